This is an optimization exercise on Yosys and OpenROAD, whose aim is small area, a short achievable clock period and few clock cycles, not a production implementation. Where RTL was checked, it was by simulation tests only, not by an equivalence proof against the original. Order is by start time. A run may have started before the one above it ended, and the first run may already hold edits. The series may have gaps, and a smaller design here may also do less where the tests do not look. The RTL of runs 2 and 3 was laid out without a check of its function.

**flow/config.mk**
```make
export PLATFORM = sky130hd
export DESIGN_NAME = top
export DESIGN_NICKNAME = top
export VERILOG_FILES = /design/flow/design.v
export SDC_FILE = /design/flow/constraint.sdc
export NUM_CORES = 8
export LEC_CHECK = 0
export CAP_MARGIN = 20
export CORE_MARGIN = 2
export CORE_UTILIZATION = 40
export SLEW_MARGIN = 20
```
**flow/constraint.sdc**
```tcl
create_clock -name core_clock -period 10.0 [get_ports {clk}]
set_input_delay 2.0000 -clock core_clock [delete_from_list [all_inputs] [get_ports {clk}]]
set_output_delay 2.0000 -clock core_clock [all_outputs]
set_load 0.01 [all_outputs]
```
**flow/design.v**
```verilog
module if_stage
(
    input wire clk,
    input wire rst_n,
    output wire ice,               
    output reg [31:0] pc,          
    output wire [31:0] iaddr,      
    input wire [31:0] jump_addr_1,  
    input wire [31:0] jump_addr_2,  
    input wire [31:0] jump_addr_3,  
    input wire [1:0] jtsel,         
    output wire [31:0] pc_plus_4,
    input wire [3:0] stall
);
wire [31:0] pc_next;  
assign pc_plus_4 = (rst_n) ? pc + 4 : 32'h00000000;
assign pc_next = (jtsel == 2'b00) ? pc_plus_4 :
                    (jtsel == 2'b01) ? jump_addr_1 :
                    (jtsel == 2'b10) ? jump_addr_3 :
                    (jtsel == 2'b11) ? jump_addr_2 : 32'h00000000;
wire ce = (!rst_n) ? 1'b0 : 1'b1;
assign ice = (stall [1] == 1'b1) ? 0 : ce;
always @(posedge clk or negedge rst_n) begin
    if (!rst_n) begin
        pc <= 32'h00000000;  
    end
    else begin
        if (stall[0] == 1'b0) begin
            pc <= pc_next;
        end
    end
end
assign iaddr = (ice) ? pc : 32'h00000000;
endmodule
module ifid_reg(
    input wire clk,
    input wire rst_n,
    input wire [31:0] if_pc,         
    output reg [31:0] id_pc,         
    input wire [31:0] if_pc_plus_4,  
    output reg [31:0] id_pc_plus_4,  
    input wire [3:0] stall
);
    always @(posedge clk or negedge rst_n) begin
        if(!rst_n) begin
            id_pc <= 32'h0000_3000;
            id_pc_plus_4 <= 32'h0000_3000;
        end else if (stall[1] == 1'b1 && stall[2] == 1'b0) begin
            id_pc <= 32'h0000_0000;
            id_pc_plus_4 <= 32'h0000_0000;
        end
        else if (stall[1] == 1'b0) begin
            id_pc <= if_pc;
            id_pc_plus_4 <= if_pc_plus_4;
        end
    end
endmodule
module id_stage(
    input wire rst_n,
    input wire [31:0] id_inst_i,
    input wire [31:0] id_pc_i,  
    input wire [31:0] rd1,
    input wire [31:0] rd2,
    output wire [2:0] id_alutype_o,   
    output wire [7:0] id_aluop_o,     
    output wire       id_whilo_o,     
    output wire       id_mreg_o,      
    output wire       id_wreg_o,      
    output wire [4:0] id_wa_o,        
    output wire [31:0] id_din_o,      
    output wire [31:0] id_src1_o,
    output wire [31:0] id_src2_o,
    output wire rreg1,
    output wire rreg2,
    output wire [4:0] ra1,
    output wire [4:0] ra2,
    input wire exe2id_wreg,
    input wire [4:0] exe2id_wa,
    input wire [31:0] exe2id_wd,
    input wire mem2id_wreg,
    input wire [4:0] mem2id_wa,
    input wire [31:0] mem2id_wd,
    input wire [31:0] pc_plus_4,  
    output wire [31:0] jump_addr_1,  
    output wire [31:0] jump_addr_2,  
    output wire [31:0] jump_addr_3,  
    output wire [1:0] jtsel ,    
    output wire [31:0] ret_addr,
    input wire exe2id_mreg,
    input wire mem2id_mreg,
    output wire stallreq_id
);
wire [31:0] id_inst = {id_inst_i[7:0], id_inst_i[15:8], id_inst_i[23:16], id_inst_i[31:24]};
wire [5:0] op = id_inst[31:26];
wire [4:0] rs = id_inst[25:21];
wire [4:0] rt = id_inst[20:16];
wire [4:0] rd = id_inst[15:11];
wire [4:0] sa = id_inst[10:6];
wire [5:0] funct = id_inst[5:0];
wire [15:0] imm = id_inst[15:0];
wire [1:0] fwrd1 = (rst_n == 1'b0) ? 2'b00 : 
                    (exe2id_wreg && exe2id_wa == ra1 && rreg1 && ra1 != 5'b0) ? 2'b01 : 
                    (mem2id_wreg && mem2id_wa == ra1 && rreg1 && ra1 != 5'b0) ? 2'b10 :
                    (rreg1) ? 2'b11 : 2'b00;
wire [1:0] fwrd2 = (rst_n == 1'b0) ? 2'b00 :
                    (exe2id_wreg && exe2id_wa == ra2 && rreg2 && ra2 != 5'b0) ? 2'b01 : 
                    (mem2id_wreg && mem2id_wa == ra2 && rreg2 && ra2 != 5'b0) ? 2'b10 :
                    (rreg2) ? 2'b11 : 2'b00;
assign id_din_o = (rst_n == 1'b0) ? 32'b0 :
                    (fwrd2 == 2'b01) ? exe2id_wd :
                    (fwrd2 == 2'b10) ? mem2id_wd :
                    (fwrd2 == 2'b11) ? rd2 : 32'b0;
wire inst_reg  = ~|op;
wire inst_div = inst_reg & ~funct[5] &  funct[4] &  funct[3] & ~funct[2] & funct[1] & ~funct[0];
wire inst_add  = inst_reg & funct[5] & ~funct[4] & ~funct[3] & ~funct[2] & ~funct[1] & ~funct[0];
wire inst_subu = inst_reg & funct[5] & ~funct[4] & ~funct[3] & ~funct[2] &  funct[1] &  funct[0];
wire inst_slt  = inst_reg & funct[5] & ~funct[4] &  funct[3] & ~funct[2] &  funct[1] & ~funct[0];
wire inst_and  = inst_reg & funct[5] & ~funct[4] & ~funct[3] &  funct[2] & ~funct[1] & ~funct[0];
wire inst_mult = inst_reg & ~funct[5] &  funct[4] &  funct[3] & ~funct[2] & ~funct[1] & ~funct[0];
wire inst_mfhi = inst_reg & ~funct[5] &  funct[4] & ~funct[3] & ~funct[2] & ~funct[1] & ~funct[0];
wire inst_mflo = inst_reg & ~funct[5] &  funct[4] & ~funct[3] & ~funct[2] &  funct[1] & ~funct[0];
wire inst_sll  = inst_reg & ~funct[5] & ~funct[4] & ~funct[3] & ~funct[2] & ~funct[1] & ~funct[0];
wire inst_ori  = ~op[5] & ~op[4] &  op[3] &  op[2] & ~op[1] &  op[0];
wire inst_lui  = ~op[5] & ~op[4] &  op[3] &  op[2] &  op[1] &  op[0];
wire inst_addiu= ~op[5] & ~op[4] &  op[3] & ~op[2] & ~op[1] &  op[0];
wire inst_sltiu= ~op[5] & ~op[4] &  op[3] & ~op[2] &  op[1] &  op[0];
wire inst_lb   =  op[5] & ~op[4] & ~op[3] & ~op[2] & ~op[1] & ~op[0];
wire inst_lw   =  op[5] & ~op[4] & ~op[3] & ~op[2] &  op[1] &  op[0];
wire inst_sb   =  op[5] & ~op[4] &  op[3] & ~op[2] & ~op[1] & ~op[0];
wire inst_sw   =  op[5] & ~op[4] &  op[3] & ~op[2] &  op[1] &  op[0];
wire inst_i = ~op[5] & ~op[4] & ~op[3] & ~op[2] & op[1] & ~op[0];
wire inst_jal = ~op[5] & ~op[4] & ~op[3] & ~op[2] & op[1] & op[0];
wire inst_jr = inst_reg & ~funct[5] & ~funct[4] & funct[3] & ~funct[2] & ~funct[1] & ~funct[0];
wire inst_beq = ~op[5] & ~op[4] & ~op[3] & op[2] & ~op[1] & ~op[0];
wire inst_ben = ~op[5] & ~op[4] & ~op[3] & op[2] & ~op[1] & op[0];
wire equ = (rst_n == 1'b0) ?1'b0 :
            (inst_beq) ? (id_src1_o == id_src2_o) :
            (inst_ben) ? (id_src1_o != id_src2_o) :
            1'b0;
assign id_alutype_o[2] = (rst_n == 1'b0) ? 1'b0 : (inst_sll | inst_i | inst_jal | inst_jr | inst_beq | inst_ben);
assign id_alutype_o[1] = (rst_n == 1'b0) ? 1'b0 : (inst_and | inst_mfhi | inst_mflo | inst_ori | inst_lui);
assign id_alutype_o[0] = (rst_n == 1'b0) ? 1'b0 : (inst_add | inst_subu | inst_slt | inst_mfhi | inst_mflo | inst_addiu | inst_sltiu | inst_lb | inst_lw | inst_sb | inst_sw | inst_i | inst_jal | inst_jr | inst_beq | inst_ben);
assign id_aluop_o[7] = (rst_n == 1'b0) ? 1'b0 : (inst_lb | inst_lw | inst_sb | inst_sw);
assign id_aluop_o[6] = 1'b0;
assign id_aluop_o[5] = (rst_n == 1'b0) ? 1'b0 : (inst_slt | inst_sltiu | inst_i | inst_jal | inst_jr | inst_beq | inst_ben);
assign id_aluop_o[4] = (rst_n == 1'b0) ? 1'b0 : (inst_add | inst_subu | inst_and | inst_mult | inst_sll | inst_ori | inst_addiu | inst_lb | inst_lw | inst_sb | inst_sw | inst_beq | inst_ben | inst_div);
assign id_aluop_o[3] = (rst_n == 1'b0) ? 1'b0 : (inst_add | inst_subu | inst_and | inst_mfhi | inst_mflo | inst_ori | inst_addiu | inst_sb | inst_sw | inst_i | inst_jal | inst_jr);
assign id_aluop_o[2] = (rst_n == 1'b0) ? 1'b0 : (inst_slt | inst_and | inst_mult | inst_mfhi | inst_mflo | inst_ori | inst_lui | inst_sltiu |inst_i | inst_jal | inst_jr | inst_div);
assign id_aluop_o[1] = (rst_n == 1'b0) ? 1'b0 : (inst_subu | inst_slt | inst_sltiu | inst_lw | inst_sw | inst_jal | inst_div);
assign id_aluop_o[0] = (rst_n == 1'b0) ? 1'b0 : (inst_subu | inst_mflo | inst_sll | inst_ori | inst_lui | inst_addiu | inst_sltiu | inst_jr | inst_ben);
assign id_wreg_o = (rst_n == 1'b0) ? 1'b0 : (inst_add | inst_subu | inst_slt | inst_and | inst_mfhi | inst_mflo | inst_sll | inst_ori | inst_lui | inst_addiu | inst_sltiu | inst_lb | inst_lw | inst_jal);
assign id_whilo_o = (rst_n == 1'b0) ? 1'b0 : (inst_mult | inst_div);
assign id_mreg_o = (rst_n == 1'b0) ? 1'b0 : (inst_lb | inst_lw);
wire shift = inst_sll;
wire immsel = inst_ori | inst_lui | inst_addiu | inst_sltiu | inst_lb | inst_lw | inst_sb | inst_sw;
wire rtsel  = inst_ori | inst_lui | inst_addiu | inst_sltiu | inst_lb | inst_lw;
wire sext   = inst_addiu | inst_sltiu | inst_lb | inst_lw | inst_sb | inst_sw;
wire upper  = inst_lui;
assign rreg1 = (rst_n == 1'b0) ? 1'b0 : (inst_add | inst_subu | inst_slt | inst_and | inst_mult | inst_ori | inst_addiu | inst_sltiu | inst_lb | inst_lw | inst_sb | inst_sw | inst_jr | inst_beq | inst_ben | inst_div);
assign rreg2 = (rst_n == 1'b0) ? 1'b0 : (inst_add | inst_subu | inst_slt | inst_and | inst_mult | inst_sll | inst_sb | inst_sw | inst_beq | inst_ben | inst_div);
assign ra1 = (rst_n == 1'b0) ? 5'b0 : rs;
assign ra2 = (rst_n == 1'b0) ? 5'b0 : rt;
wire jal = inst_jal;
assign jtsel[1] = inst_jr | inst_beq & equ | inst_ben & equ;
assign jtsel[0] = inst_i | inst_jal | inst_beq & equ | inst_ben & equ;
wire [31:0] imm_ext = (rst_n == 1'b0) ? 32'b0 :
                      (upper ? (imm << 16) : (sext ? {{16{imm[15]}}, imm} : {16'b0, imm}));
assign id_wa_o = (rst_n == 1'b0) ? 5'b0 :
                    (rtsel) ? rt :
                    (jal) ? 5'b11111 :
                    rd;
assign id_src1_o = (rst_n == 1'b0) ? 32'b0 : 
                    (shift) ? {27'b0, sa} :
                    (fwrd1 == 2'b01) ? exe2id_wd :
                    (fwrd1 == 2'b10) ? mem2id_wd :
                    (fwrd1 == 2'b11) ? rd1 : 32'b0;
assign id_src2_o = (rst_n == 1'b0) ? 32'b0 :
                    (immsel) ? imm_ext :
                    (fwrd2 == 2'b01) ? exe2id_wd :
                    (fwrd2 == 2'b10) ? mem2id_wd :
                    (fwrd2 == 2'b11) ? rd2 : 32'b0;
wire [31:0] pc_plus_8 = pc_plus_4 + 4;
wire [25:0] instr_index = id_inst[25:0];
wire [31:0] imm_jump = {{14{imm[15]}}, imm, 2'b00};
assign jump_addr_1 = {pc_plus_4[31:28], instr_index, 2'b00};
assign jump_addr_2 = pc_plus_8 + imm_jump;
assign jump_addr_3 = id_src1_o;
assign ret_addr = pc_plus_8;
assign stallreq_id = (rst_n == 1'b0) ? 1'b0 :
                        (((exe2id_wreg && exe2id_wa == ra1 && rreg1) || (exe2id_wreg && exe2id_wa == ra2 &&rreg2)) && (exe2id_mreg)) ? 1'b1 :
                        (((mem2id_wreg && mem2id_wa == ra1 && rreg1) || (mem2id_wreg && mem2id_wa == ra2 && rreg2)) && (mem2id_mreg)) ? 1'b1 : 1'b0;
endmodule
module regfile(
    input wire clk,
    input wire rst_n,
    input wire [4:0] wa,        
    input wire [31:0] wd,       
    input wire we,              
    input wire re1,             
    input wire [4:0] ra1,       
    output reg [31:0] rd1,      
    input wire re2,             
    input wire [4:0] ra2,       
    output reg [31:0] rd2       
);
reg [31:0] rf [0:31];  
integer i;
always @(posedge clk or negedge rst_n) begin
    if (!rst_n) begin
        for (i = 0; i < 32; i = i + 1) begin
            rf[i] <= 32'b0;
        end
    end else if (we ) begin
        rf[wa] <= wd;
    end
end
always @(*) begin
    if (!re1) begin
        rd1 = 32'b0;
    end else if (ra1 == 5'b0) begin
        rd1 = 32'b0;
    end else if (re1 && we && wa == ra1) begin
        rd1 = wd;
    end else begin
        rd1 = rf[ra1];
    end
end
always @(*) begin
    if (!re2) begin
        rd2 = 32'b0;
    end else if (ra2 == 5'b0) begin
        rd2 = 32'b0;
    end else if (re2 && we && wa == ra2) begin
        rd2 = wd;
    end else begin
        rd2 = rf[ra2];
    end
end
endmodule
module idexe_reg(
    input wire clk,
    input wire rst_n,
    input wire [2:0] id_alutype,   
    input wire [7:0] id_aluop,     
    input wire [31:0] id_src1,     
    input wire [31:0] id_src2,     
    input wire [4:0] id_wa,        
    input wire id_wreg,            
    input wire id_mreg,            
    input wire [31:0] id_din,      
    input wire id_whilo,           
    output reg [2:0] exe_alutype,
    output reg [7:0] exe_aluop,
    output reg [31:0] exe_src1,
    output reg [31:0] exe_src2,
    output reg [4:0] exe_wa,
    output reg exe_wreg,
    output reg exe_mreg,
    output reg [31:0] exe_din,
    output reg exe_whilo,
    input wire [31:0] id_ret_addr,
    output reg [31:0] exe_ret_addr,
    input wire [3:0] stall
);
always @(posedge clk or negedge rst_n) begin
    if (!rst_n) begin
        exe_alutype <= 3'b0;
        exe_aluop   <= 8'b0;
        exe_src1    <= 32'b0;
        exe_src2    <= 32'b0;
        exe_wa      <= 5'b0;
        exe_wreg    <= 1'b0;
        exe_mreg    <= 1'b0;
        exe_din     <= 32'b0;
        exe_whilo   <= 1'b0;
        exe_ret_addr <= 32'b0;
    end else if (stall[2] == 1'b1 && stall[3] == 1'b0) begin
        exe_alutype <= 3'b000;
        exe_aluop   <= 8'h16;
        exe_src1    <= 32'b0;
        exe_src2    <= 32'b0;
        exe_wa      <= 5'b0;
        exe_wreg    <= 1'b0;
        exe_mreg    <= 1'b0;
        exe_din     <= 32'b0;
        exe_whilo   <= 1'b0;
        exe_ret_addr <= 32'b0;
    end
    else if (stall[2] == 1'b0) begin
        exe_alutype <= id_alutype;
        exe_aluop   <= id_aluop;
        exe_src1    <= id_src1;
        exe_src2    <= id_src2;
        exe_wa      <= id_wa;
        exe_wreg    <= id_wreg;
        exe_mreg    <= id_mreg;
        exe_din     <= id_din;
        exe_whilo   <= id_whilo;
        exe_ret_addr <= id_ret_addr;
    end
end
endmodule
module exe_stage(
    input wire rst_n,
    input wire [2:0] exe_alutype_i,
    input wire [7:0] exe_aluop_i,
    input wire [31:0] exe_src1_i,
    input wire [31:0] exe_src2_i,
    input wire [4:0] exe_wa_i,
    input wire exe_wreg_i,
    input wire exe_mreg_i,
    input wire [31:0] exe_din_i,
    input wire exe_whilo_i,
    input wire [31:0] hi_i,
    input wire [31:0] lo_i,
    output wire [7:0] exe_aluop_o,
    output wire [4:0] exe_wa_o,
    output wire [31:0] exe_wd_o,
    output wire exe_wreg_o,
    output wire exe_mreg_o,
    output wire exe_whilo_o,
    output wire [31:0] exe_din_o,
    output wire [63:0] exe_hilo_o,
    input wire mem_2exe_whilo,
    input wire [63:0] mem_2exe_hilo,
    input wire wb2exe_whilo,
    input wire [63:0] wb2exe_hilo,
    input wire [31:0] ret_addr,
    input wire clk,
    output wire stallreq_exe
);
    wire [31:0] logicres = (rst_n == 1'b0) ? 32'b0 :
        (exe_aluop_i == 8'h1C) ? (exe_src1_i & exe_src2_i) :  
        (exe_aluop_i == 8'h1D) ? (exe_src1_i | exe_src2_i) :  
        (exe_aluop_i == 8'h05) ? exe_src2_i : 32'b0;          
    wire [31:0] shiftres = (rst_n == 1'b0) ? 32'b0 :
        (exe_aluop_i == 8'h11) ? (exe_src2_i << exe_src1_i) : 32'b0;  
    wire [31:0] hi_t = (rst_n == 1'b0) ? 32'b0 : 
                        (mem_2exe_whilo) ? mem_2exe_hilo[63:32] :
                        (wb2exe_whilo) ? wb2exe_hilo[63:32] : hi_i;
    wire [31:0] lo_t = (rst_n == 1'b0) ? 32'b0 : 
                        (mem_2exe_whilo) ? mem_2exe_hilo[31:0] :
                        (wb2exe_whilo) ? wb2exe_hilo[31:0] : lo_i;
    wire [31:0] moveres = (rst_n == 1'b0) ? 32'b0 :
        (exe_aluop_i == 8'h0C) ? hi_t :  
        (exe_aluop_i == 8'h0D) ? lo_t : 32'b0;  
    wire [31:0] arithres = (rst_n == 1'b0) ? 32'b0 :
        (exe_aluop_i == 8'h18) ? (exe_src1_i + exe_src2_i) :  
        (exe_aluop_i == 8'h90) ? (exe_src1_i + exe_src2_i) :  
        (exe_aluop_i == 8'h92) ? (exe_src1_i + exe_src2_i) :  
        (exe_aluop_i == 8'h98) ? (exe_src1_i + exe_src2_i) :  
        (exe_aluop_i == 8'h9A) ? (exe_src1_i + exe_src2_i) :  
        (exe_aluop_i == 8'h19) ? (exe_src1_i + exe_src2_i) :  
        (exe_aluop_i == 8'h1B) ? (exe_src1_i + (~exe_src2_i) + 1) :  
        (exe_aluop_i == 8'h26) ? (($signed(exe_src1_i) < $signed(exe_src2_i)) ? 32'b1 : 32'b0) :  
        (exe_aluop_i == 8'h27) ? ((exe_src1_i < exe_src2_i) ? 32'b1 : 32'b0) : 32'b0;  
    wire [63:0] mulres = $signed(exe_src1_i) * $signed(exe_src2_i);
    reg  [63:0] divres;
    reg  [5:0]  div_cnt;
    reg  [1:0]  state;
    reg         div_ready;
    reg  [31:0] dividend_reg, divisor_reg;
    reg  [31:0] quotient, remainder;
    reg         div_sign;
    reg         busy;
    wire        div_start = (rst_n == 1'b0) ? 1'b0 : ((exe_aluop_i == 8'h16) && (div_ready == 1'b0)) ? 1'b1 : 1'b0;
    assign stallreq_exe = (rst_n == 1'b0) ? 1'b0 : ((exe_aluop_i == 8'h16) && (div_ready == 1'b0)) ? 1'b1 : 1'b0;
    always @(posedge clk) begin
        if (!rst_n) begin
            state     <= 2'b00;
            div_ready <= 1'b0;
            divres    <= 64'b0;
            busy      <= 1'b0;
            div_cnt   <= 6'd0;
            quotient  <= 32'b0;
            remainder <= 32'b0;
            dividend_reg <= 32'b0;
            divisor_reg  <= 32'b0;
            div_sign     <= 1'b0;
        end else begin
            case (state)
            2'b00: begin  
                if (div_start) begin
                    state <= 2'b10;
                    busy  <= 1'b1;
                    div_ready <= 1'b0;
                    div_cnt   <= 6'd0;
                    div_sign <= exe_src1_i[31] ^ exe_src2_i[31];
                    dividend_reg <= exe_src1_i[31] ? (~exe_src1_i + 1) : exe_src1_i;
                    divisor_reg  <= exe_src2_i[31] ? (~exe_src2_i + 1) : exe_src2_i;
                    quotient     <= 32'b0;
                    remainder    <= 32'b0;
                end else begin
                    div_ready <= 1'b0;
                    divres    <= 64'b0;
                    busy      <= 1'b0;
                end
            end
            2'b10: begin  
                if (div_cnt < 6'd32) begin
                    {remainder, dividend_reg} = {remainder, dividend_reg} << 1;
                    if (remainder[31:0] >= divisor_reg) begin
                        remainder = remainder - divisor_reg;
                        quotient[31-div_cnt] = 1'b1;
                    end
                    div_cnt = div_cnt + 1;
                end else begin
                    if (div_sign) quotient = ~quotient + 1;
                    if (exe_src1_i[31]) remainder = ~remainder + 1;
                    divres <= {remainder, quotient};
                    div_ready <= 1'b1;
                    state <= 2'b11;
                    busy  <= 1'b0;
                end
            end
            2'b11: begin  
                if (!div_start) begin
                    state     <= 2'b00;
                    div_ready <= 1'b0;
                end
            end
            endcase
        end
    end
    assign exe_hilo_o = (rst_n == 1'b0) ? 64'b0 :
        (exe_aluop_i == 8'h14) ? mulres :
        (exe_aluop_i == 8'h16) ? divres : 64'b0;
    assign exe_aluop_o = (rst_n == 1'b0) ? 8'b0 : exe_aluop_i;
    assign exe_wa_o    = (rst_n == 1'b0) ? 5'b0 : exe_wa_i;
    assign exe_wreg_o  = (rst_n == 1'b0) ? 1'b0 : exe_wreg_i;
    assign exe_mreg_o  = (rst_n == 1'b0) ? 1'b0 : exe_mreg_i;
    assign exe_whilo_o = (rst_n == 1'b0) ? 1'b0 : exe_whilo_i;
    assign exe_din_o   = (rst_n == 1'b0) ? 32'b0 : exe_din_i;
    assign exe_wd_o = (rst_n == 1'b0) ? 32'b0 :
        (exe_alutype_i == 3'b010) ? logicres :  
        (exe_alutype_i == 3'b100) ? shiftres :  
        (exe_alutype_i == 3'b011) ? moveres  :  
        (exe_alutype_i == 3'b001) ? arithres :  
        (exe_alutype_i == 3'b101) ? ret_addr :
        32'b0;
endmodule
module exemem_reg(
    input wire clk,
    input wire rst_n,
    input wire [7:0] exe_aluop,     
    input wire [4:0] exe_wa,        
    input wire [31:0] exe_wd,       
    input wire exe_wreg,            
    input wire exe_mreg,            
    input wire exe_whilo,           
    input wire[31:0] exe_din,       
    input wire[63:0] exe_hilo,      
    output reg [7:0] mem_aluop,
    output reg [4:0] mem_wa,
    output reg [31:0] mem_wd,
    output reg mem_wreg,
    output reg mem_mreg,
    output reg mem_whilo,
    output reg [31:0] mem_din,
    output reg [63:0] mem_hilo,
    input wire [3:0] stall
);
always @(posedge clk or negedge rst_n) begin
    if (!rst_n) begin
        mem_aluop  <= 8'b0;
        mem_wa     <= 5'b0;
        mem_wd     <= 32'b0;
        mem_wreg   <= 1'b0;
        mem_mreg   <= 1'b0;
        mem_whilo  <= 1'b0;
        mem_din    <= 32'b0;
        mem_hilo   <= 64'b0;
    end else if (stall[3] == 1'b1) begin
        mem_aluop  <= 8'h11;
        mem_wa     <= 5'b00000;
        mem_wd     <= 32'b0;
        mem_wreg   <= 1'b0;
        mem_mreg   <= 1'b0;
        mem_whilo  <= 1'b0;
        mem_din    <= 32'b0;
        mem_hilo   <= 64'b0;
    end
    else if (stall[3] == 1'b0) begin
        mem_aluop  <= exe_aluop;
        mem_wa     <= exe_wa;
        mem_wd     <= exe_wd;
        mem_wreg   <= exe_wreg;
        mem_mreg   <= exe_mreg;
        mem_whilo  <= exe_whilo;
        mem_din    <= exe_din;
        mem_hilo   <= exe_hilo;
    end
end
endmodule
module mem_stage(
    input wire rst_n,
    input wire [7:0] mem_aluop_i,     
    input wire [4:0] mem_wa_i,        
    input wire mem_wreg_i,            
    input wire mem_mreg_i,            
    input wire [31:0] mem_wd_i,       
    input wire [31:0] mem_din_i,      
    input wire [63:0] mem_hilo_i,     
    input wire mem_whilo_i,           
    output wire [31:0] mem_dreg_o,
    output wire [4:0] mem_wa_o,
    output wire mem_wreg_o,
    output wire mem_mreg_o,
    output wire [3:0] dre,
    output wire mem_whilo_o,
    output wire [63:0] mem_hilo_o,
    output wire dce,
    output wire [31:0] daddr,         
    output wire [31:0] din,           
    output wire [3:0] we              
);
    wire inst_lb = (mem_aluop_i == 8'h90);
    wire inst_lw = (mem_aluop_i == 8'h92);
    wire inst_sb = (mem_aluop_i == 8'h98);
    wire inst_sw = (mem_aluop_i == 8'h9A);
    assign dre[3] = (rst_n == 1'b0) ? 1'b0 : (((inst_lb | inst_sb) & (mem_wd_i[1:0] == 2'b00)) | inst_lw | inst_sw);
    assign dre[2] = (rst_n == 1'b0) ? 1'b0 : (((inst_lb | inst_sb) & (mem_wd_i[1:0] == 2'b01)) | inst_lw | inst_sw);
    assign dre[1] = (rst_n == 1'b0) ? 1'b0 : (((inst_lb | inst_sb) & (mem_wd_i[1:0] == 2'b10)) | inst_lw | inst_sw);
    assign dre[0] = (rst_n == 1'b0) ? 1'b0 : (((inst_lb | inst_sb) & (mem_wd_i[1:0] == 2'b11)) | inst_lw | inst_sw);
    assign dce = (rst_n == 1'b0) ? 1'b0 : (inst_lb | inst_lw | inst_sb | inst_sw);
    assign daddr = (rst_n == 1'b0) ? 32'b0 : mem_wd_i;
    wire [3:0] we_internal;
    assign we_internal[3] = (rst_n == 1'b0) ? 1'b0 : ((inst_sb | inst_sw) ? dre[3] : 1'b0);
    assign we_internal[2] = (rst_n == 1'b0) ? 1'b0 : ((inst_sb | inst_sw) ? dre[2] : 1'b0);
    assign we_internal[1] = (rst_n == 1'b0) ? 1'b0 : ((inst_sb | inst_sw) ? dre[1] : 1'b0);
    assign we_internal[0] = (rst_n == 1'b0) ? 1'b0 : ((inst_sb | inst_sw) ? dre[0] : 1'b0);
    assign we = we_internal;
    wire [31:0] din_reverse = {mem_din_i[7:0], mem_din_i[15:8], mem_din_i[23:16], mem_din_i[31:24]};
    wire [31:0] din_byte    = {mem_din_i[7:0], mem_din_i[7:0], mem_din_i[7:0], mem_din_i[7:0]};
    assign din = (rst_n == 1'b0) ? 32'b0 :
                 (we == 4'b1111) ? din_reverse :
                 (we == 4'b1000) ? din_byte :
                 (we == 4'b0100) ? din_byte :
                 (we == 4'b0010) ? din_byte :
                 (we == 4'b0001) ? din_byte : 32'b0;
    assign mem_wa_o    = (rst_n == 1'b0) ? 5'b0  : mem_wa_i;
    assign mem_wreg_o  = (rst_n == 1'b0) ? 1'b0  : mem_wreg_i;
    assign mem_dreg_o  = (rst_n == 1'b0) ? 32'b0 : mem_wd_i;
    assign mem_whilo_o = (rst_n == 1'b0) ? 1'b0  : mem_whilo_i;
    assign mem_hilo_o  = (rst_n == 1'b0) ? 64'b0 : mem_hilo_i;
    assign mem_mreg_o  = (rst_n == 1'b0) ? 1'b0  : mem_mreg_i;
endmodule
module memwb_reg(
    input wire clk,
    input wire rst_n,
    input wire [31:0] mem_dreg,     
    input wire [4:0] mem_wa,        
    input wire mem_wreg,            
    input wire mem_mreg,            
    input wire [3:0] dre,
    input wire mem_whilo,           
    input wire [63:0] mem_hilo,     
    output reg [31:0] wb_dreg,
    output reg [4:0] wb_wa,
    output reg wb_wreg,
    output reg wb_mreg,
    output reg [3:0] wb_dre,
    output reg wb_whilo,
    output reg [63:0] wb_hilo
);
always @(posedge clk or negedge rst_n) begin
    if (!rst_n) begin
        wb_dreg   <= 32'b0;
        wb_wa     <= 5'b0;
        wb_wreg   <= 1'b0;
        wb_mreg   <= 1'b0;
        wb_dre    <= 4'b0;
        wb_whilo  <= 1'b0;
        wb_hilo   <= 64'b0;
    end else begin
        wb_dreg   <= mem_dreg;
        wb_wa     <= mem_wa;
        wb_wreg   <= mem_wreg;
        wb_mreg   <= mem_mreg;
        wb_dre    <= dre;
        wb_whilo  <= mem_whilo;
        wb_hilo   <= mem_hilo;
    end
end
endmodule
module wb_stage(
    input wire rst_n,
    input wire [4:0] wb_wa_i,        
    input wire wb_wreg_i,            
    input wire [31:0] wb_dreg_i,     
    input wire wb_mreg_i,            
    input wire [3:0] wb_dre_i,       
    input wire wb_whilo_i,           
    input wire [63:0] wb_hilo_i,     
    input wire [31:0] dm,            
    output wire [4:0] wb_wa_o,
    output wire wb_wreg_o,
    output wire [31:0] wb_wd_o,
    output wire wb_whilo_o,
    output wire [63:0] wb_hilo_o
);
    assign wb_wa_o    = (rst_n == 1'b0) ? 5'b0 : wb_wa_i;
    assign wb_wreg_o  = (rst_n == 1'b0) ? 1'b0 : wb_wreg_i;
    assign wb_whilo_o = (rst_n == 1'b0) ? 1'b0 : wb_whilo_i;
    assign wb_hilo_o  = (rst_n == 1'b0) ? 64'b0 : wb_hilo_i;
    wire [31:0] data = (rst_n == 1'b0) ? 32'b0 :
        (wb_dre_i == 4'b1111) ? {dm[7:0], dm[15:8], dm[23:16], dm[31:24]} :
        (wb_dre_i == 4'b1000) ? {{24{dm[31]}}, dm[31:24]} :
        (wb_dre_i == 4'b0100) ? {{24{dm[23]}}, dm[23:16]} :
        (wb_dre_i == 4'b0010) ? {{24{dm[15]}}, dm[15:8 ]} :
        (wb_dre_i == 4'b0001) ? {{24{dm[7 ]}}, dm[7 :0 ]} : 32'b0;
    assign wb_wd_o = (rst_n == 1'b0) ? 32'b0 :
        (wb_mreg_i ? data : wb_dreg_i);
endmodule
module hilo(
    input wire clk,
    input wire rst_n,
    input wire we,
    input wire [31:0] hi_i,
    input wire [31:0] lo_i,
    output reg [31:0] hi_o,
    output reg [31:0] lo_o
);
always @(posedge clk or negedge rst_n) begin
    if (!rst_n) begin
        hi_o <= 32'h0;
        lo_o <= 32'h0;
    end
    else if (we) begin
        hi_o <= hi_i;
        lo_o <= lo_i;
    end
end
endmodule
module scu(
    input wire rst_n,
    input wire stallreq_id,
    input wire stallreq_exe,
    output wire [3:0] stall
);
reg [3:0] stall_r;
assign stall = (rst_n) ? stall_r : 4'b0000;
always @(*) begin
    if (rst_n == 1'b0)
        stall_r = 4'b0000;
    else if (stallreq_exe === 1'b1)
        stall_r = 4'b1111;
    else if (stallreq_id === 1'b1)
        stall_r = 4'b0111;
    else
        stall_r = 4'b0000;
end
endmodule
module top(
    input wire clk,
    input wire rst_n,
    output wire [31:0] iaddr,
    output wire ice,
    input wire [31:0] inst,
    output wire dce,
    output wire [31:0] daddr,
    output wire [3:0] we,
    output wire [31:0] din,
    input wire [31:0] dm
);
wire [31:0] pc;
wire [31:0] id_pc_i;
wire re1;
wire [4:0] ra1;
wire [31:0] rd1;
wire re2;
wire [4:0] ra2;
wire [31:0] rd2;
wire [7:0] id_aluop_o;
wire [2:0] id_alutype_o;
wire [31:0] id_src1_o;
wire [31:0] id_src2_o;
wire id_wreg_o;
wire [4:0] id_wa_o;
wire whilo_o;
wire mreg_o;
wire [31:0] id_din_o;
wire [7:0] exe_aluop_i;
wire [2:0] exe_alutype_i;
wire [31:0] exe_src1_i;
wire [31:0] exe_src2_i;
wire exe_wreg_i;
wire [4:0] exe_wa_i;
wire whilo_i;
wire mreg_i;
wire [31:0] exe_din_i;
wire [31:0] hi_i;
wire [31:0] lo_i;
wire [7:0] exe_aluop_o;
wire exe_wreg_o;
wire [4:0] exe_wa_o;
wire [31:0] exe_wd_o;
wire exe_mreg_o;
wire [31:0] exe_din_o;
wire exe_whilo_o;
wire [63:0] exe_hilo_o;
wire [7:0] mem_aluop_i;
wire mem_wreg_i;
wire [4:0] mem_wa_i;
wire [31:0] mem_wd_i;
wire mem_mreg_i;
wire [31:0] mem_din_i;
wire mem_whilo_i;
wire [63:0] mem_hilo_i;
wire mem_wreg_o;
wire [4:0] mem_wa_o;
wire [31:0] mem_dreg_o;
wire mem_mreg_o;
wire [3:0] mem_dre_o;
wire mem_whilo_o;
wire [63:0] mem_hilo_o;
wire wb_wreg_i;
wire [4:0] wb_wa_i;
wire [31:0] wb_dreg_i;
wire wb_mreg_i;
wire [3:0] wb_dre_i;
wire wb_whilo_i;
wire [63:0] wb_hilo_i;
wire [4:0] wb_wa_o;
wire [31:0] wb_wd_o;
wire wb_wreg_o;
wire wb_whilo_o;
wire [63:0] wb_hilo_o;
wire [31:0] jump_addr_1;
wire [31:0] jump_addr_2;
wire [31:0] jump_addr_3;
wire [1:0] jtsel;
wire [31:0] ret_addr;
wire [31:0] pc_plus_4;
wire [31:0] id_pc_plus_4;
wire [31:0] id_ret_addr;
wire [3:0] stall;
wire stallreq_id;
wire stallreq_exe;
if_stage if_stage(
    .clk(clk),
    .rst_n(rst_n),
    .ice(ice),
    .iaddr(iaddr),
    .pc(pc),
    .pc_plus_4(pc_plus_4),
    .jump_addr_1(jump_addr_1),
    .jump_addr_2(jump_addr_2),
    .jump_addr_3(jump_addr_3),
    .jtsel(jtsel),
    .stall(stall)
);
ifid_reg ifid_reg(
    .clk(clk),
    .rst_n(rst_n),
    .if_pc(pc),
    .id_pc(id_pc_i),
    .if_pc_plus_4(pc_plus_4),
    .id_pc_plus_4(id_pc_plus_4),
    .stall(stall)
);
id_stage id_stage(
    .rst_n(rst_n),
    .id_inst_i(inst),
    .id_pc_i(id_pc_i),
    .rd1(rd1),
    .rd2(rd2),
    .ra1(ra1),
    .ra2(ra2),
    .rreg1(re1),
    .rreg2(re2),
    .id_aluop_o(id_aluop_o),
    .id_alutype_o(id_alutype_o),
    .id_src1_o(id_src1_o),
    .id_src2_o(id_src2_o),
    .id_wreg_o(id_wreg_o),
    .id_wa_o(id_wa_o),
    .id_whilo_o(whilo_o),
    .id_mreg_o(mreg_o),
    .id_din_o(id_din_o),
    .exe2id_wa(exe_wa_o),
    .exe2id_wreg(exe_wreg_o),
    .exe2id_wd(exe_wd_o),
    .mem2id_wa(mem_wa_o),
    .mem2id_wreg(mem_wreg_o),
    .mem2id_wd(mem_dreg_o),
    .jump_addr_1(jump_addr_1),
    .jump_addr_2(jump_addr_2),
    .jump_addr_3(jump_addr_3),
    .jtsel(jtsel),
    .ret_addr(ret_addr),
    .pc_plus_4(id_pc_plus_4),
    .exe2id_mreg(exe_mreg_o),
    .mem2id_mreg(mem_mreg_o),
    .stallreq_id(stallreq_id)
);
regfile regfile(
    .clk(clk),
    .rst_n(rst_n),
    .re1(re1),
    .ra1(ra1),
    .rd1(rd1),
    .re2(re2),
    .ra2(ra2),
    .rd2(rd2),
    .we(wb_wreg_o),
    .wa(wb_wa_o),
    .wd(wb_wd_o)
);
idexe_reg id_exe_reg(
    .clk(clk),
    .rst_n(rst_n),
    .id_alutype(id_alutype_o),
    .id_aluop(id_aluop_o),
    .id_src1(id_src1_o),
    .id_src2(id_src2_o),
    .id_wreg(id_wreg_o),
    .id_wa(id_wa_o),
    .id_whilo(whilo_o),
    .id_mreg(mreg_o),
    .id_din(id_din_o),
    .exe_alutype(exe_alutype_i),
    .exe_aluop(exe_aluop_i),
    .exe_src1(exe_src1_i),
    .exe_src2(exe_src2_i),
    .exe_wreg(exe_wreg_i),
    .exe_wa(exe_wa_i),
    .exe_whilo(whilo_i),
    .exe_mreg(mreg_i),
    .exe_din(exe_din_i),
    .id_ret_addr(ret_addr),
    .exe_ret_addr(id_ret_addr),
    .stall(stall)
);
exe_stage exe_stage(
    .rst_n(rst_n),
    .exe_alutype_i(exe_alutype_i),
    .exe_aluop_i(exe_aluop_i),
    .exe_src1_i(exe_src1_i),
    .exe_src2_i(exe_src2_i),
    .exe_wreg_i(exe_wreg_i),
    .exe_wa_i(exe_wa_i),
    .exe_whilo_i(whilo_i),
    .exe_mreg_i(mreg_i),
    .exe_din_i(exe_din_i),
    .hi_i(hi_i),
    .lo_i(lo_i),
    .exe_aluop_o(exe_aluop_o),
    .exe_wreg_o(exe_wreg_o),
    .exe_wa_o(exe_wa_o),
    .exe_wd_o(exe_wd_o),
    .exe_mreg_o(exe_mreg_o),
    .exe_din_o(exe_din_o),
    .exe_whilo_o(exe_whilo_o),
    .exe_hilo_o(exe_hilo_o),
    .mem_2exe_whilo(mem_whilo_o),
    .mem_2exe_hilo(mem_hilo_o),
    .wb2exe_whilo(wb_whilo_o),
    .wb2exe_hilo(wb_hilo_o),
    .ret_addr(id_ret_addr),
    .clk(clk),
    .stallreq_exe(stallreq_exe)
    );
exemem_reg exe_mem_reg(
    .clk(clk),
    .rst_n(rst_n),
    .exe_aluop(exe_aluop_o),
    .exe_wa(exe_wa_o),
    .exe_wd(exe_wd_o),
    .exe_wreg(exe_wreg_o),
    .exe_mreg(exe_mreg_o),
    .exe_din(exe_din_o),
    .exe_whilo(exe_whilo_o),
    .exe_hilo(exe_hilo_o),
    .mem_aluop(mem_aluop_i),
    .mem_wa(mem_wa_i),
    .mem_wd(mem_wd_i),
    .mem_wreg(mem_wreg_i),
    .mem_mreg(mem_mreg_i),
    .mem_din(mem_din_i),
    .mem_whilo(mem_whilo_i),
    .mem_hilo(mem_hilo_i),
    .stall(stall)
);
mem_stage mem_stage(
    .rst_n(rst_n),
    .mem_aluop_i(mem_aluop_i),
    .mem_wa_i(mem_wa_i),
    .mem_wreg_i(mem_wreg_i),
    .mem_mreg_i(mem_mreg_i),
    .mem_wd_i(mem_wd_i),
    .mem_din_i(mem_din_i),
    .mem_hilo_i(mem_hilo_i),
    .mem_whilo_i(mem_whilo_i),
    .mem_dreg_o(mem_dreg_o),
    .mem_wa_o(mem_wa_o),
    .mem_wreg_o(mem_wreg_o),
    .mem_mreg_o(mem_mreg_o),
    .dre(mem_dre_o),
    .mem_whilo_o(mem_whilo_o),
    .mem_hilo_o(mem_hilo_o),
    .dce(dce),
    .daddr(daddr),
    .din(din),
    .we(we)
);
memwb_reg mem_wb_reg(
    .clk(clk),
    .rst_n(rst_n),
    .mem_dreg(mem_dreg_o),
    .mem_wa(mem_wa_o),
    .mem_wreg(mem_wreg_o),
    .mem_mreg(mem_mreg_o),
    .dre(mem_dre_o),
    .mem_whilo(mem_whilo_o),
    .mem_hilo(mem_hilo_o),
    .wb_dreg(wb_dreg_i),
    .wb_wa(wb_wa_i),
    .wb_wreg(wb_wreg_i),
    .wb_mreg(wb_mreg_i),
    .wb_dre(wb_dre_i),
    .wb_whilo(wb_whilo_i),
    .wb_hilo(wb_hilo_i)
);
wb_stage wb_stage(
    .rst_n(rst_n),
    .wb_dreg_i(wb_dreg_i),
    .wb_wa_i(wb_wa_i),
    .wb_wreg_i(wb_wreg_i),
    .wb_mreg_i(wb_mreg_i),
    .wb_dre_i(wb_dre_i),
    .wb_whilo_i(wb_whilo_i),
    .wb_hilo_i(wb_hilo_i),
    .dm(dm),
    .wb_wa_o(wb_wa_o),
    .wb_wd_o(wb_wd_o),
    .wb_wreg_o(wb_wreg_o),
    .wb_whilo_o(wb_whilo_o),
    .wb_hilo_o(wb_hilo_o)
);
hilo hilo_reg(
    .clk(clk),
    .rst_n(rst_n),
    .hi_i(wb_hilo_o[63:32]),
    .lo_i(wb_hilo_o[31:0]),
    .hi_o(hi_i),
    .lo_o(lo_i),
    .we(wb_whilo_o)
);
scu scu(
    .rst_n(rst_n),
    .stall(stall),
    .stallreq_id(stallreq_id),
    .stallreq_exe(stallreq_exe)
);
endmodule
```
**flow/run.sh**
```bash
#!/bin/bash
# synth_recipe.tcl (not shown) runs the flow's synth.tcl, then flattens the netlist and writes it again
# the make line also repeats each setting of config.mk as NAME=value (left out here)
make -C /OpenROAD-flow-scripts/flow DESIGN_CONFIG=/design/flow/config.mk WORK_HOME=/design/flow/orfs CLKGATE_MAP_FILE= SYNTH_SCRIPT=/design/flow/synth_recipe.tcl finish
```
==> results.json, run 1 <==
{
  "status": "finished clean",
  "track_usage_pct": 40.55,
  "layout_common_cells": "nand2_1, dfrtp_1, o21ai_0",
  "crit_top_cell": "fa_1",
  "via_per_inst": 6.567,
  "numClockSinks": 1719,
  "holdPathStages": 2,
  "drc": 0,
  "grt_max_degree": 141,
  "tightest_slew_ns": 1.407,
  "fin_skew_ns": 0.09254,
  "synth_ff_type": "dfrtp_1",
  "cts_max_level": 4,
  "max-clock-path-buffers": 4,
  "vias": 129200,
  "grt_pass1_wl_um": 956900,
  "drive_above_1_share_pct": 9.445,
  "worstSetupPathType": "reg -> reg",
  "dieArea_um2": 333000,
  "post-dp-hpwl_um": 501000,
  "detail-route-antenna-nets": 0,
  "synth_area_leader_cell": "dfrtp_1",
  "clock_latency_ns": 0.93,
  "post-place-ws_ns": 0.4170,
  "wirelength_um": 688300,
  "rows": 210,
  "worstPathArrival_ns": 10.28,
  "io_buffers": 167,
  "gp_congestion": 1.075,
  "fin_tns_setup_ns": 0,
  "area_growth_pct": 12.51,
  "min_period_ns": 9.529,
  "top_register": "regfile.rf",
  "reg2reg_slack_ns": 0.47,
  "synth_top_area_share_pct": 28.86,
  "synth-edff-count": 0,
  "grt_pass1_vias": 120000,
  "ys_seq_area_share_pct": 31.98,
  "die_w_um": 577.1,
  "cts_buffers": 195,
  "worstPathMaxFanout": 16,
  "whs_ns": 0.4432,
  "wl_per_cell_um": 34.99,
  "final_hold_viol_count": 0,
  "core_um2": 327100,
  "crit_slowest_cell": "dfrtp_1",
  "cap_violations": 0,
  "antenna_found_initial": 86,
  "ios": 168,
  "syn_inst": 15220,
  "floorplan.die.height_um": 577.1,
  "grt_overflow": 0,
  "synth_nets": 16730,
  "slew_headroom_pct": 5.944,
  "critical_path_required_ns": 10.75,
  "synthTopCellsByArea": "dfrtp_1, fa_1, nand2_1",
  "clk_pin_slew_worst_paths_ns": 0.06,
  "cts_hold_buffers": 0,
  "maxSlewViolCount": 0,
  "drt_iter0_drc": 22590,
  "synth_mux_area_share_pct": 1.456,
  "first_pass_iters": 10,
  "synthArstFlopShare_pct": 88.25,
  "synthAdderAreaFrac_pct": 19.95,
  "ys_types": 111,
  "yosysWarnings": 10,
  "cts_tree": "built",
  "largest_reg_flops": 992,
  "fin_nets": 16640,
  "start_util_pct": 40.15,
  "ys_ff_latch": 1719,
  "rsz0062_at_grt": "false",
  "avgSynthCellArea_um2": 8.631,
  "synth-compound-area-share_pct": 19.72,
  "layout_commonest_cell": "nand2_1",
  "start_kind": "flop",
  "fin_crit_sh_pct": 95.29,
  "synth_xor_area_share_pct": 2.314,
  "rr_worst_depth": 33,
  "synth-simple-area-share_pct": 17.19,
  "max_stage_delay_ns": 1.10,
  "min-delay-path-class": "reg -> reg",
  "synth_top_family_by_area": "adder cells",
  "hold_end": "exe_mem_reg.mem_hilo[58]",
  "clock.fmax_ghz": 0.1049,
  "min-delay-start": "exe_stage.divres[58]",
  "synth_area_um2": 131400,
  "reg2reg_from": "id_exe_reg.exe_src1[27]",
  "setup_slack_ns": 0.4707,
  "r2r-end": "exe_mem_reg.mem_hilo[61]",
  "setup_viol": 0,
  "cts_root_buffer": "clkbuf_16",
  "end_kind": "flop"
}
## worst max-delay path, delay by kind of cell, from the launching register on
kind	cells	cell delay [ns]
AO/OA/AOI/OAI	13	2.75
XOR/XNOR	1	0.16
adder cells (fa/ha/maj)	9	4.07
buffers and inverters	7	0.88
flip-flops	1	1.10
AND/OR/NAND/NOR	3	0.45
## timing repair
| action | CTS | global route |
|---|---|---|
| endpoints found under the setup margin | 0 | 8 |
| setup buffers | 0 | 0 |
| resized for setup | 0 | 11 |
## synth_stat cells (all sizes together) (24+ instances only)
master / n
nand2: 2452
dfrtp: 1515
o21ai: 1451
inv: 1337
fa: 1086
clkbuf: 985
nor2: 961
a22oi: 719
a21oi: 556
ha: 357
nand3: 333
and3: 266
xnor2: 219
buf: 204
dfxtp: 202
nand4: 189
and2: 184
nor3: 138
xor2: 128
o22ai: 127
a211oi: 115
a221oi: 113
a22o: 93
a21o: 90
a31oi: 89
o31ai: 82
nand2b: 76
o211ai: 73
or3: 72
mux2: 71
nor2b: 66
a2111oi: 65
nor4: 61
mux2i: 46
a222oi: 35
or4: 35
clkinv: 33
mux4: 29
o21a: 29
o21bai: 28
o41ai: 27
nand3b: 26
a32o: 24
and4: 24
## final cells by class
type	count	area, µm²
diodes	50	125.1
well taps	4346	5438
clock inverters	79	1059
multi-input cells	10940	80610
inverters	1370	5161
fillers	32380	179300
repair buffers	903	7755
flip-flops and latches	1719	42020
clock buffers	266	5614
## worst max-delay path by stage
stage,from,slack [ns],depth (start not counted),endpoint
6_report,id_exe_reg.exe_src1[27],0.47,33,exe_mem_reg.mem_hilo[61]
2_1_floorplan,id_exe_reg.exe_src1[3],0.82,35,exe_mem_reg.mem_hilo[58]
5_1_grt,id_exe_reg.exe_src1[7],0.02,34,exe_mem_reg.mem_hilo[58]
4_1_cts,id_exe_reg.exe_src2[14],0.39,26,exe_mem_reg.mem_hilo[61]
3_3_place_gp,id_exe_reg.exe_src2[14],0.42,26,exe_mem_reg.mem_hilo[61]
3_5_place_dp,id_exe_reg.exe_src2[14],0.42,26,exe_mem_reg.mem_hilo[61]
## stage by stage
step	instances	instance area, µm²	util, %
after floorplan	15220	131400	-
after global placement	19280	140800	43.05
after detailed placement	19280	140900	43.06
after CTS	19620	147500	45.10
after global routing	19630	147700	45.14
final	19670	147800	45.18
## cells by family after synthesis
family / after synthesis
buffers and inverters: 2559
multiplexers: 146
XOR/XNOR: 347
AND/OR/NAND/NOR: 4995
AO/OA/AOI/OAI: 4010
adder cells (fa/ha/maj): 1443
flip-flops: 1719
## routing by layer
metal | track usage [%] | part of all wire, % | vias up
li1 | - | - | 51990
met1 | 54.65 | 39 | 64040
met2 | 53.04 | 38 | 10500
met3 | 17.91 | 16 | 2598
met4 | 23.62 | 7.5 | 74
met5 | 0.2009 | 0.097 | -
Testbench counts, summed over its fixed seeds: cycles 76,299.
Power of run 1 is not shown: the default activity estimate is doubtful for this run.
==> inputs of run 2 (changes only) <==
==> flow/design.v (replaced) <==
module regfile(
    input wire clk,
    input wire rst_n,
    input wire we,               
    input wire [4:0] wa,
    input wire [31:0] wd,
    input wire [4:0] ra1,
    output wire [31:0] rd1,
    input wire [4:0] ra2,
    output wire [31:0] rd2,
    output wire [31:0] r31       
);
reg [31:0] rf [0:31];
reg [31:0] vld;
integer i;
always @(posedge clk) begin
    for (i = 1; i < 32; i = i + 1)
        if (we && wa == i) rf[i] <= wd;
end
always @(posedge clk or negedge rst_n) begin
    if (!rst_n) vld <= 32'b0;
    else if (we) vld[wa] <= (wa != 5'd0);
end
assign rd1 = vld[ra1] ? rf[ra1] : 32'b0;
assign rd2 = vld[ra2] ? rf[ra2] : 32'b0;
assign r31 = vld[31] ? rf[31] : 32'b0;
endmodule
module hilo(
    input wire clk,
    input wire rst_n,
    input wire start_mul,
    input wire start_div,
    input wire [31:0] a,         
    input wire [31:0] b,         
    input wire [31:0] abs_a,
    input wire [31:0] abs_b,
    output reg [31:0] hi,
    output reg [31:0] lo,
    output reg neg_hi,
    output reg neg_lo,
    output wire busy
);
localparam IDLE = 2'd0, MUL = 2'd1, DSET = 2'd2, DIV = 2'd3;
reg [1:0] st;
reg [4:0] cnt;
reg [31:0] dv;               
reg [5:0] za, zb;            
assign busy = (st != IDLE);
function [5:0] clz;
    input [31:0] x;
    integer k;
    reg found;
    begin
        clz = 6'd32;
        found = 1'b0;
        for (k = 31; k >= 0; k = k - 1)
            if (!found && x[k]) begin
                clz = 31 - k;
                found = 1'b1;
            end
    end
endfunction
function [5:0] clz_abs;
    input [31:0] x;
    reg [31:0] y;
    begin
        y = x[31] ? ~x : x;
        clz_abs = clz(y) - {5'b0, x[31] & ~|({1'b0, y[31:1]} & ~y)};
    end
endfunction
reg [3:0] b_one, b_two, b_neg;
function [11:0] booth_dec;       
    input [7:0] x;
    input xl;
    reg [8:0] y;
    integer j;
    begin
        y = {x, xl};
        for (j = 0; j < 4; j = j + 1) begin
            booth_dec[j] = y[2*j] ^ y[2*j+1];
            booth_dec[4+j] = (~y[2*j+2] & y[2*j+1] & y[2*j]) | (y[2*j+2] & ~y[2*j+1] & ~y[2*j]);
            booth_dec[8+j] = y[2*j+2];
        end
    end
endfunction
wire [40:0] r0 = {{9{hi[31]}}, hi};
wire [40:0] r1, r2, r3, r4;
wire [40:0] r5 = {34'b0, b_neg[3], 1'b0, b_neg[2], 1'b0, b_neg[1], 1'b0, b_neg[0]};
genvar k;
generate
    for (k = 0; k < 4; k = k + 1) begin : booth
        wire [32:0] mag = ({33{b_one[k]}} & {dv[31], dv}) | ({33{b_two[k]}} & {dv, 1'b0});
        wire [32:0] row = mag ^ {33{b_neg[k]}};
        wire [40:0] ext = {{8{row[32]}}, row} << (2 * k);
        if (k == 0) assign r1 = ext;
        if (k == 1) assign r2 = ext;
        if (k == 2) assign r3 = ext;
        if (k == 3) assign r4 = ext;
    end
endgenerate
wire [40:0] s1 = r0 ^ r1 ^ r2;
wire [40:0] c1 = {(r0[39:0] & r1[39:0]) | (r0[39:0] & r2[39:0]) | (r1[39:0] & r2[39:0]), 1'b0};
wire [40:0] s2 = r3 ^ r4 ^ r5;
wire [40:0] c2 = {(r3[39:0] & r4[39:0]) | (r3[39:0] & r5[39:0]) | (r4[39:0] & r5[39:0]), 1'b0};
wire [40:0] s3 = s1 ^ c1 ^ s2;
wire [40:0] c3 = {(s1[39:0] & c1[39:0]) | (s1[39:0] & s2[39:0]) | (c1[39:0] & s2[39:0]), 1'b0};
wire [40:0] s4 = s3 ^ c3 ^ c2;
wire [40:0] c4 = {(s3[39:0] & c3[39:0]) | (s3[39:0] & c2[39:0]) | (c3[39:0] & c2[39:0]), 1'b0};
wire [40:0] prod = s4 + c4;
wire [5:0] sh = zb - za;
wire [31:0] dv_al = dv << sh[4:0];
wire [32:0] diff = {1'b0, hi} - {1'b0, dv};
wire ge = ~diff[32];
always @(posedge clk or negedge rst_n) begin
    if (!rst_n) begin
        st <= IDLE;
        hi <= 32'b0;
        lo <= 32'b0;
        neg_hi <= 1'b0;
        neg_lo <= 1'b0;
        cnt <= 5'd0;
        b_one <= 4'b0;
        b_two <= 4'b0;
        b_neg <= 4'b0;
    end else begin
        case (st)
        IDLE: begin
            if (start_mul) begin
                hi <= 32'b0;
                lo <= b;
                neg_hi <= 1'b0;
                neg_lo <= 1'b0;
                cnt <= 5'd0;
                {b_neg, b_two, b_one} <= booth_dec(b[7:0], 1'b0);
                st <= MUL;
            end else if (start_div) begin
                hi <= abs_a;
                neg_hi <= a[31];
                neg_lo <= a[31] ^ b[31];
                st <= DSET;
            end
        end
        MUL: begin
            hi <= prod[39:8];
            lo <= {prod[7:0], lo[31:8]};
            {b_neg, b_two, b_one} <= booth_dec(lo[15:8], lo[7]);
            cnt <= cnt + 5'd1;
            if (cnt[1:0] == 2'd3) st <= IDLE;
        end
        DSET: begin
            if (zb == 6'd32) begin           
                lo <= 32'hffffffff;
                st <= IDLE;
            end else if (zb < za) begin      
                lo <= 32'b0;
                st <= IDLE;
            end else begin
                lo <= 32'b0;
                cnt <= sh[4:0];
                st <= DIV;
            end
        end
        DIV: begin
            if (ge) hi <= diff[31:0];
            lo <= {lo[30:0], ge};
            cnt <= cnt - 5'd1;
            if (cnt == 5'd0) st <= IDLE;
        end
        endcase
    end
end
always @(posedge clk) begin
    if (st == IDLE) begin
        if (start_mul) dv <= a;
        else if (start_div) dv <= abs_b;
        za <= clz_abs(a);
        zb <= clz_abs(b);
    end else if (st == DSET) begin
        dv <= dv_al;
    end else if (st == DIV) begin
        dv <= {1'b0, dv[31:1]};
    end
end
endmodule
module top(
    input wire clk,
    input wire rst_n,
    output wire [31:0] iaddr,
    output wire ice,
    input wire [31:0] inst,
    output wire dce,
    output wire [31:0] daddr,
    output wire [3:0] we,
    output wire [31:0] din,
    input wire [31:0] dm
);
reg [31:0] pc_f;             
reg        kill_d;           
reg [31:0] e_a;              
reg [31:0] e_b;              
reg [31:0] e_alt;            
reg [15:0] e_imm16;
reg [4:0]  e_dest;
reg        e_wreg;
reg        e_add, e_sub, e_slt, e_sltu, e_and, e_or, e_sll, e_lui, e_jal;
reg        e_mfhi, e_mflo, e_mult, e_div;
reg        e_beq, e_bne, e_jr, e_pred;
reg        e_load, e_lb, e_store, e_sb;
reg        e_imm;            
reg        e_zext;           
reg        fa_m, fa_w, fa_x, fb_m, fb_w, fb_x;
reg        hz;
reg [31:0] m_res;
reg [4:0]  m_dest;
reg        m_wreg, m_load, m_lb, m_dce;
reg [3:0]  m_we;
reg [31:0] m_din;
reg [31:0] w_res;
reg [4:0]  w_dest;
reg        w_wreg, w_load, w_lb;
reg [31:0] x_val;
reg [4:0]  x_dest;
reg        x_wreg;
wire stall;
wire redirect;
wire [31:0] w_val;             
wire [31:0] redirect_pc;
wire [31:0] pc_f4 = pc_f + 32'd4;
assign iaddr = pc_f;
assign ice = ~stall;
wire [31:0] ir = {inst[7:0], inst[15:8], inst[23:16], inst[31:24]};
wire [5:0]  op = ir[31:26];
wire [4:0]  rs = ir[25:21];
wire [4:0]  rt = ir[20:16];
wire [4:0]  rd = ir[15:11];
wire [5:0]  fn = ir[5:0];
wire [15:0] imm = ir[15:0];
wire rtype   = (op == 6'h00);
wire i_sll   = rtype & (fn == 6'h00);
wire i_jr    = rtype & (fn == 6'h08);
wire i_mfhi  = rtype & (fn == 6'h10);
wire i_mflo  = rtype & (fn == 6'h12);
wire i_mult  = rtype & (fn == 6'h18);
wire i_div   = rtype & (fn == 6'h1a);
wire i_add   = rtype & (fn == 6'h20);
wire i_subu  = rtype & (fn == 6'h23);
wire i_and   = rtype & (fn == 6'h24);
wire i_slt   = rtype & (fn == 6'h2a);
wire i_j     = (op == 6'h02);
wire i_jal   = (op == 6'h03);
wire i_beq   = (op == 6'h04);
wire i_bne   = (op == 6'h05);
wire i_addiu = (op == 6'h09);
wire i_sltiu = (op == 6'h0b);
wire i_ori   = (op == 6'h0d);
wire i_lui   = (op == 6'h0f);
wire i_lb    = (op == 6'h20);
wire i_lw    = (op == 6'h23);
wire i_sb    = (op == 6'h28);
wire i_sw    = (op == 6'h2b);
wire d_valid = ~kill_d;
wire use_rs = i_add | i_subu | i_slt | i_and | i_mult | i_div | i_jr |
              i_ori | i_addiu | i_sltiu | i_lb | i_lw | i_sb | i_sw | i_beq | i_bne;
wire use_rt = i_add | i_subu | i_slt | i_and | i_sll | i_mult | i_div |
              i_sb | i_sw | i_beq | i_bne;
wire wr_rd  = i_add | i_subu | i_slt | i_and | i_sll | i_mfhi | i_mflo;
wire wr_rt  = i_ori | i_lui | i_addiu | i_sltiu | i_lb | i_lw;
wire [4:0] d_dest = i_jal ? 5'd31 : wr_rt ? rt : rd;
wire d_wreg = (wr_rd | wr_rt | i_jal) & (d_dest != 5'd0);
wire [4:0] d_rsn = (d_valid & use_rs) ? rs : 5'd0;
wire [4:0] d_rtn = (d_valid & use_rt) ? rt : 5'd0;
wire [31:0] rd1, rd2, r31;
wire pred_jr = i_jr & (rs == 5'd31);
wire take_d  = d_valid & (i_j | i_jal | pred_jr);
wire [31:0] d_target = pred_jr ? r31 : {pc_f[31:28], ir[25:0], 2'b00};
regfile regfile(
    .clk(clk),
    .rst_n(rst_n),
    .we(w_wreg),
    .wa(w_dest),
    .wd(w_val),
    .ra1(rs),
    .rd1(rd1),
    .ra2(rt),
    .rd2(rd2),
    .r31(r31)
);
wire e_go = e_wreg & ~stall;             
wire nfa_m = e_go & (e_dest == d_rsn);
wire nfa_w = m_wreg & (m_dest == d_rsn);
wire nfa_x = w_wreg & (w_dest == d_rsn);
wire nfb_m = e_go & (e_dest == d_rtn);
wire nfb_w = m_wreg & (m_dest == d_rtn);
wire nfb_x = w_wreg & (w_dest == d_rtn);
wire nhz = (nfa_m & e_load) | (~nfa_m & nfa_w & m_load) |
           (nfb_m & e_load) | (~nfb_m & nfb_w & m_load);
wire [31:0] fa = fa_m ? m_res : fa_w ? w_res : fa_x ? x_val : e_a;
wire [31:0] fb = fb_m ? m_res : fb_w ? w_res : fb_x ? x_val : e_b;
wire md_busy;
wire md_op = e_mfhi | e_mflo | e_mult | e_div;
assign stall = hz | (md_op & md_busy);
wire [31:0] immx = {e_zext ? 16'b0 : {16{e_imm16[15]}}, e_imm16};
wire [31:0] opb = e_imm ? immx : fb;
wire sub = e_sub | e_slt | e_sltu;
wire [33:0] sum2 = {1'b0, fa, 1'b1} + {1'b0, sub ? ~opb : opb, sub};
wire [32:0] sum = sum2[33:1];
wire lt_s = (fa[31] ^ opb[31]) ? fa[31] : sum[31];
wire lt_u = ~sum[32];
wire [31:0] shl = fb << e_imm16[10:6];
wire [31:0] hi, lo;
wire neg_hi, neg_lo;
wire mf = e_mfhi | e_mflo;
wire [31:0] hl = e_mfhi ? hi : lo;
wire hl_neg = e_mfhi ? neg_hi : neg_lo;
wire [31:0] neg_in = mf ? hl : fa;
wire [31:0] neg_out = 32'd0 - neg_in;
wire [31:0] abs_a = fa[31] ? neg_out : fa;
wire [31:0] abs_b = fb[31] ? (32'd0 - fb) : fb;
wire [31:0] mfres = hl_neg ? neg_out : hl;
wire [31:0] e_res = ({32{e_add | e_sub}} & sum[31:0]) |
                    {31'b0, (e_slt & lt_s) | (e_sltu & lt_u)} |
                    ({32{e_and}} & (fa & opb)) |
                    ({32{e_or}} & (fa | opb)) |
                    ({32{e_sll}} & shl) |
                    ({32{e_lui}} & {e_imm16, 16'b0}) |
                    ({32{e_jal}} & e_alt) |
                    ({32{mf}} & mfres);
wire [31:0] btarget = e_alt + {{14{e_imm16[15]}}, e_imm16, 2'b00};
wire eq = (fa == fb);
wire taken = (e_beq & eq) | (e_bne & ~eq);
wire jr_mis = e_jr & (~e_pred | (e_alt != fa));
assign redirect = ~stall & (taken | jr_mis);
assign redirect_pc = e_jr ? fa : btarget;
hilo hilo_reg(
    .clk(clk),
    .rst_n(rst_n),
    .start_mul(e_mult & ~stall),
    .start_div(e_div & ~stall),
    .a(fa),
    .b(fb),
    .abs_a(abs_a),
    .abs_b(abs_b),
    .hi(hi),
    .lo(lo),
    .neg_hi(neg_hi),
    .neg_lo(neg_lo),
    .busy(md_busy)
);
wire [7:0] lbyte = (w_res[1:0] == 2'd0) ? dm[31:24] :
                   (w_res[1:0] == 2'd1) ? dm[23:16] :
                   (w_res[1:0] == 2'd2) ? dm[15:8] : dm[7:0];
wire [31:0] ldval = w_lb ? {{24{lbyte[7]}}, lbyte} :
                    {dm[7:0], dm[15:8], dm[23:16], dm[31:24]};
assign w_val = w_load ? ldval : w_res;
assign dce = m_dce;
assign daddr = m_res;
assign we = m_we;
assign din = m_din;
always @(posedge clk or negedge rst_n) begin
    if (!rst_n) begin
        pc_f <= 32'b0;
        kill_d <= 1'b0;
    end else if (!stall) begin
        pc_f <= redirect ? redirect_pc : take_d ? d_target : pc_f4;
        kill_d <= redirect;
    end
end
always @(posedge clk or negedge rst_n) begin
    if (!rst_n) begin
        fa_m <= 1'b0; fa_w <= 1'b0; fa_x <= 1'b0;
        fb_m <= 1'b0; fb_w <= 1'b0; fb_x <= 1'b0;
        hz <= 1'b0;
    end else if (stall) begin
        fa_m <= 1'b0; fa_w <= fa_m; fa_x <= fa_w;
        fb_m <= 1'b0; fb_w <= fb_m; fb_x <= fb_w;
        hz <= (fa_m | fb_m) & m_load;
    end else begin
        fa_m <= nfa_m; fa_w <= nfa_w; fa_x <= nfa_x;
        fb_m <= nfb_m; fb_w <= nfb_w; fb_x <= nfb_x;
        hz <= nhz;
    end
end
always @(posedge clk or negedge rst_n) begin
    if (!rst_n) begin
        e_dest <= 5'd0; e_wreg <= 1'b0;
        e_add <= 1'b0; e_sub <= 1'b0; e_slt <= 1'b0; e_sltu <= 1'b0;
        e_and <= 1'b0; e_or <= 1'b0; e_sll <= 1'b0; e_lui <= 1'b0; e_jal <= 1'b0;
        e_mfhi <= 1'b0; e_mflo <= 1'b0; e_mult <= 1'b0; e_div <= 1'b0;
        e_beq <= 1'b0; e_bne <= 1'b0; e_jr <= 1'b0; e_pred <= 1'b0;
        e_load <= 1'b0; e_lb <= 1'b0; e_store <= 1'b0; e_sb <= 1'b0;
        e_imm <= 1'b0; e_zext <= 1'b0;
    end else if (!stall) begin
        e_dest <= d_dest;
        e_wreg <= d_valid & d_wreg;
        e_add <= d_valid & (i_add | i_addiu | i_lb | i_lw | i_sb | i_sw);
        e_sub <= d_valid & i_subu;
        e_slt <= d_valid & i_slt;
        e_sltu <= d_valid & i_sltiu;
        e_and <= d_valid & i_and;
        e_or <= d_valid & i_ori;
        e_sll <= d_valid & i_sll;
        e_lui <= d_valid & i_lui;
        e_jal <= d_valid & i_jal;
        e_mfhi <= d_valid & i_mfhi;
        e_mflo <= d_valid & i_mflo;
        e_mult <= d_valid & i_mult;
        e_div <= d_valid & i_div;
        e_beq <= d_valid & i_beq;
        e_bne <= d_valid & i_bne;
        e_jr <= d_valid & i_jr;
        e_pred <= pred_jr;
        e_load <= d_valid & (i_lb | i_lw);
        e_lb <= i_lb;
        e_store <= d_valid & (i_sb | i_sw);
        e_sb <= i_sb;
        e_imm <= i_addiu | i_sltiu | i_ori | i_lb | i_lw | i_sb | i_sw;
        e_zext <= i_ori;
    end
end
always @(posedge clk) begin
    if (stall) begin
        e_a <= fa;
        e_b <= fb;
    end else begin
        e_a <= rd1;
        e_b <= rd2;
        e_alt <= i_jr ? r31 : pc_f4;
        e_imm16 <= imm;
    end
end
always @(posedge clk or negedge rst_n) begin
    if (!rst_n) begin
        m_dest <= 5'd0; m_wreg <= 1'b0; m_load <= 1'b0; m_lb <= 1'b0;
        m_dce <= 1'b0; m_we <= 4'b0;
    end else begin
        m_dest <= e_dest;
        m_wreg <= e_wreg & ~stall;
        m_load <= e_load & ~stall;
        m_lb <= e_lb;
        m_dce <= (e_load | e_store) & ~stall;
        m_we <= (e_store & ~stall) ? (e_sb ? (4'b1000 >> sum[1:0]) : 4'b1111) : 4'b0000;
    end
end
always @(posedge clk) begin
    m_res <= e_res;
    m_din <= e_sb ? {4{fb[7:0]}} : {fb[7:0], fb[15:8], fb[23:16], fb[31:24]};
end
always @(posedge clk or negedge rst_n) begin
    if (!rst_n) begin
        w_dest <= 5'd0; w_wreg <= 1'b0; w_load <= 1'b0; w_lb <= 1'b0;
        x_dest <= 5'd0; x_wreg <= 1'b0;
    end else begin
        w_dest <= m_dest;
        w_wreg <= m_wreg;
        w_load <= m_load;
        w_lb <= m_lb;
        x_dest <= w_dest;
        x_wreg <= w_wreg;
    end
end
always @(posedge clk) begin
    w_res <= m_res;
    x_val <= w_val;
end
endmodule
--- a/flow/config.mk
+++ b/flow/config.mk
@@ -6,6 +6,8 @@
 export NUM_CORES = 8
 export LEC_CHECK = 0
+export ABC_CLOCK_PERIOD_IN_PS = 4000
 export CAP_MARGIN = 20
 export CORE_MARGIN = 2
 export CORE_UTILIZATION = 40
+export SETUP_SLACK_MARGIN = 5
 export SLEW_MARGIN = 20
==> run 2 against run 1 <==
Effect of this change: first-iteration DRC count fell by 11%; sequential share of layout area rose by 12 points; final area fell by 30%; die area fell by 32%; still clean on timing, DRC and antenna; non-clock buffer count fell by 283; core utilization rose by 1.6 points.
==> results.json, run 2 <==
{
  "floorplan.die.height_um": 475.4,
  "max-clock-path-buffers": 3,
  "clock_latency_ns": 0.89,
  "synth_mux_area_share_pct": 4.302,
  "grt_overflow": 0,
  "cap_violations": 0,
  "hold_end": "w_lb",
  "min_period_ns": 5.272,
  "cts_buffers": 163,
  "start_kind": "flop",
  "synthTopCellsByCount": "edfxtp_1, nand2_1, clkbuf_1, nor2_1, o21ai_0",
  "vias": 87000,
  "dieArea_um2": 226000,
  "synthTopCellsByArea": "edfxtp_1, dfrtp_1, dfxtp_1",
  "drive_above_1_share_pct": 15.48,
  "track_usage_pct": 40.72,
  "synthAdderAreaFrac_pct": 5.240,
  "synth_area_leader_cell": "edfxtp_1",
  "worstSetupPathType": "reg -> reg",
  "final_cells": 11680,
  "setup_slack_ns": 4.728,
  "die_w_um": 475.4,
  "synth_top_family_by_area": "compound AO/OA/AOI/OAI gates",
  "avgSynthCellArea_um2": 10.55,
  "max_stage_delay_ns": 0.52,
  "gp_congestion": 1.050,
  "ys_types": 109,
  "nFillCells": 20050,
  "cts_root_buffer": "clkbuf_16",
  "final_hold_viol_count": 0,
  "holdPathStages": 0,
  "wirelength_um": 479200,
  "r2r-end": "hilo_reg.hi[29]",
  "via_per_inst": 7.447,
  "synth_ff_type": "edfxtp_1",
  "rr_worst_depth": 21,
  "syn_inst": 8428,
  "synth-simple-area-share_pct": 10.33,
  "critical_path_required_ns": 10.65,
  "post-dp-hpwl_um": 302200,
  "worstPathArrival_ns": 5.92,
  "drc": 0,
  "numClockSinks": 1483,
  "min-delay-path-class": "reg -> reg",
  "area_growth_pct": 16.76,
  "synth-edff-count": 1084,
  "worstPathMaxFanout": 6,
  "synth_area_um2": 88880,
  "grt_max_degree": 120,
  "synthArstFlopShare_pct": 13.96,
  "setup_viol": 0,
  "synth-compound-area-share_pct": 24.09,
  "clk_pin_slew_worst_paths_ns": 0.06,
  "yosysMostFrequentCell": "edfxtp_1",
  "wl_per_cell_um": 41.02,
  "placed_cells": 11200,
  "end_kind": "flop",
  "fin_tns_setup_ns": 0,
  "cts_tree": "built",
  "postPlaceCellArea_um2": 95100,
  "antenna_found_initial": 38,
  "fin_nets": 8913,
  "finalInstanceArea_um2": 103800,
  "rows": 173,
  "layout_common_cells": "edfxtp_1, nand2_1, nor2_1",
  "reg2reg_from": "hilo_reg.b_one[0]",
  "first_pass_iters": 22,
  "largest_reg_flops": 992,
  "synth_top_area_share_pct": 36.63,
  "drt_iter0_drc": 20010,
  "status": "finished clean",
  "clock.fmax_ghz": 0.1897,
  "cts_hold_buffers": 0,
  "reg2reg_slack_ns": 4.73,
  "top_register": "regfile.rf",
  "maxSlewViolCount": 0,
  "synth_nets": 8802,
  "rsz0062_at_grt": "true",
  "fin_skew_ns": 0.1146,
  "cts_max_level": 4,
  "crit_slowest_cell": "or4b_4",
  "grt_pass1_wl_um": 643900,
  "ys_seq_area_share_pct": 46.78,
  "layout_commonest_cell": "edfxtp_1",
  "detail-route-antenna-nets": 0,
  "synth_xor_area_share_pct": 4.839,
  "yosysWarnings": 36,
  "ys_ff_latch": 1483,
  "grt_pass1_vias": 79530,
  "min-delay-start": "m_lb",
  "tightest_slew_ns": 1.157,
  "ios": 168,
  "path_cells": "buf_6 > buf_4 > a22oi_2 > xor2_1 > fa_2 > inv_2 > fa_1 > inv_1 > fa_1 > inv_2 > ha_4 > o21ai_2 > o21ai_1 > or4b_4 > a221oi_4 > a41oi_4 > o21ai_4 > a311oi_2 > xnor2_2 > a221oi_2 > a31oi_1",
  "io_buffers": 167,
  "core_um2": 221700,
  "post-place-ws_ns": 3.609,
  "start_util_pct": 40.10,
  "fin_crit_sh_pct": 52.72,
  "slew_headroom_pct": 22.88
}
[run 2: cell types whose count changed after synthesis, sizes merged, moves of 194 or more]
cell,previous run,this run
a221oi,113,358
a22o,93,287
a22oi,719,394
and3,266,30
clkbuf,985,559
dfrtp,1515,207
edfxtp,0,1084
fa,1086,107
inv,1337,320
nand2,2452,601
nor2,961,528
o21ai,1451,459
[run 2: cell type report]
| cell class | instances | area [µm²] | share of cell area [%] |
|---|---|---|---|
| diodes | 28 | 70.07 | 0.06752 |
| clock buffers | 201 | 4353 | 4.195 |
| clock inverters | 105 | 1339 | 1.290 |
| inverters | 330 | 1297 | 1.250 |
| multi-input cells | 5938 | 45780 | 44.12 |
| flip-flops and latches | 1483 | 41620 | 40.11 |
| well taps | 2975 | 3722 | 3.587 |
| repair buffers | 620 | 5557 | 5.355 |
| repair inverters | 3 | 26.28 | 0.02532 |
[run 2: cells by family after synthesis]
group           count (synthesis)
compound gates               2888
simple gates                 1940
flops                        1483
buf+inv                      1007
xor+xnor                      491
mux                           311
fa+ha+maj                     308
[run 2: worst max path at each step]
stage	startpoint	endpoint	slack (ns)
after global routing	hilo_reg.b_one[0]	hilo_reg.hi[29]	4.55
after CTS	hilo_reg.b_one[0]	hilo_reg.hi[29]	4.79
after global placement	inst[13]	e_a[20]	3.62
after floorplan	hilo_reg.b_one[1]	hilo_reg.hi[29]	4.94
final	hilo_reg.b_one[0]	hilo_reg.hi[29]	4.73
after detailed placement	inst[5]	pc_f[12]	3.61
[run 2: layer usage]
| metal | global-route usage [%] | up-vias | part of all wire, % |
|---|---|---|---|
| met5 | 2.537 | - | 0.27 |
| met4 | 29.20 | 44 | 9.5 |
| met3 | 19.59 | 2791 | 17 |
| met2 | 56.14 | 9120 | 39 |
| met1 | 49.06 | 41840 | 34 |
| li1 | - | 33210 | - |
[run 2: what timing repair did]
item,CTS,global route
cloned,5,0
endpoints found under the hold margin,0,0
pin swaps,66,66
setup buffers,113,33
endpoints found under the setup margin,157,126
gates resized for setup,204,141
[run 2: per-stage QoR]
step / utilization [%] / hold slack [ns]
after detailed placement: 42.91 / 0.3388
after floorplan: - / 0.3312
after CTS: 46.36 / 0.3574
final: 46.82 / 0.3528
after global routing: 46.79 / 0.3668
after global placement: 42.89 / 0.3357
[run 2: worst max-delay path, delay by kind of cell, from the launching register on]
family          cells  cell delay [ns]
compound gates      9             1.78
xor+xnor            2             0.41
fa+ha+maj           4             1.49
buf+inv             5             0.42
flops               1             0.49
simple gates        1             0.52
Power of run 2 is not shown: the default activity estimate is doubtful for this run.
==> inputs of run 3 (changes only) <==
--- a/flow/design.v
+++ b/flow/design.v
@@ -22,6 +22,16 @@
     else if (we) vld[wa] <= (wa != 5'd0);
 end
-assign rd1 = vld[ra1] ? rf[ra1] : 32'b0;
-assign rd2 = vld[ra2] ? rf[ra2] : 32'b0;
+reg [31:0] rd1_r, rd2_r;
+integer j;
+always @(*) begin
+    rd1_r = 32'b0;
+    rd2_r = 32'b0;
+    for (j = 1; j < 32; j = j + 1) begin
+        rd1_r = rd1_r | ({32{vld[j] && ra1 == j}} & rf[j]);
+        rd2_r = rd2_r | ({32{vld[j] && ra2 == j}} & rf[j]);
+    end
+end
+assign rd1 = rd1_r;
+assign rd2 = rd2_r;
 assign r31 = vld[31] ? rf[31] : 32'b0;
 endmodule
@@ -33,13 +43,16 @@
     input wire [31:0] a,         
     input wire [31:0] b,         
-    input wire [31:0] abs_a,
-    input wire [31:0] abs_b,
-    output reg [31:0] hi,
-    output reg [31:0] lo,
-    output reg neg_hi,
-    output reg neg_lo,
-    output wire busy
+    output wire [31:0] mf_hi,    
+    output wire [31:0] mf_lo,    
+    output wire dset,            
+    output wire [31:0] sh_in,
+    output wire [4:0] sh_amt,
+    input wire [31:0] sh_out,
+    output wire busy,
+    output wire busy_next
 );
 localparam IDLE = 2'd0, MUL = 2'd1, DSET = 2'd2, DIV = 2'd3;
+reg [31:0] hi, lo;
+reg neg_hi, neg_lo;
 reg [1:0] st;
 reg [4:0] cnt;
@@ -47,4 +60,8 @@
 reg [5:0] za, zb;            
 assign busy = (st != IDLE);
+assign busy_next = (st == IDLE) ? (start_mul | start_div) :
+                   (st == MUL) ? (cnt[1:0] != 2'd3) :
+                   (st == DSET) ? (zb != 6'd32 && zb >= za) :
+                   (cnt != 5'd0);
 function [5:0] clz;
     input [31:0] x;
@@ -108,6 +125,14 @@
 wire [40:0] c4 = {(s3[39:0] & c3[39:0]) | (s3[39:0] & c2[39:0]) | (c3[39:0] & c2[39:0]), 1'b0};
 wire [40:0] prod = s4 + c4;
+wire [31:0] n1 = 32'd0 - hi;
+wire [31:0] n2 = 32'd0 - ((st == DSET) ? dv : lo);
+assign mf_hi = neg_hi ? n1 : hi;
+assign mf_lo = neg_lo ? n2 : lo;
 wire [5:0] sh = zb - za;
-wire [31:0] dv_al = dv << sh[4:0];
+wire [31:0] abs_b = (neg_hi ^ neg_lo) ? n2 : dv;
+assign dset = (st == DSET);
+assign sh_in = abs_b;
+assign sh_amt = sh[4:0];
+wire [31:0] dv_al = sh_out;
 wire [32:0] diff = {1'b0, hi} - {1'b0, dv};
 wire ge = ~diff[32];
@@ -135,5 +160,5 @@
                 st <= MUL;
             end else if (start_div) begin
-                hi <= abs_a;
+                hi <= a;
                 neg_hi <= a[31];
                 neg_lo <= a[31] ^ b[31];
@@ -149,4 +174,5 @@
         end
         DSET: begin
+            hi <= mf_hi;
             if (zb == 6'd32) begin           
                 lo <= 32'hffffffff;
@@ -173,5 +199,5 @@
     if (st == IDLE) begin
         if (start_mul) dv <= a;
-        else if (start_div) dv <= abs_b;
+        else if (start_div) dv <= b;
         za <= clz_abs(a);
         zb <= clz_abs(b);
@@ -210,5 +236,4 @@
 reg        e_zext;           
 reg        fa_m, fa_w, fa_x, fb_m, fb_w, fb_x;
-reg        hz;
 reg [31:0] m_res;
 reg [4:0]  m_dest;
@@ -271,7 +296,11 @@
 wire [4:0] d_rtn = (d_valid & use_rt) ? rt : 5'd0;
 wire [31:0] rd1, rd2, r31;
+wire [10:0] bsum = {1'b0, pc_f4[11:2]} + {1'b0, imm[9:0]};
+wire pred_b  = (i_beq | i_bne) & (&imm[15:10]) & bsum[10];
 wire pred_jr = i_jr & (rs == 5'd31);
-wire take_d  = d_valid & (i_j | i_jal | pred_jr);
-wire [31:0] d_target = pred_jr ? r31 : {pc_f[31:28], ir[25:0], 2'b00};
+wire take_d  = d_valid & (i_j | i_jal | pred_jr | pred_b);
+wire [31:0] d_target = pred_jr ? r31 :
+                       pred_b ? {pc_f4[31:12], bsum[9:0], pc_f4[1:0]} :
+                       {pc_f[31:28], ir[25:0], 2'b00};
 regfile regfile(
     .clk(clk),
@@ -297,7 +326,13 @@
 wire [31:0] fa = fa_m ? m_res : fa_w ? w_res : fa_x ? x_val : e_a;
 wire [31:0] fb = fb_m ? m_res : fb_w ? w_res : fb_x ? x_val : e_b;
-wire md_busy;
+wire md_busy, md_busy_next;
 wire md_op = e_mfhi | e_mflo | e_mult | e_div;
-assign stall = hz | (md_op & md_busy);
+reg stall_r;
+assign stall = stall_r;
+wire d_mdop = d_valid & (i_mfhi | i_mflo | i_mult | i_div);
+wire md_start_div = e_div & ~stall & ~md_busy;
+wire nstall = (stall ? ((fa_m | fb_m) & m_load) : nhz) |
+              (md_start_div & (stall ? e_sll : d_valid & i_sll)) |
+              ((stall ? md_op : d_mdop) & md_busy_next);
 wire [31:0] immx = {e_zext ? 16'b0 : {16{e_imm16[15]}}, e_imm16};
 wire [31:0] opb = e_imm ? immx : fb;
@@ -307,15 +342,11 @@
 wire lt_s = (fa[31] ^ opb[31]) ? fa[31] : sum[31];
 wire lt_u = ~sum[32];
-wire [31:0] shl = fb << e_imm16[10:6];
-wire [31:0] hi, lo;
-wire neg_hi, neg_lo;
+wire md_dset;
+wire [31:0] md_sh_in;
+wire [4:0] md_sh_amt;
+wire [31:0] shl = (md_dset ? md_sh_in : fb) << (md_dset ? md_sh_amt : e_imm16[10:6]);
+wire [31:0] mf_hi, mf_lo;
 wire mf = e_mfhi | e_mflo;
-wire [31:0] hl = e_mfhi ? hi : lo;
-wire hl_neg = e_mfhi ? neg_hi : neg_lo;
-wire [31:0] neg_in = mf ? hl : fa;
-wire [31:0] neg_out = 32'd0 - neg_in;
-wire [31:0] abs_a = fa[31] ? neg_out : fa;
-wire [31:0] abs_b = fb[31] ? (32'd0 - fb) : fb;
-wire [31:0] mfres = hl_neg ? neg_out : hl;
+wire [31:0] mfres = e_mfhi ? mf_hi : mf_lo;
 wire [31:0] e_res = ({32{e_add | e_sub}} & sum[31:0]) |
                     {31'b0, (e_slt & lt_s) | (e_sltu & lt_u)} |
@@ -329,7 +360,8 @@
 wire eq = (fa == fb);
 wire taken = (e_beq & eq) | (e_bne & ~eq);
+wire br_mis = (e_beq | e_bne) & (taken ^ e_pred);
 wire jr_mis = e_jr & (~e_pred | (e_alt != fa));
-assign redirect = ~stall & (taken | jr_mis);
-assign redirect_pc = e_jr ? fa : btarget;
+assign redirect = ~stall & (br_mis | jr_mis);
+assign redirect_pc = e_jr ? fa : taken ? btarget : e_alt;
 hilo hilo_reg(
     .clk(clk),
@@ -339,11 +371,12 @@
     .a(fa),
     .b(fb),
-    .abs_a(abs_a),
-    .abs_b(abs_b),
-    .hi(hi),
-    .lo(lo),
-    .neg_hi(neg_hi),
-    .neg_lo(neg_lo),
-    .busy(md_busy)
+    .mf_hi(mf_hi),
+    .mf_lo(mf_lo),
+    .dset(md_dset),
+    .sh_in(md_sh_in),
+    .sh_amt(md_sh_amt),
+    .sh_out(shl),
+    .busy(md_busy),
+    .busy_next(md_busy_next)
 );
 wire [7:0] lbyte = (w_res[1:0] == 2'd0) ? dm[31:24] :
@@ -358,4 +391,8 @@
 assign din = m_din;
 always @(posedge clk or negedge rst_n) begin
+    if (!rst_n) stall_r <= 1'b0;
+    else stall_r <= nstall;
+end
+always @(posedge clk or negedge rst_n) begin
     if (!rst_n) begin
         pc_f <= 32'b0;
@@ -370,13 +407,10 @@
         fa_m <= 1'b0; fa_w <= 1'b0; fa_x <= 1'b0;
         fb_m <= 1'b0; fb_w <= 1'b0; fb_x <= 1'b0;
-        hz <= 1'b0;
     end else if (stall) begin
         fa_m <= 1'b0; fa_w <= fa_m; fa_x <= fa_w;
         fb_m <= 1'b0; fb_w <= fb_m; fb_x <= fb_w;
-        hz <= (fa_m | fb_m) & m_load;
     end else begin
         fa_m <= nfa_m; fa_w <= nfa_w; fa_x <= nfa_x;
         fb_m <= nfb_m; fb_w <= nfb_w; fb_x <= nfb_x;
-        hz <= nhz;
     end
 end
@@ -409,5 +443,5 @@
         e_bne <= d_valid & i_bne;
         e_jr <= d_valid & i_jr;
-        e_pred <= pred_jr;
+        e_pred <= pred_jr | pred_b;
         e_load <= d_valid & (i_lb | i_lw);
         e_lb <= i_lb;
==> flow/flow/run.sh (new file) <==
#!/bin/bash
# Standard ORFS layout, with timing repair aiming for extra setup slack.
# Each ORFS step writes its own log under orfs/logs/; make's output goes
# to flow_make.log.
set -o pipefail
MARGIN=$(cat flow/margin.txt)
bash standard.sh SETUP_SLACK_MARGIN=$MARGIN finish > flow_make.log 2>&1
==> flow/flow/margin.txt (new file) <==
6
==> flow/standard.sh (new file) <==
#!/bin/bash
# synth_recipe.tcl (not shown) runs the flow's synth.tcl, then flattens the netlist and writes it again
# the make line also repeats each setting of config.mk as NAME=value (left out here)
make -C /OpenROAD-flow-scripts/flow DESIGN_CONFIG=/design/flow/config.mk WORK_HOME=/design/flow/orfs CLKGATE_MAP_FILE= SYNTH_SCRIPT=/design/flow/synth_recipe.tcl "${@:-finish}"
--- a/flow/config.mk
+++ b/flow/config.mk
@@ -10,4 +10,3 @@
 export CORE_MARGIN = 2
 export CORE_UTILIZATION = 40
-export SETUP_SLACK_MARGIN = 5
 export SLEW_MARGIN = 20
removed: flow/run.sh
==> run 3 against run 2 <==
Effect of this change: critical path type unchanged; critical path depth stayed put; global-route usage is 3.2 points higher; via count is 6.2% higher; critical endpoint is now hilo_reg.hi[31]; still clean on timing, DRC and antenna; synthesized area is 0.71% higher; non-clock buffer count is 362 higher; fmax is 1.8% lower; sequential cell count is 1 lower.
==> results.json, run 3 <==
{
  "worstPathArrival_ns": 6.08,
  "yosysMostFrequentCell": "edfxtp_1",
  "layout_common_cells": "edfxtp_1, buf_4, nand2_1",
  "finalInstanceArea_um2": 112100,
  "avgSynthCellArea_um2": 10.13,
  "first_pass_iters": 13,
  "clk_pin_slew_worst_paths_ns": 0.06,
  "dieArea_um2": 227600,
  "largest_reg_flops": 992,
  "maxSlewViolCount": 0,
  "setup_viol": 0,
  "synthTopCellsByCount": "edfxtp_1, clkbuf_1, a21oi_1, nand2_1, a22oi_1",
  "max-clock-path-buffers": 3,
  "ys_seq_area_share_pct": 46.42,
  "area_growth_pct": 25.21,
  "synthArstFlopShare_pct": 13.90,
  "fin_tns_setup_ns": 0,
  "fin_nets": 9626,
  "core_um2": 222300,
  "min-delay-path-class": "reg -> reg",
  "cts_buffers": 165,
  "synth_area_leader_cell": "edfxtp_1",
  "critical_path_required_ns": 10.71,
  "final_hold_viol_count": 0,
  "path_cells": "buf_6 > a22oi_2 > xnor2_1 > fa_1 > fa_1 > inv_2 > fa_1 > inv_2 > ha_4 > o21ai_2 > o21a_1 > o21ai_2 > a21oi_2 > o31a_1 > o21ai_4 > a31oi_4 > o21ai_2 > o211ai_1 > mux2i_1 > a41oi_1 > mux2_4",
  "crit_slowest_cell": "edfxtp_1",
  "synth-edff-count": 1084,
  "layout_commonest_cell": "edfxtp_1",
  "vias": 92380,
  "drt_iter0_drc": 19670,
  "cts_hold_buffers": 0,
  "clock_latency_ns": 0.91,
  "synth_top_area_share_pct": 36.37,
  "grt_pass1_vias": 84820,
  "synth_nets": 9216,
  "slew_headroom_pct": 8.695,
  "min_period_ns": 5.367,
  "clock.fmax_ghz": 0.1863,
  "tightest_slew_ns": 1.370,
  "fin_crit_sh_pct": 53.67,
  "worstPathMaxFanout": 5,
  "antenna_found_initial": 39,
  "ios": 168,
  "top_register": "regfile.rf",
  "floorplan.die.height_um": 477.0,
  "max_stage_delay_ns": 0.61,
  "post-route-util_pct": 50.41,
  "grt_pass1_wl_um": 700600,
  "synthTopCellsByArea": "edfxtp_1, dfrtp_1, a22oi_1",
  "wl_per_cell_um": 42.38,
  "post-dp-hpwl_um": 327000,
  "status": "finished clean",
  "worstSetupPathType": "reg -> reg",
  "whs_ns": 0.3636,
  "start_kind": "flop",
  "cts_root_buffer": "clkbuf_16",
  "cap_violations": 0,
  "fin_skew_ns": 0.08661,
  "numClockSinks": 1482,
  "postPlaceCellArea_um2": 95760,
  "track_usage_pct": 43.95,
  "io_buffers": 167,
  "synth_area_um2": 89500,
  "via_per_inst": 7.451,
  "crit_family": "compound AO/OA/AOI/OAI gates",
  "cts_max_level": 4,
  "grt_overflow": 0,
  "crit_buf_inv": 3,
  "grt_max_degree": 115,
  "synth_ff_type": "edfxtp_1",
  "start_util_pct": 40.26,
  "ys_ff_latch": 1482,
  "ys_types": 111,
  "detail-route-antenna-nets": 0,
  "gp_congestion": 1.087,
  "die_w_um": 477.0,
  "rows": 173,
  "syn_inst": 8835,
  "drc": 0,
  "cts_tree": "built",
  "wirelength_um": 525500,
  "drive_above_1_share_pct": 22.51,
  "rsz0062_at_grt": "true",
  "yosysWarnings": 4,
  "end_kind": "flop",
  "nFillCells": 19690
}
[run 3: logic make-up (layout without fill, tap and decap cells)]
logic type | after synthesis | in the layout | share of synthesized area, %
other | 0 | 38 | 0
AND/OR/NAND/NOR | 2118 | 2122 | 11.45
XOR/XNOR | 475 | 475 | 4.648
adder cells (fa/ha/maj) | 315 | 315 | 5.309
flip-flops | 1482 | 1482 | 46.42
multiplexers | 194 | 195 | 2.371
AO/OA/AOI/OAI | 3162 | 3162 | 25.03
buffers and inverters | 1089 | 1634 | 4.773
[run 3: per-layer routing]
metal | vias up | GRT usage (%) | share of wire [%]
met5 | - | 1.008 | 0.11
met4 | 37 | 39.31 | 12
met3 | 3358 | 19.40 | 15
met2 | 9575 | 62.84 | 41
met1 | 44280 | 49.25 | 32
li1 | 35140 | - | -
[run 3: final cells by class]
cell class	instances	area [µm²]	area share, %
diodes	38	95.09	0.08485
clock buffers	203	4312	3.847
clock inverters	104	1365	1.218
inverters	344	1469	1.311
multi-input cells	6269	49610	44.27
flip-flops and latches	1482	41640	37.16
well taps	2975	3722	3.321
repair buffers	982	9842	8.782
repair inverters	1	8.758	0.007815
[run 3: worst register-to-register path, stage by stage (launching register included)]
cell and delay [ns]:
edfxtp_1 0.61, buf_6 0.23, a22oi_2 0.13, xnor2_1 0.16
fa_1 0.50, fa_1 0.57, inv_2 0.04, fa_1 0.50
inv_2 0.05, ha_4 0.27, o21ai_2 0.06, o21a_1 0.20
o21ai_2 0.20, a21oi_2 0.11, o31a_1 0.32, o21ai_4 0.28
a31oi_4 0.16, o21ai_2 0.16, o211ai_1 0.12, mux2i_1 0.18
a41oi_1 0.12, mux2_4 0.29
[run 3: repair_timing]
action | CTS | global route
gates resized for setup | 935 | 434
cloned | 36 | 6
pin swaps | 249 | 253
setup buffers | 334 | 144
endpoints found under the setup margin | 258 | 219
[run 3: worst paths after layout]
check | cells after the start | slack, ns | startpoint | end
worst min register to register | 0 | 0.36 | m_lb | w_lb
worst min-delay path | 0 | 0.36 | m_lb | w_lb
worst max-delay path | 21 | 4.63 | hilo_reg.dv[2] | hilo_reg.hi[31]
worst max register to register | 21 | 4.63 | hilo_reg.dv[2] | hilo_reg.hi[31]
min in group asynchronous | 1 | 1.10 | rst_n | regfile.vld[5]
max in group asynchronous | 2 | 7.24 | rst_n | hilo_reg.b_one[1]
[run 3: metrics by stage]
| stage | setup WS (ns) | cells |
|---|---|---|
| 3_5_place_dp | 3.850 | 11530 |
| 3_3_place_gp | 3.865 | 11530 |
| 5_1_grt | 4.476 | 12360 |
| 2_1_floorplan | 5.075 | 8835 |
| 4_1_cts | 4.742 | 12210 |
| 6_report | 4.633 | 12400 |
Power of run 3 is not shown: the default activity estimate is doubtful for this run.
==> inputs of run 4 (changes only) <==
--- a/flow/design.v
+++ b/flow/design.v
@@ -226,5 +226,4 @@
 reg [31:0] e_b;              
 reg [31:0] e_alt;            
-reg [15:0] e_imm16;
 reg [4:0]  e_dest;
 reg        e_wreg;
@@ -234,5 +233,4 @@
 reg        e_load, e_lb, e_store, e_sb;
 reg        e_imm;            
-reg        e_zext;           
 reg        fa_m, fa_w, fa_x, fb_m, fb_w, fb_x;
 reg [31:0] m_res;
@@ -296,10 +294,10 @@
 wire [4:0] d_rtn = (d_valid & use_rt) ? rt : 5'd0;
 wire [31:0] rd1, rd2, r31;
-wire [10:0] bsum = {1'b0, pc_f4[11:2]} + {1'b0, imm[9:0]};
-wire pred_b  = (i_beq | i_bne) & (&imm[15:10]) & bsum[10];
+wire [31:0] btarget = pc_f4 + {{14{imm[15]}}, imm, 2'b00};     
+wire pred_b  = (i_beq | i_bne) & imm[15];
 wire pred_jr = i_jr & (rs == 5'd31);
 wire take_d  = d_valid & (i_j | i_jal | pred_jr | pred_b);
 wire [31:0] d_target = pred_jr ? r31 :
-                       pred_b ? {pc_f4[31:12], bsum[9:0], pc_f4[1:0]} :
+                       pred_b ? btarget :
                        {pc_f[31:28], ir[25:0], 2'b00};
 regfile regfile(
@@ -335,6 +333,5 @@
               (md_start_div & (stall ? e_sll : d_valid & i_sll)) |
               ((stall ? md_op : d_mdop) & md_busy_next);
-wire [31:0] immx = {e_zext ? 16'b0 : {16{e_imm16[15]}}, e_imm16};
-wire [31:0] opb = e_imm ? immx : fb;
+wire [31:0] opb = e_imm ? e_alt : fb;
 wire sub = e_sub | e_slt | e_sltu;
 wire [33:0] sum2 = {1'b0, fa, 1'b1} + {1'b0, sub ? ~opb : opb, sub};
@@ -345,5 +342,5 @@
 wire [31:0] md_sh_in;
 wire [4:0] md_sh_amt;
-wire [31:0] shl = (md_dset ? md_sh_in : fb) << (md_dset ? md_sh_amt : e_imm16[10:6]);
+wire [31:0] shl = (md_dset ? md_sh_in : fb) << (md_dset ? md_sh_amt : e_alt[10:6]);
 wire [31:0] mf_hi, mf_lo;
 wire mf = e_mfhi | e_mflo;
@@ -354,8 +351,6 @@
                     ({32{e_or}} & (fa | opb)) |
                     ({32{e_sll}} & shl) |
-                    ({32{e_lui}} & {e_imm16, 16'b0}) |
-                    ({32{e_jal}} & e_alt) |
+                    ({32{e_lui | e_jal}} & e_alt) |
                     ({32{mf}} & mfres);
-wire [31:0] btarget = e_alt + {{14{e_imm16[15]}}, e_imm16, 2'b00};
 wire eq = (fa == fb);
 wire taken = (e_beq & eq) | (e_bne & ~eq);
@@ -363,5 +358,5 @@
 wire jr_mis = e_jr & (~e_pred | (e_alt != fa));
 assign redirect = ~stall & (br_mis | jr_mis);
-assign redirect_pc = e_jr ? fa : taken ? btarget : e_alt;
+assign redirect_pc = e_jr ? fa : e_alt;
 hilo hilo_reg(
     .clk(clk),
@@ -423,5 +418,5 @@
         e_beq <= 1'b0; e_bne <= 1'b0; e_jr <= 1'b0; e_pred <= 1'b0;
         e_load <= 1'b0; e_lb <= 1'b0; e_store <= 1'b0; e_sb <= 1'b0;
-        e_imm <= 1'b0; e_zext <= 1'b0;
+        e_imm <= 1'b0;
     end else if (!stall) begin
         e_dest <= d_dest;
@@ -449,5 +444,4 @@
         e_sb <= i_sb;
         e_imm <= i_addiu | i_sltiu | i_ori | i_lb | i_lw | i_sb | i_sw;
-        e_zext <= i_ori;
     end
 end
@@ -459,6 +453,9 @@
         e_a <= rd1;
         e_b <= rd2;
-        e_alt <= i_jr ? r31 : pc_f4;
-        e_imm16 <= imm;
+        e_alt <= i_jal ? pc_f4 :
+                 (i_beq | i_bne) ? (pred_b ? pc_f4 : btarget) :
+                 i_jr ? r31 :
+                 i_lui ? {imm, 16'b0} :
+                 i_ori ? {16'b0, imm} : {{16{imm[15]}}, imm};
     end
 end
==> flow/run.sh (new file) <==
#!/bin/bash
# synth_recipe.tcl (not shown) runs the flow's synth.tcl, then flattens the netlist and writes it again
# the make line also repeats each setting of config.mk as NAME=value (left out here)
make -C /OpenROAD-flow-scripts/flow DESIGN_CONFIG=/design/flow/config.mk WORK_HOME=/design/flow/orfs CLKGATE_MAP_FILE= SYNTH_SCRIPT=/design/flow/synth_recipe.tcl finish
--- a/flow/config.mk
+++ b/flow/config.mk
@@ -10,3 +10,4 @@
 export CORE_MARGIN = 2
 export CORE_UTILIZATION = 40
+export SETUP_SLACK_MARGIN = 5
 export SLEW_MARGIN = 20
removed: flow/flow/run.sh
removed: flow/flow/margin.txt
removed: flow/standard.sh
==> run 4 against run 3 <==
Effect of this change: critical endpoint is now hilo_reg.hi[12]; routed wire length shrank 2.6%; critical path depth is 1 lower; clock skew fell by 0.012 ns.
==> results.json, run 4 <==
{
  "core_um2": 220200,
  "r2r-end": "hilo_reg.hi[12]",
  "start_kind": "flop",
  "critical_path_required_ns": 10.75,
  "min-delay-path-class": "reg -> reg",
  "yosysWarnings": 4,
  "holdPathStages": 0,
  "min-delay-start": "m_lb",
  "clock.fmax_ghz": 0.1867,
  "layout_commonest_cell": "edfxtp_1",
  "drc": 0,
  "ios": 168,
  "avgSynthCellArea_um2": 10.10,
  "area_growth_pct": 18.32,
  "rr_worst_depth": 20,
  "drive_above_1_share_pct": 16.17,
  "status": "finished clean",
  "synth_area_leader_cell": "edfxtp_1",
  "clock_latency_ns": 0.91,
  "ys_ff_latch": 1465,
  "synthTopCellsByArea": "edfxtp_1, dfrtp_1, dfxtp_1",
  "grt_pass1_vias": 81610,
  "rsz0062_at_grt": "true",
  "worstPathArrival_ns": 6.10,
  "end_kind": "flop",
  "yosysMostFrequentCell": "edfxtp_1",
  "fin_crit_sh_pct": 53.56,
  "syn_inst": 8790,
  "track_usage_pct": 43.63,
  "numClockSinks": 1465,
  "final_hold_viol_count": 0,
  "grt_max_degree": 98,
  "clk_pin_slew_worst_paths_ns": 0.06,
  "grt_overflow": 0,
  "fin_tns_setup_ns": 0,
  "cts_buffers": 165,
  "dieArea_um2": 225800,
  "maxSlewViolCount": 0,
  "synth_top_area_share_pct": 36.11,
  "path_cells": "buf_12 > a22oi_2 > xnor2_2 > fa_1 > fa_1 > inv_2 > fa_1 > ha_4 > o21a_1 > o21a_1 > o21ai_2 > a211oi_4 > nor2_4 > o21ai_2 > a21o_1 > a21oi_2 > xor2_2 > o22ai_4 > a211oi_4 > a21oi_1",
  "synthArstFlopShare_pct": 13.99,
  "synthTopCellsByCount": "edfxtp_1, a21oi_1, clkbuf_1, nand2_1, nor2_1",
  "reg2reg_from": "hilo_reg.b_two[1]",
  "fin_skew_ns": 0.07489,
  "top_register": "regfile.rf",
  "ys_types": 102,
  "cts_max_level": 4,
  "antenna_found_initial": 45,
  "cap_violations": 0,
  "min_period_ns": 5.356,
  "tightest_slew_ns": 1.242,
  "io_buffers": 167,
  "grt_pass1_wl_um": 682500,
  "crit_top_cell": "fa_1",
  "synth_nets": 9160,
  "synth_area_um2": 88820,
  "floorplan.die.height_um": 475.2,
  "die_w_um": 475.2,
  "wl_per_cell_um": 42.50,
  "post-dp-hpwl_um": 327800,
  "first_pass_iters": 13,
  "rows": 172,
  "largest_reg_flops": 992,
  "layout_common_cells": "edfxtp_1, nand2_1, a21oi_1",
  "reg2reg_slack_ns": 4.64,
  "setup_viol": 0,
  "detail-route-antenna-nets": 0,
  "via_per_inst": 7.384,
  "synth-edff-count": 1068,
  "fin_nets": 9286,
  "slew_headroom_pct": 16.32,
  "cts_root_buffer": "clkbuf_16",
  "worstPathMaxFanout": 8,
  "multiInputGateArea_um2": 46580,
  "hold_end": "w_lb",
  "worstSetupPathType": "reg -> reg",
  "crit_family": "compound AO/OA/AOI/OAI gates",
  "ys_seq_area_share_pct": 46.21,
  "vias": 88960,
  "crit_buf_inv": 2,
  "gp_congestion": 1.087,
  "crit_slowest_cell": "a211oi_4",
  "start_util_pct": 40.34,
  "nFillCells": 20090,
  "synth_ff_type": "edfxtp_1",
  "wirelength_um": 512100,
  "regArea_um2": 41090,
  "max-clock-path-buffers": 3,
  "drt_iter0_drc": 17750,
  "cts_tree": "built",
  "max_stage_delay_ns": 0.58
}
[run 4: cell families after synthesis]
group	Yosys count	share of synthesized area, %
AOI/OAI and AO/OA	3161	25.17
xor gates and xnor gates	497	4.901
DFF	1465	46.21
muxes	252	3.116
buffers and inverters	1091	4.735
and+or+nand+nor	2020	10.68
adders and majority gates	304	5.187
[run 4: how the worst max path moves through the flow]
stage / from / cells after the start / slack (ns) / end
3_3_place_gp: hilo_reg.b_neg[0] / 21 / 3.06 / hilo_reg.hi[12]
4_1_cts: hilo_reg.b_two[1] / 21 / 4.81 / hilo_reg.hi[12]
3_5_place_dp: inst[3] / 15 / 3.37 / pc_f[21]
6_report: hilo_reg.b_two[1] / 20 / 4.64 / hilo_reg.hi[12]
2_1_floorplan: hilo_reg.b_neg[1] / 21 / 5.01 / hilo_reg.hi[31]
5_1_grt: hilo_reg.b_one[0] / 22 / 4.56 / hilo_reg.hi[31]
[run 4: what timing repair did]
| item | CTS | global route |
|---|---|---|
| cloned | 11 | 4 |
| pin swaps | 111 | 90 |
| hold buffers | 0 | 0 |
| resized for setup | 347 | 222 |
| setup buffers | 152 | 61 |
| setup endpoints to repair | 148 | 145 |
[run 4: routing by layer]
layer | global-route usage [%] | up-vias | share of wire (%)
met4 | 36.25 | 40 | 11
met1 | 50.98 | 43230 | 33
met5 | 0.4478 | - | 0.089
li1 | - | 34260 | -
met3 | 17.10 | 2760 | 15
met2 | 62.92 | 8674 | 41
[run 4: area by class of cell]
class / instances / share of cell area [%]
Antenna cell: 36 / 0.08573
Clock buffer: 213 / 4.228
Clock inverter: 92 / 1.197
Inverter: 350 / 1.353
Multi-Input combinational cell: 6238 / 44.33
Sequential cell: 1465 / 39.10
Tap cell: 2958 / 3.522
Timing Repair Buffer: 696 / 6.187
[run 4: through the flow]
stage                     instances  hold slack (ns)  instance area [µm²]  utilization (%)  setup WS (ns)
after global routing          12010           0.3691               105000            47.69          4.557
final                         12050           0.3566               105100            47.73          4.644
after CTS                     11950           0.3610               103400            46.96          4.810
after detailed placement      11480           0.3386                94480            42.91          3.373
after global placement        11480           0.3442                94390            42.87          3.062
after floorplan                8790           0.3312                88880                -          5.013
Testbench counts for the RTL of run 4, summed over its fixed seeds: cycles 42,920.
Power of run 4 is not shown: the default activity estimate is doubtful for this run.
==> inputs of run 5 (changes only) <==
--- a/flow/design.v
+++ b/flow/design.v
@@ -53,9 +53,14 @@
 );
 localparam IDLE = 2'd0, MUL = 2'd1, DSET = 2'd2, DIV = 2'd3;
-reg [31:0] hi, lo;
+reg [32:0] hi;                
+reg [32:0] hc;                
+reg cin;                      
+reg hi_cs;                    
+reg [31:0] lo;
 reg neg_hi, neg_lo;
 reg [1:0] st;
 reg [4:0] cnt;
-reg [31:0] dv;               
+reg [32:0] dv;               
+reg dset_q;                  
 reg [5:0] za, zb;            
 assign busy = (st != IDLE);
@@ -101,15 +106,17 @@
     end
 endfunction
-wire [40:0] r0 = {{9{hi[31]}}, hi};
+wire [40:0] r0 = {8'b0, hi};
+wire [40:0] r5 = {8'b0, hc};
+wire [40:0] r6 = {2'b0, 1'b1, 1'b0, 1'b1, 1'b0, 1'b1, 1'b0, 1'b1, 25'b0,
+                  b_neg[3], 1'b0, b_neg[2], 1'b0, b_neg[1], 1'b0, b_neg[0]};
 wire [40:0] r1, r2, r3, r4;
-wire [40:0] r5 = {34'b0, b_neg[3], 1'b0, b_neg[2], 1'b0, b_neg[1], 1'b0, b_neg[0]};
 genvar k;
 generate
     for (k = 0; k < 4; k = k + 1) begin : booth
-        wire [32:0] mag = ({33{b_one[k]}} & {dv[31], dv}) | ({33{b_two[k]}} & {dv, 1'b0});
-        wire [32:0] row = mag ^ {33{b_neg[k]}};
-        wire [40:0] ext = {{8{row[32]}}, row} << (2 * k);
+        wire [33:0] mag = ({34{b_one[k]}} & {dv[31], dv[31], dv[31:0]}) | ({34{b_two[k]}} & {dv[31], dv[31:0], 1'b0});
+        wire [33:0] row = mag ^ {34{b_neg[k]}};
+        wire [40:0] ext = {7'b0, ~row[33], row[32:0]} << (2 * k);
         if (k == 0) assign r1 = ext;
-        if (k == 1) assign r2 = ext;
+        if (k == 1) assign r2 = {ext[40:1], cin};
         if (k == 2) assign r3 = ext;
         if (k == 3) assign r4 = ext;
@@ -124,21 +131,27 @@
 wire [40:0] s4 = s3 ^ c3 ^ c2;
 wire [40:0] c4 = {(s3[39:0] & c3[39:0]) | (s3[39:0] & c2[39:0]) | (c3[39:0] & c2[39:0]), 1'b0};
-wire [40:0] prod = s4 + c4;
-wire [31:0] n1 = 32'd0 - hi;
-wire [31:0] n2 = 32'd0 - ((st == DSET) ? dv : lo);
-assign mf_hi = neg_hi ? n1 : hi;
+wire [40:0] s5 = s4 ^ c4 ^ r6;
+wire [40:0] c5 = {(s4[39:0] & c4[39:0]) | (s4[39:0] & r6[39:0]) | (c4[39:0] & r6[39:0]), 1'b0};
+wire [8:0] lowb = {1'b0, s5[7:0]} + {1'b0, c5[7:0]};
+wire [31:0] n1 = (hi_cs ? hi[31:0] : ~hi[31:0]) + (hi_cs ? hc[31:0] : 32'd0) + {31'b0, hi_cs ? cin : 1'b1};
+wire [31:0] n2 = 32'd0 - lo;
+assign mf_hi = (hi_cs | neg_hi) ? n1 : hi[31:0];
 assign mf_lo = neg_lo ? n2 : lo;
 wire [5:0] sh = zb - za;
-wire [31:0] abs_b = (neg_hi ^ neg_lo) ? n2 : dv;
-assign dset = (st == DSET);
-assign sh_in = abs_b;
+wire bneg = neg_hi ^ neg_lo;             
+assign dset = dset_q;
+assign sh_in = dv[31:0];
 assign sh_amt = sh[4:0];
 wire [31:0] dv_al = sh_out;
-wire [32:0] diff = {1'b0, hi} - {1'b0, dv};
-wire ge = ~diff[32];
+wire [33:0] diff = {2'b0, hi[31:0]} + ({dv[32], dv} ^ {34{~bneg}}) + {33'b0, ~bneg};
+wire ge = ~diff[33];
 always @(posedge clk or negedge rst_n) begin
     if (!rst_n) begin
         st <= IDLE;
-        hi <= 32'b0;
+        hi <= 33'b0;
+        hc <= 33'b0;
+        cin <= 1'b0;
+        hi_cs <= 1'b0;
+        dset_q <= 1'b0;
         lo <= 32'b0;
         neg_hi <= 1'b0;
@@ -149,8 +162,12 @@
         b_neg <= 4'b0;
     end else begin
+        dset_q <= (st == IDLE) & ~start_mul & start_div;
         case (st)
         IDLE: begin
             if (start_mul) begin
-                hi <= 32'b0;
+                hi <= {1'b1, 32'b0};
+                hc <= 33'b0;
+                cin <= 1'b0;
+                hi_cs <= 1'b1;
                 lo <= b;
                 neg_hi <= 1'b0;
@@ -160,5 +177,6 @@
                 st <= MUL;
             end else if (start_div) begin
-                hi <= a;
+                hi <= {1'b0, a};
+                hi_cs <= 1'b0;
                 neg_hi <= a[31];
                 neg_lo <= a[31] ^ b[31];
@@ -167,6 +185,8 @@
         end
         MUL: begin
-            hi <= prod[39:8];
-            lo <= {prod[7:0], lo[31:8]};
+            hi <= s5[40:8];
+            hc <= c5[40:8];
+            cin <= lowb[8];
+            lo <= {lowb[7:0], lo[31:8]};
             {b_neg, b_two, b_one} <= booth_dec(lo[15:8], lo[7]);
             cnt <= cnt + 5'd1;
@@ -174,5 +194,5 @@
         end
         DSET: begin
-            hi <= mf_hi;
+            hi <= {1'b0, mf_hi};
             if (zb == 6'd32) begin           
                 lo <= 32'hffffffff;
@@ -188,5 +208,5 @@
         end
         DIV: begin
-            if (ge) hi <= diff[31:0];
+            if (ge) hi <= {1'b0, diff[31:0]};
             lo <= {lo[30:0], ge};
             cnt <= cnt - 5'd1;
@@ -198,12 +218,12 @@
 always @(posedge clk) begin
     if (st == IDLE) begin
-        if (start_mul) dv <= a;
-        else if (start_div) dv <= b;
+        if (start_mul) dv <= {a[31], a};
+        else if (start_div) dv <= {b[31], b};
         za <= clz_abs(a);
         zb <= clz_abs(b);
     end else if (st == DSET) begin
-        dv <= dv_al;
+        dv <= {bneg, dv_al};
     end else if (st == DIV) begin
-        dv <= {1'b0, dv[31:1]};
+        dv <= {dv[32], dv[32:1]};
     end
 end
==> flow/flow/run.sh (new file) <==
#!/bin/bash
# Standard ORFS layout, with timing repair aiming for extra setup slack.
# Each ORFS step writes its own log under orfs/logs/; make's output goes
# to flow_make.log.
set -o pipefail
MARGIN=$(cat flow/margin.txt)
bash standard.sh SETUP_SLACK_MARGIN=$MARGIN finish > flow_make.log 2>&1
==> flow/flow/margin.txt (new file) <==
6
==> flow/standard.sh (new file) <==
#!/bin/bash
# synth_recipe.tcl (not shown) runs the flow's synth.tcl, then flattens the netlist and writes it again
# the make line also repeats each setting of config.mk as NAME=value (left out here)
make -C /OpenROAD-flow-scripts/flow DESIGN_CONFIG=/design/flow/config.mk WORK_HOME=/design/flow/orfs CLKGATE_MAP_FILE= SYNTH_SCRIPT=/design/flow/synth_recipe.tcl "${@:-finish}"
--- a/flow/config.mk
+++ b/flow/config.mk
@@ -10,4 +10,3 @@
 export CORE_MARGIN = 2
 export CORE_UTILIZATION = 40
-export SETUP_SLACK_MARGIN = 5
 export SLEW_MARGIN = 20
removed: flow/run.sh
==> run 5 against run 4 <==
Effect of this change: via count grew 2.9%; clock skew fell by 0.012 ns; die area is 2.5% higher; final area increased by 7.5%; sequential share of layout area shrank 1.8 points; synthesized area rose by 2.5%; setup slack better by 0.85 ns; hold slack better by 0.0066 ns; sequential cell count is 38 higher; register-to-register slack improved by 0.85 ns; core utilization is 2.1 points higher; critical endpoint is now hilo_reg.za[4].
==> results.json, run 5 <==
{
  "numClockSinks": 1503,
  "regArea_um2": 42140,
  "area_growth_pct": 24.14,
  "synth_nets": 9203,
  "worstPathArrival_ns": 5.08,
  "post-dp-hpwl_um": 315100,
  "layout_commonest_cell": "edfxtp_1",
  "cts_tree": "built",
  "min_period_ns": 4.507,
  "die_w_um": 481.0,
  "start_util_pct": 40.13,
  "largest_reg_flops": 992,
  "grt_pass1_wl_um": 689200,
  "clock.fmax_ghz": 0.2219,
  "clk_pin_slew_worst_paths_ns": 0.06,
  "end_kind": "flop",
  "wirelength_um": 518400,
  "min-delay-path-class": "reg -> reg",
  "start_kind": "flop",
  "maxSlewViolCount": 0,
  "wl_per_cell_um": 41.88,
  "layout_common_cells": "edfxtp_1, buf_4, nand2_1",
  "drc": 0,
  "reg2reg_slack_ns": 5.49,
  "cts_max_level": 4,
  "finalInstanceArea_um2": 113000,
  "ys_ff_latch": 1503,
  "synthTopCellsByCount": "edfxtp_1, clkbuf_1, a21oi_1, nand2_1, a22oi_1",
  "track_usage_pct": 42.69,
  "yosysMostFrequentCell": "edfxtp_1",
  "top_register": "regfile.rf",
  "tightest_slew_ns": 1.392,
  "floorplan.die.height_um": 481.0,
  "post-place-ws_ns": 3.894,
  "path_cells": "buf_12 > clkbuf_16 > mux2_2 > mux2i_4 > o21a_1 > buf_12 > inv_8 > or4_4 > a21o_1 > and4bb_2 > and2_4 > a221oi_4 > ha_4 > ha_4 > nand2_4 > nor2_4 > xnor2_2",
  "nFillCells": 20220,
  "cts_hold_buffers": 0,
  "gp_congestion": 1.033,
  "ios": 168,
  "clock_latency_ns": 0.88,
  "via_per_inst": 7.397,
  "ys_types": 98,
  "fin_crit_sh_pct": 45.07,
  "first_pass_iters": 15,
  "whs_ns": 0.3632,
  "vias": 91570,
  "synth_area_um2": 91020,
  "crit_family": "simple AND/OR/NAND/NOR gates",
  "antenna_found_initial": 42,
  "fin_nets": 9609,
  "postPlaceCellArea_um2": 96610,
  "cts_root_buffer": "clkbuf_16",
  "synthArstFlopShare_pct": 16.10,
  "status": "finished clean",
  "fin_skew_ns": 0.06257,
  "synth-edff-count": 1069,
  "drt_iter0_drc": 19130,
  "critical_path_required_ns": 10.57,
  "yosysWarnings": 4,
  "cap_violations": 0,
  "synth_ff_type": "edfxtp_1",
  "ys_seq_area_share_pct": 46.14,
  "setup_viol": 0,
  "syn_inst": 8794,
  "rsz0062_at_grt": "true",
  "max_stage_delay_ns": 0.57,
  "dieArea_um2": 231400,
  "rows": 175,
  "worstSetupStartpoint": "fa_x",
  "multiInputGateArea_um2": 49540,
  "max-clock-path-buffers": 3,
  "crit_buf_inv": 4,
  "worstPathMaxFanout": 8,
  "final_hold_viol_count": 0,
  "cts_buffers": 169,
  "grt_overflow": 0,
  "detail-route-antenna-nets": 0,
  "grt_max_degree": 83,
  "synthTopCellsByArea": "edfxtp_1, dfrtp_1, dfxtp_1",
  "avgSynthCellArea_um2": 10.35,
  "synth_area_leader_cell": "edfxtp_1",
  "worstSetupPathType": "reg -> reg",
  "reg2reg_from": "fa_x",
  "drive_above_1_share_pct": 22.99,
  "core_um2": 226800,
  "setup_slack_ns": 5.493,
  "fin_tns_setup_ns": 0,
  "slew_headroom_pct": 6.878,
  "io_buffers": 167,
  "crit_slowest_cell": "dfrtp_4",
  "synth_top_area_share_pct": 35.27,
  "grt_pass1_vias": 84120,
  "min-delay-start": "m_lb"
}
==> run 5: routing by layer <==
layer / GRT usage [%] / wire [µm] / vias up
met3: 18.64 / 79990 / 3219
met2: 60.74 / 208800 / 9405
met5: 1.988 / 353 / -
met4: 37.77 / 61670 / 38
li1: - / - / 34810
met1: 48.30 / 167600 / 44100
==> run 5: area by class of cell <==
cell class / count / share of cell area, %
flip-flops and latches: 1503 / 37.29
clock inverters: 100 / 1.283
clock buffers: 215 / 4.013
repair inverters: 2 / 0.01550
repair buffers: 984 / 8.564
inverters: 426 / 1.600
diodes: 26 / 0.05758
multi-input cells: 6114 / 43.84
well taps: 3009 / 3.332
==> run 5: per-stage QoR <==
step           instances  util, %
5_1_grt            12360    49.78
3_3_place_gp       11500    42.57
4_1_cts            12110    47.72
6_report           12380    49.81
2_1_floorplan       8794        -
3_5_place_dp       11500    42.59
==> run 5: repair_timing <==
| action | in CTS | in global routing |
|---|---|---|
| gates resized for setup | 826 | 571 |
| endpoints found under the setup margin | 725 | 529 |
| pin swaps | 143 | 256 |
| gates cloned | 20 | 13 |
| setup buffers | 270 | 231 |
==> run 5: kinds of logic after synthesis <==
logic type | count (synthesis) | share of synthesized area [%]
fa+ha+maj | 343 | 5.820
xor+xnor | 509 | 4.906
mux | 285 | 3.782
simple gates | 1944 | 10.45
compound gates | 3030 | 23.92
flops | 1503 | 46.14
buf+inv | 1180 | 4.979
==> run 5: worst paths after layout <==
check | to | depth (start not counted)
max | hilo_reg.za[4] | 17
min | w_lb | 0
max reg2reg | hilo_reg.za[4] | 17
min reg2reg | w_lb | 0
max in group asynchronous | stall_r | 2
min in group asynchronous | pc_f[15] | 1
Testbench counts for the RTL of run 5, summed over its fixed seeds: cycles 42,920.
Power of run 5 is not shown: the default activity estimate is doubtful for this run.
==> inputs of run 6 (changes only) <==
==> flow/run.sh (new file) <==
#!/bin/bash
# synth_recipe.tcl (not shown) runs the flow's synth.tcl, then flattens the netlist and writes it again
# the make line also repeats each setting of config.mk as NAME=value (left out here)
make -C /OpenROAD-flow-scripts/flow DESIGN_CONFIG=/design/flow/config.mk WORK_HOME=/design/flow/orfs CLKGATE_MAP_FILE= SYNTH_SCRIPT=/design/flow/synth_recipe.tcl finish
--- a/flow/config.mk
+++ b/flow/config.mk
@@ -10,3 +10,4 @@
 export CORE_MARGIN = 2
 export CORE_UTILIZATION = 40
+export SETUP_SLACK_MARGIN = 5
 export SLEW_MARGIN = 20
removed: flow/flow/run.sh
removed: flow/flow/margin.txt
removed: flow/standard.sh
==> run 6 against run 5 <==
Effect of this change: sequential cell count did not move; fmax is 11% lower; hold slack better by 0.020 ns; non-clock buffer count decreased by 473; synthesized cell count did not move; still clean; core utilization shrank 4.2 points; synthesized area unchanged; routed wire length shrank 4.6%; setup slack worse by 0.55 ns; register-to-register slack got worse by 0.46 ns.
==> results.json, run 6 <==
{
  "worstPathMaxFanout": 24,
  "maxSlewViolCount": 0,
  "via_per_inst": 7.318,
  "layout_common_cells": "edfxtp_1, nand2_1, a21oi_1",
  "clk_pin_slew_worst_paths_ns": 0.06,
  "wirelength_um": 494400,
  "cap_violations": 0,
  "min_period_ns": 5.060,
  "tightest_slew_ns": 1.323,
  "cts_root_buffer": "clkbuf_16",
  "synthAdderAreaFrac_pct": 5.820,
  "grt_use_met2_pct": 60.81,
  "status": "finished clean",
  "synth-simple-area-share_pct": 10.45,
  "post-route-util_pct": 45.63,
  "core_um2": 226800,
  "syn_inst": 8794,
  "cts_tree": "built",
  "dieArea_um2": 231400,
  "slew_headroom_pct": 11.19,
  "grt_pass1_vias": 81680,
  "gr-usage-met1_pct": 47.66,
  "whs_ns": 0.3832,
  "post-place-ws_ns": 3.468,
  "synthTopCellsByCount": "edfxtp_1, clkbuf_1, a21oi_1, nand2_1, a22oi_1",
  "antenna_found_initial": 43,
  "ys_ff_latch": 1503,
  "worstPathArrival_ns": 5.76,
  "vias": 87190,
  "grt.busiest_layer": "met2",
  "start_util_pct": 40.13,
  "layout_commonest_cell": "edfxtp_1",
  "largest_reg_flops": 992,
  "ys_seq_area_share_pct": 46.14,
  "grt_pass1_wl_um": 668800,
  "top_register": "regfile.rf",
  "setup_viol": 0,
  "fin_tns_setup_ns": 0,
  "final_hold_viol_count": 0,
  "synth_xor_area_share_pct": 4.906,
  "rows": 175,
  "synthTopCellsByArea": "edfxtp_1, dfrtp_1, dfxtp_1",
  "drc": 0,
  "post-dp-hpwl_um": 322500,
  "drive_above_1_share_pct": 12.20,
  "drt_iter0_drc": 16960,
  "io_buffers": 167,
  "end_kind": "flop",
  "fin_crit_sh_pct": 50.60,
  "start_kind": "input port",
  "synth_top_area_share_pct": 35.27,
  "ys_types": 98,
  "die_w_um": 481.0,
  "avgSynthCellArea_um2": 10.35,
  "yosysWarnings": 4,
  "rsz0062_at_grt": "true",
  "grt_overflow": 0,
  "floorplan.die.height_um": 481.0,
  "ios": 168,
  "synth_area_um2": 91020,
  "numClockSinks": 1503,
  "grt_max_degree": 97,
  "synth_top_family_by_area": "compound AO/OA/AOI/OAI gates",
  "first_pass_iters": 13,
  "synthArstFlopShare_pct": 16.10,
  "wl_per_cell_um": 41.49,
  "clock_latency_ns": 0.87,
  "min-delay-path-class": "reg -> reg",
  "cts_max_level": 4,
  "detail-route-antenna-nets": 0,
  "synth_mux_area_share_pct": 3.782,
  "grt_use_met3_pct": 15.26,
  "worstSetupPathType": "in -> reg",
  "area_growth_pct": 13.71,
  "synth-compound-area-share_pct": 23.92,
  "fin_nets": 9129,
  "clock.fmax_ghz": 0.1976,
  "setup_slack_ns": 4.940,
  "gp_congestion": 1.047,
  "synth-edff-count": 1069,
  "synth_nets": 9203,
  "synth_area_leader_cell": "edfxtp_1",
  "cts_hold_buffers": 0,
  "synth_ff_type": "edfxtp_1",
  "fin_skew_ns": 0.06236,
  "critical_path_required_ns": 10.70,
  "max-clock-path-buffers": 3,
  "track_usage_pct": 41.32,
  "cts_buffers": 166,
  "yosysMostFrequentCell": "edfxtp_1"
}
-- run 6: what timing repair did --
item,in CTS,in global routing
setup buffers,11,13
endpoints found under the setup margin,114,79
pin swaps,3,6
resized for setup,74,82
gates cloned,1,1
-- run 6: critical path: stages --
cell	delay [ns]
clkdlybuf4s50_1	0.74
nor2b_1	0.35
nor2b_1	0.22
and3_2	0.45
buf_4	0.38
a22o_1	0.30
a221oi_1	0.21
nand4_1	0.14
nor3_2	0.76
a21oi_1	0.08
-- run 6: final timing paths --
path                           from              end  slack [ns]  cells past startpoint
min in group asynchronous     rst_n         pc_f[23]        0.99                      1
max in group asynchronous     rst_n  regfile.vld[31]        7.09                      3
min                            e_lb             m_lb        0.38                      0
max                        inst[15]           e_a[6]        4.94                     10
max reg2reg                   e_imm        m_res[30]        5.03                     14
min reg2reg                    e_lb             m_lb        0.38                      0
-- run 6: final cells by class --
type / instances / area [µm²]
Fill cell: 21070 / 123300
Multi-Input combinational cell: 6111 / 45650
Sequential cell: 1503 / 42050
Clock buffer: 202 / 4486
Timing Repair Buffer: 511 / 4436
Tap cell: 3009 / 3765
Inverter: 426 / 1644
Clock inverter: 107 / 1356
Antenna cell: 45 / 112.6
Timing Repair inverter: 1 / 5.005
-- run 6: layer usage --
| layer | wire, µm | vias to the layer above | part of all wire, % |
|---|---|---|---|
| met5 | 556 | - | 0.11 |
| met4 | 53560 | 26 | 11 |
| met3 | 67290 | 2614 | 14 |
| met2 | 207600 | 8291 | 42 |
| met1 | 165400 | 42430 | 33 |
| li1 | - | 33830 | - |
-- run 6: cells by family (layout without fill, tap and decap cells) --
kind of cell	count (synthesis)	count (layout)
DFF	1503	1503
adders and majority gates	343	343
muxes	285	285
other	0	45
buffers and inverters	1180	1247
xor gates and xnor gates	509	509
and+or+nand+nor	1944	1944
AOI/OAI and AO/OA	3030	3030
-- run 6: stage by stage --
stage | cell area [µm²] | std cells
2_1_floorplan | 91020 | 8794
3_3_place_gp | 96610 | 11530
3_5_place_dp | 96640 | 11530
4_1_cts | 102800 | 11850
5_1_grt | 103400 | 11880
6_report | 103500 | 11920
Power of run 6 is not shown: the default activity estimate is doubtful for this run.
==> inputs of run 7 (changes only) <==
--- a/flow/design.v
+++ b/flow/design.v
@@ -63,5 +63,9 @@
 reg [32:0] dv;               
 reg dset_q;                  
-reg [5:0] za, zb;            
+reg hl_v;                    
+reg [5:0] za_r, zb_r;        
+reg za_c, zb_c;              
+wire [5:0] za = za_r - {5'b0, za_c};      
+wire [5:0] zb = zb_r - {5'b0, zb_c};      
 assign busy = (st != IDLE);
 assign busy_next = (st == IDLE) ? (start_mul | start_div) :
@@ -83,10 +87,8 @@
     end
 endfunction
-function [5:0] clz_abs;
+function clz_cor;
     input [31:0] x;
-    reg [31:0] y;
     begin
-        y = x[31] ? ~x : x;
-        clz_abs = clz(y) - {5'b0, x[31] & ~|({1'b0, y[31:1]} & ~y)};
+        clz_cor = x[31] & ~|({1'b0, ~x[31:1]} & x);
     end
 endfunction
@@ -136,8 +138,8 @@
 wire [31:0] n1 = (hi_cs ? hi[31:0] : ~hi[31:0]) + (hi_cs ? hc[31:0] : 32'd0) + {31'b0, hi_cs ? cin : 1'b1};
 wire [31:0] n2 = 32'd0 - lo;
-assign mf_hi = (hi_cs | neg_hi) ? n1 : hi[31:0];
-assign mf_lo = neg_lo ? n2 : lo;
+assign mf_hi = {32{hl_v}} & ((hi_cs | neg_hi) ? n1 : hi[31:0]);
+assign mf_lo = {32{hl_v}} & (neg_lo ? n2 : lo);
 wire [5:0] sh = zb - za;
-wire bneg = neg_hi ^ neg_lo;             
+reg bneg;                                
 assign dset = dset_q;
 assign sh_in = dv[31:0];
@@ -149,16 +151,6 @@
     if (!rst_n) begin
         st <= IDLE;
-        hi <= 33'b0;
-        hc <= 33'b0;
-        cin <= 1'b0;
-        hi_cs <= 1'b0;
         dset_q <= 1'b0;
-        lo <= 32'b0;
-        neg_hi <= 1'b0;
-        neg_lo <= 1'b0;
-        cnt <= 5'd0;
-        b_one <= 4'b0;
-        b_two <= 4'b0;
-        b_neg <= 4'b0;
+        hl_v <= 1'b0;
     end else begin
         dset_q <= (st == IDLE) & ~start_mul & start_div;
@@ -166,65 +158,69 @@
         IDLE: begin
             if (start_mul) begin
-                hi <= {1'b1, 32'b0};
-                hc <= 33'b0;
-                cin <= 1'b0;
-                hi_cs <= 1'b1;
-                lo <= b;
-                neg_hi <= 1'b0;
-                neg_lo <= 1'b0;
-                cnt <= 5'd0;
-                {b_neg, b_two, b_one} <= booth_dec(b[7:0], 1'b0);
+                hl_v <= 1'b1;
                 st <= MUL;
             end else if (start_div) begin
-                hi <= {1'b0, a};
-                hi_cs <= 1'b0;
-                neg_hi <= a[31];
-                neg_lo <= a[31] ^ b[31];
+                hl_v <= 1'b1;
                 st <= DSET;
             end
         end
-        MUL: begin
-            hi <= s5[40:8];
-            hc <= c5[40:8];
-            cin <= lowb[8];
-            lo <= {lowb[7:0], lo[31:8]};
-            {b_neg, b_two, b_one} <= booth_dec(lo[15:8], lo[7]);
-            cnt <= cnt + 5'd1;
-            if (cnt[1:0] == 2'd3) st <= IDLE;
-        end
+        MUL: if (cnt[1:0] == 2'd3) st <= IDLE;
         DSET: begin
-            hi <= {1'b0, mf_hi};
-            if (zb == 6'd32) begin           
-                lo <= 32'hffffffff;
-                st <= IDLE;
-            end else if (zb < za) begin      
-                lo <= 32'b0;
-                st <= IDLE;
-            end else begin
-                lo <= 32'b0;
-                cnt <= sh[4:0];
-                st <= DIV;
-            end
-        end
-        DIV: begin
-            if (ge) hi <= {1'b0, diff[31:0]};
-            lo <= {lo[30:0], ge};
-            cnt <= cnt - 5'd1;
-            if (cnt == 5'd0) st <= IDLE;
+            if (zb == 6'd32 || zb < za) st <= IDLE;
+            else st <= DIV;
         end
+        DIV: if (cnt == 5'd0) st <= IDLE;
         endcase
     end
 end
 always @(posedge clk) begin
-    if (st == IDLE) begin
-        if (start_mul) dv <= {a[31], a};
-        else if (start_div) dv <= {b[31], b};
-        za <= clz_abs(a);
-        zb <= clz_abs(b);
-    end else if (st == DSET) begin
+    case (st)
+    IDLE: begin
+        if (start_mul) begin
+            hi <= {1'b1, 32'b0};
+            hc <= 33'b0;
+            cin <= 1'b0;
+            hi_cs <= 1'b1;
+            lo <= b;
+            neg_hi <= 1'b0;
+            neg_lo <= 1'b0;
+            cnt <= 5'd0;
+            {b_neg, b_two, b_one} <= booth_dec(b[7:0], 1'b0);
+            dv <= {a[31], a};
+        end else if (start_div) begin
+            hi <= {1'b0, a};
+            hi_cs <= 1'b0;
+            neg_hi <= a[31];
+            neg_lo <= a[31] ^ b[31];
+            bneg <= b[31];
+            dv <= {b[31], b};
+        end
+        za_r <= clz(a[31] ? ~a : a);
+        za_c <= clz_cor(a);
+        zb_r <= clz(b[31] ? ~b : b);
+        zb_c <= clz_cor(b);
+    end
+    MUL: begin
+        hi <= s5[40:8];
+        hc <= c5[40:8];
+        cin <= lowb[8];
+        lo <= {lowb[7:0], lo[31:8]};
+        {b_neg, b_two, b_one} <= booth_dec(lo[15:8], lo[7]);
+        cnt <= cnt + 5'd1;
+    end
+    DSET: begin
+        hi <= {1'b0, mf_hi};
+        if (zb == 6'd32) lo <= 32'hffffffff;     
+        else lo <= 32'b0;
+        cnt <= sh[4:0];
         dv <= {bneg, dv_al};
-    end else if (st == DIV) begin
+    end
+    DIV: begin
+        if (ge) hi <= {1'b0, diff[31:0]};
+        lo <= {lo[30:0], ge};
+        cnt <= cnt - 5'd1;
         dv <= {dv[32], dv[32:1]};
     end
+    endcase
 end
 endmodule
@@ -253,5 +249,6 @@
 reg        e_load, e_lb, e_store, e_sb;
 reg        e_imm;            
-reg        fa_m, fa_w, fa_x, fb_m, fb_w, fb_x;
+reg        fa_m, fa_w, fa_x, fa_r, fb_m, fb_w, fb_x, fb_r;
+reg        ob_m, ob_w, ob_x, ob_r, ob_i;      
 reg [31:0] m_res;
 reg [4:0]  m_dest;
@@ -312,4 +309,5 @@
 wire d_wreg = (wr_rd | wr_rt | i_jal) & (d_dest != 5'd0);
 wire [4:0] d_rsn = (d_valid & use_rs) ? rs : 5'd0;
+wire d_imm = i_addiu | i_sltiu | i_ori | i_lb | i_lw | i_sb | i_sw;
 wire [4:0] d_rtn = (d_valid & use_rt) ? rt : 5'd0;
 wire [31:0] rd1, rd2, r31;
@@ -342,6 +340,6 @@
 wire nhz = (nfa_m & e_load) | (~nfa_m & nfa_w & m_load) |
            (nfb_m & e_load) | (~nfb_m & nfb_w & m_load);
-wire [31:0] fa = fa_m ? m_res : fa_w ? w_res : fa_x ? x_val : e_a;
-wire [31:0] fb = fb_m ? m_res : fb_w ? w_res : fb_x ? x_val : e_b;
+wire [31:0] fa = ({32{fa_m}} & m_res) | ({32{fa_w}} & w_res) | ({32{fa_x}} & x_val) | ({32{fa_r}} & e_a);
+wire [31:0] fb = ({32{fb_m}} & m_res) | ({32{fb_w}} & w_res) | ({32{fb_x}} & x_val) | ({32{fb_r}} & e_b);
 wire md_busy, md_busy_next;
 wire md_op = e_mfhi | e_mflo | e_mult | e_div;
@@ -353,5 +351,6 @@
               (md_start_div & (stall ? e_sll : d_valid & i_sll)) |
               ((stall ? md_op : d_mdop) & md_busy_next);
-wire [31:0] opb = e_imm ? e_alt : fb;
+wire [31:0] opb = ({32{ob_m}} & m_res) | ({32{ob_w}} & w_res) | ({32{ob_x}} & x_val) |
+                  ({32{ob_r}} & e_b) | ({32{ob_i}} & e_alt);
 wire sub = e_sub | e_slt | e_sltu;
 wire [33:0] sum2 = {1'b0, fa, 1'b1} + {1'b0, sub ? ~opb : opb, sub};
@@ -420,12 +419,25 @@
 always @(posedge clk or negedge rst_n) begin
     if (!rst_n) begin
-        fa_m <= 1'b0; fa_w <= 1'b0; fa_x <= 1'b0;
-        fb_m <= 1'b0; fb_w <= 1'b0; fb_x <= 1'b0;
+        fa_m <= 1'b0; fa_w <= 1'b0; fa_x <= 1'b0; fa_r <= 1'b1;
+        fb_m <= 1'b0; fb_w <= 1'b0; fb_x <= 1'b0; fb_r <= 1'b1;
+        ob_m <= 1'b0; ob_w <= 1'b0; ob_x <= 1'b0; ob_r <= 1'b1; ob_i <= 1'b0;
     end else if (stall) begin
-        fa_m <= 1'b0; fa_w <= fa_m; fa_x <= fa_w;
-        fb_m <= 1'b0; fb_w <= fb_m; fb_x <= fb_w;
+        fa_m <= 1'b0; fa_w <= fa_m; fa_x <= fa_w; fa_r <= ~fa_m & ~fa_w;
+        fb_m <= 1'b0; fb_w <= fb_m; fb_x <= fb_w; fb_r <= ~fb_m & ~fb_w;
+        ob_m <= 1'b0; ob_w <= ob_m; ob_x <= ob_w; ob_r <= ~ob_m & ~ob_w & ~ob_i;
     end else begin
-        fa_m <= nfa_m; fa_w <= nfa_w; fa_x <= nfa_x;
-        fb_m <= nfb_m; fb_w <= nfb_w; fb_x <= nfb_x;
+        fa_m <= nfa_m;
+        fa_w <= ~nfa_m & nfa_w;
+        fa_x <= ~nfa_m & ~nfa_w & nfa_x;
+        fa_r <= ~nfa_m & ~nfa_w & ~nfa_x;
+        fb_m <= nfb_m;
+        fb_w <= ~nfb_m & nfb_w;
+        fb_x <= ~nfb_m & ~nfb_w & nfb_x;
+        fb_r <= ~nfb_m & ~nfb_w & ~nfb_x;
+        ob_m <= ~d_imm & nfb_m;
+        ob_w <= ~d_imm & ~nfb_m & nfb_w;
+        ob_x <= ~d_imm & ~nfb_m & ~nfb_w & nfb_x;
+        ob_r <= ~d_imm & ~nfb_m & ~nfb_w & ~nfb_x;
+        ob_i <= d_imm;
     end
 end
@@ -463,5 +475,5 @@
         e_store <= d_valid & (i_sb | i_sw);
         e_sb <= i_sb;
-        e_imm <= i_addiu | i_sltiu | i_ori | i_lb | i_lw | i_sb | i_sw;
+        e_imm <= d_imm;
     end
 end
==> flow/flow/run.sh (new file) <==
#!/bin/bash
# Standard ORFS layout, with timing repair aiming for extra setup slack.
# Each ORFS step writes its own log under orfs/logs/; make's output goes
# to flow_make.log.
set -o pipefail
MARGIN=$(cat flow/margin.txt)
bash standard.sh SETUP_SLACK_MARGIN=$MARGIN finish > flow_make.log 2>&1
==> flow/flow/margin.txt (new file) <==
6
==> flow/standard.sh (new file) <==
#!/bin/bash
# synth_recipe.tcl (not shown) runs the flow's synth.tcl, then flattens the netlist and writes it again
# the make line also repeats each setting of config.mk as NAME=value (left out here)
make -C /OpenROAD-flow-scripts/flow DESIGN_CONFIG=/design/flow/config.mk WORK_HOME=/design/flow/orfs CLKGATE_MAP_FILE= SYNTH_SCRIPT=/design/flow/synth_recipe.tcl "${@:-finish}"
--- a/flow/config.mk
+++ b/flow/config.mk
@@ -6,8 +6,6 @@
 export NUM_CORES = 8
 export LEC_CHECK = 0
-export ABC_CLOCK_PERIOD_IN_PS = 4000
 export CAP_MARGIN = 20
 export CORE_MARGIN = 2
 export CORE_UTILIZATION = 40
-export SETUP_SLACK_MARGIN = 5
 export SLEW_MARGIN = 20
removed: flow/run.sh
==> run 7 against run 6 <==
Effect of this change: synthesized cell count down 5.6%; setup slack better by 0.71 ns; routed wire length up 1.1%; die area down 2.5%; final cell count down 2.6%; count of clock-buffer cells in the layout unchanged; sequential share of layout area down 0.15 points; synthesized area down 2.6%; final area up 2.5%; global-route usage up 1.1 points; critical path type is now reg -> reg; highest routed layer unchanged.
==> results.json, run 7 <==
{
  "die_w_um": 474.9,
  "synth_nets": 8717,
  "max_stage_delay_ns": 0.52,
  "synthAdderAreaFrac_pct": 6.058,
  "antenna_found_initial": 40,
  "synth_xor_area_share_pct": 4.809,
  "worstPathArrival_ns": 4.93,
  "vias": 86640,
  "r2r-end": "hilo_reg.lo[31]",
  "largest_reg_flops": 992,
  "cts_root_buffer": "clkbuf_16",
  "layout_commonest_cell": "edfxtp_1",
  "drc": 0,
  "rows": 172,
  "synth_ff_type": "edfxtp_1",
  "post-dp-hpwl_um": 312300,
  "start_util_pct": 40.29,
  "via_per_inst": 7.469,
  "placed_cells": 10970,
  "track_usage_pct": 42.44,
  "clk_pin_slew_worst_paths_ns": 0.06,
  "numClockSinks": 1513,
  "cts_hold_buffers": 0,
  "first_pass_iters": 15,
  "drive_above_1_share_pct": 18.96,
  "detail-route-antenna-nets": 0,
  "rsz0062_at_grt": "true",
  "cts_tree": "built",
  "dieArea_um2": 225500,
  "fin_crit_sh_pct": 43.49,
  "synthTopCellsByArea": "edfxtp_1, a22oi_1, dfxtp_1",
  "min-delay-start": "m_lb",
  "setup_viol": 0,
  "wirelength_um": 500000,
  "synth_area_leader_cell": "edfxtp_1",
  "ys_seq_area_share_pct": 48.33,
  "nFillCells": 19780,
  "maxSlewViolCount": 0,
  "whs_ns": 0.3504,
  "drt_iter0_drc": 18710,
  "core_um2": 220200,
  "syn_inst": 8302,
  "ios": 168,
  "cap_violations": 0,
  "crit_slowest_cell": "edfxtp_1",
  "top_register": "regfile.rf",
  "ys_types": 116,
  "avgSynthCellArea_um2": 10.68,
  "critical_path_required_ns": 10.58,
  "fin_nets": 8879,
  "reg2reg_from": "hilo_reg.dv[2]",
  "crit_family": "adder cells",
  "slew_headroom_pct": 9.018,
  "synth-simple-area-share_pct": 10.43,
  "layout_common_cells": "edfxtp_1, a22oi_1, nand2_1",
  "cts_buffers": 171,
  "synthTopCellsByCount": "edfxtp_1, clkbuf_1, a22oi_1, nand2_1, a21oi_1",
  "synth_top_family_by_area": "compound AO/OA/AOI/OAI gates",
  "io_buffers": 167,
  "max-clock-path-buffers": 3,
  "end_kind": "flop",
  "final_cells": 11600,
  "gp_congestion": 1.067,
  "grt_max_degree": 71,
  "worstSetupPathType": "reg -> reg",
  "synth_top_area_share_pct": 40.32,
  "reg2reg_slack_ns": 5.65,
  "status": "finished clean",
  "synth_mux_area_share_pct": 1.686,
  "fin_tns_setup_ns": 0,
  "holdPathStages": 0,
  "worstPathMaxFanout": 4,
  "synth-edff-count": 1191,
  "hold_end": "w_lb",
  "yosysMostFrequentCell": "edfxtp_1",
  "fin_skew_ns": 0.07659,
  "cts_max_level": 4,
  "synth-compound-area-share_pct": 24.20,
  "synth_area_um2": 88690,
  "grt_pass1_vias": 79650,
  "min-delay-path-class": "reg -> reg",
  "grt_overflow": 0,
  "yosysWarnings": 4,
  "area_growth_pct": 19.60,
  "min_period_ns": 4.349,
  "final_hold_viol_count": 0,
  "tightest_slew_ns": 1.348,
  "grt_pass1_wl_um": 663700,
  "clock_latency_ns": 0.90,
  "path_cells": "a22oi_2 > xnor2_2 > fa_1 > inv_1 > fa_1 > inv_2 > ha_4 > inv_2 > fa_1 > inv_2 > ha_4 > a21o_1 > a21o_1 > a21o_1 > a21oi_2 > xnor2_2 > a221oi_2 > o21ai_1",
  "start_kind": "flop",
  "rr_worst_depth": 18,
  "clock.fmax_ghz": 0.2299,
  "synthArstFlopShare_pct": 8.592,
  "ys_ff_latch": 1513,
  "wl_per_cell_um": 43.10,
  "crit_buf_inv": 4,
  "floorplan.die.height_um": 474.9
}
[run 7: cell types whose count changed in the layout (fill, tap and decap cells not counted), sizes merged, moves of 43 or more]
cell    delta
nor2      +49
nand2     -57
a21oi     -78
a222oi    +43
a22oi    +109
o21ai     -65
mux2      -44
inv      -155
mux2i     -66
edfxtp   +122
buf      +200
dfrtp    -115
[run 7: what timing repair did]
item / 4_1_cts / 5_1_grt
gates cloned: 13 / 5
pin swaps: 100 / 152
setup endpoints to repair: 316 / 250
setup buffers: 132 / 130
resized for setup: 574 / 347
[run 7: stage by stage]
step | utilization (%) | area, µm² | setup slack [ns]
final | 48.18 | 106100 | 5.651
after detailed placement | 42.74 | 94090 | 3.897
after global placement | 42.73 | 94070 | 3.903
after global routing | 48.15 | 106000 | 5.490
after floorplan | - | 89200 | 5.677
after CTS | 47.01 | 103500 | 5.690
[run 7: worst max-delay path by stage]
stage,from,endpoint,cells after the start
2_1_floorplan,inst[25],pc_f[23],11
3_3_place_gp,inst[4],pc_f[29],13
3_5_place_dp,inst[4],pc_f[29],13
4_1_cts,hilo_reg.dv[1],hilo_reg.lo[30],17
5_1_grt,hilo_reg.b_one[0],hilo_reg.lo[31],18
6_report,hilo_reg.dv[2],hilo_reg.lo[31],18
[run 7: final cells by class]
type	instances	area, µm²	share of cell area, %
inverter	273	1072	1.011
clock inverter	120	1444	1.361
multi-input combinational	5798	45780	43.16
clock buffer	202	4498	4.241
timing repair buffer	707	6573	6.196
sequential	1513	42930	40.47
antenna	30	75.07	0.07077
tap	2958	3701	3.489
[run 7: cell families (layout without fill, tap and decap cells)]
| kind of cell | count (synthesis) | count (layout) |
|---|---|---|
| DFF | 1513 | 1513 |
| adders and majority gates | 349 | 349 |
| xor gates and xnor gates | 487 | 487 |
| and+or+nand+nor | 1901 | 1905 |
| buffers and inverters | 997 | 1302 |
| other | 0 | 30 |
| AOI/OAI and AO/OA | 2916 | 2916 |
| muxes | 139 | 141 |
[run 7: per-layer routing]
metal	share of wire (%)	wire length, µm	up-vias	track usage, %
li1	-	-	32860	-
met1	33	164200	41910	48.87
met2	40	199600	8892	59.56
met3	16	79940	2946	19.71
met4	11	55380	38	35.16
met5	0.16	801	-	1.795
Testbench counts for the RTL of run 7, summed over its fixed seeds: cycles 42,920.
Power of run 7 is not shown: the default activity estimate is doubtful for this run.
==> inputs of run 8 (changes only) <==
--- a/flow/design.v
+++ b/flow/design.v
@@ -120,19 +120,19 @@
         wire [40:0] ext = {7'b0, ~row[33], row[32:0]} << (2 * k);
         if (k == 0) assign r1 = ext;
-        if (k == 1) assign r2 = {ext[40:1], cin};
+        if (k == 1) assign r2 = ext;
         if (k == 2) assign r3 = ext;
         if (k == 3) assign r4 = ext;
     end
 endgenerate
-wire [40:0] s1 = r0 ^ r1 ^ r2;
-wire [40:0] c1 = {(r0[39:0] & r1[39:0]) | (r0[39:0] & r2[39:0]) | (r1[39:0] & r2[39:0]), 1'b0};
-wire [40:0] s2 = r3 ^ r4 ^ r5;
-wire [40:0] c2 = {(r3[39:0] & r4[39:0]) | (r3[39:0] & r5[39:0]) | (r4[39:0] & r5[39:0]), 1'b0};
+wire [40:0] se = r0 ^ r5 ^ r6;
+wire [40:0] ce = {(r0[39:0] & r5[39:0]) | (r0[39:0] & r6[39:0]) | (r5[39:0] & r6[39:0]), cin};
+wire [40:0] s1 = r1 ^ r2 ^ r3;
+wire [40:0] c1 = {(r1[39:0] & r2[39:0]) | (r1[39:0] & r3[39:0]) | (r2[39:0] & r3[39:0]), 1'b0};
+wire [40:0] s2 = r4 ^ se ^ ce;
+wire [40:0] c2 = {(r4[39:0] & se[39:0]) | (r4[39:0] & ce[39:0]) | (se[39:0] & ce[39:0]), 1'b0};
 wire [40:0] s3 = s1 ^ c1 ^ s2;
 wire [40:0] c3 = {(s1[39:0] & c1[39:0]) | (s1[39:0] & s2[39:0]) | (c1[39:0] & s2[39:0]), 1'b0};
-wire [40:0] s4 = s3 ^ c3 ^ c2;
-wire [40:0] c4 = {(s3[39:0] & c3[39:0]) | (s3[39:0] & c2[39:0]) | (c3[39:0] & c2[39:0]), 1'b0};
-wire [40:0] s5 = s4 ^ c4 ^ r6;
-wire [40:0] c5 = {(s4[39:0] & c4[39:0]) | (s4[39:0] & r6[39:0]) | (c4[39:0] & r6[39:0]), 1'b0};
+wire [40:0] s5 = s3 ^ c3 ^ c2;
+wire [40:0] c5 = {(s3[39:0] & c3[39:0]) | (s3[39:0] & c2[39:0]) | (c3[39:0] & c2[39:0]), 1'b0};
 wire [8:0] lowb = {1'b0, s5[7:0]} + {1'b0, c5[7:0]};
 wire [31:0] n1 = (hi_cs ? hi[31:0] : ~hi[31:0]) + (hi_cs ? hc[31:0] : 32'd0) + {31'b0, hi_cs ? cin : 1'b1};
@@ -146,5 +146,5 @@
 assign sh_amt = sh[4:0];
 wire [31:0] dv_al = sh_out;
-wire [33:0] diff = {2'b0, hi[31:0]} + ({dv[32], dv} ^ {34{~bneg}}) + {33'b0, ~bneg};
+wire [33:0] diff = {2'b0, hi[31:0]} + {dv[32], dv} + {33'b0, ~bneg};
 wire ge = ~diff[33];
 always @(posedge clk or negedge rst_n) begin
@@ -214,5 +214,5 @@
         else lo <= 32'b0;
         cnt <= sh[4:0];
-        dv <= {bneg, dv_al};
+        dv <= {bneg, dv_al} ^ {33{~bneg}};    
     end
     DIV: begin
==> run 8 against run 7 <==
Effect of this change: register-to-register slack better by 0.03 ns; largest cell class unchanged; still clean on timing, DRC and antenna; sequential share of layout area is 0.089 points higher; synthesized area is 0.86% lower; final cell count is 1.4% lower.
==> results.json, run 8 <==
{
  "hold_end": "w_lb",
  "max_stage_delay_ns": 0.63,
  "crit_family": "compound AO/OA/AOI/OAI gates",
  "synth_ff_type": "edfxtp_1",
  "io_buffers": 167,
  "grt_max_degree": 92,
  "synthArstFlopShare_pct": 8.598,
  "clock.fmax_ghz": 0.2313,
  "final_cells": 11440,
  "cts_root_buffer": "clkbuf_16",
  "slew_headroom_pct": 14.56,
  "post-dp-hpwl_um": 328000,
  "start_util_pct": 40.14,
  "grt_pass1_wl_um": 677900,
  "core_um2": 219100,
  "reg2reg_slack_ns": 5.68,
  "min_period_ns": 4.323,
  "drive_above_1_share_pct": 19.38,
  "min-delay-path-class": "reg -> reg",
  "crit_buf_inv": 2,
  "worstPathMaxFanout": 8,
  "final_hold_viol_count": 0,
  "fin_tns_setup_ns": 0,
  "crit_cells": 15,
  "tightest_slew_ns": 1.277,
  "rows": 172,
  "synth_nets": 8554,
  "rr_worst_depth": 15,
  "numClockSinks": 1512,
  "top_layer": "met5",
  "drt_iter0_drc": 19030,
  "multiInputGateArea_um2": 45480,
  "via_per_inst": 7.537,
  "status": "finished clean",
  "grt_overflow": 0,
  "grt_pass1_vias": 79660,
  "synthTopCellsByCount": "edfxtp_1, clkbuf_1, a21oi_1, a22oi_1, nor2_1",
  "wl_met3_um": 78050,
  "reg2reg_from": "ob_x",
  "wirelength_um": 513300,
  "synth-edff-count": 1190,
  "crit_slowest_cell": "a22oi_2",
  "cts_max_level": 4,
  "die_w_um": 472.9,
  "wl_per_cell_um": 44.89,
  "antenna_found_initial": 36,
  "layout_commonest_cell": "edfxtp_1",
  "ys_seq_area_share_pct": 48.71,
  "syn_inst": 8144,
  "avgSynthCellArea_um2": 10.80,
  "r2r-end": "m_res[19]",
  "reg_top3": "regfile.rf: 992 flops, hilo_reg.dv: 33 flops, hilo_reg.hi: 33 flops",
  "cap_violations": 0,
  "top_register": "regfile.rf",
  "layout_common_cells": "edfxtp_1, a22oi_1, buf_4",
  "track_usage_pct": 43.83,
  "cts_tree": "built",
  "min-delay-start": "m_lb",
  "clk_pin_slew_worst_paths_ns": 0.06,
  "clock_latency_ns": 0.88,
  "yosysMostFrequentCell": "edfxtp_1",
  "area_growth_pct": 20.26,
  "crit_top_cell": "a31oi_4",
  "fin_crit_sh_pct": 43.23,
  "placed_cells": 10780,
  "synth_top_area_share_pct": 40.64,
  "yosysWarnings": 4,
  "path_cells": "buf_12 > a22oi_2 > nand2_4 > xnor2_4 > ha_4 > a2111oi_4 > or3b_4 > a31oi_4 > o31ai_4 > buf_4 > a31oi_4 > xor2_2 > o21ai_4 > a21oi_2 > o211ai_1",
  "fin_skew_ns": 0.06906,
  "critical_path_required_ns": 10.71,
  "max-clock-path-buffers": 3,
  "cts_buffers": 168,
  "worstPathArrival_ns": 5.03,
  "wl_met2_um": 205700,
  "synth_area_um2": 87930,
  "rsz0062_at_grt": "true",
  "ys_types": 101,
  "cts_hold_buffers": 0,
  "synthTopCellsByArea": "edfxtp_1, a22oi_1, dfxtp_1",
  "vias": 86190,
  "first_pass_iters": 21,
  "worstSetupPathType": "reg -> reg",
  "start_kind": "flop",
  "ys_ff_latch": 1512,
  "dieArea_um2": 223600,
  "nFillCells": 19720,
  "largest_reg_flops": 992,
  "maxSlewViolCount": 0,
  "fin_nets": 8794,
  "whs_ns": 0.3613,
  "holdPathStages": 0,
  "drc": 0,
  "floorplan.die.height_um": 472.9,
  "regArea_um2": 42900,
  "wl_met1_um": 173300,
  "ios": 168,
  "synth_area_leader_cell": "edfxtp_1",
  "detail-route-antenna-nets": 0,
  "end_kind": "flop",
  "gp_congestion": 1.064,
  "setup_viol": 0
}
[run 8: cell count changes after synthesis, moves of 20 or more]
cell     previous run  this run
a21oi_1           509       529
nor3_1            177       209
o21ai_0           313       279
inv_1             253       168
nand2_1           516       450
a22o_1            360       388
[run 8: worst max-delay path by stage]
| stage | start | to | slack (ns) |
|---|---|---|---|
| global route | ob_i | m_res[19] | 5.68 |
| floorplan | inst[31] | pc_f[17] | 5.43 |
| CTS | inst[24] | pc_f[18] | 5.75 |
| finish | ob_x | m_res[19] | 5.68 |
| global placement | inst[24] | pc_f[18] | 3.71 |
| detailed placement | inst[24] | pc_f[18] | 3.74 |
[run 8: logic make-up (layout without fill, tap and decap cells)]
logic type,after synthesis,after routing,share of synthesized area (%)
simple gates,1890,1893,10.54
flops,1512,1512,48.71
compound gates,2883,2883,24.06
other cells,0,36,0
buf+inv,896,1275,4.003
fa+ha+maj,344,344,6.082
mux,137,139,1.804
xor+xnor,482,482,4.801
[run 8: through the flow]
step	setup WS, ns	area [µm²]	util, %
after floorplan	5.431	88500	-
after global placement	3.709	93610	42.73
after detailed placement	3.745	93650	42.75
after CTS	5.753	103200	47.09
after global routing	5.682	105700	48.23
final	5.677	105700	48.27
[run 8: final cells by class]
class / instances / share of cell area, %
Antenna cell: 36 / 0.08519
Inverter: 183 / 0.7075
Timing Repair Buffer: 777 / 6.956
Clock buffer: 205 / 4.135
Multi-Input combinational cell: 5741 / 43.01
Tap cell: 2871 / 3.397
Clock inverter: 109 / 1.142
Sequential cell: 1512 / 40.56
Timing Repair inverter: 1 / 0.008282
[run 8: per-layer routing]
| layer | global-route usage (%) | vias to the layer above |
|---|---|---|
| li1 | - | 32600 |
| met1 | 51.83 | 41900 |
| met2 | 62.06 | 8791 |
| met3 | 18.63 | 2870 |
| met4 | 34.91 | 30 |
| met5 | 0.6273 | - |
[run 8: what timing repair did]
| item | 4_1_cts | 5_1_grt |
|---|---|---|
| setup endpoints to repair | 297 | 289 |
| cloned | 18 | 8 |
| pin swaps | 117 | 183 |
| resized for setup | 607 | 326 |
| setup buffers | 172 | 107 |
Testbench counts for the RTL of run 8, summed over its fixed seeds: cycles 42,920.
Power of run 8 is not shown: the default activity estimate is doubtful for this run.
==> inputs of run 9 (changes only) <==
==> flow/flow/run.sh (replaced) <==
#!/bin/bash
# Standard ORFS layout, with timing repair aiming for extra setup slack and
# no dummy clock loads in the clock tree.  Each ORFS step writes its own log
# under orfs/logs/; make's output goes to flow_make.log.
set -o pipefail
MARGIN=$(cat flow/margin.txt)
bash standard.sh SETUP_SLACK_MARGIN=$MARGIN \
  "CTS_ARGS=-sink_clustering_enable -repair_clock_nets -dont_use_dummy_load" \
  finish > flow_make.log 2>&1
==> flow/flow/margin.txt (replaced) <==
5.75
==> run 9 against run 8 <==
Effect of this change: still clean on timing, DRC and antenna; clock skew up 0.016 ns; global-route usage shrank 2.5 points; setup slack improved by 0.016 ns; sequential cell count unchanged; core utilization decreased by 2.2 points; count of clock-buffer cells in the layout shrank 37; synthesized area unchanged; synthesized cell count stayed put; critical path depth decreased by 4; highest routed layer unchanged.
==> results.json, run 9 <==
{
  "status": "finished clean",
  "min-delay-path-class": "reg -> reg",
  "synth_area_um2": 87930,
  "yosysMostFrequentCell": "edfxtp_1",
  "cap_violations": 0,
  "core_um2": 219100,
  "yosysWarnings": 4,
  "vias": 84340,
  "start_util_pct": 40.14,
  "track_usage_pct": 41.37,
  "synthTopCellsByArea": "edfxtp_1, a22oi_1, dfxtp_1",
  "tightest_slew_ns": 1.258,
  "clock_latency_ns": 0.90,
  "layout_commonest_cell": "edfxtp_1",
  "critical_path_required_ns": 10.77,
  "wirelength_um": 482600,
  "fin_crit_sh_pct": 43.07,
  "fin_skew_ns": 0.08538,
  "worstSetupPathType": "in -> reg",
  "ys_ff_latch": 1512,
  "drc": 0,
  "synth-edff-count": 1190,
  "avgSynthCellArea_um2": 10.80,
  "setup_viol": 0,
  "via_per_inst": 7.608,
  "min_period_ns": 4.307,
  "cts_root_buffer": "clkbuf_16",
  "synth_top_area_share_pct": 40.64,
  "crit_slowest_cell": "and3_4",
  "worstPathMaxFanout": 17,
  "max-clock-path-buffers": 3,
  "first_pass_iters": 17,
  "top_register": "regfile.rf",
  "io_buffers": 167,
  "end_kind": "flop",
  "dieArea_um2": 223600,
  "cts_tree": "built",
  "drive_above_1_share_pct": 14.11,
  "clock.fmax_ghz": 0.2322,
  "largest_reg_flops": 992,
  "synth_ff_type": "edfxtp_1",
  "crit_top_cell": "buf_6",
  "synthArstFlopShare_pct": 8.598,
  "grt_pass1_vias": 77770,
  "reg_top3": "regfile.rf: 992 flops, hilo_reg.dv: 33 flops, hilo_reg.hi: 33 flops",
  "antenna_found_initial": 35,
  "post-dp-hpwl_um": 310700,
  "cts_max_level": 4,
  "ys_seq_area_share_pct": 48.71,
  "fin_tns_setup_ns": 0,
  "drt_iter0_drc": 18190,
  "numClockSinks": 1512,
  "maxSlewViolCount": 0,
  "synth_nets": 8554,
  "layout_common_cells": "edfxtp_1, a22oi_1, a21oi_1",
  "die_w_um": 472.9,
  "grt_overflow": 0,
  "path_cells": "clkdlybuf4s50_1 > buf_6 > nor2b_1 > and2_1 > and3_4 > buf_6 > a22o_1 > a221oi_1 > nand4_1 > nor3_2 > a21oi_1",
  "clk_pin_slew_worst_paths_ns": 0.06,
  "cts_buffers": 168,
  "grt_max_degree": 108,
  "start_kind": "input port",
  "rsz0062_at_grt": "true",
  "synth_area_leader_cell": "edfxtp_1",
  "synthTopCellsByCount": "edfxtp_1, clkbuf_1, a21oi_1, a22oi_1, nor2_1",
  "final_hold_viol_count": 0,
  "syn_inst": 8144,
  "slew_headroom_pct": 15.99,
  "worstPathArrival_ns": 5.07,
  "wl_per_cell_um": 43.54,
  "floorplan.die.height_um": 472.9,
  "grt_pass1_wl_um": 644600,
  "detail-route-antenna-nets": 0,
  "rows": 172,
  "gp_congestion": 1.049,
  "max_stage_delay_ns": 0.58,
  "fin_nets": 8602,
  "ys_types": 101,
  "ios": 168,
  "area_growth_pct": 14.89
}
## run 9: logic make-up after synthesis
| group | after synthesis | synth area share, % |
|---|---|---|
| flip-flops | 1512 | 48.71 |
| buffers and inverters | 896 | 4.003 |
| XOR/XNOR | 482 | 4.801 |
| multiplexers | 137 | 1.804 |
| AND/OR/NAND/NOR | 1890 | 10.54 |
| adder cells (fa/ha/maj) | 344 | 6.082 |
| AO/OA/AOI/OAI | 2883 | 24.06 |
## run 9: cell type report
type	count	area, µm²
Timing Repair Buffer	588	5484
Multi-Input combinational cell	5738	44090
Antenna cell	24	60.06
Clock buffer	168	4204
Timing Repair inverter	1	5.005
Sequential cell	1512	42860
Tap cell	2871	3592
Inverter	183	726.9
Fill cell	19880	118100
## run 9: routing by layer
layer	GRT usage, %	routed length (µm)
met3	18.05	75570
met1	48.44	159900
met5	1.990	684
met4	32.69	51580
met2	58.76	194900
## run 9: repair_timing
action,4_1_cts,5_1_grt
hold buffers,0,0
setup endpoints to repair,241,193
gates cloned,6,8
gates resized for setup,309,244
pin swaps,33,77
buffers inserted,47,63
## run 9: path summary, 6_finish.rpt
| kind | startpoint | to | slack, ns | cells after the start |
|---|---|---|---|---|
| max | inst[10] | e_b[26] | 5.69 | 11 |
| min | m_lb | w_lb | 0.36 | 0 |
| max reg2reg | fb_x | pc_f[12] | 5.74 | 12 |
| min reg2reg | m_lb | w_lb | 0.36 | 0 |
| max in group asynchronous | rst_n | pc_f[11] | 7.38 | 2 |
| min in group asynchronous | rst_n | regfile.vld[7] | 1.21 | 1 |
## run 9: stage by stage
| stage | instances | hold WS [ns] | utilization (%) | area (µm²) | setup WS [ns] |
|---|---|---|---|---|---|
| 6_report | 11090 | 0.3584 | 46.11 | 101000 | 5.693 |
| 4_1_cts | 10990 | 0.3617 | 45.29 | 99220 | 5.751 |
| 5_1_grt | 11060 | 0.3779 | 46.09 | 101000 | 5.648 |
| 2_1_floorplan | 8144 | 0.3312 | - | 88160 | 5.428 |
| 3_5_place_dp | 10770 | 0.3458 | 42.63 | 93390 | 3.878 |
| 3_3_place_gp | 10770 | 0.3422 | 42.62 | 93380 | 3.816 |
## run 9: worst max-delay path, delay by kind of cell
family	cells	cell delay [ns]
AO/OA/AOI/OAI	3	0.36
AND/OR/NAND/NOR	5	1.53
buffers and inverters	3	1.12
Power of run 9 is not shown: the default activity estimate is doubtful for this run.
==> inputs of run 10 (changes only) <==
--- a/flow/design.v
+++ b/flow/design.v
@@ -313,5 +313,6 @@
 wire [31:0] rd1, rd2, r31;
 wire [31:0] btarget = pc_f4 + {{14{imm[15]}}, imm, 2'b00};     
-wire pred_b  = (i_beq | i_bne) & imm[15];
+wire same_reg = (rs == rt);
+wire pred_b  = (i_beq & (same_reg | imm[15])) | (i_bne & ~same_reg & imm[15]);
 wire pred_jr = i_jr & (rs == 5'd31);
 wire take_d  = d_valid & (i_j | i_jal | pred_jr | pred_b);
@@ -486,5 +487,5 @@
         e_b <= rd2;
         e_alt <= i_jal ? pc_f4 :
-                 (i_beq | i_bne) ? (pred_b ? pc_f4 : btarget) :
+                 (i_beq | i_bne) ? (imm[15] ? pc_f4 : btarget) :    
                  i_jr ? r31 :
                  i_lui ? {imm, 16'b0} :
==> flow/flow/margin.txt (replaced) <==
6
==> run 10 against run 9 <==
Effect of this change: first-iteration DRC count rose by 5.8%; critical path depth fell by 1; die area rose by 1.1%; critical path type unchanged; register-to-register slack improved by 0.07 ns; setup slack got worse by 0.074 ns; synthesized cell count rose by 2.2%; still clean; via count rose by 3.7%; core utilization rose by 1.9 points; routed wire length rose by 6.7%; sequential share of layout area fell by 2.1 points; count of clock-buffer cells in the layout rose by 2; fmax fell by 1.7%; highest routed layer unchanged.
==> results.json, run 10 <==
{
  "status": "finished clean",
  "clk_pin_slew_worst_paths_ns": 0.06,
  "die_w_um": 475.4,
  "synth_top_area_share_pct": 40.20,
  "end_kind": "flop",
  "largest_reg_flops": 992,
  "cts_tree": "built",
  "fin_nets": 8981,
  "grt_overflow": 0,
  "track_usage_pct": 43.56,
  "postPlaceCellArea_um2": 94800,
  "synth-edff-count": 1190,
  "gp_congestion": 1.072,
  "synth_ff_type": "edfxtp_1",
  "max-clock-path-buffers": 3,
  "antenna_found_initial": 37,
  "clock_latency_ns": 0.89,
  "regArea_um2": 42910,
  "yosysWarnings": 4,
  "cts_max_level": 4,
  "vias": 87440,
  "fin_crit_sh_pct": 43.80,
  "fin_tns_setup_ns": 0,
  "synthArstFlopShare_pct": 8.598,
  "ys_types": 91,
  "ys_ff_latch": 1512,
  "worstSetupPathType": "in -> reg",
  "multiInputGateArea_um2": 46690,
  "cts_root_buffer": "clkbuf_16",
  "min_period_ns": 4.380,
  "reg2reg_slack_ns": 5.81,
  "drc": 0,
  "tightest_slew_ns": 1.196,
  "worstSetupStartpoint": "inst[13]",
  "grt_pass1_vias": 80330,
  "ios": 168,
  "grt_max_degree": 82,
  "reg2reg_from": "ob_x",
  "nFillCells": 20040,
  "via_per_inst": 7.550,
  "drive_above_1_share_pct": 19.00,
  "yosysMostFrequentCell": "edfxtp_1",
  "avgSynthCellArea_um2": 10.68,
  "fin_skew_ns": 0.09738,
  "wl_per_cell_um": 44.47,
  "finalInstanceArea_um2": 106500,
  "final_hold_viol_count": 0,
  "top_register": "regfile.rf",
  "post-dp-hpwl_um": 328200,
  "synth_area_leader_cell": "edfxtp_1",
  "cts_buffers": 170,
  "whs_ns": 0.3701,
  "synth_nets": 8735,
  "rsz0062_at_grt": "true",
  "critical_path_required_ns": 10.69,
  "first_pass_iters": 17,
  "cts_hold_buffers": 0,
  "detail-route-antenna-nets": 0,
  "grt_pass1_wl_um": 678700,
  "min-delay-path-class": "reg -> reg",
  "clock.fmax_ghz": 0.2283,
  "layout_commonest_cell": "edfxtp_1",
  "synthTopCellsByArea": "edfxtp_1, a22oi_1, dfxtp_1",
  "numClockSinks": 1512,
  "io_buffers": 167,
  "rows": 173,
  "reg_top3": "regfile.rf: 992 flops, hilo_reg.dv: 33 flops, hilo_reg.hi: 33 flops",
  "slew_headroom_pct": 20.30,
  "layout_common_cells": "edfxtp_1, a22oi_1, nand2_1",
  "start_util_pct": 40.11,
  "syn_inst": 8325,
  "setup_viol": 0,
  "start_kind": "input port",
  "worstPathMaxFanout": 32,
  "crit_end": "e_a[0]",
  "dieArea_um2": 226000,
  "wirelength_um": 515000,
  "ys_seq_area_share_pct": 48.19,
  "maxSlewViolCount": 0,
  "synthTopCellsByCount": "edfxtp_1, clkbuf_1, a22oi_1, nand2_1, a21oi_1",
  "worstPathArrival_ns": 5.07,
  "floorplan.die.height_um": 475.4,
  "core_um2": 221700,
  "rr_worst_depth": 14,
  "drt_iter0_drc": 19240,
  "area_growth_pct": 19.79,
  "synth_area_um2": 88890,
  "r2r-end": "m_res[29]",
  "cap_violations": 0
}
==> run 10: how the worst min path moves through the flow <==
stage / from / to / slack [ns] / cells past startpoint
3_5_place_dp: m_lb / w_lb / 0.35 / 0
3_3_place_gp: m_lb / w_lb / 0.36 / 0
4_1_cts: m_lb / w_lb / 0.38 / 0
2_1_floorplan: m_lb / w_lb / 0.33 / 0
5_1_grt: m_lb / w_lb / 0.39 / 0
6_report: m_lb / w_lb / 0.37 / 0
==> run 10: final cells by class <==
cell class	count	share of cell area, %
flip-flops and latches	1512	40.30
inverters	186	0.7203
clock buffers	170	3.995
multi-input cells	5905	43.84
diodes	37	0.08695
well taps	2975	3.496
repair buffers	796	7.562
==> run 10: cells by family after synthesis <==
group,share of synthesized area (%)
AOI/OAI and AO/OA,24.58
xor gates and xnor gates,4.404
adders and majority gates,6.016
buffers and inverters,3.961
DFF,48.19
muxes,1.958
and+or+nand+nor,10.89
==> run 10: worst max-delay path: stages <==
cell,delay (ns)
clkdlybuf4s50_1,0.45
buf_12,0.18
nor3b_4,0.67
and3_4,0.31
clkbuf_8,0.53
a22o_1,0.24
a221oi_1,0.05
nand4_1,0.16
nor3_1,0.08
a22oi_2,0.38
==> run 10: metrics by stage <==
step	worst slack, ns	instances	util, %
6_report	5.620	11580	48.04
5_1_grt	5.737	11550	48.00
4_1_cts	5.815	11380	46.53
3_5_place_dp	3.639	11050	42.77
3_3_place_gp	3.642	11050	42.76
2_1_floorplan	5.657	8325	-
==> run 10: timing repair <==
| item | CTS | global route |
|---|---|---|
| pin swaps | 107 | 131 |
| gates cloned | 17 | 19 |
| buffers inserted | 141 | 145 |
| resized for setup | 674 | 426 |
| endpoints found under the setup margin | 303 | 236 |
==> run 10: routing by layer <==
layer | GRT usage (%) | part of all wire (%) | vias up
met5 | 1.194 | 0.098 | -
met4 | 36.02 | 11 | 27
met3 | 18.38 | 15 | 2893
met2 | 61.95 | 40 | 8874
met1 | 50.82 | 33 | 42420
li1 | - | - | 33230
Testbench counts for the RTL of run 10, summed over its fixed seeds: cycles 42,645.
Power of run 10 is not shown: the default activity estimate is doubtful for this run.
==> inputs of run 11 (changes only) <==
==> flow/flow/margin.txt (replaced) <==
5.75
==> run 11 against run 10 <==
Effect of this change: global-route usage shrank 0.76 points; sequential cell count is the same; first-iteration DRC count shrank 5.8%; synthesized area is the same; final cell count shrank 1.6%; core utilization shrank 1.6 points; count of clock-buffer cells in the layout shrank 2; sequential share of layout area grew 1.4 points; non-clock buffer count shrank 167; critical path type unchanged; highest routed layer unchanged.
==> results.json, run 11 <==
{
  "post-dp-hpwl_um": 327500,
  "ys_ff_latch": 1512,
  "final_hold_viol_count": 0,
  "rows": 173,
  "numClockSinks": 1512,
  "detail-route-antenna-nets": 0,
  "synth_top_family_by_area": "compound AO/OA/AOI/OAI gates",
  "fin_nets": 8807,
  "ios": 168,
  "holdPathStages": 0,
  "fin_skew_ns": 0.09327,
  "rsz0062_at_grt": "true",
  "wirelength_um": 502700,
  "avgSynthCellArea_um2": 10.68,
  "yosysMostFrequentCell": "edfxtp_1",
  "grt_overflow": 0,
  "antenna_found_initial": 40,
  "max-clock-path-buffers": 3,
  "io_buffers": 167,
  "cts_buffers": 168,
  "top_register": "regfile.rf",
  "end_kind": "flop",
  "setup_viol": 0,
  "floorplan.die.height_um": 475.4,
  "min-delay-start": "m_lb",
  "synth_nets": 8735,
  "worstSetupPathType": "in -> reg",
  "largest_reg_flops": 992,
  "synth-simple-area-share_pct": 10.89,
  "synth_top_area_share_pct": 40.20,
  "status": "finished clean",
  "area_growth_pct": 15.78,
  "slew_headroom_pct": 17.22,
  "fin_crit_sh_pct": 43.37,
  "synth_xor_area_share_pct": 4.404,
  "wl_per_cell_um": 44.10,
  "drc": 0,
  "synth-compound-area-share_pct": 24.58,
  "layout_common_cells": "edfxtp_1, a22oi_1, nand2_1",
  "postPlaceCellArea_um2": 94600,
  "layout_commonest_cell": "edfxtp_1",
  "clk_pin_slew_worst_paths_ns": 0.05,
  "synthArstFlopShare_pct": 8.598,
  "die_w_um": 475.4,
  "synth_ff_type": "edfxtp_1",
  "grt_pass1_vias": 78510,
  "synthTopCellsByArea": "edfxtp_1, a22oi_1, dfxtp_1",
  "ys_types": 91,
  "synth-edff-count": 1190,
  "cap_violations": 0,
  "worstPathMaxFanout": 18,
  "fin_tns_setup_ns": 0,
  "nFillCells": 20400,
  "first_pass_iters": 12,
  "synthTopCellsByCount": "edfxtp_1, clkbuf_1, a22oi_1, nand2_1, a21oi_1",
  "grt_max_degree": 93,
  "min-delay-path-class": "reg -> reg",
  "critical_path_required_ns": 10.62,
  "cts_hold_buffers": 0,
  "reg2reg_from": "ob_w",
  "dieArea_um2": 226000,
  "hold_end": "w_lb",
  "start_util_pct": 40.11,
  "whs_ns": 0.3468,
  "maxSlewViolCount": 0,
  "via_per_inst": 7.508,
  "synth_mux_area_share_pct": 1.958,
  "core_um2": 221700,
  "synthAdderAreaFrac_pct": 6.016,
  "drt_iter0_drc": 18120,
  "track_usage_pct": 42.80,
  "cts_tree": "built",
  "reg2reg_slack_ns": 5.68,
  "vias": 85600,
  "finalInstanceArea_um2": 102900,
  "synth_area_leader_cell": "edfxtp_1",
  "r2r-end": "m_res[31]",
  "synth_area_um2": 88890,
  "worstPathArrival_ns": 4.96,
  "rr_worst_depth": 15,
  "ys_seq_area_share_pct": 48.19,
  "gp_congestion": 1.093,
  "grt_pass1_wl_um": 667800,
  "clock.fmax_ghz": 0.2306,
  "cts_root_buffer": "clkbuf_16",
  "tightest_slew_ns": 1.234,
  "start_kind": "input port",
  "drive_above_1_share_pct": 14.81,
  "cts_max_level": 4,
  "reg_top3": "regfile.rf: 992 flops, hilo_reg.dv: 33 flops, hilo_reg.hi: 33 flops",
  "syn_inst": 8325,
  "min_period_ns": 4.337,
  "clock_latency_ns": 0.85,
  "yosysWarnings": 4
}
## run 11: cell count changes in the layout (fill, tap and decap cells not counted), sizes merged, moves of 3 or more
cell / before / now
clkdlybuf4s50: 123 / 142
buf: 619 / 453
bufbuf: 11 / 3
inv: 161 / 168
and3: 90 / 87
dlygate4sd2: 10 / 5
clkinvlp: 10 / 6
clkbuf: 190 / 187
dlymetal6s2s: 8 / 1
clkinv: 15 / 12
diode: 37 / 30
## run 11: stage by stage
stage               instances  setup slack [ns]  utilization [%]
global route            11370             5.589            46.40
global placement        11050             3.553            42.66
detailed placement      11050             3.622            42.68
finish                  11400             5.663            46.43
CTS                     11280             5.676            45.50
floorplan                8325             5.657                -
## run 11: area by class of cell
| cell class | instances | area, µm² | area share, % |
|---|---|---|---|
| Tap cell | 2975 | 3722 | 3.617 |
| Sequential cell | 1512 | 42860 | 41.65 |
| Inverter | 186 | 748.2 | 0.7270 |
| Antenna cell | 30 | 75.07 | 0.07294 |
| Timing Repair Buffer | 629 | 6001 | 5.831 |
| Multi-Input combinational cell | 5900 | 45310 | 44.02 |
| Clock buffer | 168 | 4204 | 4.085 |
## run 11: worst max-delay path: stages
cell             delay, ns
clkdlybuf4s50_1       0.44
buf_12                0.18
and3_2                0.27
and3_4                0.36
buf_6                 0.33
a22o_1                0.28
a221oi_1              0.21
nand4_1               0.19
nor3_4                0.53
a21oi_1               0.10
## run 11: how the worst max path moves through the flow
stage	start	to	slack, ns	cells past startpoint
floorplan	inst[31]	e_alt[31]	5.66	11
CTS	inst[14]	e_a[4]	5.68	10
finish	inst[0]	e_a[4]	5.66	10
detailed placement	inst[2]	pc_f[21]	3.62	12
global route	inst[24]	e_alt[30]	5.59	14
global placement	inst[2]	pc_f[21]	3.55	12
## run 11: kinds of logic after synthesis
| family | count (synthesis) |
|---|---|
| AOI/OAI and AO/OA | 2984 |
| muxes | 142 |
| xor gates and xnor gates | 447 |
| and+or+nand+nor | 1980 |
| buffers and inverters | 916 |
| DFF | 1512 |
| adders and majority gates | 344 |
## run 11: timing repair
| action | 4_1_cts | 5_1_grt |
|---|---|---|
| endpoints found under the setup margin | 349 | 200 |
| resized for setup | 362 | 302 |
| setup buffers | 61 | 76 |
| cloned | 6 | 10 |
| pin swaps | 37 | 97 |
## run 11: layer usage
metal,GRT usage (%),wire length (µm),up-vias
li1,-,-,32880
met4,34.22,52500,26
met1,51.15,170000,41540
met3,16.70,75630,2542
met5,1.365,583,-
met2,61.00,204000,8605
Power of run 11 is not shown: the default activity estimate is doubtful for this run.
==> inputs of run 12 (changes only) <==
--- a/flow/config.mk
+++ b/flow/config.mk
@@ -8,4 +8,4 @@
 export CAP_MARGIN = 20
 export CORE_MARGIN = 2
-export CORE_UTILIZATION = 40
+export CORE_UTILIZATION = 30
 export SLEW_MARGIN = 20
==> run 12 against run 11 <==
Effect of this change: sequential cell count unchanged; fmax down 2.4%; critical path depth up 1; final area up 1.2%; routed wire length up 0.63%; via count up 1.5%; synthesized cell count unchanged; setup slack worse by 0.11 ns; final cell count up 8.2%; sequential share of layout area down 0.49 points.
==> results.json, run 12 <==
{
  "status": "finished clean",
  "first_pass_iters": 12,
  "synthTopCellsByCount": "edfxtp_1, clkbuf_1, a22oi_1, nand2_1, a21oi_1",
  "nFillCells": 28860,
  "syn_inst": 8325,
  "start_util_pct": 30.20,
  "synth-edff-count": 1190,
  "end_kind": "flop",
  "grt_use_met2_pct": 45.30,
  "post-dp-hpwl_um": 315400,
  "yosysMostFrequentCell": "edfxtp_1",
  "crit_top_cell": "a21oi_1",
  "wl_per_cell_um": 41.00,
  "crit_buf_inv": 1,
  "yosysWarnings": 4,
  "layout_common_cells": "edfxtp_1, a22oi_1, nand2_1",
  "numClockSinks": 1512,
  "grt.busiest_layer": "met2",
  "synthArstFlopShare_pct": 8.598,
  "io_buffers": 167,
  "postPlaceCellArea_um2": 95620,
  "drc": 0,
  "grt_pass1_wl_um": 670200,
  "track_usage_pct": 31.83,
  "worstPathArrival_ns": 5.11,
  "dieArea_um2": 300700,
  "min_period_ns": 4.444,
  "maxSlewViolCount": 0,
  "area_growth_pct": 17.20,
  "fin_tns_setup_ns": 0,
  "min-delay-path-class": "reg -> reg",
  "grt_max_degree": 105,
  "path_cells": "buf_6 > a22oi_1 > nand2_1 > o21ai_0 > mux4_2 > nor2_1 > a21oi_1 > a21oi_1 > a21oi_1 > o221ai_1 > a211o_1",
  "rows": 199,
  "layout_commonest_cell": "edfxtp_1",
  "crit_slowest_cell": "o21ai_0",
  "ys_types": 91,
  "clock.fmax_ghz": 0.2250,
  "worstPathMaxFanout": 13,
  "synth_ff_type": "edfxtp_1",
  "fin_crit_sh_pct": 44.44,
  "grt_use_met3_pct": 14.23,
  "critical_path_required_ns": 10.67,
  "grt_overflow": 0,
  "clock_latency_ns": 0.87,
  "detail-route-antenna-nets": 0,
  "max_stage_delay_ns": 0.81,
  "synth_area_leader_cell": "edfxtp_1",
  "tightest_slew_ns": 1.240,
  "max-clock-path-buffers": 3,
  "cts_max_level": 4,
  "wirelength_um": 505800,
  "drive_above_1_share_pct": 14.87,
  "synth_nets": 8735,
  "rsz0062_at_grt": "true",
  "core_um2": 294300,
  "final_hold_viol_count": 0,
  "via_per_inst": 7.040,
  "cts_tree": "built",
  "gp_congestion": 1.060,
  "fin_nets": 8803,
  "avgSynthCellArea_um2": 10.68,
  "worstSetupPathType": "reg -> reg",
  "fin_skew_ns": 0.1251,
  "gr-usage-met1_pct": 36.97,
  "ys_seq_area_share_pct": 48.19,
  "largest_reg_flops": 992,
  "start_kind": "flop",
  "die_w_um": 548.3,
  "synth_top_area_share_pct": 40.20,
  "top_register": "regfile.rf",
  "ys_ff_latch": 1512,
  "cap_violations": 0,
  "antenna_found_initial": 44,
  "cts_buffers": 165,
  "clk_pin_slew_worst_paths_ns": 0.06,
  "grt_pass1_vias": 79640,
  "slew_headroom_pct": 16.76,
  "crit_family": "compound AO/OA/AOI/OAI gates",
  "cts_root_buffer": "clkbuf_16",
  "finalInstanceArea_um2": 104200,
  "floorplan.die.height_um": 548.3,
  "synth_area_um2": 88890,
  "reg_top3": "regfile.rf: 992 flops, hilo_reg.dv: 33 flops, hilo_reg.hi: 33 flops",
  "drt_iter0_drc": 20230,
  "vias": 86860,
  "synthTopCellsByArea": "edfxtp_1, a22oi_1, dfxtp_1",
  "setup_viol": 0,
  "ios": 168
}
run 12: worst paths after layout:
kind	slack (ns)	cells after the start	to	startpoint
hold / removal	0.35	0	w_lb	m_lb
min in group asynchronous	1.22	1	w_dest[3]	rst_n
hold reg to reg	0.35	0	w_lb	m_lb
max in group asynchronous	7.25	2	pc_f[5]	rst_n
setup / recovery	5.56	11	m_res[19]	fb_r
setup reg to reg	5.56	11	m_res[19]	fb_r
run 12: worst register-to-register path, cell delays in order, from the launching register on:
cell      delay, ns
dfstp_4        0.57
buf_6          0.20
a22oi_1        0.36
nand2_1        0.33
o21ai_0        0.82
mux4_2         0.44
nor2_1         0.05
a21oi_1        0.20
a21oi_1        0.10
a21oi_1        0.47
o221ai_1       0.27
a211o_1        0.47
run 12: area by class of cell:
type,count,area [µm²],area share [%]
Multi-Input combinational cell,5903,45320,43.50
Tap cell,3919,4903,4.707
Clock buffer,165,4129,3.963
Antenna cell,28,70.07,0.06725
Timing Repair Buffer,625,6111,5.866
Sequential cell,1512,42880,41.16
Inverter,186,770.7,0.7398
run 12: layer usage:
| metal | share of wire (%) | vias to the layer above |
|---|---|---|
| met2 | 40 | 9061 |
| li1 | - | 32870 |
| met3 | 16 | 2857 |
| met4 | 11 | 44 |
| met1 | 33 | 42030 |
| met5 | 0.11 | - |
run 12: repair_timing:
item	4_1_cts	5_1_grt
gates cloned	11	13
hold buffers	0	0
endpoints found under the setup margin	280	209
setup buffers	65	95
gates resized for setup	359	306
pin swaps	48	94
run 12: kinds of logic (layout without fill, tap and decap cells):
logic type	count (synthesis)	after routing	synth area share [%]
mux	142	143	1.958
compound gates	2984	2984	24.58
fa+ha+maj	344	344	6.016
simple gates	1980	1985	10.89
buf+inv	916	976	3.961
other cells	0	28	0
flops	1512	1512	48.19
xor+xnor	447	447	4.404
run 12: stage by stage:
step           util (%)  hold slack [ns]  std cells  setup slack (ns)
2_1_floorplan         -           0.3312       8325             5.657
3_3_place_gp      32.48           0.3475      11960             3.930
4_1_cts           34.62           0.3496      12200             5.665
3_5_place_dp      32.49           0.3402      11960             3.935
5_1_grt           35.38           0.3569      12310             5.628
6_report          35.40           0.3472      12340             5.556
Power of run 12 is not shown: the default activity estimate is doubtful for this run.
==> inputs of run 13 (changes only) <==
==> flow/flow/margin.txt (replaced) <==
5.5
--- a/flow/config.mk
+++ b/flow/config.mk
@@ -8,4 +8,4 @@
 export CAP_MARGIN = 20
 export CORE_MARGIN = 2
-export CORE_UTILIZATION = 30
+export CORE_UTILIZATION = 40
 export SLEW_MARGIN = 20
==> run 13 against run 12 <==
Effect of this change: clock skew decreased by 0.010 ns; critical path type is now in -> reg; still clean on timing, DRC and antenna; final area decreased by 3.4%; global-route usage increased by 11 points; synthesized cell count unchanged; count of clock-buffer cells in the layout increased by 3; die area decreased by 25%; via count decreased by 3.5%; critical path depth decreased by 1; sequential share of layout area increased by 1.4 points.
==> results.json, run 13 <==
{
  "vias": 83810,
  "ys_types": 91,
  "postPlaceCellArea_um2": 94540,
  "setup_viol": 0,
  "worstPathMaxFanout": 32,
  "status": "finished clean",
  "grt_pass1_wl_um": 661700,
  "clk_pin_slew_worst_paths_ns": 0.06,
  "ys_seq_area_share_pct": 48.19,
  "gp_congestion": 1.061,
  "cap_violations": 0,
  "synth_area_um2": 88890,
  "clock.fmax_ghz": 0.2108,
  "synthArstFlopShare_pct": 8.598,
  "synth-edff-count": 1190,
  "drc": 0,
  "start_util_pct": 40.11,
  "fin_nets": 8703,
  "final_hold_viol_count": 0,
  "post-dp-hpwl_um": 325000,
  "cts_tree": "built",
  "detail-route-antenna-nets": 0,
  "synthTopCellsByCount": "edfxtp_1, clkbuf_1, a22oi_1, nand2_1, a21oi_1",
  "min-delay-path-class": "reg -> reg",
  "layout_common_cells": "edfxtp_1, a22oi_1, nand2_1",
  "fin_crit_sh_pct": 47.43,
  "synth_top_area_share_pct": 40.20,
  "numClockSinks": 1512,
  "synthTopCellsByArea": "edfxtp_1, a22oi_1, dfxtp_1",
  "wl_per_cell_um": 44.11,
  "die_w_um": 475.4,
  "path_cells": "clkdlybuf4s50_1 > buf_4 > and3b_1 > and3_2 > buf_4 > a22o_1 > a221oi_1 > nand4_1 > nor3_1 > a21oi_1",
  "rows": 173,
  "via_per_inst": 7.432,
  "critical_path_required_ns": 10.63,
  "yosysMostFrequentCell": "edfxtp_1",
  "synth_ff_type": "edfxtp_1",
  "fin_tns_setup_ns": 0,
  "start_kind": "input port",
  "top_register": "regfile.rf",
  "syn_inst": 8325,
  "cts_buffers": 168,
  "avgSynthCellArea_um2": 10.68,
  "min_period_ns": 4.743,
  "max_stage_delay_ns": 0.94,
  "floorplan.die.height_um": 475.4,
  "crit_buf_inv": 3,
  "rsz0062_at_grt": "true",
  "crit_family": "simple AND/OR/NAND/NOR gates",
  "reg_top3": "regfile.rf: 992 flops, hilo_reg.dv: 33 flops, hilo_reg.hi: 33 flops",
  "synth_area_leader_cell": "edfxtp_1",
  "antenna_found_initial": 40,
  "slew_headroom_pct": 19.14,
  "max-clock-path-buffers": 3,
  "cts_max_level": 4,
  "setup_slack_ns": 5.257,
  "track_usage_pct": 42.38,
  "first_pass_iters": 12,
  "yosysWarnings": 4,
  "end_kind": "flop",
  "core_um2": 221700,
  "clock_latency_ns": 0.89,
  "finalInstanceArea_um2": 100700,
  "post-place-ws_ns": 3.741,
  "dieArea_um2": 226000,
  "grt_overflow": 0,
  "crit_top_cell": "buf_4",
  "ys_ff_latch": 1512,
  "worstPathArrival_ns": 5.37,
  "layout_commonest_cell": "edfxtp_1",
  "fin_skew_ns": 0.1151,
  "drive_above_1_share_pct": 12.18,
  "crit_slowest_cell": "nor3_1",
  "synth_nets": 8735,
  "drt_iter0_drc": 17540,
  "ios": 168,
  "post-route-util_pct": 45.41,
  "cts_root_buffer": "clkbuf_16",
  "grt_max_degree": 89,
  "io_buffers": 167,
  "grt_pass1_vias": 78110,
  "maxSlewViolCount": 0,
  "largest_reg_flops": 992,
  "worstSetupPathType": "in -> reg",
  "tightest_slew_ns": 1.204,
  "area_growth_pct": 13.23,
  "wirelength_um": 497400
}
==> run 13: changes by cell type in the layout (fill, tap and decap cells not counted), moves of 11 or more <==
cell,delta
buf_8,-15
xnor2_1,+13
buf_6,-31
ha_4,-16
o21ai_0,+11
nand2_1,+12
and3_4,-11
xnor2_2,-13
nor3_2,+12
buf_12,-18
diode_2,-18
nand2_2,-12
ha_1,+16
buf_4,-22
==> run 13: path summary, 6_finish.rpt <==
| kind | from | end | slack [ns] | cells past startpoint |
|---|---|---|---|---|
| min in group asynchronous | rst_n | regfile.vld[13] | 1.24 | 1 |
| hold reg to reg | e_lb | m_lb | 0.37 | 0 |
| hold / removal | e_lb | m_lb | 0.37 | 0 |
| setup reg to reg | fb_r | hilo_reg.dv[20] | 5.42 | 10 |
| setup / recovery | inst[0] | e_a[2] | 5.26 | 10 |
| max in group asynchronous | rst_n | pc_f[8] | 7.32 | 2 |
==> run 13: stage by stage <==
| step | hold WS, ns | cells |
|---|---|---|
| 2_1_floorplan | 0.3312 | 8325 |
| 3_3_place_gp | 0.3507 | 11040 |
| 3_5_place_dp | 0.3448 | 11040 |
| 4_1_cts | 0.3606 | 11230 |
| 5_1_grt | 0.3732 | 11270 |
| 6_report | 0.3665 | 11280 |
==> run 13: logic make-up after synthesis <==
logic type                 share of synthesized area (%)
AOI/OAI and AO/OA                                  24.58
xor gates and xnor gates                           4.404
adders and majority gates                          6.016
buffers and inverters                              3.961
DFF                                                48.19
muxes                                              1.958
and+or+nand+nor                                    10.89
==> run 13: final cells by class <==
class	count	area, µm²
inverters	186	742.0
clock buffers	168	4204
multi-input cells	5901	44490
repair buffers	524	4616
flip-flops and latches	1512	42860
well taps	2975	3722
fillers	20520	121000
diodes	10	25.02
==> run 13: layer usage <==
| metal | global-route usage, % | part of all wire, % | vias to the layer above |
|---|---|---|---|
| met2 | 61.29 | 41 | 7826 |
| met5 | 1.130 | 0.12 | - |
| met1 | 50.65 | 34 | 40950 |
| met4 | 33.66 | 10 | 38 |
| li1 | - | - | 32630 |
| met3 | 15.52 | 14 | 2360 |
==> run 13: repair_timing <==
| item | in CTS | in global routing |
|---|---|---|
| cloned | 1 | 6 |
| setup buffers | 22 | 25 |
| hold buffers | 0 | 0 |
| endpoints found under the setup margin | 228 | 186 |
| gates resized for setup | 184 | 159 |
| pin swaps | 24 | 25 |
Power of run 13 is not shown: the default activity estimate is doubtful for this run.
==> inputs of run 14 (changes only) <==
==> flow/flow/run.sh (replaced) <==
#!/bin/bash
# Standard ORFS layout, with timing repair aiming for extra setup slack and
# no dummy clock loads and larger sink clusters in the clock tree.  Each ORFS step writes its own log
# under orfs/logs/; make's output goes to flow_make.log.
set -o pipefail
MARGIN=$(cat flow/margin.txt)
bash standard.sh SETUP_SLACK_MARGIN=$MARGIN \
  "CTS_ARGS=-sink_clustering_enable -repair_clock_nets -dont_use_dummy_load -sink_clustering_size 22 -sink_clustering_max_diameter 100" \
  finish > flow_make.log 2>&1
==> flow/flow/margin.txt (replaced) <==
5.75
==> run 14 against run 13 <==
Effect of this change: sequential share of layout area is 0.25 points lower; count of clock-buffer cells in the layout fell by 80; via count is 0.83% higher; final area grew 0.60%; critical endpoint is now e_a[0]; setup slack better by 0.26 ns; global-route usage increased by 0.29 points.
==> results.json, run 14 <==
{
  "syn_inst": 8325,
  "drt_iter0_drc": 17660,
  "gp_congestion": 1.093,
  "synth_top_area_share_pct": 40.20,
  "maxSlewViolCount": 0,
  "layout_common_cells": "edfxtp_1, a22oi_1, nand2_1",
  "drc": 0,
  "max-clock-path-buffers": 3,
  "worstSetupPathType": "in -> reg",
  "ios": 168,
  "worstPathMaxFanout": 19,
  "grt_max_degree": 93,
  "yosysMostFrequentCell": "edfxtp_1",
  "ys_seq_area_share_pct": 48.19,
  "ys_types": 91,
  "reg_top3": "regfile.rf: 992 flops, hilo_reg.dv: 33 flops, hilo_reg.hi: 33 flops",
  "cap_violations": 0,
  "start_kind": "input port",
  "worstSetupStartpoint": "inst[15]",
  "clk_pin_slew_worst_paths_ns": 0.10,
  "avgSynthCellArea_um2": 10.68,
  "grt_overflow": 0,
  "yosysWarnings": 4,
  "final_hold_viol_count": 0,
  "core_um2": 221700,
  "via_per_inst": 7.471,
  "cts_buffers": 88,
  "synth_nets": 8735,
  "min_period_ns": 4.478,
  "antenna_found_initial": 28,
  "synthArstFlopShare_pct": 8.598,
  "largest_reg_flops": 992,
  "clock_latency_ns": 0.82,
  "rsz0062_at_grt": "true",
  "first_pass_iters": 12,
  "track_usage_pct": 42.67,
  "fin_skew_ns": 0.1092,
  "die_w_um": 475.4,
  "cts_tree": "built",
  "synthTopCellsByArea": "edfxtp_1, a22oi_1, dfxtp_1",
  "cts_max_level": 3,
  "critical_path_required_ns": 10.60,
  "r2r-end": "m_res[19]",
  "drive_above_1_share_pct": 14.37,
  "wirelength_um": 501200,
  "synth_ff_type": "edfxtp_1",
  "fin_nets": 8730,
  "vias": 84510,
  "status": "finished clean",
  "io_buffers": 167,
  "worstPathArrival_ns": 5.08,
  "grt_pass1_vias": 78070,
  "wl_per_cell_um": 44.31,
  "area_growth_pct": 13.90,
  "floorplan.die.height_um": 475.4,
  "cts_root_buffer": "clkbuf_16",
  "dieArea_um2": 226000,
  "setup_viol": 0,
  "start_util_pct": 40.11,
  "rows": 173,
  "tightest_slew_ns": 1.215,
  "top_register": "regfile.rf",
  "reg2reg_slack_ns": 5.64,
  "synth_area_leader_cell": "edfxtp_1",
  "slew_headroom_pct": 18.70,
  "reg2reg_from": "fb_m",
  "min-delay-path-class": "reg -> reg",
  "synthTopCellsByCount": "edfxtp_1, clkbuf_1, a22oi_1, nand2_1, a21oi_1",
  "rr_worst_depth": 11,
  "layout_commonest_cell": "edfxtp_1",
  "clock.fmax_ghz": 0.2233,
  "numClockSinks": 1512,
  "crit_end": "e_a[0]",
  "fin_crit_sh_pct": 44.78,
  "ys_ff_latch": 1512,
  "fin_tns_setup_ns": 0,
  "detail-route-antenna-nets": 0,
  "synth-edff-count": 1190,
  "synth_area_um2": 88890,
  "end_kind": "flop",
  "grt_pass1_wl_um": 666500,
  "post-dp-hpwl_um": 327500,
  "cts_hold_buffers": 0
}
## run 14: worst min path at each step
stage,startpoint,end,cells after the start
after floorplan,m_lb,w_lb,0
after global placement,m_lb,w_lb,0
after detailed placement,m_lb,w_lb,0
after CTS,m_lb,w_lb,0
after global routing,m_lb,w_lb,0
final,m_lb,w_lb,0
## run 14: metal layers
layer | wire length, µm | GRT usage (%) | up-vias
li1 | - | - | 32680
met1 | 168800 | 50.64 | 41170
met2 | 203600 | 61.17 | 8170
met3 | 75390 | 16.97 | 2460
met4 | 53050 | 33.87 | 28
met5 | 438 | 0.5544 | -
## run 14: timing repair
action / CTS / global route
cloned: 5 / 12
buffers inserted: 77 / 62
pin swaps: 44 / 87
endpoints found under the setup margin: 354 / 242
resized for setup: 398 / 326
## run 14: cell families (layout without fill, tap and decap cells)
group	after synthesis	in the layout	synth area share, %
adder cells (fa/ha/maj)	344	344	6.016
XOR/XNOR	447	447	4.404
multiplexers	142	143	1.958
AO/OA/AOI/OAI	2984	2984	24.58
AND/OR/NAND/NOR	1980	1981	10.89
flip-flops	1512	1512	48.19
buffers and inverters	916	907	3.961
other	0	18	0
## run 14: worst max-delay path, cell delays in order
cell and delay (ns):
clkdlybuf4s50_1 0.47, buf_6 0.20, nor2b_2 0.40, and3_4 0.56
buf_4 0.57, a221oi_1 0.16, nand3_1 0.12, nor3_1 0.08
a22oi_1 0.47
## run 14: layout make-up
class	instances	area (µm²)
sequential	1512	42860
inverter	186	749.5
fill	20520	120400
multi-input combinational	5899	45530
tap	2975	3722
antenna	18	45.04
clock buffer	88	2202
timing repair buffer	633	6137
## run 14: metrics by stage
stage | hold WS, ns | cell area, µm² | cells | setup WS (ns) | utilization (%)
floorplan | 0.3312 | 89150 | 8325 | 5.657 | -
global placement | 0.3457 | 94560 | 11050 | 3.553 | 42.66
detailed placement | 0.3371 | 94600 | 11050 | 3.622 | 42.68
CTS | 0.3593 | 99210 | 11220 | 5.716 | 44.76
global route | 0.3743 | 101200 | 11300 | 5.552 | 45.66
finish | 0.3569 | 101300 | 11310 | 5.522 | 45.68
Power of run 14 is not shown: the default activity estimate is doubtful for this run.
==> inputs of run 15 (changes only) <==
--- a/flow/design.v
+++ b/flow/design.v
@@ -313,6 +313,5 @@
 wire [31:0] rd1, rd2, r31;
 wire [31:0] btarget = pc_f4 + {{14{imm[15]}}, imm, 2'b00};     
-wire same_reg = (rs == rt);
-wire pred_b  = (i_beq & (same_reg | imm[15])) | (i_bne & ~same_reg & imm[15]);
+wire pred_b  = (i_beq | i_bne) & imm[15];
 wire pred_jr = i_jr & (rs == 5'd31);
 wire take_d  = d_valid & (i_j | i_jal | pred_jr | pred_b);
@@ -487,5 +486,5 @@
         e_b <= rd2;
         e_alt <= i_jal ? pc_f4 :
-                 (i_beq | i_bne) ? (imm[15] ? pc_f4 : btarget) :    
+                 (i_beq | i_bne) ? (pred_b ? pc_f4 : btarget) :
                  i_jr ? r31 :
                  i_lui ? {imm, 16'b0} :
==> run 15 against run 14 <==
Effect of this change: setup slack better by 0.13 ns; critical path depth is 7 higher; synthesized cell count is 2.2% lower; global-route usage is 1.4 points lower; synthesized area is 1.1% lower; die area is 1.1% lower; core utilization is 0.18 points lower.
==> results.json, run 15 <==
{
  "tightest_slew_ns": 1.165,
  "start_kind": "flop",
  "syn_inst": 8144,
  "slew_headroom_pct": 21.49,
  "ios": 168,
  "synthArstFlopShare_pct": 8.598,
  "rsz0062_at_grt": "true",
  "final_hold_viol_count": 0,
  "vias": 83970,
  "critical_path_required_ns": 10.60,
  "rows": 172,
  "start_util_pct": 40.14,
  "avgSynthCellArea_um2": 10.80,
  "area_growth_pct": 13.35,
  "clk_pin_slew_worst_paths_ns": 0.10,
  "die_w_um": 472.9,
  "yosysMostFrequentCell": "edfxtp_1",
  "synth-edff-count": 1190,
  "post-dp-hpwl_um": 310700,
  "numClockSinks": 1512,
  "layout_commonest_cell": "edfxtp_1",
  "drive_above_1_share_pct": 13.96,
  "max-clock-path-buffers": 3,
  "ys_seq_area_share_pct": 48.71,
  "synth_nets": 8554,
  "fin_nets": 8561,
  "synthTopCellsByArea": "edfxtp_1, a22oi_1, dfxtp_1",
  "whs_ns": 0.3856,
  "largest_reg_flops": 992,
  "grt_pass1_vias": 77160,
  "clock.fmax_ghz": 0.2299,
  "ys_types": 101,
  "setup_viol": 0,
  "cts_root_buffer": "clkbuf_16",
  "fin_tns_setup_ns": 0,
  "synth_area_leader_cell": "edfxtp_1",
  "layout_common_cells": "edfxtp_1, a22oi_1, a21oi_1",
  "grt_pass1_wl_um": 643900,
  "detail-route-antenna-nets": 0,
  "worstPathMaxFanout": 7,
  "end_kind": "flop",
  "io_buffers": 167,
  "ys_ff_latch": 1512,
  "synth_top_area_share_pct": 40.64,
  "worstPathArrival_ns": 4.94,
  "fin_skew_ns": 0.1241,
  "min_period_ns": 4.349,
  "cts_buffers": 89,
  "core_um2": 219100,
  "min-delay-path-class": "reg -> reg",
  "cts_max_level": 3,
  "worstSetupPathType": "reg -> reg",
  "synth_ff_type": "edfxtp_1",
  "synthTopCellsByCount": "edfxtp_1, clkbuf_1, a21oi_1, a22oi_1, nor2_1",
  "gp_congestion": 1.049,
  "maxSlewViolCount": 0,
  "floorplan.die.height_um": 472.9,
  "yosysWarnings": 4,
  "via_per_inst": 7.602,
  "fin_crit_sh_pct": 43.49,
  "grt_max_degree": 108,
  "cts_hold_buffers": 0,
  "top_register": "regfile.rf",
  "status": "finished clean",
  "drt_iter0_drc": 18280,
  "first_pass_iters": 19,
  "drc": 0,
  "wl_per_cell_um": 43.76,
  "synth_area_um2": 87930,
  "cap_violations": 0,
  "cts_tree": "built",
  "reg_top3": "regfile.rf: 992 flops, hilo_reg.dv: 33 flops, hilo_reg.hi: 33 flops",
  "clock_latency_ns": 0.85,
  "dieArea_um2": 223600,
  "wirelength_um": 483300,
  "track_usage_pct": 41.26,
  "grt_overflow": 0,
  "antenna_found_initial": 37
}
## run 15: cell count changes after synthesis, moves of 32 or more
cell | before | now
a22oi_1 | 566 | 524
a221oi_1 | 356 | 388
xnor2_1 | 337 | 373
nand2_1 | 526 | 450
o21ai_0 | 333 | 279
clkbuf_1 | 626 | 591
## run 15: final cells by class
cell class / count / area [µm²]
clock buffer: 89 / 2227
antenna: 26 / 65.06
tap: 2871 / 3592
sequential: 1512 / 42850
inverter: 183 / 734.5
multi-input combinational: 5737 / 44230
timing repair inverter: 1 / 5.005
timing repair buffer: 627 / 5963
fill: 20030 / 119400
## run 15: timing repair
item | 4_1_cts | 5_1_grt
resized for setup | 326 | 305
pin swaps | 36 | 114
cloned | 7 | 10
endpoints found under the setup margin | 242 | 214
setup buffers | 54 | 93
## run 15: final timing paths
path / from / end / slack (ns) / cells past startpoint
min: m_lb / w_lb / 0.39 / 0
max reg2reg: ob_m / m_res[25] / 5.65 / 16
max in group asynchronous: rst_n / pc_f[30] / 7.27 / 2
min in group asynchronous: rst_n / regfile.vld[4] / 1.24 / 1
max: ob_m / m_res[25] / 5.65 / 16
min reg2reg: m_lb / w_lb / 0.39 / 0
## run 15: cells by family after synthesis
kind of cell / share of synthesized area [%]
AOI/OAI and AO/OA: 24.06
buffers and inverters: 4.003
xor gates and xnor gates: 4.801
DFF: 48.71
and+or+nand+nor: 10.54
adders and majority gates: 6.082
muxes: 1.804
## run 15: stage by stage
| step | utilization (%) | instances | worst slack (ns) | cell area [µm²] |
|---|---|---|---|---|
| 2_1_floorplan | - | 8144 | 5.428 | 88160 |
| 3_3_place_gp | 42.62 | 10770 | 3.816 | 93380 |
| 3_5_place_dp | 42.63 | 10770 | 3.878 | 93390 |
| 6_report | 45.50 | 11050 | 5.651 | 99670 |
| 4_1_cts | 44.46 | 10920 | 5.687 | 97410 |
| 5_1_grt | 45.47 | 11030 | 5.604 | 99620 |
## run 15: routing by layer
layer / vias to the layer above / routed length, µm / GRT usage [%]
met4: 35 / 51180 / 32.76
met2: 8292 / 195600 / 58.60
met1: 40970 / 160800 / 48.68
met5: - / 781 / 1.514
li1: 31940 / - / -
met3: 2730 / 74940 / 17.40
## run 15: critical path: stages (launching register included)
cell and delay (ns):
dfrtp_2 0.46, buf_12 0.16, a222oi_1 0.30, nand2_1 0.21
xnor2_1 0.26, ha_2 0.34, a21o_1 0.23, a2111oi_4 0.33
or3b_4 0.43, a31oi_4 0.19, o31ai_4 0.14, a211oi_2 0.34
buf_4 0.19, nor2_2 0.04, a31oi_2 0.20, xor2_1 0.21
o221ai_1 0.13
Testbench counts for the RTL of run 15, summed over its fixed seeds: cycles 42,920.
Power of run 15 is not shown: the default activity estimate is doubtful for this run.
==> inputs of run 16 (changes only) <==
--- a/flow/design.v
+++ b/flow/design.v
@@ -313,5 +313,6 @@
 wire [31:0] rd1, rd2, r31;
 wire [31:0] btarget = pc_f4 + {{14{imm[15]}}, imm, 2'b00};     
-wire pred_b  = (i_beq | i_bne) & imm[15];
+wire same_reg = (rs == rt);
+wire pred_b  = (i_beq & (same_reg | imm[15])) | (i_bne & ~same_reg & imm[15]);
 wire pred_jr = i_jr & (rs == 5'd31);
 wire take_d  = d_valid & (i_j | i_jal | pred_jr | pred_b);
@@ -486,5 +487,5 @@
         e_b <= rd2;
         e_alt <= i_jal ? pc_f4 :
-                 (i_beq | i_bne) ? (pred_b ? pc_f4 : btarget) :
+                 (i_beq | i_bne) ? (imm[15] ? pc_f4 : btarget) :    
                  i_jr ? r31 :
                  i_lui ? {imm, 16'b0} :
==> flow/flow/run.sh (replaced) <==
#!/bin/bash
# Standard ORFS layout, with timing repair aiming for extra setup slack and
# no dummy clock loads in the clock tree.  Each ORFS step writes its own log
# under orfs/logs/; make's output goes to flow_make.log.
set -o pipefail
MARGIN=$(cat flow/margin.txt)
bash standard.sh SETUP_SLACK_MARGIN=$MARGIN \
  "CTS_ARGS=-sink_clustering_enable -repair_clock_nets -dont_use_dummy_load" \
  finish > flow_make.log 2>&1
==> flow/flow/margin.txt (replaced) <==
5.85
==> run 16 against run 15 <==
Effect of this change: hold slack got worse by 0.045 ns; sequential share of layout area fell by 2.4 points; count of clock-buffer cells in the layout up 79; synthesized cell count grew 2.2%; still clean; setup slack worse by 0.095 ns; global-route usage increased by 2.1 points; final area up 5.9%; core utilization up 2.1 points.
==> results.json, run 16 <==
{
  "area_growth_pct": 18.76,
  "min_period_ns": 4.444,
  "final_hold_viol_count": 0,
  "gp_congestion": 1.056,
  "wl_met2_um": 209300,
  "cts_buffers": 168,
  "grt_max_degree": 96,
  "worstPathMaxFanout": 17,
  "cts_root_buffer": "clkbuf_16",
  "synth_nets": 8735,
  "fin_skew_ns": 0.1277,
  "avgSynthCellArea_um2": 10.68,
  "cts_tree": "built",
  "regArea_um2": 42880,
  "wirelength_um": 521700,
  "final_cells": 11560,
  "top_layer": "met5",
  "core_um2": 221700,
  "nFillCells": 20260,
  "cts_max_level": 4,
  "fin_crit_sh_pct": 44.44,
  "die_w_um": 475.4,
  "fin_nets": 8939,
  "antenna_found_initial": 50,
  "reg_top3": "regfile.rf: 992 flops, hilo_reg.dv: 33 flops, hilo_reg.hi: 33 flops",
  "ys_seq_area_share_pct": 48.19,
  "crit_top_cell": "buf_6",
  "drt_iter0_drc": 19220,
  "slew_headroom_pct": 14.04,
  "clock_latency_ns": 0.93,
  "multiInputGateArea_um2": 46440,
  "rows": 173,
  "max_stage_delay_ns": 0.65,
  "synth_ff_type": "edfxtp_1",
  "layout_commonest_cell": "edfxtp_1",
  "synthArstFlopShare_pct": 8.598,
  "synthTopCellsByArea": "edfxtp_1, a22oi_1, dfxtp_1",
  "postPlaceCellArea_um2": 94650,
  "wl_per_cell_um": 45.14,
  "ys_types": 91,
  "dieArea_um2": 226000,
  "clock.fmax_ghz": 0.2250,
  "cts_hold_buffers": 0,
  "via_per_inst": 7.641,
  "track_usage_pct": 43.37,
  "tightest_slew_ns": 1.289,
  "synth_area_leader_cell": "edfxtp_1",
  "maxSlewViolCount": 0,
  "status": "finished clean",
  "fin_tns_setup_ns": 0,
  "numClockSinks": 1512,
  "max-clock-path-buffers": 3,
  "ios": 168,
  "drive_above_1_share_pct": 17.71,
  "first_pass_iters": 16,
  "cap_violations": 0,
  "setup_slack_ns": 5.556,
  "wl_met3_um": 82390,
  "syn_inst": 8325,
  "synth_area_um2": 88890,
  "wl_met1_um": 170300,
  "post-place-ws_ns": 3.570,
  "synth-edff-count": 1190,
  "clk_pin_slew_worst_paths_ns": 0.06,
  "ys_ff_latch": 1512,
  "grt_overflow": 0,
  "worstSetupPathType": "in -> reg",
  "placed_cells": 11040,
  "path_cells": "clkdlybuf4s50_1 > buf_6 > nor2b_4 > buf_6 > and3_4 > a22o_1 > a221oi_1 > nand3_1 > nor3_1 > a22oi_1",
  "setup_viol": 0,
  "end_kind": "flop",
  "largest_reg_flops": 992,
  "synthTopCellsByCount": "edfxtp_1, clkbuf_1, a22oi_1, nand2_1, a21oi_1",
  "start_kind": "input port",
  "yosysMostFrequentCell": "edfxtp_1",
  "drc": 0,
  "grt_pass1_vias": 79790,
  "rsz0062_at_grt": "true",
  "io_buffers": 167,
  "finalInstanceArea_um2": 105600,
  "worstPathArrival_ns": 5.18,
  "min-delay-path-class": "reg -> reg",
  "synth_top_area_share_pct": 40.20,
  "yosysWarnings": 4,
  "post-dp-hpwl_um": 323800,
  "floorplan.die.height_um": 475.4,
  "grt_pass1_wl_um": 676000,
  "layout_common_cells": "edfxtp_1, a22oi_1, nand2_1",
  "vias": 88310,
  "critical_path_required_ns": 10.73,
  "crit_slowest_cell": "and3_4",
  "start_util_pct": 40.11,
  "top_register": "regfile.rf",
  "detail-route-antenna-nets": 0
}
## run 16: changes by cell type after synthesis, moves of 14 or more
cell | previous run | this run
nand2_1 | 450 | 526
clkbuf_1 | 591 | 626
xnor2_1 | 373 | 337
a22o_1 | 388 | 404
a21oi_1 | 529 | 503
nor4_1 | 22 | 36
a221oi_1 | 388 | 356
o211a_1 | 6 | 22
o21ai_0 | 279 | 333
o211ai_1 | 64 | 79
a22oi_1 | 524 | 566
## run 16: area by class of cell
class                      count  share of cell area [%]
timing repair buffer         752                   7.032
sequential                  1512                   40.62
clock buffer                 168                   3.982
tap                         2975                   3.526
multi-input combinational   5909                   43.99
antenna                       55                  0.1304
inverter                     186                  0.7289
## run 16: final timing paths
path                            startpoint             end  slack, ns  depth (start not counted)
worst max-delay path              inst[15]          e_a[0]       5.56                         10
worst min-delay path                  m_lb            w_lb       0.34                          0
worst max register to register        ob_i       m_res[31]       5.65                         15
worst min register to register        m_lb            w_lb       0.34                          0
max in group asynchronous            rst_n         m_we[1]       7.37                          2
min in group asynchronous            rst_n  regfile.vld[5]       1.17                          1
## run 16: cells by family (layout without fill, tap and decap cells)
logic type	Yosys count	after routing	share of synthesized area (%)
AOI/OAI and AO/OA	2984	2984	24.58
and+or+nand+nor	1980	1991	10.89
adders and majority gates	344	344	6.016
muxes	142	143	1.958
DFF	1512	1512	48.19
buffers and inverters	916	1106	3.961
other	0	55	0
xor gates and xnor gates	447	447	4.404
## run 16: metrics by stage
stage	hold slack (ns)	utilization, %
finish	0.3402	47.63
global route	0.3553	47.58
CTS	0.3412	46.06
detailed placement	0.3466	42.70
global placement	0.3413	42.68
floorplan	0.3312	-
## run 16: metal layers
layer / vias to the layer above / track usage (%)
met2: 9214 / 61.49
met5: - / 1.279
met1: 42810 / 50.16
met3: 3067 / 19.60
li1: 33180 / -
met4: 44 / 35.25
## run 16: repair_timing
action,CTS,global route
endpoints found under the setup margin,266,204
pin swaps,77,171
buffers inserted,111,146
resized for setup,504,415
gates cloned,16,24
## run 16: critical path, delay by kind of cell
kind                   cells  cell delay, ns
buffers and inverters      3            0.97
AOI/OAI and AO/OA          3            0.81
and+or+nand+nor            4            1.37
Testbench counts for the RTL of run 16, summed over its fixed seeds: cycles 42,645.
Power of run 16 is not shown: the default activity estimate is doubtful for this run.
==> inputs of run 17 (changes only) <==
--- a/flow/design.v
+++ b/flow/design.v
@@ -313,6 +313,5 @@
 wire [31:0] rd1, rd2, r31;
 wire [31:0] btarget = pc_f4 + {{14{imm[15]}}, imm, 2'b00};     
-wire same_reg = (rs == rt);
-wire pred_b  = (i_beq & (same_reg | imm[15])) | (i_bne & ~same_reg & imm[15]);
+wire pred_b  = (i_beq | i_bne) & imm[15];
 wire pred_jr = i_jr & (rs == 5'd31);
 wire take_d  = d_valid & (i_j | i_jal | pred_jr | pred_b);
@@ -487,5 +486,5 @@
         e_b <= rd2;
         e_alt <= i_jal ? pc_f4 :
-                 (i_beq | i_bne) ? (imm[15] ? pc_f4 : btarget) :    
+                 (i_beq | i_bne) ? (pred_b ? pc_f4 : btarget) :
                  i_jr ? r31 :
                  i_lui ? {imm, 16'b0} :
==> flow/flow/run.sh (replaced) <==
#!/bin/bash
# Standard ORFS layout, with timing repair aiming for extra setup slack and
# no dummy clock loads and larger sink clusters in the clock tree.  Each ORFS step writes its own log
# under orfs/logs/; make's output goes to flow_make.log.
set -o pipefail
MARGIN=$(cat flow/margin.txt)
bash standard.sh SETUP_SLACK_MARGIN=$MARGIN \
  "CTS_ARGS=-sink_clustering_enable -repair_clock_nets -dont_use_dummy_load -sink_clustering_size 22 -sink_clustering_max_diameter 100" \
  finish > flow_make.log 2>&1
==> run 17 against run 16 <==
Effect of this change: still clean; die area decreased by 1.1%; global-route usage shrank 0.75 points; core utilization is 1.7 points lower; final cell count fell by 4.0%; largest cell class unchanged.
==> results.json, run 17 <==
{
  "reg2reg_slack_ns": 5.82,
  "fin_tns_setup_ns": 0,
  "maxSlewViolCount": 0,
  "min-delay-start": "m_lb",
  "cts_tree": "built",
  "clock_latency_ns": 0.82,
  "holdPathStages": 0,
  "antenna_found_initial": 37,
  "vias": 84800,
  "avgSynthCellArea_um2": 10.80,
  "synth-edff-count": 1190,
  "core_um2": 219100,
  "clock.fmax_ghz": 0.2288,
  "placed_cells": 10760,
  "rsz0062_at_grt": "true",
  "fin_nets": 8599,
  "synth_nets": 8554,
  "clk_pin_slew_worst_paths_ns": 0.09,
  "rr_worst_depth": 17,
  "wirelength_um": 502100,
  "cts_buffers": 90,
  "yosysMostFrequentCell": "edfxtp_1",
  "hold_end": "w_lb",
  "synth_area_um2": 87930,
  "setup_viol": 0,
  "synthTopCellsByCount": "edfxtp_1, clkbuf_1, a21oi_1, a22oi_1, nor2_1",
  "worstPathArrival_ns": 5.08,
  "drt_iter0_drc": 18560,
  "status": "finished clean",
  "yosysWarnings": 4,
  "tightest_slew_ns": 1.278,
  "fin_crit_sh_pct": 43.71,
  "wl_per_cell_um": 45.28,
  "synth_top_area_share_pct": 40.64,
  "final_hold_viol_count": 0,
  "worstSetupPathType": "in -> reg",
  "layout_common_cells": "edfxtp_1, a22oi_1, a21oi_1",
  "die_w_um": 472.9,
  "io_buffers": 167,
  "final_cells": 11090,
  "first_pass_iters": 17,
  "largest_reg_flops": 992,
  "floorplan.die.height_um": 472.9,
  "max-clock-path-buffers": 3,
  "grt_pass1_vias": 77700,
  "synth_ff_type": "edfxtp_1",
  "start_util_pct": 40.14,
  "rows": 172,
  "ios": 168,
  "drive_above_1_share_pct": 15.04,
  "ys_types": 101,
  "post-dp-hpwl_um": 316000,
  "wl_met1_um": 165500,
  "end_kind": "flop",
  "dieArea_um2": 223600,
  "detail-route-antenna-nets": 0,
  "min-delay-path-class": "reg -> reg",
  "synthTopCellsByArea": "edfxtp_1, a22oi_1, dfxtp_1",
  "grt_overflow": 0,
  "cts_max_level": 3,
  "numClockSinks": 1512,
  "track_usage_pct": 42.63,
  "slew_headroom_pct": 13.57,
  "synth_area_leader_cell": "edfxtp_1",
  "start_kind": "input port",
  "gp_congestion": 1.070,
  "nFillCells": 20080,
  "drc": 0,
  "ys_seq_area_share_pct": 48.71,
  "grt_pass1_wl_um": 660000,
  "via_per_inst": 7.647,
  "worstPathMaxFanout": 17,
  "top_layer": "met5",
  "layout_commonest_cell": "edfxtp_1",
  "reg2reg_from": "hilo_reg.zb_r[0]",
  "syn_inst": 8144,
  "fin_skew_ns": 0.1052,
  "area_growth_pct": 14.41,
  "ys_ff_latch": 1512,
  "cts_root_buffer": "clkbuf_16",
  "cap_violations": 0,
  "reg_top3": "regfile.rf: 992 flops, hilo_reg.dv: 33 flops, hilo_reg.hi: 33 flops",
  "synthArstFlopShare_pct": 8.598,
  "min_period_ns": 4.371,
  "grt_max_degree": 94,
  "wl_met3_um": 77060,
  "multiInputGateArea_um2": 44720,
  "wl_met2_um": 203000,
  "r2r-end": "m_res[25]",
  "critical_path_required_ns": 10.71,
  "regArea_um2": 42860,
  "top_register": "regfile.rf"
}
[run 17: cells by family (layout without fill, tap and decap cells)]
kind of cell / count (synthesis) / count (layout) / synth area share [%]
adders and majority gates: 344 / 344 / 6.082
muxes: 137 / 138 / 1.804
buffers and inverters: 896 / 930 / 4.003
other: 0 / 32 / 0
and+or+nand+nor: 1890 / 1898 / 10.54
xor gates and xnor gates: 482 / 482 / 4.801
DFF: 1512 / 1512 / 48.71
AOI/OAI and AO/OA: 2883 / 2883 / 24.06
[run 17: per-stage QoR]
step | util [%] | cell area, µm² | setup slack [ns] | hold slack [ns]
finish | 45.92 | 100600 | 5.629 | 0.3546
global route | 45.89 | 100500 | 5.662 | 0.3583
CTS | 44.90 | 98360 | 5.784 | 0.3521
detailed placement | 42.68 | 93500 | 3.886 | 0.3365
global placement | 42.66 | 93460 | 3.895 | 0.3511
floorplan | - | 88310 | 5.430 | 0.3312
[run 17: area by class of cell]
cell class	count	share of cell area, %
antenna	32	0.07960
clock buffer	90	2.239
inverter	183	0.7313
multi-input combinational	5745	44.45
sequential	1512	42.61
tap	2871	3.571
timing repair buffer	656	6.319
timing repair inverter	1	0.004975
[run 17: worst max path at each step]
stage,startpoint,cells past startpoint,end
after detailed placement,inst[24],13,pc_f[18]
after CTS,pc_f[10],18,pc_f[30]
final,inst[13],9,e_a[27]
after global placement,inst[24],13,pc_f[18]
after floorplan,inst[31],11,pc_f[17]
after global routing,fa_m,16,m_res[25]
[run 17: timing repair]
| item | 4_1_cts | 5_1_grt |
|---|---|---|
| endpoints found under the setup margin | 333 | 208 |
| pin swaps | 56 | 118 |
| buffers inserted | 84 | 96 |
| hold buffers | 0 | 0 |
| gates resized for setup | 458 | 280 |
| cloned | 11 | 13 |
[run 17: critical path, stage by stage]
cell,delay [ns]
clkdlybuf4s15_1,0.49
inv_2,0.23
nor3_4,0.56
and3_2,1.12
a22o_1,0.28
a221oi_1,0.05
nand4_1,0.13
nor3_1,0.07
a21oi_1,0.12
[run 17: layer usage]
layer	GRT usage [%]	up-vias
li1	-	32060
met1	49.72	41180
met2	60.70	8558
met3	18.31	2979
met4	34.56	32
met5	1.103	-
Testbench counts for the RTL of run 17, summed over its fixed seeds: cycles 42,920.
Power of run 17 is not shown: the default activity estimate is doubtful for this run.
==> inputs of run 18 (changes only) <==
==> flow/flow/margin.txt (replaced) <==
5.65
==> run 18 against run 17 <==
Effect of this change: still clean on timing, DRC and antenna; sequential share of layout area rose by 0.77 points; synthesized cell count unchanged; sequential cell count unchanged; synthesized area unchanged; final cell count down 0.55%; die area unchanged; core utilization is 0.82 points lower; critical path type unchanged; largest cell class unchanged.
==> results.json, run 18 <==
{
  "yosysWarnings": 4,
  "reg2reg_slack_ns": 5.54,
  "vias": 83780,
  "io_buffers": 167,
  "finalInstanceArea_um2": 98810,
  "cts_max_level": 3,
  "via_per_inst": 7.596,
  "rsz0062_at_grt": "true",
  "wirelength_um": 486500,
  "start_util_pct": 40.14,
  "largest_reg_flops": 992,
  "synth_ff_type": "edfxtp_1",
  "synth_nets": 8554,
  "floorplan.die.height_um": 472.9,
  "syn_inst": 8144,
  "wl_per_cell_um": 44.11,
  "core_um2": 219100,
  "wl_met1_um": 163000,
  "min-delay-start": "m_lb",
  "maxSlewViolCount": 0,
  "min-delay-path-class": "reg -> reg",
  "dieArea_um2": 223600,
  "ios": 168,
  "synth-edff-count": 1190,
  "synthTopCellsByArea": "edfxtp_1, a22oi_1, dfxtp_1",
  "min_period_ns": 4.618,
  "critical_path_required_ns": 10.63,
  "grt_pass1_wl_um": 649900,
  "post-dp-hpwl_um": 318500,
  "synthArstFlopShare_pct": 8.598,
  "worstSetupPathType": "in -> reg",
  "detail-route-antenna-nets": 0,
  "r2r-end": "pc_f[18]",
  "final_hold_viol_count": 0,
  "setup_viol": 0,
  "wl_met2_um": 195000,
  "layout_common_cells": "edfxtp_1, a22oi_1, a21oi_1",
  "cts_buffers": 88,
  "start_kind": "input port",
  "antenna_found_initial": 31,
  "holdPathStages": 0,
  "layout_commonest_cell": "edfxtp_1",
  "drive_above_1_share_pct": 13.16,
  "grt_pass1_vias": 78030,
  "worstPathArrival_ns": 5.25,
  "status": "finished clean",
  "cts_root_buffer": "clkbuf_16",
  "drc": 0,
  "top_layer": "met5",
  "synth_top_area_share_pct": 40.64,
  "fin_nets": 8549,
  "rows": 172,
  "hold_end": "w_lb",
  "first_pass_iters": 22,
  "end_kind": "flop",
  "area_growth_pct": 12.37,
  "slew_headroom_pct": 11.08,
  "gp_congestion": 1.089,
  "fin_crit_sh_pct": 46.18,
  "clock.fmax_ghz": 0.2166,
  "wl_met3_um": 74750,
  "synth_area_um2": 87930,
  "numClockSinks": 1512,
  "track_usage_pct": 41.69,
  "drt_iter0_drc": 17800,
  "top_register": "regfile.rf",
  "rr_worst_depth": 18,
  "tightest_slew_ns": 1.326,
  "avgSynthCellArea_um2": 10.80,
  "yosysMostFrequentCell": "edfxtp_1",
  "clk_pin_slew_worst_paths_ns": 0.09,
  "ys_types": 101,
  "postPlaceCellArea_um2": 93520,
  "grt_max_degree": 121,
  "max-clock-path-buffers": 3,
  "reg_top3": "regfile.rf: 992 flops, hilo_reg.dv: 33 flops, hilo_reg.hi: 33 flops",
  "reg2reg_from": "pc_f[6]",
  "die_w_um": 472.9,
  "cts_tree": "built",
  "cap_violations": 0,
  "fin_skew_ns": 0.1349,
  "clock_latency_ns": 0.84,
  "synth_area_leader_cell": "edfxtp_1",
  "fin_tns_setup_ns": 0,
  "ys_ff_latch": 1512,
  "grt_overflow": 0,
  "worstPathMaxFanout": 8,
  "synthTopCellsByCount": "edfxtp_1, clkbuf_1, a21oi_1, a22oi_1, nor2_1",
  "ys_seq_area_share_pct": 48.71
}
-- run 18: worst max path at each step --
stage / startpoint / endpoint / slack, ns
2_1_floorplan: inst[31] / pc_f[17] / 5.43
3_3_place_gp: inst[24] / pc_f[18] / 3.78
3_5_place_dp: inst[24] / pc_f[18] / 3.82
4_1_cts: inst[24] / pc_f[18] / 5.59
5_1_grt: inst[21] / pc_f[18] / 5.45
6_report: inst[21] / pc_f[18] / 5.38
-- run 18: metal layers --
layer / vias to the layer above / global-route usage, %
li1: 31920 / -
met1: 40750 / 48.37
met2: 8355 / 58.81
met3: 2712 / 18.88
met4: 36 / 34.11
met5: - / 0.9518
-- run 18: what timing repair did --
action,in CTS,in global routing
gates cloned,4,6
buffers inserted,47,90
endpoints found under the setup margin,225,213
hold buffers,0,0
gates resized for setup,264,220
pin swaps,29,63
-- run 18: cells by family after synthesis --
family | Yosys count | share of synthesized area, %
adders and majority gates | 344 | 6.082
AOI/OAI and AO/OA | 2883 | 24.06
buffers and inverters | 896 | 4.003
xor gates and xnor gates | 482 | 4.801
muxes | 137 | 1.804
DFF | 1512 | 48.71
and+or+nand+nor | 1890 | 10.54
-- run 18: critical path, cell delays in order --
cell             delay (ns)
clkdlybuf4s15_2        0.38
ha_2                   0.40
a41oi_2                0.21
o21ai_2                0.11
a21oi_2                0.15
nand2_1                0.10
a31oi_4                0.24
xnor2_4                0.16
a222oi_1               1.00
a211o_1                0.25
nand3_1                0.08
o21a_1                 0.14
-- run 18: final cells by class --
type,count,area (µm²)
Tap cell,2871,3592
Antenna cell,21,52.55
Multi-Input combinational cell,5739,43830
Sequential cell,1512,42850
Timing Repair Buffer,614,5542
Timing Repair inverter,1,5.005
Inverter,183,733.2
Fill cell,20090,120300
Clock buffer,88,2202
-- run 18: metrics by stage --
stage / hold slack, ns / std cells / util [%] / setup slack [ns]
2_1_floorplan: 0.3312 / 8144 / - / 5.428
3_3_place_gp: 0.3479 / 10770 / 42.66 / 3.783
3_5_place_dp: 0.3450 / 10770 / 42.69 / 3.819
4_1_cts: 0.3673 / 10910 / 44.32 / 5.590
5_1_grt: 0.3857 / 11010 / 45.08 / 5.446
6_report: 0.3724 / 11030 / 45.10 / 5.382
Power of run 18 is not shown: the default activity estimate is doubtful for this run.
==> inputs of run 19 (changes only) <==
==> flow/flow/margin.txt (replaced) <==
5.75
--- a/flow/config.mk
+++ b/flow/config.mk
@@ -8,4 +8,4 @@
 export CAP_MARGIN = 20
 export CORE_MARGIN = 2
-export CORE_UTILIZATION = 40
+export CORE_UTILIZATION = 50
 export SLEW_MARGIN = 20
==> run 19 against run 18 <==
Effect of this change: still clean; count of clock-buffer cells in the layout down 3; final area down 0.12%; fmax up 4.4%; hold slack better by 0.010 ns; die area down 20%; register-to-register slack better by 0.18 ns; critical endpoint is now e_b[0].
==> results.json, run 19 <==
{
  "status": "finished clean",
  "numClockSinks": 1512,
  "synth_nets": 8554,
  "clock_latency_ns": 0.80,
  "ys_ff_latch": 1512,
  "dieArea_um2": 179200,
  "start_util_pct": 50.42,
  "maxSlewViolCount": 0,
  "rsz0062_at_grt": "true",
  "worstPathArrival_ns": 5.04,
  "whs_ns": 0.3828,
  "slew_headroom_pct": 12.64,
  "cts_tree": "built",
  "via_per_inst": 8.007,
  "clock.fmax_ghz": 0.2260,
  "io_buffers": 167,
  "antenna_found_initial": 33,
  "synth_area_um2": 87930,
  "fin_skew_ns": 0.09578,
  "vias": 84010,
  "fin_nets": 8563,
  "grt_overflow": 0,
  "layout_commonest_cell": "edfxtp_1",
  "synth-edff-count": 1190,
  "drive_above_1_share_pct": 14.21,
  "ys_types": 101,
  "wl_per_cell_um": 45.36,
  "cts_buffers": 85,
  "final_hold_viol_count": 0,
  "wirelength_um": 476000,
  "tightest_slew_ns": 1.310,
  "rows": 153,
  "synthArstFlopShare_pct": 8.598,
  "clk_pin_slew_worst_paths_ns": 0.11,
  "layout_common_cells": "edfxtp_1, a22oi_1, a21oi_1",
  "track_usage_pct": 51.03,
  "largest_reg_flops": 992,
  "synthTopCellsByArea": "edfxtp_1, a22oi_1, dfxtp_1",
  "synthTopCellsByCount": "edfxtp_1, clkbuf_1, a21oi_1, a22oi_1, nor2_1",
  "cts_hold_buffers": 0,
  "grt_pass1_wl_um": 635000,
  "drc": 0,
  "synth_area_leader_cell": "edfxtp_1",
  "ios": 168,
  "detail-route-antenna-nets": 0,
  "fin_tns_setup_ns": 0,
  "grt_max_degree": 102,
  "area_growth_pct": 12.24,
  "synth_top_area_share_pct": 40.64,
  "die_w_um": 423.4,
  "drt_iter0_drc": 19420,
  "min-delay-path-class": "reg -> reg",
  "top_register": "regfile.rf",
  "floorplan.die.height_um": 423.4,
  "yosysWarnings": 4,
  "start_kind": "input port",
  "worstSetupPathType": "in -> reg",
  "yosysMostFrequentCell": "edfxtp_1",
  "cts_root_buffer": "clkbuf_16",
  "cts_max_level": 3,
  "min_period_ns": 4.425,
  "fin_crit_sh_pct": 44.25,
  "setup_slack_ns": 5.575,
  "ys_seq_area_share_pct": 48.71,
  "end_kind": "flop",
  "syn_inst": 8144,
  "critical_path_required_ns": 10.61,
  "grt_pass1_vias": 76830,
  "post-route-util_pct": 56.59,
  "avgSynthCellArea_um2": 10.80,
  "post-place-ws_ns": 3.893,
  "cap_violations": 0,
  "reg_top3": "regfile.rf: 992 flops, hilo_reg.dv: 33 flops, hilo_reg.hi: 33 flops",
  "setup_viol": 0,
  "max-clock-path-buffers": 3,
  "gp_congestion": 1.094,
  "post-dp-hpwl_um": 312100,
  "synth_ff_type": "edfxtp_1",
  "first_pass_iters": 19,
  "worstPathMaxFanout": 22,
  "core_um2": 174400
}
## run 19: cell count changes in the layout (fill, tap and decap cells not counted), moves of 10 or more
| cell | previous run | this run |
|---|---|---|
| and3_2 | 30 | 47 |
| and3_4 | 36 | 18 |
| buf_4 | 378 | 397 |
| buf_6 | 41 | 31 |
| nor3_1 | 171 | 158 |
| nor3_4 | 8 | 18 |
| xnor2_1 | 361 | 348 |
## run 19: critical path, cell delays in order
cell	delay, ns
clkdlybuf4s18_2	0.39
and2_1	0.30
nor2b_1	0.19
and3_2	0.25
buf_4	0.32
a22o_1	0.31
a221oi_1	0.23
nand4_1	0.18
nor3_1	0.78
a21oi_1	0.08
## run 19: layout make-up
type / count / area (µm²)
diodes: 16 / 40.04
well taps: 2325 / 2909
flip-flops and latches: 1512 / 42860
clock buffers: 85 / 2127
inverters: 183 / 730.7
repair inverters: 1 / 5.005
multi-input cells: 5739 / 44270
repair buffers: 631 / 5747
fillers: 14760 / 75700
## run 19: per-layer routing
layer  wire, µm  track usage (%)  vias to the layer above
li1           -                -                    31940
met1     157000            60.59                    40400
met2     190100            71.14                     8807
met3      76660            22.88                     2840
met4      51780            40.71                       26
met5        360            1.640                        -
## run 19: cell families after synthesis
family	count (synthesis)	synth area share, %
XOR/XNOR	482	4.801
buffers and inverters	896	4.003
adder cells (fa/ha/maj)	344	6.082
AND/OR/NAND/NOR	1890	10.54
flip-flops	1512	48.71
multiplexers	137	1.804
AO/OA/AOI/OAI	2883	24.06
## run 19: final timing paths
path / start / cells after the start / to / slack [ns]
setup / recovery: inst[8] / 10 / e_b[0] / 5.58
hold / removal: m_lb / 0 / w_lb / 0.38
setup reg to reg: fb_x / 15 / pc_f[13] / 5.72
hold reg to reg: m_lb / 0 / w_lb / 0.38
max in group asynchronous: rst_n / 2 / regfile.vld[31] / 7.36
min in group asynchronous: rst_n / 1 / e_dest[0] / 1.30
## run 19: metrics by stage
step                std cells  cell area, µm²
floorplan                8144           88160
global placement        10240           92810
detailed placement      10240           92850
CTS                     10380           96630
global route            10480           98650
finish                  10490           98690
## run 19: timing repair
action	4_1_cts	5_1_grt
buffers inserted	54	87
cloned	5	9
pin swaps	43	105
endpoints found under the setup margin	241	233
resized for setup	330	275
Power of run 19 is not shown: the default activity estimate is doubtful for this run.

-- re-timing with driven ports --
In the flow no input, the clock included, has a driving cell. The finished layouts below were timed again as built, in two steps. Step 1 assumes that a clkbuf_16 drives the clock port and a buf_2 every other input. Step 2 times the ports against the registers' clock, not the clock port: input delays grow and output delays shrink by t, the midpoint of the rising clock arrivals with the driver on. Slacks: ideal ports / drivers / drivers and shift; pairs: ideal ports / drivers.
| run | shift t [ns] | slack for setup (ns) | slew at the worst register clock pin (ns) |
|---|---|---|---|
| run 1 | 0.986 | 0.471 / 0.471 / 0.092 | 0.08 / 0.08 |
| run 2 | 0.918 | 4.728 / 4.728 / 3.996 | 0.07 / 0.07 |
| run 3 | 0.949 | 4.633 / 4.633 / 4.633 | 0.07 / 0.07 |
| run 4 | 0.965 | 4.644 / 4.644 / 3.893 | 0.07 / 0.07 |
| run 5 | 0.943 | 5.493 / 5.493 / 4.994 | 0.07 / 0.07 |
| run 6 | 0.930 | 4.940 / 5.014 / 4.084 | 0.07 / 0.07 |
| run 7 | 0.962 | 5.651 / 5.651 / 4.883 | 0.08 / 0.08 |
| run 8 | 0.940 | 5.677 / 5.677 / 4.981 | 0.07 / 0.07 |
| run 9 | 0.939 | 5.693 / 5.636 / 4.824 | 0.07 / 0.07 |
| run 10 | 0.939 | 5.620 / 5.690 / 4.751 | 0.07 / 0.07 |
| run 11 | 0.911 | 5.663 / 5.656 / 4.821 | 0.07 / 0.07 |
| run 12 | 0.904 | 5.556 / 5.482 / 4.578 | 0.07 / 0.07 |
| run 13 | 0.920 | 5.257 / 5.327 / 4.407 | 0.07 / 0.07 |
| run 14 | 0.856 | 5.522 / 5.586 / 4.730 | 0.10 / 0.10 |
| run 15 | 0.869 | 5.651 / 5.651 / 4.872 | 0.10 / 0.10 |
| run 16 | 0.948 | 5.556 / 5.615 / 4.667 | 0.07 / 0.07 |
| run 17 | 0.849 | 5.629 / 5.696 / 4.848 | 0.10 / 0.10 |
| run 18 | 0.869 | 5.382 / 5.430 / 4.561 | 0.11 / 0.11 |
| run 19 | 0.850 | 5.575 / 5.648 / 4.798 | 0.11 / 0.11 |
After both steps setup and hold are still met in every run listed. The setup slack of run 12, which loses most, moves by -0.074 ns with the drivers and by -0.978 ns with both steps.
